Source: an optimization exercise on an open RTL-to-GDS flow (aim: small area). Production flows keep margins and buffers that such runs may drop. Function was checked by simulation only, so behaviour that the tests miss may differ from the original. Order is by start time. A run may have started before the one above it ended, and the first run may already hold edits. Some runs may be left out. An edit can pass the tests and still lose a function that they never use.

## config.mk

```make
export PLATFORM = sky130hd
export DESIGN_NAME = cf_cpu
export DESIGN_NICKNAME = cf_cpu
export VERILOG_FILES = /design/flow/design.v
export SDC_FILE = /design/flow/constraint.sdc
export NUM_CORES = 4
export LEC_CHECK = 0
export CAP_MARGIN = 20
export CORE_MARGIN = 2
export CORE_UTILIZATION = 40
export SLEW_MARGIN = 20
```

## constraint.sdc

```tcl
create_clock -name core_clock -period 10.0 [get_ports {clk}]
set_input_delay 2.0000 -clock core_clock [delete_from_list [all_inputs] [get_ports {clk}]]
set_output_delay 2.0000 -clock core_clock [all_outputs]
set_load 0.01 [all_outputs]
```

## design.v

```verilog
`timescale 1ns/1ps
`default_nettype none
module serial_divide
	#(parameter
		BIT_WIDTH=16
	)(
	input wire clk,
	input wire rst_n,
	input wire [BIT_WIDTH-1:0] num,
	input wire [BIT_WIDTH-1:0] denom,
	input wire valid,
	output reg ready,
	output reg [BIT_WIDTH-1:0] quotient,
	output reg [BIT_WIDTH-1:0] remainder);
	reg [BIT_WIDTH-1:0] num_l;
	reg [BIT_WIDTH-1:0] denom_l;
	reg [BIT_WIDTH-1:0] tmp;
	reg [1:0] fsm_state;
	localparam
		FSM_IDLE      = 0,				 
		FSM_DONE      = 1,				 
		FSM_NORMALIZE = 2,				 
		FSM_REDUCE    = 3;				 
	always @(posedge clk) begin
		if (!rst_n) begin
			ready     <= 0;
			fsm_state <= FSM_IDLE;
		end else begin
			case(fsm_state)
				FSM_IDLE:
					begin
						if (valid) begin
							quotient  <= 0;
							remainder <= 0;
							num_l     <= num;
							denom_l   <= denom;
							tmp	      <= 1;
							if (num < denom || denom == 0) begin
								remainder <= denom > 0 ? num : 0;
								ready     <= 1;
								fsm_state <= FSM_DONE;
							end else begin
								fsm_state <= FSM_NORMALIZE;
							end
						end	
					end
				FSM_NORMALIZE:
					begin
						if ({denom_l, 1'b0} <= {1'b0, num_l}) begin
							denom_l <= {denom_l[BIT_WIDTH-2:0], 1'b0};
							tmp     <= {tmp[BIT_WIDTH-2:0], 1'b0};
						end else begin
							fsm_state <= FSM_REDUCE;
						end
					end
				FSM_REDUCE:
					begin
						if (denom_l <= num_l) begin
							quotient <= quotient + tmp;
							num_l    <= num_l - denom_l;
						end else begin
							denom_l  <= {1'b0, denom_l[BIT_WIDTH-1:1]};
							tmp		 <= {1'b0, tmp[BIT_WIDTH-1:1]};
							if (tmp == 1) begin
								remainder <= num_l;
								ready     <= 1;
								fsm_state <= FSM_DONE;
							end
						end
					end
				FSM_DONE:
					begin
						if (!valid) begin
							ready     <= 0;
							fsm_state <= FSM_IDLE;
						end
					end
				default: fsm_state <= FSM_IDLE;
			endcase
		end
	end
endmodule
`default_nettype none
`timescale 1ns/1ps
module cf_cpu #(
	parameter TOP_VER     = 8'h00,
    parameter BOOT_VECTOR = 16'hF000,
    parameter USE_BARREL  = 1            
)(
	input wire clk,
	input wire rst_n,
	output reg [16:0] bus_address,		 
	output reg bus_wr_en,				 
	output reg bus_io_flag,				 
	output reg bus_burst,				 
	output reg [15:0] bus_data_in,		 
	output reg bus_enable,				 
	input wire bus_ready,				 
	input wire [15:0] bus_data_out		 
);
	reg [15:0] reg_ACC;
	reg [15:0] reg_INDEX;
    reg [15:0] reg_R[0:1];
	reg [15:0] reg_SP;
	reg [15:0] reg_PC;
	reg [7:0]  reg_flags;  				 
	reg [15:0] reg_alt;
	reg [7:0]  cur_opcode;				 
    reg [7:0]  cur_opcode2;
	reg [15:0] reg_operand;				 
	reg 	   reg_operand_16;			 
	reg [15:0] switch_table_addr;		 
	reg [15:0] switch_addr;				 
    reg [15:0] cycle_count;              
	localparam
		FLAG_SLT = 0,
		FLAG_SGT = 1,
		FLAG_ULT = 2,
		FLAG_UGT = 3,
		FLAG_EQ  = 4;
	reg [3:0]  fsm_state;
	localparam
		FSM_FETCH_OPCODE                  = 0,
		FSM_FETCH_ALU_OPERAND_00_97       = 1,		 
		FSM_FETCH_ALU_OPERAND2_00_97      = 2,
		FSM_EXECUTE_ALU_OPCODE_00_97      = 3,
		FSM_FETCH_ALU_OPERAND_98_B7       = 4,		 
		FSM_FETCH_ALU_OPERAND_98_B7_STORE = 5,  	 
		FSM_EXECUTE_OPCODE_C8_CF          = 6,		 
		FSM_EXECUTE_OPERAND_D0_D9         = 7,		 
		FSM_OPCODE_D8_1                   = 8,
		FSM_EXECUTE_OPERAND_DA_DF         = 9,		 
		FSM_EXECUTE_OPERAND_E0_FF         = 10,		 
		FSM_SWITCH_LOAD_ADDR              = 11,		 
		FSM_SWITCH_LOAD_VALUE		      = 12;
	reg cf_start_fetch;
	reg [15:0] sd_num;
	reg [15:0] sd_denom;
	reg sd_valid;
	wire sd_ready;
	wire [15:0] sd_quotient;
	wire [15:0] sd_remainder;
	serial_divide divider(
		.clk(clk),
		.rst_n(rst_n),
		.num(sd_num), .denom(sd_denom), .valid(sd_valid),
		.ready(sd_ready), .quotient(sd_quotient), .remainder(sd_remainder));
    reg [31:0] temp_mult;
	always @(posedge clk) begin
		if (!rst_n) begin
			bus_enable   <= 0;
			reg_PC       <= BOOT_VECTOR;
			fsm_state    <= FSM_FETCH_OPCODE;
			sd_valid	 <= 0;
			cf_start_fetch <= 0;
            cycle_count  <= 0;
		end else begin
			cf_start_fetch <= 1'b0;
            cycle_count <= cycle_count + 1'b1;
			case(fsm_state)
				FSM_FETCH_OPCODE:
					begin
						if (!bus_enable) begin
							cf_start_fetch <= 1'b1;
							bus_enable  <= 1'b1;
							bus_wr_en   <= 1'b0;
							bus_io_flag <= 1'b0;
							bus_burst   <= 1'b1;
							bus_address <= {1'b0, reg_PC};
						end else if (bus_enable && bus_ready) begin
							reg_PC      <= reg_PC + 1'b1;
							cur_opcode  <= bus_data_out[7:0];
                            cur_opcode2 <= bus_data_out[15:8];
							bus_enable  <= 1'b0;
                            bus_burst   <= 1'b0;
                            case (1'b1)
                                (bus_data_out[7:0] <= 8'h97): begin
                                    fsm_state      <= FSM_FETCH_ALU_OPERAND_00_97;
                                    reg_operand_16 <= ~bus_data_out[3];
                                end
                                (bus_data_out[7:0] >= 8'h98 && bus_data_out[7:0] <= 8'hB7): begin
                                    fsm_state 		<= FSM_FETCH_ALU_OPERAND_98_B7;
                                    reg_operand_16 	<= (bus_data_out[7:4] == 4'hB) ? 1'b1 : ~bus_data_out[3];  
                                end
                                (bus_data_out[7:0] >= 8'hB8 && bus_data_out[7:0] <= 8'hC7): begin
                                    fsm_state		<= FSM_FETCH_ALU_OPERAND_00_97;
                                    reg_operand_16  <= 0;
                                end
                                (bus_data_out[7:0] >= 8'hC8 && bus_data_out[7:0] <= 8'hCF): begin
                                    fsm_state <= FSM_EXECUTE_OPCODE_C8_CF;
                                end
                                (bus_data_out[7:0] >= 8'hD0 && bus_data_out[7:0] <= 8'hD9): begin
                                    fsm_state <= FSM_EXECUTE_OPERAND_D0_D9;
                                end
                                (bus_data_out[7:0] >= 8'hDA && bus_data_out[7:0] <= 8'hDF): begin
                                    fsm_state <= FSM_EXECUTE_OPERAND_DA_DF;
                                end
                                (bus_data_out[7:0] >= 8'hE0): begin
                                    fsm_state <= FSM_EXECUTE_OPERAND_E0_FF;
                                end 
							endcase
						end
					end
				FSM_FETCH_ALU_OPERAND_00_97:
					begin
						if (!bus_enable) begin
							bus_enable  <= 1'b1;
                            bus_burst   <= 1'b1;
							case(cur_opcode[2:0])
								0:  
									begin
                                        if (reg_operand_16) begin
                                            bus_address <= {1'b0, reg_PC};
                                            reg_PC 		<= reg_PC + 1'b1 + reg_operand_16;
                                            bus_burst   <= reg_operand_16;		 
                                        end else begin
                                            bus_enable  <= 1'b0;
                                            reg_operand <= {8'b0, cur_opcode2};
                                            reg_PC      <= reg_PC + 1'b1;
                                            fsm_state   <= FSM_EXECUTE_ALU_OPCODE_00_97;
                                        end
									end
								1:  
									begin
										bus_address <= {1'b0, reg_PC};		 
										reg_PC 		<= reg_PC + 16'd2;
									end
								2:  
									begin
										bus_address <= {1'b1, reg_INDEX};	 
										bus_burst   <= reg_operand_16;		 
									end
								3:  
									begin
										bus_address <= {1'b1, reg_INDEX + {8'b0, cur_opcode2}};
										bus_burst   <= reg_operand_16;
										fsm_state   <= FSM_FETCH_ALU_OPERAND2_00_97;
                                        reg_PC      <= reg_PC + 1'b1;
									end
								4:  
									begin
										bus_address <= {1'b1, reg_SP + {8'b0, cur_opcode2}};
										bus_burst   <= reg_operand_16;
										fsm_state   <= FSM_FETCH_ALU_OPERAND2_00_97;
                                        reg_PC      <= reg_PC + 1'b1;
									end
								5, 6:  
									begin
										bus_address <= {1'b1, reg_SP};		 
										reg_SP      <= reg_SP + 16'd2;		 
									end
								7:  
									begin
										bus_address <= {1'b1, reg_SP};		 
									end
							endcase
						end else if (bus_enable && bus_ready) begin					 
							bus_enable <= 1'b0;
							case(cur_opcode[2:0])
								0:  
									begin
										reg_operand <= bus_data_out;
										fsm_state   <= FSM_EXECUTE_ALU_OPCODE_00_97;
									end
								1:  
									begin
										bus_address <= {1'b1, bus_data_out};
										bus_burst   <= reg_operand_16;
										fsm_state   <= FSM_FETCH_ALU_OPERAND2_00_97;
									end
								2:  
									begin
										reg_operand <= bus_data_out;
										fsm_state   <= FSM_EXECUTE_ALU_OPCODE_00_97;
									end
								5:  
									begin
										reg_operand <= bus_data_out;
										fsm_state   <= FSM_EXECUTE_ALU_OPCODE_00_97;
									end
								6:  
									begin
										bus_address <= {1'b1, bus_data_out};
										bus_burst   <= reg_operand_16;
										fsm_state   <= FSM_FETCH_ALU_OPERAND2_00_97;
									end
								7:  
									begin
										bus_address <= {1'b1, bus_data_out};
										bus_burst   <= reg_operand_16;
										fsm_state   <= FSM_FETCH_ALU_OPERAND2_00_97;
									end
							endcase
						end
					end
				FSM_FETCH_ALU_OPERAND2_00_97:
					begin
						if (!bus_enable) begin
							bus_enable  <= 1'b1;
						end else if (bus_enable && bus_ready) begin
							bus_enable  <= 1'b0;
							reg_operand <= bus_data_out;					 
							fsm_state   <= FSM_EXECUTE_ALU_OPCODE_00_97;
						end
					end
				FSM_EXECUTE_ALU_OPCODE_00_97:
					begin
						fsm_state <= FSM_FETCH_OPCODE;
						bus_enable  <= 1'b1;
						bus_wr_en   <= 1'b0;
						bus_io_flag <= 1'b0;
						bus_burst   <= 1'b1;
						bus_address <= {1'b0, reg_PC};
						case(cur_opcode[7:4])
							4'h0:  
								begin
									reg_ACC <= reg_operand;
								end
							4'h1:  
								begin
									reg_ACC <= reg_ACC + reg_operand;
								end
							4'h2:  
								begin
									reg_ACC <= reg_ACC - reg_operand;
								end
							4'h3:  
								begin
                                    if (bus_enable == 1'b0) begin
                                        fsm_state <= fsm_state;
                                        temp_mult <= {reg_ACC, reg_operand};
                                    end else begin
                                        {reg_alt,reg_ACC} <= temp_mult[15:0] * temp_mult[31:16];
                                    end
								end
							4'h4:  
								begin
									fsm_state <= fsm_state;			 
                                    sd_valid  <= ~sd_ready;
                                    sd_num   <= reg_ACC;
                                    sd_denom <= reg_operand;
									if (sd_ready) begin
										fsm_state <= FSM_FETCH_OPCODE;
										reg_ACC   <= sd_quotient;						 
										reg_alt   <= sd_remainder;
									end
								end
							4'h5:  
								begin
									reg_ACC <= reg_ACC & reg_operand;
								end
							4'h6:  
								begin
									reg_ACC <= reg_ACC | reg_operand;
								end
							4'h7:  
								begin
									reg_ACC <= reg_ACC ^ reg_operand;
								end
							4'h8:  
								begin
									reg_flags[FLAG_EQ]  <= (reg_ACC == reg_operand) ? 1'b1 : 1'b0;
									reg_ACC             <= (reg_ACC == reg_operand) ? 16'd1 : 16'd0;
									if (reg_operand_16) begin
										reg_flags[FLAG_SLT] <= ($signed(reg_ACC) < $signed(reg_operand)) ? 1'b1 : 1'b0;
										reg_flags[FLAG_SGT] <= ($signed(reg_ACC) > $signed(reg_operand)) ? 1'b1 : 1'b0;
									end else begin
										reg_flags[FLAG_SLT] <= ($signed(reg_ACC[7:0]) < $signed(reg_operand[7:0])) ? 1'b1 : 1'b0;
										reg_flags[FLAG_SGT] <= ($signed(reg_ACC[7:0]) > $signed(reg_operand[7:0])) ? 1'b1 : 1'b0;
									end
									reg_flags[FLAG_ULT] <= (reg_ACC < reg_operand) ? 1'b1 : 1'b0;
									reg_flags[FLAG_UGT] <= (reg_ACC > reg_operand) ? 1'b1 : 1'b0;
								end
							4'h9:  
								begin
									reg_INDEX <= reg_operand;
								end
							default:
								begin
									case(cur_opcode[7:3])
										5'h17:  
											begin
                                                if (USE_BARREL == 1) begin
                                                    if (bus_enable == 1'b0) begin
                                                        fsm_state      <= fsm_state;
                                                        temp_mult[3:0] <= reg_operand[3:0];
                                                    end else begin
                                                        reg_ACC <= reg_ACC >> temp_mult[3:0];
                                                    end
                                                end else begin
                                                    if (reg_operand != 0) begin
                                                        reg_ACC 	<= {1'b0, reg_ACC[15:1]};
                                                        reg_operand <= reg_operand - 1'b1;
                                                        fsm_state 	<= fsm_state;
                                                    end
                                                end
                                            end
										5'h18:  
											begin
                                                if (USE_BARREL == 1) begin
                                                    if (bus_enable == 1'b0) begin
                                                        fsm_state      <= fsm_state;
                                                        temp_mult[3:0] <= reg_operand[3:0];
                                                    end else begin
                                                        reg_ACC <= reg_ACC << temp_mult[3:0];
                                                    end
                                                end else begin
                                                    if (reg_operand != 0) begin
                                                        reg_ACC		<= {reg_ACC[14:0], 1'b0};
                                                        reg_operand <= reg_operand - 1'b1;
                                                        fsm_state   <= fsm_state;
                                                    end
                                                end
											end
										default: begin end
									endcase
								end
						endcase
					end
				FSM_FETCH_ALU_OPERAND_98_B7:								 
					begin
						if (!bus_enable) begin				 
							bus_enable  <= 1'b1;
							bus_wr_en   <= 1'b0;
                            bus_burst   <= 1'b1;
							bus_data_in <= (cur_opcode[7:4] == 4'hA) ? reg_ACC : reg_INDEX;  
							case(cur_opcode[2:0])
								1:  
									begin
										bus_address <= {1'b0, reg_PC};		 
										reg_PC 		<= reg_PC + 16'd2;
									end
								2:  
									begin
										bus_enable  <= 1'b0;
										bus_address <= {1'b0, reg_INDEX};
										fsm_state   <= FSM_FETCH_ALU_OPERAND_98_B7_STORE;
										bus_burst   <= reg_operand_16;									 
									end
								3:  
									begin
										bus_enable  <= 1'b0;
                                        fsm_state   <= FSM_FETCH_ALU_OPERAND_98_B7_STORE;
										bus_address <= {1'b0, reg_INDEX + cur_opcode2};
										reg_PC 		<= reg_PC + 1'b1;
										bus_burst   <= reg_operand_16;									 
									end
								4:  
									begin
										bus_enable  <= 1'b0;
                                        fsm_state   <= FSM_FETCH_ALU_OPERAND_98_B7_STORE;
										bus_address <= {1'b0, reg_SP + cur_opcode2};
										reg_PC 		<= reg_PC + 1'b1;
										bus_burst   <= reg_operand_16;									 
									end
								6:  
									begin
										bus_address <= {1'b1, reg_SP};		 
										if (cur_opcode[7:4] != 4'h9) begin   
											reg_SP <= reg_SP + 16'd2;
										end
									end
								7:  
									begin
										bus_address <= {1'b1, reg_SP};		 
									end
								default:  
									begin end
							endcase
						end else if (bus_enable && bus_ready) begin					 
							bus_enable  <= 1'b0;
							fsm_state   <= FSM_FETCH_ALU_OPERAND_98_B7_STORE;
							bus_burst   <= reg_operand_16;									 
                            bus_address <= {1'b1, bus_data_out};
						end
					end
				FSM_FETCH_ALU_OPERAND_98_B7_STORE:
					begin
						if (!bus_enable) begin
							if (cur_opcode[7:4] == 4'h9) begin  
								reg_INDEX <= bus_address[15:0];
								fsm_state <= FSM_FETCH_OPCODE;
							end else begin						 
								bus_wr_en  <= 1'b1;
								bus_enable <= 1'b1;
							end
						end else if (bus_enable && bus_ready) begin
							bus_wr_en  <= 1'b0;
							bus_enable <= 1'b0;
							fsm_state  <= FSM_FETCH_OPCODE;
						end
					end
				FSM_EXECUTE_OPCODE_C8_CF:  
					begin
						fsm_state <= FSM_FETCH_OPCODE;
						bus_enable  <= 1'b1;
						bus_wr_en   <= 1'b0;
						bus_io_flag <= 1'b0;
						bus_burst   <= 1'b1;
						bus_address <= {1'b0, reg_PC };
						case(cur_opcode[3:0])
							4'h8:  
								reg_ACC <= { 15'b0, reg_flags[FLAG_SLT] };
							4'h9:  
								reg_ACC <= { 15'b0, reg_flags[FLAG_SLT] | reg_flags[FLAG_EQ] };
							4'hA:  
								reg_ACC <= { 15'b0, reg_flags[FLAG_SGT] };
							4'hB:  
								reg_ACC <= { 15'b0, reg_flags[FLAG_SGT] | reg_flags[FLAG_EQ] };
							4'hC:  
								reg_ACC <= { 15'b0, reg_flags[FLAG_ULT] };
							4'hD:  
								reg_ACC <= { 15'b0, reg_flags[FLAG_ULT] | reg_flags[FLAG_EQ] };
							4'hE:  
								reg_ACC <= { 15'b0, reg_flags[FLAG_UGT] };
							4'hF:  
								reg_ACC <= { 15'b0, reg_flags[FLAG_UGT] | reg_flags[FLAG_EQ] };
							default: begin end
						endcase
					end
				FSM_EXECUTE_OPERAND_D0_D9:  
					begin
						if (!bus_enable) begin
							bus_enable  <= 1'b1;
							bus_wr_en   <= 1'b0;
							bus_io_flag <= 1'b0;
                            bus_burst   <= 1'b1;
							case(cur_opcode[3:0])
								4'h0, 4'h1, 4'h2:  
									begin
										bus_address <= {1'b0, reg_PC};
										reg_PC      <= reg_PC + 16'd2;
									end
								4'h3:  
									begin
										reg_PC <= reg_PC + 1'b1 + { {8{cur_opcode2[7]}}, cur_opcode2[7:0] };
                                        bus_enable <= 1'b0;
                                        fsm_state <= FSM_FETCH_OPCODE;
									end
								4'h4:  
									begin
										if (reg_ACC == 0) begin
											reg_PC <= reg_PC + 1'b1 + { {8{cur_opcode2[7]}}, cur_opcode2[7:0] };
										end else begin
                                            reg_PC <= reg_PC + 1'b1;
                                        end
                                        bus_enable <= 1'b0;
                                        fsm_state <= FSM_FETCH_OPCODE;
									end
								4'h5:  
									begin
										if (reg_ACC != 0) begin
											reg_PC <= reg_PC + 1'b1 + { {8{cur_opcode2[7]}}, cur_opcode2[7:0] };
										end	else begin
                                            reg_PC <= reg_PC + 1'b1;
                                        end
                                        bus_enable <= 1'b0;
                                        fsm_state <= FSM_FETCH_OPCODE;
									end
								4'h6:  
									begin
										bus_enable  <= 1'b0;
										reg_PC	    <= reg_ACC;
										fsm_state   <= FSM_FETCH_OPCODE;
									end
								4'h7:  
									begin
										bus_enable        <= 1'b0;
										bus_address 	  <= {1'b0, reg_INDEX};
										switch_table_addr <= reg_INDEX;
										fsm_state   	  <= FSM_SWITCH_LOAD_ADDR;
									end
								4'h8:  
									begin
										bus_address <= {1'b0, reg_PC};
										reg_PC      <= reg_PC + 16'd2;
									end
								4'h9:  
									begin
										bus_address <= {1'b1, reg_SP};
										reg_SP      <= reg_SP + 16'd2;
									end
								default: begin end
							endcase
						end else if (bus_enable && bus_ready) begin							 
							bus_enable <= 1'b0;
							fsm_state  <= FSM_FETCH_OPCODE;
							case(cur_opcode[3:0])
								4'h0:  
									begin
										reg_PC <= bus_data_out;
									end
								4'h1:  
									begin
										if (reg_ACC == 0) begin
											reg_PC <= bus_data_out;
										end
									end
								4'h2:  
									begin
										if (reg_ACC != 0) begin
											reg_PC <= bus_data_out;
										end
									end
								4'h8:  
									begin
										fsm_state <= FSM_OPCODE_D8_1;			 
										bus_address <= {1'b1, reg_SP - 16'd2};
										bus_data_in <= reg_PC;
										bus_wr_en   <= 1'b1;
										reg_SP      <= reg_SP - 16'd2;
										reg_PC      <= bus_data_out;
									end
								4'h9:  
									begin
										reg_PC <= bus_data_out;
									end
								default: begin end  
							endcase
						end
					end
				FSM_OPCODE_D8_1:  
					begin
						if (!bus_enable) begin
							bus_enable <= 1'b1;
						end else if (bus_enable && bus_ready) begin
							bus_enable <= 1'b0;
							bus_wr_en  <= 1'b0;
							fsm_state  <= FSM_FETCH_OPCODE;
						end
					end
				FSM_EXECUTE_OPERAND_DA_DF:  
					begin
						if (!bus_enable) begin
							bus_enable  <= 1'b1;
							bus_wr_en   <= 1'b0;
							bus_io_flag <= 1'b0;
							bus_burst   <= 1'b1;
							case(cur_opcode[3:0])
								4'hA:  
									begin
                                        bus_address <= {1'b0, reg_PC + 1'b1 };
										reg_PC      <= reg_PC + 1'b1;
                                        reg_SP      <= reg_SP - cur_opcode2;
                                        fsm_state   <= FSM_FETCH_OPCODE;
									end
								4'hB:  
									begin
                                        bus_address <= {1'b0, reg_PC + 1'b1 };
										reg_PC      <= reg_PC + 1'b1;
                                        reg_SP      <= reg_SP + cur_opcode2;
                                        fsm_state   <= FSM_FETCH_OPCODE;
									end
								4'hC:  
									begin
										bus_wr_en    <= 1'b1;
										bus_address  <= {1'b1, reg_SP - 16'd2};
										bus_data_in  <= reg_ACC;
										reg_SP	     <= reg_SP - 16'd2;
									end
								4'hD:  
									begin
										bus_wr_en    <= 1'b1;
										bus_address  <= {1'b1, reg_SP - 16'd2};
										bus_data_in  <= reg_INDEX;
										reg_SP	     <= reg_SP - 16'd2;
									end
								4'hE:  
									begin
                                        bus_address  <= {1'b0, reg_PC};
										reg_SP    <= reg_ACC;
										fsm_state <= FSM_FETCH_OPCODE;
									end
								4'hF:  
									begin
                                        bus_address  <= {1'b0, reg_PC};
										reg_ACC   <= reg_SP;
										fsm_state <= FSM_FETCH_OPCODE;
									end
								default: begin end  
							endcase
						end else if (bus_enable && bus_ready) begin
							bus_enable <= 1'b0;
							fsm_state  <= FSM_FETCH_OPCODE;
						end
					end
				FSM_EXECUTE_OPERAND_E0_FF:  
					begin
						if (!bus_enable) begin
							fsm_state <= FSM_FETCH_OPCODE;
							bus_enable  <= 1'b1;
							bus_wr_en   <= 1'b0;
							bus_io_flag <= 1'b0;
							bus_burst   <= 1'b1;
							bus_address <= {1'b0, reg_PC};
							case(cur_opcode[4:0])
								5'h00:  
									reg_ACC <= 0;
								5'h01:  
									reg_ACC <= ~reg_ACC;
								5'h02:  
									reg_ACC <= -reg_ACC;
								5'h03:  
									reg_ACC <= reg_ACC == 0 ? 16'd1 : 16'd0;
								5'h04:  
									reg_ACC <= reg_ACC + 1'b1;
								5'h05:  
									reg_ACC <= reg_ACC - 1'b1;
								5'h06:  
									reg_INDEX <= reg_ACC;
								5'h07:  
									reg_ACC <= reg_INDEX;
								5'h08:  
									reg_INDEX <= reg_INDEX + reg_ACC;
								5'h09:  
									reg_ACC <= reg_alt;
								5'h0A, 5'h0B:  
									begin
                                        fsm_state   <= fsm_state;
                                        bus_io_flag <= 1'b1;
                                        bus_address <= {1'b0, 8'b0, cur_opcode2};
                                        bus_data_in <= reg_ACC;
                                        bus_wr_en   <= cur_opcode[3:0] == 4'hA ? 1'b1 : 1'b0;   
                                        reg_PC      <= reg_PC + 1'b1;
									end
                                5'h0D:  
                                    reg_ACC   <= {TOP_VER, 8'h06};
                                5'h0E:  
                                    begin
                                        reg_ACC     <= cycle_count;
                                        cycle_count <= 16'b0;
                                    end
                                5'h0F:  
                                    reg_R[0] <= reg_ACC;
                                5'h10:  
                                    reg_R[1] <= reg_ACC;
                                5'h11:  
                                    reg_ACC <= reg_R[0];
                                5'h12:  
                                    reg_ACC <= reg_R[1];
                                5'h13:  
                                    begin
                                        reg_ACC <= reg_R[0];
                                        reg_R[0] <= reg_ACC;
                                    end
                                5'h14:  
                                    begin
                                        reg_ACC <= reg_R[1];
                                        reg_R[1] <= reg_ACC;
                                    end
                                5'h15:  
                                    begin
                                        reg_ACC  <= reg_R[0] - 1'b1;
                                        reg_R[0] <= reg_R[0] - 1'b1;
                                    end
                                5'h16:  
                                    begin
                                        reg_ACC  <= reg_R[1] - 1'b1;
                                        reg_R[1] <= reg_R[1] - 1'b1;
                                    end
                                5'h17:  
                                    reg_R[0] <= reg_R[0] + reg_ACC;
                                5'h18:  
                                    reg_R[1] <= reg_R[1] + reg_ACC;
                                5'h19:  
                                    begin
                                        reg_INDEX <= reg_R[0] + 1'b1;
                                        reg_R[0]  <= reg_R[0] + 1'b1;
                                    end
                                5'h1A:  
                                    begin
                                        reg_INDEX <= reg_R[1] + 1'b1;
                                        reg_R[1]  <= reg_R[1] + 1'b1;
                                    end
                                default: begin end
							endcase
						end else if (bus_enable && bus_ready) begin
							if (cur_opcode == 8'hEB || (bus_address[7:2] == 6'b111100)) begin	 
								reg_ACC <= bus_data_out;
							end
							bus_enable  <= 1'b0;
							bus_io_flag <= 1'b0;
                            bus_wr_en   <= 1'b0;
							fsm_state   <= FSM_FETCH_OPCODE;
						end
                    end
				FSM_SWITCH_LOAD_ADDR:  
					begin
						if (!bus_enable) begin
							bus_enable 		  <= 1'b1;
							switch_table_addr <= switch_table_addr + 16'd2;
						end else if (bus_enable && bus_ready) begin
							switch_addr <= bus_data_out;
							bus_enable  <= 1'b0;
							bus_address <= {1'b0, switch_table_addr};
							fsm_state   <= FSM_SWITCH_LOAD_VALUE;
						end
					end
				FSM_SWITCH_LOAD_VALUE:  
					begin
						if (!bus_enable) begin
							bus_enable 		  <= 1'b1;
							switch_table_addr <= switch_table_addr + 16'd2;
						end else if (bus_enable && bus_ready) begin
							bus_enable <= 1'b0;
                            fsm_state  <= FSM_FETCH_OPCODE;
							if (switch_addr == 0) begin				 
								reg_PC    <= bus_data_out;
							end else if (bus_data_out == reg_ACC) begin					 
								reg_PC    <= switch_addr;
							end else begin										 
								bus_address <= {1'b0, switch_table_addr};
								fsm_state   <= FSM_SWITCH_LOAD_ADDR;
							end
						end
					end					
				default:
					fsm_state <= FSM_FETCH_OPCODE;
			endcase
		end
	end
endmodule
```

## run.sh

```bash
#!/bin/bash
# synth_recipe.tcl (not shown) runs the flow's synth.tcl, then flattens the netlist and writes it again
# the make line also repeats each setting of config.mk as NAME=value (left out here)
make -C /OpenROAD-flow-scripts/flow DESIGN_CONFIG=/design/flow/config.mk WORK_HOME=/design/flow/orfs CLKGATE_MAP_FILE= SYNTH_SCRIPT=/design/flow/synth_recipe.tcl finish
```

==> results.tsv, run 1 <==
metric	value	unit
status	timing/DRC/antenna clean	
cts_hold_buf	0	
avgViaCountPerCell	6.672	
ioPinCount	56	
post_drt_wl_per_cell	30.55	um
netlist-cell-type-count	101	
rr_worst_depth	19	
yosysSeqAreaShare	24.41	%
yosys.area.top_type	edfxtp_1	
drv_cap	0	
holdCritPathClass	register to register	
worstSkewPairLatency	670	ps
met1_length	82360	um
synth_common_cells	nand2_1 (540), inv_1 (421), nor2_1 (413)	
top_regs	reg_R x32, temp_mult x32, bus_address x17	
fin_crit	7235	ps
post-cts-setup-buffers	0	
htree_levels	2	
finClkSkew	50.52	ps
drt_iter0_markers	7176	
cp-start-kind	register	
die-area	117600	sq um
cts.sinks	387	
timing.rr.start	temp_mult[4]	
coreArea	114200	sq um
drt-total-wl	213600	um
max-slew-margin-rel	14.74	%
dp_hpwl	155200	um
yosysMostFrequentCell	nand2_1	
hold_viol	0	
antenna_found_initial	15	
grt_max_degree	68	
end_kind	register	
cts_made_buffers	51	
root_buffer	clkbuf_16	
crit_fanout	16	
nets	5975	
critPathArrivalTime	7690	ps
worst_r2r_endpoint	reg_alt[13]	
grt_pass1_wl	307900	um
cts_resized	0	
initial_core_util	40.22	%
critical_path_class	register to register	
ys_seq_elements	387	
synth_warnings	3	
tightest_slew	1274	ps
vias	46640	
synthesis.area	45930	sq um
syn_to_final_growth	9.001	%
top_layer	met5	
syn_inst	5543	
avgSynthCellArea	8.286	sq um
synth_edf_count	346	
dieWidth	342.9	um
grt_overflow_total	0	
cts_buffer_depth	3	
port_buffers	55	
cp-startpoint	temp_mult[4]	
fin_setup_tns	0	ps
synthFlopType	edfxtp_1	
num_rows	124	
die_y	342.9	um
cp.required	10450	ps
r2r_setup_slack	2770	ps
synth_top_area_share	22.62	%
layout-drive-gt1-share	6.530	%
wl_met3	27790	um
rsz0062_at_grt	no	
cts_tree	yes	
globalplace.congestion	1.036	
fmax	0.1382	GHz
drc	0	
syn-num-nets	6092	
clk_pin_slew	60	ps
met2_length	87630	um
endpoint	reg_alt[13]	
ys_async_sr_fraction	0	%
drtPass1Iterations	10	
antenna_left	0	
min_period_over_period	72.35	%
grt_pass1_vias	44000	
setup_viol	0	
track_usage	35.40	%
drv_slew	0	
yosys-top-cells-area	edfxtp_1 (23%), fa_1 (9.0%), ha_1 (8.8%)	
-- metrics by stage --
stage,hold slack (ps),setup slack (ps),instances,cell area [sq um],utilization (%)
floorplan,440.7,1880,5543,45930,-
global placement,463.3,3037,6885,48300,42.30
detailed placement,468.3,2932,6885,48300,42.30
CTS,482.1,2860,6979,50030,43.82
global route,532.7,2544,6979,50040,43.82
finish,477.8,2765,6990,50060,43.84
-- how the worst min path moves through the flow --
| stage | startpoint | to | slack, ps | depth (start not counted) |
|---|---|---|---|---|
| after floorplan | cycle_count[0] | cycle_count[0] | 440 | 1 |
| after detailed placement | cycle_count[0] | cycle_count[0] | 470 | 1 |
| after CTS | cycle_count[0] | cycle_count[0] | 480 | 1 |
| after global routing | cycle_count[0] | cycle_count[0] | 530 | 1 |
| final | cycle_count[0] | cycle_count[0] | 480 | 1 |
| after global placement | cycle_count[0] | cycle_count[0] | 460 | 1 |
-- layer usage --
metal	vias up	global-route usage [%]
met5	-	0.3205
met4	18	20.57
li1	20090	-
met2	3183	51.04
met3	819	11.21
met1	22530	46.41
-- layout by cell type (no fill, tap or decap), drive strengths merged, types with 49 or more instances in the layout --
| cell | instances |
|---|---|
| nand2 | 540 |
| inv | 430 |
| nor2 | 414 |
| o21ai | 351 |
| a21oi | 346 |
| edfxtp | 346 |
| ha | 324 |
| fa | 206 |
| xnor2 | 169 |
| buf | 163 |
| and2 | 148 |
| nor3 | 138 |
| xor2 | 122 |
| nand3 | 118 |
| mux2i | 81 |
| a221oi | 80 |
| a22oi | 76 |
| a211oi | 75 |
| clkbuf | 71 |
| o211ai | 68 |
| nor2b | 67 |
| o22ai | 64 |
| nor4 | 62 |
| a21o | 59 |
| a31oi | 59 |
| or3 | 55 |
| clkdlybuf4s50 | 54 |
| o221ai | 49 |
-- cell type report --
type	instances	area (sq um)
Sequential cell	387	11220
Inverter	426	1599
Clock buffer	71	1454
Clock inverter	23	276.5
Timing Repair Buffer	217	1762
Tap cell	1512	1892
Multi-Input combinational cell	4343	31840
Antenna cell	11	27.53
Fill cell	11520	64130
-- cell families (layout without fill, tap and decap cells) --
kind of cell	count (synthesis)	count (layout)	synth area share, %
AND/OR/NAND/NOR	1788	1788	19.06
AO/OA/AOI/OAI	1633	1633	24.09
buffers and inverters	813	737	6.731
adder cells (fa/ha/maj)	530	530	17.80
flip-flops	387	387	24.41
XOR/XNOR	291	291	5.549
multiplexers	101	101	2.354
other	0	11	0
-- worst max-delay path: stages, from the launching register on --
cell and delay [ps]:
edfxtp_1 720, and2_1 330, fa_1 500, inv_1 50, fa_1 490, inv_1 60, fa_1 520, fa_1 590
fa_1 560, inv_1 60, fa_1 530, inv_1 40, ha_1 380, nand3_1 200, a2111oi_0 990, a22o_1 340
o21a_1 180, o41ai_1 110, and3_1 190, o31ai_1 190
Power of run 1 is not shown: the default activity estimate is doubtful for this run.
==> run 2, diff against run 1 <==
==> design.v (replaced) <==
`timescale 1ns/1ps
`default_nettype none
module serial_divide;
endmodule
`default_nettype none
`timescale 1ns/1ps
module cf_cpu (
	input wire clk,
	input wire rst_n,
	output wire [16:0] bus_address,
	output wire bus_wr_en,
	output wire bus_io_flag,
	output wire bus_burst,
	output wire [15:0] bus_data_in,
	output wire bus_enable,
	input wire bus_ready,
	input wire [15:0] bus_data_out
);
	localparam [5:0]
		S_INIT  = 6'd0,  S_FETCH = 6'd1,  S_RDOP  = 6'd2,  S_OPA   = 6'd3,
		S_OPN   = 6'd4,  S_NORM  = 6'd5,  S_AN    = 6'd6,  S_AXS   = 6'd7,
		S_ASP   = 6'd8,  S_RDP   = 6'd9,  S_AM    = 6'd10, S_RDO   = 6'd11,
		S_EXA   = 6'd12, S_CMP1  = 6'd13, S_SETB  = 6'd14, S_CLRT  = 6'd15,
		S_MSTEP = 6'd16, S_DZ    = 6'd17, S_SHLT  = 6'd18, S_TRIAL = 6'd19,
		S_STEP  = 6'd20, S_SHIFTA= 6'd21, S_SHX   = 6'd22, S_DATA  = 6'd23,
		S_WR    = 6'd24, S_LEA   = 6'd25, S_AP    = 6'd26, S_RDT   = 6'd27,
		S_JM    = 6'd28, S_SJ    = 6'd29, S_SWA   = 6'd30, S_SWB   = 6'd31,
		S_SWV   = 6'd32, S_SWC   = 6'd33, S_SWE   = 6'd34, S_PSH1  = 6'd35,
		S_PD    = 6'd36, S_SN    = 6'd37, S_MISC  = 6'd38, S_IOA   = 6'd39,
		S_IOX   = 6'd40, S_SWP1  = 6'd41, S_SWP2  = 6'd42, S_SWP3  = 6'd43;
	localparam [3:0] A_0 = 0, A_A = 1, A_X = 2, A_R0 = 3, A_R1 = 4, A_S = 5,
	                 A_P = 6, A_T = 7, A_M = 8, A_AR = 9;
	localparam [3:0] B_0 = 0, B_M = 1, B_N = 2, B_A = 3, B_K2 = 4, B_K6 = 5,
	                 B_KF = 6, B_V = 7, B_MQ = 8;
	localparam [2:0] O_ADD = 0, O_AND = 1, O_OR = 2, O_XOR = 3, O_SHL = 4;
	reg [3:0]  bc;
	reg [5:0]  st;
	reg        sy;
	reg [15:0] rA, rX, rR0, rR1, rS, rP, rT;
	reg [15:0] M, AR;
	reg [7:0]  IR;
	reg [3:0]  cnt;
	reg        c, q, zf, zA;
	reg        f_slt, f_seq, f_ult, f_eq;
	wire ph0  = (bc == 4'd0);
	wire ph7  = (bc == 4'd7);
	wire ph15 = (bc == 4'd15);
	wire [2:0] md = IR[2:0];
	wire g_alu = (IR <= 8'h97) || (IR >= 8'hB8 && IR <= 8'hC7);
	wire g_st  = (IR >= 8'h98 && IR <= 8'hB7);
	wire leai  = (IR[7:3] == 5'b10011);
	wire w16   = (IR <= 8'h97) ? ~IR[3] : 1'b0;
	wire isbus = (st == S_RDOP) | (st == S_RDP) | (st == S_RDO) | (st == S_WR) |
	             (st == S_RDT) | (st == S_SWA) | (st == S_SWV) | (st == S_IOX);
	wire step_end = ph15 & (~isbus | sy);
	reg [3:0] asel, bsel;
	reg [2:0] op;
	reg inv, cin;
	reg [1:0] cisel;        
	reg wA, wX, wR0, wR1, wS, wP, wT, wAR, arA, msh;
	reg [1:0] msel;         
	reg rshA, rshT;
	reg [5:0] nxt;
	wire en_sh = (cnt < M[3:0]);
	wire zA_n, zf_n;
	wire [5:0] adone = g_alu ? S_RDO : (leai ? S_LEA : S_DATA);
	reg [5:0] exd;
	always @* begin
		case (IR[7:4])
			4'h3: exd = S_CLRT;
			4'h4: exd = S_DZ;
			4'h8: exd = S_CMP1;
			4'hB, 4'hC: exd = S_SHX;
			default: exd = S_EXA;
		endcase
	end
	reg [5:0] disp;
	always @* begin
		disp = S_FETCH;
		if (g_alu || g_st) begin
			case (md)
				3'd0: disp = w16 ? S_OPA : S_OPN;
				3'd1: disp = S_OPA;
				3'd2, 3'd7: disp = S_AXS;
				3'd3, 3'd4: disp = S_AN;
				default: disp = S_ASP;
			endcase
		end else if (IR[7:3] == 5'b11001) begin
			disp = S_SETB;                        
		end else begin
			case (IR)
				8'hD0: disp = S_AP;
				8'hD1: disp = zA_n ? S_AP : S_OPA;
				8'hD2: disp = zA_n ? S_OPA : S_AP;
				8'hD3: disp = S_SJ;
				8'hD4: disp = zA_n ? S_SJ : S_OPN;
				8'hD5: disp = zA_n ? S_OPN : S_SJ;
				8'hD7: disp = S_AXS;
				8'hD8: disp = S_PSH1;
				8'hD9: disp = S_ASP;
				8'hDA, 8'hDB: disp = S_SN;
				8'hDC, 8'hDD: disp = S_PSH1;
				8'hE3: disp = S_SETB;
				8'hEA, 8'hEB: disp = S_OPN;
				8'hF3, 8'hF4: disp = S_SWP1;
				default: disp = S_MISC;
			endcase
		end
	end
	always @* begin
		asel = A_0; bsel = B_0; op = O_ADD; inv = 1'b0; cin = 1'b0; cisel = 2'd0;
		wA = 0; wX = 0; wR0 = 0; wR1 = 0; wS = 0; wP = 0; wT = 0; wAR = 0; arA = 0;
		msh = 0; msel = 2'd0; rshA = 0; rshT = 0;
		nxt = S_FETCH;
		case (st)
			S_INIT:  begin bsel = B_KF; wP = 1; end
			S_FETCH: begin asel = A_P; cin = 1; wP = 1; wAR = 1; arA = 1; nxt = S_RDOP; end
			S_RDOP:  nxt = disp;
			S_OPA:   begin asel = A_P; bsel = B_K2; wP = 1; wAR = 1; arA = 1;
			               nxt = (IR[7:4] == 4'hD) ? S_FETCH : (md == 3'd1 ? S_RDP : S_RDO); end
			S_OPN:   begin asel = A_P; cin = 1; wP = 1;
			               if (IR == 8'hEA || IR == 8'hEB) nxt = S_IOA;
			               else if (IR[7:4] == 4'hD) nxt = S_FETCH;
			               else if (md == 3'd0) nxt = S_NORM;
			               else nxt = adone; end
			S_NORM:  begin bsel = B_N; msh = 1; msel = 2'd0; nxt = exd; end
			S_AN:    begin asel = md[0] ? A_X : A_S; bsel = B_N; msh = 1; wAR = 1; nxt = S_OPN; end
			S_AXS:   begin asel = (md == 3'd7 && IR != 8'hD7) ? A_S : A_X; wAR = 1;
			               nxt = (IR == 8'hD7) ? S_SWA : (md == 3'd7 ? S_RDP : adone); end
			S_ASP:   begin asel = A_S; bsel = B_K2; wS = ~leai; wAR = 1; arA = 1;
			               nxt = (IR == 8'hD9) ? S_RDT : (md == 3'd6 ? S_RDP : S_RDO); end
			S_RDP:   nxt = S_AM;
			S_AM:    begin asel = A_M; msh = 1; msel = 2'd1; wAR = 1; nxt = adone; end
			S_RDO:   nxt = exd;
			S_EXA:   begin
			             bsel = B_M; msh = 1; msel = 2'd1;
			             case (IR[7:4])
			                 4'h1: asel = A_A;
			                 4'h2: begin asel = A_A; inv = 1; cin = 1; end
			                 4'h5: begin asel = A_A; op = O_AND; end
			                 4'h6: begin asel = A_A; op = O_OR; end
			                 4'h7: begin asel = A_A; op = O_XOR; end
			                 default: ;
			             endcase
			             if (IR[7:4] == 4'h9) wX = 1; else wA = 1;
			         end
			S_CMP1:  begin asel = A_A; bsel = B_M; inv = 1; cin = 1; wA = 1; msh = 1; msel = 2'd1; nxt = S_SETB; end
			S_SETB:  begin bsel = B_V; wA = 1; end
			S_CLRT:  begin wT = 1; nxt = S_MSTEP; end
			S_MSTEP: begin asel = A_T; bsel = B_MQ; msh = 1; msel = 2'd1; rshA = 1; rshT = 1;
			               nxt = (cnt == 4'd15) ? S_FETCH : S_MSTEP; end
			S_DZ:    begin wT = 1; msh = 1; msel = 2'd1; nxt = zf_n ? S_MISC : S_SHLT; end
			S_SHLT:  begin asel = A_T; op = O_SHL; cisel = 2'd2; wT = 1; nxt = S_TRIAL; end
			S_TRIAL: begin asel = A_T; bsel = B_M; inv = 1; cin = 1; msh = 1; msel = 2'd1; nxt = S_STEP; end
			S_STEP:  begin asel = A_T; bsel = B_MQ; inv = q; cin = q; msh = 1; msel = 2'd1; wT = 1; nxt = S_SHIFTA; end
			S_SHIFTA:begin asel = A_A; op = O_SHL; cisel = 2'd1; wA = 1;
			               nxt = (cnt == 4'd15) ? S_FETCH : S_SHLT; end
			S_SHX:   begin asel = A_A; op = O_SHL;
			               if (IR[7:4] == 4'hC) wA = en_sh; else rshA = en_sh;
			               nxt = (cnt == 4'd15) ? S_FETCH : S_SHX; end
			S_DATA:  begin asel = ((IR[7:3] == 5'b10110) || IR == 8'hDD) ? A_X : A_A; msh = 1; msel = 2'd0;
			               nxt = (IR[7:4] == 4'hE) ? S_IOX : S_WR; end
			S_WR:    nxt = (IR == 8'hD8) ? S_AP : S_FETCH;
			S_LEA:   begin asel = A_AR; wAR = 1; wX = 1; end
			S_AP:    begin asel = A_P; wAR = 1; nxt = S_RDT; end
			S_RDT:   nxt = S_JM;
			S_JM:    begin bsel = B_M; msh = 1; msel = 2'd1; wP = 1; end
			S_SJ:    begin asel = A_P; bsel = B_N; cin = 1; msh = 1; msel = 2'd2; wP = 1; end
			S_SWA:   nxt = S_SWB;
			S_SWB:   begin asel = A_AR; bsel = B_K2; wAR = 1; msh = 1; msel = 2'd1; nxt = S_SWV; end
			S_SWV:   nxt = zf ? S_JM : S_SWC;
			S_SWC:   begin asel = A_A; bsel = B_M; inv = 1; cin = 1; msh = 1; msel = 2'd0; nxt = S_SWE; end
			S_SWE:   begin asel = A_AR; bsel = B_K2; inv = zf; cin = zf; wAR = 1; nxt = zf ? S_RDT : S_SWA; end
			S_PSH1:  begin asel = A_S; bsel = B_K2; inv = 1; cin = 1; wS = 1; wAR = 1;
			               nxt = (IR == 8'hD8) ? S_PD : S_DATA; end
			S_PD:    begin asel = A_P; bsel = B_K2; msh = 1; msel = 2'd0; nxt = S_WR; end
			S_SN:    begin asel = A_S; bsel = B_N; msh = 1; inv = ~IR[0]; cin = ~IR[0]; wS = 1; nxt = S_OPN; end
			S_IOA:   begin bsel = B_N; msh = 1; wAR = 1; nxt = S_DATA; end
			S_IOX:   nxt = (IR[0] || AR[7:2] == 6'b111100) ? S_EXA : S_FETCH;
			S_SWP1:  begin asel = A_A; msh = 1; msel = 2'd0; nxt = S_SWP2; end
			S_SWP2:  begin asel = IR[0] ? A_R0 : A_R1; wA = 1; nxt = S_SWP3; end
			S_SWP3:  begin asel = A_M; msh = 1; msel = 2'd1; if (IR[0]) wR0 = 1; else wR1 = 1; end
			S_MISC:  begin
			             case (IR)
			                 8'hD6: begin asel = A_A; wP = 1; end                  
			                 8'hDE: begin asel = A_A; wS = 1; end                  
			                 8'hDF: begin asel = A_S; wA = 1; end                  
			                 8'hE0: wA = 1;                                         
			                 8'hE1: begin asel = A_A; inv = 1; op = O_XOR; wA = 1; end  
			                 8'hE2: begin bsel = B_A; inv = 1; cin = 1; wA = 1; end     
			                 8'hE4: begin asel = A_A; cin = 1; wA = 1; end         
			                 8'hE5: begin asel = A_A; inv = 1; wA = 1; end         
			                 8'hE6: begin asel = A_A; wX = 1; end                  
			                 8'hE7: begin asel = A_X; wA = 1; end                  
			                 8'hE8: begin asel = A_X; bsel = B_A; wX = 1; end      
			                 8'hE9: begin asel = A_T; wA = 1; end                  
			                 8'hED: begin bsel = B_K6; wA = 1; end                 
			                 8'hEF: begin asel = A_A; wR0 = 1; end                 
			                 8'hF0: begin asel = A_A; wR1 = 1; end                 
			                 8'hF1: begin asel = A_R0; wA = 1; end                 
			                 8'hF2: begin asel = A_R1; wA = 1; end                 
			                 8'hF5: begin asel = A_R0; inv = 1; wR0 = 1; wA = 1; end   
			                 8'hF6: begin asel = A_R1; inv = 1; wR1 = 1; wA = 1; end   
			                 8'hF7: begin asel = A_R0; bsel = B_A; wR0 = 1; end    
			                 8'hF8: begin asel = A_R1; bsel = B_A; wR1 = 1; end    
			                 8'hF9: begin asel = A_R0; cin = 1; wR0 = 1; wX = 1; end   
			                 8'hFA: begin asel = A_R1; cin = 1; wR1 = 1; wX = 1; end   
			                 default: if (IR[7:4] == 4'h4) wA = 1;                 
			             endcase
			         end
			default: ;
		endcase
	end
	reg a, b;
	always @* begin
		case (asel)
			A_A:  a = rA[0];
			A_X:  a = rX[0];
			A_R0: a = rR0[0];
			A_R1: a = rR1[0];
			A_S:  a = rS[0];
			A_P:  a = rP[0];
			A_T:  a = rT[0];
			A_M:  a = M[0];
			A_AR: a = AR[0];
			default: a = 1'b0;
		endcase
	end
	wire f_sgt = ~f_slt & ~f_seq;
	wire f_ugt = ~f_ult & ~f_eq;
	wire fbase = IR[2] ? (IR[1] ? f_ugt : f_ult) : (IR[1] ? f_sgt : f_slt);
	wire fv    = fbase | (IR[0] & f_eq);
	wire v     = (IR[7:5] == 3'b110) ? fv : zA;
	always @* begin
		case (bsel)
			B_M:  b = M[0];
			B_N:  b = M[8] & (~bc[3] | (st == S_SJ));
			B_A:  b = rA[0];
			B_K2: b = (bc == 4'd1);
			B_K6: b = (bc == 4'd1) | (bc == 4'd2);
			B_KF: b = bc[3] & bc[2];
			B_V:  b = ph0 & v;
			B_MQ: b = M[0] & q;
			default: b = 1'b0;
		endcase
	end
	wire bi = b ^ inv;
	reg  ci;
	always @* begin
		if (ph0) begin
			case (cisel)
				2'd1: ci = q;
				2'd2: ci = rA[15];
				default: ci = (op == O_SHL) ? 1'b0 : cin;
			endcase
		end else ci = c;
	end
	wire sum  = a ^ bi ^ ci;
	wire cout = (a & bi) | (a & ci) | (bi & ci);
	reg z, cn;
	always @* begin
		cn = cout;
		case (op)
			O_AND: z = a & bi;
			O_OR:  z = a | bi;
			O_XOR: z = a ^ bi;
			O_SHL: begin z = ci; cn = a; end
			default: z = sum;
		endcase
	end
	wire act = ~isbus;
	wire [15:0] dA_in;
	wire a15_in = rshA ? (ph0 ? (rshT & z) : rA[15]) : (wA ? z : rA[0]);
	wire a14_in = (rshA & ~ph0) ? rA[0] : rA[15];
	wire t15_in = rshT ? cn : (wT ? z : rT[0]);
	wire t14_in = (rshT & ~ph0) ? z : rT[15];
	wire m15_in = (msel == 2'd0) ? z : ((msel == 2'd1) ? M[0] : M[15]);
	assign zA_n = (ph0 | zA) & ~a15_in;
	assign zf_n = (ph0 | zf) & ~m15_in;
	always @(posedge clk) begin
		rA  <= {a15_in, a14_in, rA[14:1]};
		rT  <= {t15_in, t14_in, rT[14:1]};
		rX  <= {(wX  ? z : rX[0]),  rX[15:1]};
		rR0 <= {(wR0 ? z : rR0[0]), rR0[15:1]};
		rR1 <= {(wR1 ? z : rR1[0]), rR1[15:1]};
		rS  <= {(wS  ? z : rS[0]),  rS[15:1]};
		rP  <= {(wP  ? z : rP[0]),  rP[15:1]};
		c   <= cn;
		zA  <= zA_n;
		if (wAR) AR <= {(arA ? a : z), AR[15:1]};
		if (isbus & ~sy & bus_ready) M <= bus_data_out;
		else if (msh) M <= {m15_in, M[15:1]};
		if (msh) zf <= zf_n;
		if (st == S_RDOP && ~sy && bus_ready) IR <= bus_data_out[7:0];
		if ((st == S_CLRT || st == S_MSTEP) && ph15) q <= rA[1];
		if (st == S_SHLT && ph15) q <= cn;
		if (st == S_TRIAL && ph15) q <= q | cn;
		if (st == S_CMP1) begin
			if (ph15) begin
				f_ult <= ~cn;
				f_eq  <= zA_n;
			end
			if (IR[3] ? ph7 : ph15) begin
				f_slt <= z ^ ci ^ cn;
				f_seq <= zA_n;
			end
		end
	end
	always @(posedge clk) begin
		if (!rst_n) begin
			bc  <= 4'd0;
			st  <= S_INIT;
			sy  <= 1'b0;
		end else begin
			bc <= bc + 1'b1;
			if (isbus & ~sy & bus_ready) sy <= 1'b1;
			if (step_end) begin
				st <= nxt;
				sy <= 1'b0;
			end
			if (st == S_FETCH) cnt <= 4'd0;
			else if (step_end && (st == S_MSTEP || st == S_SHIFTA || st == S_SHX)) cnt <= cnt + 1'b1;
		end
	end
	assign bus_enable  = isbus & ~sy;
	assign bus_wr_en   = (st == S_WR) | ((st == S_IOX) & ~IR[0]);
	assign bus_io_flag = (st == S_IOX);
	assign bus_burst   = ~(((st == S_RDO) & IR[3] & (md != 3'd5)) | ((st == S_WR) & (IR[7:3] == 5'b10101)));
	assign bus_address = {~(st == S_IOX) & ~((IR[7:6] == 2'b10) & ((md == 3'd2) | (md == 3'd3) | (md == 3'd4))), AR};
	assign bus_data_in = M;
endmodule
==> run 2 against run 1 <==
  * Sequential share of layout area increased by 17 points
  * Setup slack better by 1400 ps
  * Critical path type unchanged
  * Wire length fell by 86%
  * Clock skew decreased by 36 ps
  * Still clean
  * Area after synthesis is 81% lower
  * Design area is 80% lower
  * Worst hold slack worse by 150 ps
  * Register-to-register slack improved by 1400 ps
  * Global-route usage is 9.7 points lower
==> results.tsv, run 2 <==
metric	value	unit	change
worstSkewPairLatency	430	ps	-240 ps
cts_buffer_depth	2		-1
synthFlopType	dfxtp_1		
htree_levels	4		+2
hold_viol	0		unchanged
fmax	0.1726	GHz	+25%
synth_warnings	1		-2
end_kind	register		
fin_setup_tns	0	ps	unchanged
drt_iter0_markers	1007		-86%
syn_inst	968		-83%
cpMostUsedCell	a211o_1		
diodes	0		-11
yosys-top-cells-area	dfxtp_1 (28%), edfxtp_1 (17%), o21ai_0 (3.6%)		
placed_cells	1249		-82%
synth_top_area_share	28.11	%	+5.5 points
syn-num-nets	1001		-84%
cp-start-kind	register		
cts_tree	yes		
antenna_left	0		unchanged
cp.required	10360	ps	-90 ps
cp-startpoint	st[1]		
grt_overflow_total	0		unchanged
coreArea	21820	sq um	-81%
dieWidth	153.2	um	-55%
syn_to_final_growth	14.58	%	
ioPinCount	56		unchanged
path_cells	buf_4, nor2_1, and3_1, a211o_1, a41oi_1, and2_1, and3b_1, or3_1, a32oi_1, fa_1, nor3b_2, a211o_1, a31o_2, mux2i_1, or3b_1, a41oi_2		
min_period_over_period	57.94	%	-14 points
track_usage	25.71	%	-9.7 points
dp_hpwl	21900	um	-86%
netlist-cell-type-count	105		+4.0%
multi_input_area	4422	sq um	-86%
yosys.area.top_type	dfxtp_1		
die-area	23470	sq um	-80%
cts_resized	0		unchanged
grt_max_degree	50		-26%
path_delay_family	simple AND/OR/NAND/NOR gates		
worst-path-buf-inv	1		-3
critical_path_class	register to register		
final_core_util	46.74	%	+2.9 points
fin_cells	1281		-82%
root_buffer	clkbuf_16		
seq_area	4004	sq um	-64%
critPathArrivalTime	6160	ps	-1530 ps
die_y	153.2	um	-55%
synth_edf_count	50		-86%
place_area	9584	sq um	-80%
cts.sinks	175		-55%
nets	1021		-83%
layout-drive-gt1-share	9.690	%	+3.2 points
num_rows	54		-56%
post-cts-setup-buffers	0		unchanged
design_area	10200	sq um	-80%
ys_seq_elements	175		-55%
drtPass1Iterations	5		-5
vias	8109		-83%
rsz0062_at_grt	no		
finClkSkew	14.50	ps	-36.01 ps
fin_crit	5794	ps	-1441 ps
cp_slowest_cell	dfxtp_1		
globalplace.congestion	1.013		-2.2%
cts_made_buffers	17		-67%
holdCritPathClass	register to register		
setup_viol	0		unchanged
r2r_setup_slack	4210	ps	+1440 ps
clk_pin_slew	80	ps	+20 ps
mostFrequentLayoutCells	dfxtp_1 (125), nor2_1 (80), nand2_1 (76)		
timing.rr.start	st[1]		
tightest_slew	1292	ps	+17.96 ps
layout_commonest_cell	dfxtp_1		
cpPeakStageDelay	770	ps	-220 ps
grt_pass1_wl	46460	um	-85%
post_drt_wl_per_cell	23.72	um	-22%
port_buffers	55		unchanged
drt-total-wl	30380	um	-86%
avgViaCountPerCell	6.330		-5.1%
drv_cap	0		unchanged
grt_pass1_vias	7619		-83%
antenna_found_initial	0		-15
status	timing/DRC/antenna clean		
synthesis.area	8902	sq um	-81%
yosysMostFrequentCell	dfxtp_1		
hold_start	rR1[15]		
cts_hold_buf	0		unchanged
initial_core_util	40.79	%	+0.57 points
ys_async_sr_fraction	0	%	unchanged
drv_slew	0		unchanged
yosysSeqAreaShare	44.98	%	+21 points
avgSynthCellArea	9.197	sq um	+11%
nFillCells	2103		-82%
max-slew-margin-rel	11.62	%	-3.1 points
synth_common_cells	dfxtp_1 (125), nor2_1 (80), nand2_1 (76)		
drc	0		unchanged
crit_fanout	38		+22
-- run 2: cell types whose count changed in the layout (fill, tap and decap cells not counted), sizes merged, moves of 101 or more --
cell and change:
nand2 -464, fa -205, nor2 -333, a21oi -292, inv -393, nor3 -101
o21ai -281, ha -311, and2 -136, xnor2 -162, xor2 -116, buf -144
edfxtp -296
-- run 2: final cells by class --
class                           count  area share [%]
Multi-Input combinational cell    690           43.35
Tap cell                          280           3.435
Timing Repair Buffer               74           6.796
Inverter                           30           1.129
Sequential cell                   175           39.25
Clock inverter                     15           1.865
Clock buffer                       17           4.171
-- run 2: final timing paths --
| path | to | cells past startpoint |
|---|---|---|
| worst max-delay path | st[3] | 16 |
| worst min-delay path | rR1[14] | 0 |
| worst max register to register | st[3] | 16 |
| worst min register to register | rR1[14] | 0 |
-- run 2: metal layers --
| layer | global-route usage [%] | up-vias | part of all wire [%] | routed length, um |
|---|---|---|---|---|
| li1 | - | 3641 | - | - |
| met1 | 35.04 | 3863 | 42 | 12890 |
| met2 | 38.44 | 511 | 44 | 13350 |
| met3 | 5.727 | 94 | 9.0 | 2730 |
| met4 | 12.92 | 0 | 4.6 | 1411 |
| met5 | 0 | - | 0 | 0 |
-- run 2: worst reg2reg max path, delay by kind of cell, from the launching register on --
family / cells / cell delay (ps)
muxes: 1 / 150
and+or+nand+nor: 7 / 1970
DFF: 1 / 770
AOI/OAI and AO/OA: 6 / 1830
adders and majority gates: 1 / 520
buffers and inverters: 1 / 490
-- run 2: cell families after synthesis --
kind of cell / share of synthesized area [%]
buffers and inverters: 5.355
DFF: 44.98
muxes: 3.162
adders and majority gates: 2.164
AOI/OAI and AO/OA: 21.07
and+or+nand+nor: 22.00
xor gates and xnor gates: 1.279
-- run 2: stage by stage --
| step | worst slack [ps] | hold slack [ps] |
|---|---|---|
| after floorplan | 5607 | 309.6 |
| after global placement | 4279 | 310.8 |
| after detailed placement | 4397 | 312.1 |
| after CTS | 4384 | 323.7 |
| after global routing | 3968 | 328.0 |
| final | 4206 | 325.5 |
Power of run 2 is not shown: the default activity estimate is doubtful for this run.
==> run 3, diff against run 2 <==
--- a/config.mk
+++ b/config.mk
@@ -6,4 +6,5 @@
 export NUM_CORES = 4
 export LEC_CHECK = 0
+export ABC_AREA = 1
 export CAP_MARGIN = 20
 export CORE_MARGIN = 2
==> run 3 against run 2 <==
  * Critical endpoint is now bus_enable
  * Utilization is 1.8 points higher
  * Highest routed layer unchanged
  * Design area is 10% lower
  * Still clean
  * Via count is 15% lower
  * Critical path type is now register to primary output
==> results.tsv, run 3 <==
metric	value	unit	change
status	timing/DRC/antenna clean		
finClkSkew	19.19	ps	+4.690 ps
hold_viol	0		unchanged
grt_pass1_wl	37000	um	-20%
antenna_found_initial	0		unchanged
cpMostUsedCell	inv_1		
post_drt_wl_per_cell	19.16	um	-19%
drt_iter0_markers	612		-39%
synth_edf_count	50		unchanged
dieWidth	142.9	um	-6.7%
drv_slew	0		unchanged
critical_path_class	register to primary output		
synth_common_cells	nand2_1 (181), nor2_1 (140), dfxtp_1 (125)		
rsz0062_at_grt	no		
cp-start-kind	register		
num_rows	50		-7.4%
fin_crit	5257	ps	-536.4 ps
dp_hpwl	18560	um	-15%
critPathArrivalTime	3260	ps	-2900 ps
syn-num-nets	963		-3.8%
diodes	0		unchanged
post-cts-setup-buffers	0		unchanged
initial_core_util	40.97	%	+0.18 points
setup_viol	0		unchanged
min_period_over_period	52.57	%	-5.4 points
syn_to_final_growth	18.44	%	
htree_levels	4		unchanged
cp_slowest_cell	clkdlybuf4s50_1		
crit_fanout	11		-71%
path_cells	inv_2, nor2_1, inv_1, nor3_1, inv_1, nand2_1, inv_1, nand4_1, nand2_1, inv_1, clkdlybuf4s50_1		
avgViaCountPerCell	5.448		-14%
grt_overflow_total	0		unchanged
grt_pass1_vias	6546		-14%
clk_pin_slew	90	ps	about the same
fmax	0.1902	GHz	+10%
drtPass1Iterations	6		+1
nFillCells	1860		-12%
worstSkewPairLatency	450	ps	+20 ps
track_usage	24.52	%	-1.2 points
die_y	142.9	um	-6.7%
port_buffers	55		unchanged
cpPeakStageDelay	540	ps	-230 ps
mostFrequentLayoutCells	nand2_1 (181), nor2_1 (140), dfxtp_1 (125)		
yosys-top-cells-area	dfxtp_1 (32%), edfxtp_1 (19%), nand2_1 (8.8%)		
grt_max_degree	23		-54%
synth_top_area_share	32.44	%	+4.3 points
tightest_slew	1127	ps	-164.8 ps
synthFlopType	dfxtp_1		
cts_made_buffers	17		unchanged
coreArea	18830	sq um	-14%
cp.required	8000	ps	-2360 ps
yosysMostFrequentCell	nand2_1		
layout-drive-gt1-share	8.591	%	-1.1 points
syn_inst	930		-3.9%
cts.sinks	175		unchanged
root_buffer	clkbuf_16		
layout_commonest_cell	nand2_1		
globalplace.congestion	1.001		-1.2%
max-slew-margin-rel	22.90	%	+11 points
cts_resized	0		unchanged
synthesis.area	7715	sq um	-13%
yosysSeqAreaShare	51.90	%	+6.9 points
holdCritPathClass	register to register		
vias	6870		-15%
synth_warnings	1		unchanged
cts_hold_buf	0		unchanged
avgSynthCellArea	8.296	sq um	-9.8%
nets	1021		unchanged
end_kind	primary output		
ys_seq_elements	175		unchanged
yosys.area.top_type	dfxtp_1		
fin_setup_tns	0	ps	unchanged
die-area	20410	sq um	-13%
netlist-cell-type-count	50		-52%
ys_async_sr_fraction	0	%	unchanged
hold_slack	322.8	ps	-2.674 ps
cts_buffer_depth	2		unchanged
cts_tree	yes		
drv_cap	0		unchanged
ioPinCount	56		unchanged
drc	0		unchanged
drt-total-wl	24160	um	-20%
antenna_left	0		unchanged
## run 3: final cells by class
| class | instances | area [sq um] | share of cell area (%) |
|---|---|---|---|
| clock inverters | 15 | 217.7 | 2.383 |
| inverters | 118 | 444.2 | 4.861 |
| repair buffers | 55 | 550.5 | 6.025 |
| well taps | 260 | 325.3 | 3.560 |
| flip-flops and latches | 175 | 4004 | 43.82 |
| clock buffers | 17 | 425.4 | 4.656 |
| multi-input cells | 621 | 3171 | 34.70 |
## run 3: metal layers
metal  up-vias  track usage, %  wire length (um)
li1       3231               -                 -
met1      3161           32.17             10560
met2       399           36.94             10240
met3        79           7.478              2359
met4         0           11.67               999
met5         -               0                 0
## run 3: critical path: cells and delay by family, from the launching register on
family                 cells  cell delay [ps]
flip-flops                 1              420
AND/OR/NAND/NOR            5             1240
buffers and inverters      6             1140
## run 3: worst paths after layout
path,depth (start not counted),end,from,slack [ps]
hold reg to reg,0,rS[3],rS[4],320
setup / recovery,11,bus_enable,st[4],4740
setup reg to reg,29,st[3],st[4],4970
hold / removal,0,rS[3],rS[4],320
## run 3: logic make-up after synthesis
logic type	count (synthesis)	synth area share, %
AO/OA/AOI/OAI	130	10.07
XOR/XNOR	4	0.4542
adder cells (fa/ha/maj)	14	2.368
buffers and inverters	134	7.006
flip-flops	175	51.90
multiplexers	12	1.752
AND/OR/NAND/NOR	461	26.45
## run 3: stage by stage
stage	setup slack, ps	util [%]	instance area [sq um]	std cells
6_report	4743	48.52	9138	1261
5_1_grt	4362	48.52	9138	1261
4_1_cts	4802	48.52	9138	1261
3_5_place_dp	5057	45.11	8494	1229
3_3_place_gp	5128	45.11	8494	1229
2_1_floorplan	6375	-	7715	930
Power of run 3 is not shown: the default activity estimate is doubtful for this run.
==> run 4, diff against run 3 <==
==> flow/run.sh (new file) <==
#!/bin/bash
# Layout flow: the standard flow, with smaller port buffers and a clock tree
# built without dummy loads.  Each tool's output goes to a log of its own.
set -e
cp standard.sh standard_sh_copy.log
cat >> config.mk <<'EOF'
export BUFFER_PORTS_ARGS = -buffer_cell sky130_fd_sc_hd__buf_1
export CTS_ARGS = -sink_clustering_enable -repair_clock_nets -dont_use_dummy_load
EOF
bash standard.sh > standard.log 2>&1
==> standard.sh (new file) <==
#!/bin/bash
# synth_recipe.tcl (not shown) runs the flow's synth.tcl, then flattens the netlist and writes it again
# the make line also repeats each setting of config.mk as NAME=value (left out here)
make -C /OpenROAD-flow-scripts/flow DESIGN_CONFIG=/design/flow/config.mk WORK_HOME=/design/flow/orfs CLKGATE_MAP_FILE= SYNTH_SCRIPT=/design/flow/synth_recipe.tcl "${@:-finish}"
--- a/config.mk
+++ b/config.mk
@@ -11,2 +11,4 @@
 export CORE_UTILIZATION = 40
 export SLEW_MARGIN = 20
+export BUFFER_PORTS_ARGS = -buffer_cell sky130_fd_sc_hd__buf_1
+export CTS_ARGS = -sink_clustering_enable -repair_clock_nets -dont_use_dummy_load
removed: run.sh
==> run 4 against run 3 <==
  * Wire length is 3.0% higher
  * Worst hold slack got worse by 16 ps
  * Die area did not move
  * Flip-flop and latch count stayed put
  * Critical path depth increased by 18
  * Largest cell class unchanged
  * Highest routed layer unchanged
==> results.tsv, run 4 <==
metric	value	unit	change
synth_warnings	1		unchanged
yosysSeqAreaShare	51.90	%	unchanged
critical_path_class	register to register		
finClkSkew	55.72	ps	+36.53 ps
cts_buffer_depth	2		unchanged
root_buffer	clkbuf_16		
globalplace.congestion	1.008		+0.70%
status	timing/DRC/antenna clean		
fin_setup_tns	0	ps	unchanged
dp_hpwl	19530	um	+5.2%
cp-start-kind	register		
hold_slack	307.3	ps	-15.57 ps
ys_async_sr_fraction	0	%	unchanged
synth_common_cells	nand2_1 (181), nor2_1 (140), dfxtp_1 (125)		
hold_viol	0		unchanged
grt_pass1_vias	6433		-1.7%
cts_resized	0		unchanged
drt-total-wl	24870	um	+3.0%
post-cts-setup-buffers	0		unchanged
end_kind	register		
drv_slew	0		unchanged
syn_to_final_growth	11.35	%	
avgViaCountPerCell	5.497		+0.89%
die_y	142.9	um	unchanged
grt_pass1_wl	37470	um	+1.3%
cpMostUsedCell	nand2_1		
final_core_util	45.62	%	-2.9 points
seq_area	4004	sq um	unchanged
post_drt_wl_per_cell	19.93	um	+4.0%
max-slew-margin-rel	42.71	%	+20 points
fin_crit	5078	ps	-179.7 ps
post-place-ws	5045	ps	-11.81 ps
grt_max_degree	23		unchanged
ys_seq_elements	175		unchanged
critPathArrivalTime	5370	ps	+2110 ps
cts_made_buffers	17		unchanged
yosysMostFrequentCell	nand2_1		
synth_top_area_share	32.44	%	unchanged
synthFlopType	dfxtp_1		
cts_hold_buf	0		unchanged
fmax	0.1969	GHz	+3.5%
die-area	20410	sq um	unchanged
mostFrequentLayoutCells	nand2_1 (181), nor2_1 (140), dfxtp_1 (125)		
drv_cap	0		unchanged
worstSkewPairLatency	440	ps	about the same
netlist-cell-type-count	50		unchanged
track_usage	24.93	%	+0.41 points
holdCritPathClass	register to register		
rsz0062_at_grt	no		
worst_slack	4922	ps	+179.7 ps
nFillCells	1872		+0.65%
crit_fanout	11		unchanged
synth_edf_count	50		unchanged
port_buffers	55		unchanged
synthesis.area	7715	sq um	unchanged
setup_viol	0		unchanged
syn-num-nets	963		unchanged
yosys-top-cells-area	dfxtp_1 (32%), edfxtp_1 (19%), nand2_1 (8.8%)		
layout-drive-gt1-share	7.389	%	-1.2 points
htree_levels	4		unchanged
tightest_slew	857.3	ps	-270.0 ps
ioPinCount	56		unchanged
drtPass1Iterations	6		unchanged
syn_inst	930		unchanged
cp_slowest_cell	nor2_1		
nets	1023		+0.20%
layout_commonest_cell	nand2_1		
cp.required	10290	ps	+2290 ps
multi_input_area	3171	sq um	unchanged
antenna_left	0		unchanged
yosys.area.top_type	dfxtp_1		
drt_iter0_markers	769		+26%
dieWidth	142.9	um	unchanged
cts.sinks	175		unchanged
min_period_over_period	50.78	%	-1.8 points
cpPeakStageDelay	570	ps	+30 ps
antenna_found_initial	0		unchanged
drc	0		unchanged
avgSynthCellArea	8.296	sq um	unchanged
initial_core_util	40.97	%	unchanged
num_rows	50		unchanged
coreArea	18830	sq um	unchanged
diodes	0		unchanged
cts_tree	yes		
vias	6860		-0.15%
grt_overflow_total	0		unchanged
clk_pin_slew	60	ps	-30 ps
==> run 4: cell counts after synthesis <==
No cell type changed its count.
==> run 4: cell families after synthesis <==
logic type | synth area share [%]
and+or+nand+nor | 26.45
xor gates and xnor gates | 0.4542
muxes | 1.752
buffers and inverters | 7.006
adders and majority gates | 2.368
DFF | 51.90
AOI/OAI and AO/OA | 10.07
==> run 4: critical path: cells and delay by family (launching register included) <==
family | cells | cell delay, ps
buf+inv | 5 | 750
compound gates | 3 | 380
simple gates | 20 | 2890
flops | 1 | 410
fa+ha+maj | 1 | 530
==> run 4: path summary, 6_finish.rpt <==
| check | from | end | slack (ps) | cells after the start |
|---|---|---|---|---|
| worst max-delay path | st[4] | st[3] | 4920 | 29 |
| worst min-delay path | rR0[7] | rR0[6] | 310 | 0 |
| worst max register to register | st[4] | st[3] | 4920 | 29 |
| worst min register to register | rR0[7] | rR0[6] | 310 | 0 |
==> run 4: layout make-up <==
cell class / instances / share of cell area [%]
clock buffer: 17 / 4.952
timing repair buffer: 57 / 2.578
tap: 260 / 3.787
inverter: 118 / 5.170
multi-input combinational: 621 / 36.91
sequential: 175 / 46.61
==> run 4: metrics by stage <==
step	instances	instance area (sq um)
finish	1248	8591
global route	1248	8591
CTS	1248	8591
detailed placement	1231	8165
global placement	1231	8165
floorplan	930	7715
==> run 4: metal layers <==
| metal | up-vias | global-route usage [%] | share of wire [%] |
|---|---|---|---|
| li1 | 3213 | - | - |
| met1 | 3219 | 34.10 | 44 |
| met2 | 375 | 37.50 | 43 |
| met3 | 53 | 5.701 | 9.1 |
| met4 | 0 | 11.57 | 3.8 |
| met5 | - | 0 | 0 |
Power of run 4 is not shown: the default activity estimate is doubtful for this run.
==> run 5, diff against run 4 <==
--- a/flow/run.sh
+++ b/flow/run.sh
@@ -6,5 +6,5 @@
 cat >> config.mk <<'EOF'
 export BUFFER_PORTS_ARGS = -buffer_cell sky130_fd_sc_hd__buf_1
-export CTS_ARGS = -sink_clustering_enable -repair_clock_nets -dont_use_dummy_load
+export CTS_ARGS = -sink_clustering_enable -repair_clock_nets -dont_use_dummy_load -buf_list sky130_fd_sc_hd__clkbuf_8
 EOF
 bash standard.sh > standard.log 2>&1
--- a/config.mk
+++ b/config.mk
@@ -12,3 +12,3 @@
 export SLEW_MARGIN = 20
 export BUFFER_PORTS_ARGS = -buffer_cell sky130_fd_sc_hd__buf_1
-export CTS_ARGS = -sink_clustering_enable -repair_clock_nets -dont_use_dummy_load
+export CTS_ARGS = -sink_clustering_enable -repair_clock_nets -dont_use_dummy_load -buf_list sky130_fd_sc_hd__clkbuf_8
==> run 5 against run 4 <==
  * Flip-flop and latch count unchanged
  * Die area unchanged
  * Design area shrank 2.2%
  * Utilization decreased by 1.0 points
  * Final cell count about the same
  * Clock skew is 1.1 ps higher
  * Wire length fell by 0.68%
  * Worst hold slack worse by 0.85 ps
  * Clock-buffer cell count unchanged
  * Synthesized cell count unchanged
  * Register-to-register slack got worse by 40 ps
  * Highest routed layer unchanged
==> results.tsv, run 5 <==
metric	value	unit	change
setup_viol	0		unchanged
htree_levels	4		unchanged
grt_overflow_total	0		unchanged
syn_inst	930		unchanged
ys_seq_elements	175		unchanged
fin_setup_tns	0	ps	unchanged
cpMostUsedCell	nand2_1		
yosys-top-cells-area	dfxtp_1 (32%), edfxtp_1 (19%), nand2_1 (8.8%)		
hold_viol	0		unchanged
dieWidth	142.9	um	unchanged
post-cts-setup-buffers	0		unchanged
netlist-cell-type-count	50		unchanged
initial_core_util	40.97	%	unchanged
critical_path_class	register to register		
status	timing/DRC/antenna clean		
drv_slew	0		unchanged
drt-total-wl	24700	um	-0.68%
min_period_over_period	51.17	%	+0.40 points
root_buffer	clkbuf_8		
layout_commonest_cell	nand2_1		
cpPeakStageDelay	580	ps	about the same
dp_hpwl	19530	um	unchanged
holdCritPathClass	register to register		
post_drt_wl_per_cell	19.78	um	-0.76%
cts_buffer_depth	2		unchanged
antenna_found_initial	1		+1
avgSynthCellArea	8.296	sq um	unchanged
num_rows	50		unchanged
cp.required	10310	ps	+20 ps
layout-drive-gt1-share	7.389	%	unchanged
end_kind	register		
multi_input_area	3171	sq um	unchanged
yosysMostFrequentCell	nand2_1		
drtPass1Iterations	5		-1
syn-num-nets	963		unchanged
drc	0		unchanged
finClkSkew	56.79	ps	+1.066 ps
cp_slowest_cell	nor2_1		
cts_tree	yes		
synthesis.area	7715	sq um	unchanged
critPathArrivalTime	5430	ps	+60 ps
coreArea	18830	sq um	unchanged
fmax	0.1954	GHz	-0.77%
port_buffers	55		unchanged
mostFrequentLayoutCells	nand2_1 (181), nor2_1 (140), dfxtp_1 (125)		
synthFlopType	dfxtp_1		
ys_async_sr_fraction	0	%	unchanged
die-area	20410	sq um	unchanged
drt_iter0_markers	805		+4.7%
cts_resized	0		unchanged
yosys.area.top_type	dfxtp_1		
antenna_left	0		unchanged
nFillCells	1889		+0.91%
synth_edf_count	50		unchanged
vias	6876		+0.23%
ioPinCount	56		unchanged
worstSkewPairLatency	450	ps	about the same
synth_top_area_share	32.44	%	unchanged
die_y	142.9	um	unchanged
yosysSeqAreaShare	51.90	%	unchanged
synth_warnings	1		unchanged
grt_pass1_vias	6434		+0.016%
synth_common_cells	nand2_1 (181), nor2_1 (140), dfxtp_1 (125)		
clk_pin_slew	80	ps	+20 ps
cp-start-kind	register		
seq_area	4004	sq um	unchanged
nets	1023		unchanged
grt_pass1_wl	37480	um	about the same
rsz0062_at_grt	no		
globalplace.congestion	1.008		unchanged
cts_hold_buf	0		unchanged
fin_crit	5117	ps	+39.51 ps
cts_made_buffers	17		unchanged
track_usage	24.76	%	-0.17 points
tightest_slew	855.4	ps	-1.958 ps
crit_fanout	11		unchanged
cts.sinks	175		unchanged
drv_cap	0		unchanged
grt_max_degree	23		unchanged
avgViaCountPerCell	5.505		+0.15%
max-slew-margin-rel	42.81	%	+0.11 points
syn_to_final_growth	8.904	%	
run 5: cell counts after synthesis:
No cell type changed its count.
run 5: layout make-up:
cell class / instances / area share [%]
Sequential cell: 175 / 47.65
Multi-Input combinational cell: 621 / 37.74
Inverter: 118 / 5.287
Tap cell: 260 / 3.872
Clock buffer: 17 / 2.785
Timing Repair Buffer: 57 / 2.636
Antenna cell: 1 / 0.02978
run 5: worst paths after layout:
path / from / endpoint / slack (ps) / depth (start not counted)
setup / recovery: st[4] / st[3] / 4880 / 29
hold / removal: rR0[7] / rR0[6] / 310 / 0
setup reg to reg: st[4] / st[3] / 4880 / 29
hold reg to reg: rR0[7] / rR0[6] / 310 / 0
run 5: cell families (layout without fill, tap and decap cells):
group           after synthesis  count (layout)  synth area share [%]
other cells                   0               1                     0
simple gates                461             461                 26.45
fa+ha+maj                    14              14                 2.368
buf+inv                     134             192                 7.006
flops                       175             175                 51.90
compound gates              130             130                 10.07
xor+xnor                      4               4                0.4542
mux                          12              12                 1.752
run 5: per-layer routing:
layer  GRT usage (%)  up-vias  part of all wire [%]
li1                -     3213                     -
met1           34.17     3240                    45
met2           37.27      356                    42
met3           4.930       67                   8.3
met4           11.83        0                   4.2
met5               0        -                     0
run 5: worst max-delay path, delay by kind of cell, from the launching register on:
kind / cells / cell delay (ps)
AND/OR/NAND/NOR: 20 / 2900
buffers and inverters: 5 / 790
adder cells (fa/ha/maj): 1 / 530
flip-flops: 1 / 410
AO/OA/AOI/OAI: 3 / 380
run 5: through the flow:
step	area [sq um]	setup WS (ps)	utilization, %	hold slack (ps)	cells
global placement	8165	4973	43.36	310.0	1231
detailed placement	8165	5045	43.36	312.1	1231
floorplan	7715	6375	-	309.6	930
global route	8399	4482	44.60	304.1	1248
CTS	8399	5002	44.60	308.4	1248
finish	8402	4883	44.62	306.4	1249
Power of run 5 is not shown: the default activity estimate is doubtful for this run.
==> run 6, diff against run 5 <==
==> design.v (replaced) <==
`timescale 1ns/1ps
`default_nettype none
module serial_divide;
endmodule
`default_nettype none
`timescale 1ns/1ps
module cf_cpu (
	input wire clk,
	input wire rst_n,
	output wire [16:0] bus_address,
	output wire bus_wr_en,
	output wire bus_io_flag,
	output wire bus_burst,
	output wire [15:0] bus_data_in,
	output wire bus_enable,
	input wire bus_ready,
	input wire [15:0] bus_data_out
);
	reg [3:0]  bc;
	reg [6:0]  st;
	reg        sy;
	reg [15:0] rA, rX, rR0, rR1, rS, rP, rT;
	reg [15:0] M, AR;
	reg [7:0]  IR;
	reg [3:0]  cnt;
	reg        c, q, zf, zAr;
	reg        f_slt, f_seq, f_ult, f_eq;
	wire ph0  = (bc == 4'd0);
	wire ph7  = (bc == 4'd7);
	wire ph15 = (bc == 4'd15);
	wire [2:0] md = IR[2:0];
	wire zA   = zAr & ~rA[0];           
	wire zfn  = zf & ~M[0];            
	wire last = (cnt == 4'd15);
	wire port = (AR[7:2] == 6'b111100);
	wire s_O_C8 = (st == 7'd72);
	wire s_O_C9 = (st == 7'd73);
	wire s_O_CA = (st == 7'd74);
	wire s_O_CB = (st == 7'd75);
	wire s_O_CC = (st == 7'd76);
	wire s_O_CD = (st == 7'd77);
	wire s_O_CE = (st == 7'd78);
	wire s_O_CF = (st == 7'd79);
	wire s_O_D0 = (st == 7'd80);
	wire s_O_D1 = (st == 7'd81);
	wire s_O_D2 = (st == 7'd82);
	wire s_O_D3 = (st == 7'd83);
	wire s_O_D4 = (st == 7'd84);
	wire s_O_D5 = (st == 7'd85);
	wire s_O_D6 = (st == 7'd86);
	wire s_O_D7 = (st == 7'd87);
	wire s_O_D8 = (st == 7'd88);
	wire s_O_D9 = (st == 7'd89);
	wire s_O_DA = (st == 7'd90);
	wire s_O_DB = (st == 7'd91);
	wire s_O_DC = (st == 7'd92);
	wire s_O_DD = (st == 7'd93);
	wire s_O_DE = (st == 7'd94);
	wire s_O_DF = (st == 7'd95);
	wire s_O_E0 = (st == 7'd96);
	wire s_O_E1 = (st == 7'd97);
	wire s_O_E2 = (st == 7'd98);
	wire s_O_E3 = (st == 7'd99);
	wire s_O_E4 = (st == 7'd100);
	wire s_O_E5 = (st == 7'd101);
	wire s_O_E6 = (st == 7'd102);
	wire s_O_E7 = (st == 7'd103);
	wire s_O_E8 = (st == 7'd104);
	wire s_O_E9 = (st == 7'd105);
	wire s_O_EA = (st == 7'd106);
	wire s_O_EB = (st == 7'd107);
	wire s_O_ED = (st == 7'd109);
	wire s_O_EF = (st == 7'd111);
	wire s_O_F0 = (st == 7'd112);
	wire s_O_F1 = (st == 7'd113);
	wire s_O_F2 = (st == 7'd114);
	wire s_O_F3 = (st == 7'd115);
	wire s_O_F4 = (st == 7'd116);
	wire s_O_F5 = (st == 7'd117);
	wire s_O_F6 = (st == 7'd118);
	wire s_O_F7 = (st == 7'd119);
	wire s_O_F8 = (st == 7'd120);
	wire s_O_F9 = (st == 7'd121);
	wire s_O_FA = (st == 7'd122);
	wire s_X_0 = (st == 7'd32);
	wire s_X_1 = (st == 7'd33);
	wire s_X_2 = (st == 7'd34);
	wire s_X_3 = (st == 7'd35);
	wire s_X_4 = (st == 7'd36);
	wire s_X_5 = (st == 7'd37);
	wire s_X_6 = (st == 7'd38);
	wire s_X_7 = (st == 7'd39);
	wire s_X_8 = (st == 7'd40);
	wire s_X_9 = (st == 7'd41);
	wire s_X_B = (st == 7'd43);
	wire s_X_C = (st == 7'd44);
	wire s_MD0 = (st == 7'd48);
	wire s_MD1 = (st == 7'd49);
	wire s_MD2 = (st == 7'd50);
	wire s_MD3 = (st == 7'd51);
	wire s_MD4 = (st == 7'd52);
	wire s_MD5 = (st == 7'd53);
	wire s_MD6 = (st == 7'd54);
	wire s_MD7 = (st == 7'd55);
	wire s_FETCH = (st == 7'd0);
	wire s_INIT = (st == 7'd1);
	wire s_AM = (st == 7'd2);
	wire s_OPN = (st == 7'd3);
	wire s_DATA = (st == 7'd4);
	wire s_LEA = (st == 7'd5);
	wire s_JM = (st == 7'd6);
	wire s_SJB = (st == 7'd7);
	wire s_MSTEP = (st == 7'd8);
	wire s_SHLT = (st == 7'd9);
	wire s_TRIAL = (st == 7'd10);
	wire s_STEP = (st == 7'd11);
	wire s_SHIFTA = (st == 7'd12);
	wire s_SWB = (st == 7'd13);
	wire s_SWC = (st == 7'd14);
	wire s_SWE = (st == 7'd15);
	wire s_PD = (st == 7'd16);
	wire s_IOA = (st == 7'd17);
	wire s_SWP2 = (st == 7'd18);
	wire s_SWP3 = (st == 7'd19);
	wire s_RDOP = (st == 7'd24);
	wire s_RDP = (st == 7'd25);
	wire s_RDO = (st == 7'd26);
	wire s_WR = (st == 7'd27);
	wire s_RDT = (st == 7'd28);
	wire s_SWA = (st == 7'd29);
	wire s_SWV = (st == 7'd30);
	wire s_IOX = (st == 7'd31);
	wire c_aA = (~st[6] & ~st[4] & st[3] & st[2] & ~st[0]) | (st[5] & ~st[4] & ~st[3] & ~st[1] & st[0]) | (~st[6] & st[5] & ~st[4] & st[1] & ~st[0]) | (~st[6] & st[5] & ~st[4] & st[2] & st[0]) | (~st[6] & st[5] & st[3] & ~st[0]) | (~st[5] & st[4] & ~st[3] & st[2] & st[1] & ~st[0]) | (st[6] & st[4] & st[3] & st[2] & st[1] & ~st[0]) | (st[6] & ~st[4] & ~st[3] & st[2] & ~st[0]) | (st[5] & st[3] & st[2] & st[1]) | (st[6] & st[5] & st[4] & ~st[3] & ~st[1] & ~st[0]) | (st[6] & st[5] & st[4] & ~st[2] & st[1] & st[0]) | (s_DATA & ((~IR[4]) | (IR[3] & ~IR[0])));
	wire c_aX = (~st[6] & st[5] & st[4] & ~st[2] & st[1]) | (~st[5] & st[4] & ~st[3] & st[2] & st[1] & st[0]) | (st[6] & ~st[4] & ~st[3] & st[2] & st[1] & st[0]) | (st[6] & st[5] & ~st[4] & st[3] & ~st[1] & ~st[0]) | (s_DATA & ((IR[4] & IR[0]) | (IR[4] & ~IR[3])));
	wire c_aR = (~st[6] & ~st[5] & st[4] & ~st[3] & st[1] & ~st[0]) | (st[6] & st[5] & st[4] & ~st[1] & st[0]) | (st[6] & st[5] & st[4] & st[1] & ~st[0]) | (st[6] & st[5] & st[4] & st[2] & st[0]) | (st[5] & st[4] & st[3]);
	wire c_aS = (~st[6] & st[4] & ~st[3] & st[2]) | (st[6] & ~st[5] & st[4] & st[3] & ~st[1]) | (st[6] & ~st[5] & st[4] & st[3] & ~st[2]) | (st[6] & st[4] & st[3] & st[1] & st[0]);
	wire c_aP = (~st[5] & ~st[3] & ~st[2] & ~st[1] & ~st[0]) | (~st[5] & ~st[4] & ~st[3] & st[1] & st[0]) | (~st[6] & st[5] & st[4] & ~st[2] & ~st[1]) | (st[6] & ~st[5] & ~st[3] & ~st[1]) | (st[6] & ~st[5] & ~st[3] & ~st[2]) | (st[5] & ~st[4] & st[3] & st[1] & ~st[0]) | (st[6] & st[5] & st[3] & ~st[2] & st[1] & st[0]);
	wire c_aT = (~st[6] & ~st[5] & ~st[4] & st[3] & ~st[2]) | (st[6] & st[5] & ~st[4] & st[3] & ~st[2] & ~st[1] & st[0]);
	wire c_aM = (~st[5] & ~st[4] & ~st[3] & ~st[2] & st[1] & ~st[0]) | (~st[6] & ~st[5] & st[4] & ~st[3] & st[1] & st[0]);
	wire c_aAR = (~st[5] & ~st[4] & ~st[3] & st[2] & ~st[1] & st[0]) | (~st[6] & ~st[4] & st[3] & st[2] & st[0]);
	wire c_bM = (~st[6] & ~st[4] & st[2] & st[1] & ~st[0]) | (~st[6] & ~st[4] & st[3] & st[1] & ~st[0]) | (~st[6] & st[5] & ~st[4] & ~st[2] & ~st[0]) | (~st[6] & st[5] & ~st[4] & ~st[1] & st[0]) | (~st[6] & st[5] & ~st[4] & st[2] & st[0]);
	wire c_bN = (~st[5] & ~st[4] & ~st[3] & st[2] & st[1] & st[0]) | (~st[6] & ~st[5] & st[4] & ~st[3] & ~st[1] & st[0]) | (~st[6] & st[5] & st[4] & ~st[2] & st[1] & st[0]) | (~st[6] & st[4] & ~st[3] & st[2] & ~st[1] & ~st[0]) | (st[6] & ~st[5] & ~st[3] & ~st[2] & st[1] & st[0]) | (st[6] & ~st[5] & st[4] & st[3] & ~st[2] & st[1]);
	wire c_bA = (st[6] & ~st[4] & ~st[3] & ~st[2] & st[1] & ~st[0]) | (st[6] & st[5] & st[3] & ~st[1] & ~st[0]) | (st[6] & st[5] & st[4] & st[2] & st[1] & st[0]);
	wire c_bK2 = (~st[6] & ~st[4] & st[3] & st[2] & st[0]) | (~st[6] & ~st[5] & st[4] & ~st[3] & ~st[1] & ~st[0]) | (~st[6] & st[5] & st[4] & ~st[1] & st[0]) | (~st[6] & st[4] & ~st[3] & st[2] & st[1] & ~st[0]) | (st[6] & ~st[5] & ~st[3] & ~st[2] & ~st[1] & st[0]) | (st[6] & ~st[5] & ~st[3] & ~st[2] & st[1] & ~st[0]) | (st[6] & ~st[5] & st[4] & st[3] & ~st[1]) | (s_MD0 & ((~IR[6] & ~IR[3]) | (~IR[7] & ~IR[3])));
	wire c_bK6 = (st[5] & st[3] & st[2] & ~st[1] & st[0]);
	wire c_bKF = (~st[5] & ~st[4] & ~st[3] & ~st[2] & ~st[1] & st[0]);
	wire c_bV = (st[6] & ~st[5] & ~st[4]) | (st[6] & ~st[4] & ~st[3] & ~st[2] & st[1] & st[0]);
	wire c_bMQ = (~st[6] & ~st[5] & ~st[4] & st[3] & ~st[2] & ~st[1] & ~st[0]) | (~st[6] & ~st[5] & ~st[4] & st[3] & ~st[2] & st[1] & st[0]);
	wire c_inv = (~st[6] & ~st[4] & st[3] & st[1] & ~st[0]) | (st[5] & ~st[4] & ~st[3] & ~st[2] & st[1] & ~st[0]) | (~st[6] & st[5] & st[3] & ~st[2] & ~st[0]) | (st[6] & ~st[5] & st[4] & st[3] & ~st[2] & ~st[0]) | (st[6] & st[4] & st[3] & st[2] & ~st[1]) | (st[6] & ~st[4] & ~st[3] & ~st[1] & st[0]) | (st[6] & st[5] & ~st[3] & st[2] & ~st[1] & st[0]) | (st[6] & st[5] & st[4] & st[2] & st[1] & ~st[0]);
	wire c_cin = (~st[5] & ~st[4] & ~st[3] & ~st[2] & ~st[1] & ~st[0]) | (~st[5] & ~st[4] & ~st[3] & ~st[2] & st[1] & st[0]) | (~st[6] & ~st[4] & st[3] & st[1] & ~st[0]) | (st[5] & ~st[4] & ~st[2] & st[1] & ~st[0]) | (~st[6] & st[5] & st[3] & ~st[2] & ~st[0]) | (st[6] & ~st[5] & ~st[3] & ~st[2] & st[1] & st[0]) | (~st[5] & st[4] & ~st[3] & st[2] & ~st[1]) | (st[6] & ~st[5] & st[4] & st[3] & ~st[1] & ~st[0]) | (st[6] & st[4] & st[3] & ~st[2] & st[1] & ~st[0]) | (st[6] & st[4] & st[3] & st[2] & ~st[1]) | (st[6] & ~st[4] & ~st[3] & st[2] & ~st[1] & ~st[0]) | (st[6] & st[5] & st[3] & ~st[2] & st[1]) | (st[5] & st[4] & st[3] & st[0]) | (s_MD0 & ((IR[3]) | (IR[7] & IR[6])));
	wire c_invq = (~st[6] & ~st[5] & ~st[4] & st[3] & ~st[2] & st[1] & st[0]);
	wire c_invz = (~st[6] & ~st[4] & st[3] & st[2] & st[1] & st[0]);
	wire c_oAND = (~st[6] & st[5] & ~st[4] & st[2] & ~st[1] & st[0]);
	wire c_oOR = (~st[6] & st[5] & ~st[4] & st[2] & st[1] & ~st[0]);
	wire c_oXOR = (~st[6] & st[5] & ~st[4] & st[2] & st[1] & st[0]) | (st[6] & ~st[4] & ~st[3] & ~st[2] & ~st[1] & st[0]);
	wire c_oSHL = (~st[6] & ~st[5] & ~st[4] & st[3] & ~st[2] & ~st[1] & st[0]) | (~st[6] & ~st[4] & st[3] & st[2] & ~st[1] & ~st[0]);
	wire c_ciQ = (~st[6] & ~st[5] & ~st[4] & st[3] & st[2] & ~st[1] & ~st[0]);
	wire c_ciA = (~st[6] & ~st[5] & ~st[4] & st[3] & ~st[2] & ~st[1] & st[0]);
	wire c_wA = (~st[5] & ~st[4] & st[3] & st[2] & ~st[1] & ~st[0]) | (~st[6] & ~st[5] & st[4] & ~st[3] & st[1] & ~st[0]) | (st[5] & ~st[4] & ~st[3] & ~st[2] & ~st[0]) | (st[5] & ~st[4] & ~st[3] & ~st[1] & st[0]) | (~st[6] & st[5] & ~st[4] & st[1] & ~st[0]) | (st[5] & ~st[4] & ~st[3] & st[2] & st[0]) | (~st[6] & st[5] & st[3] & ~st[2] & ~st[0]) | (st[6] & ~st[5] & ~st[4]) | (st[6] & st[4] & st[3] & st[2] & st[1] & st[0]) | (st[6] & ~st[4] & ~st[3] & st[0]) | (st[6] & ~st[4] & st[2] & ~st[1]) | (st[6] & ~st[4] & ~st[1] & st[0]) | (st[6] & st[5] & ~st[3] & ~st[1] & st[0]) | (st[6] & st[5] & ~st[3] & ~st[2] & st[1] & ~st[0]) | (st[6] & st[5] & st[4] & st[2] & st[1] & ~st[0]);
	wire c_wX = (~st[5] & ~st[4] & ~st[3] & st[2] & ~st[1] & st[0]) | (~st[6] & st[5] & st[3] & ~st[1] & st[0]) | (st[6] & ~st[4] & ~st[3] & st[2] & st[1] & ~st[0]) | (st[6] & st[5] & ~st[4] & st[3] & ~st[1] & ~st[0]) | (st[5] & st[4] & st[3] & st[0]) | (st[5] & st[4] & st[3] & st[1]);
	wire c_wR = (~st[6] & ~st[5] & st[4] & ~st[3] & st[1] & st[0]) | (st[5] & st[3] & st[2] & st[1]) | (st[6] & st[5] & st[4] & ~st[2] & ~st[1] & ~st[0]) | (st[6] & st[5] & st[4] & st[2] & st[0]) | (st[6] & st[5] & st[4] & st[2] & st[1]) | (st[5] & st[4] & st[3]);
	wire c_wS = (~st[6] & st[4] & ~st[3] & st[2] & ~st[1] & st[0]) | (st[6] & ~st[5] & st[4] & st[3] & ~st[0]) | (st[6] & ~st[5] & st[4] & st[3] & ~st[1]) | (st[6] & ~st[5] & st[4] & st[3] & ~st[2]) | (s_MD6 & ((~IR[3]) | (~IR[4]) | (~IR[7]) | (IR[5])));
	wire c_wP = (~st[5] & ~st[4] & ~st[3] & ~st[2] & ~st[1]) | (~st[5] & ~st[4] & ~st[3] & st[1] & st[0]) | (~st[5] & ~st[3] & st[2] & st[1] & ~st[0]) | (~st[6] & st[5] & st[4] & ~st[2] & ~st[1]) | (st[6] & ~st[5] & ~st[3] & ~st[1] & st[0]) | (st[6] & ~st[5] & ~st[3] & st[1] & ~st[0]) | (st[6] & ~st[5] & ~st[3] & ~st[2] & st[0]) | (~st[5] & st[4] & ~st[3] & st[2] & ~st[0]) | (st[5] & ~st[4] & st[3] & st[1] & ~st[0]) | (st[6] & st[5] & st[3] & ~st[2] & st[1] & st[0]);
	wire c_wT = (~st[6] & ~st[5] & ~st[4] & st[3] & ~st[2] & st[0]) | (~st[6] & st[5] & ~st[4] & ~st[3] & ~st[2] & st[1] & st[0]) | (~st[6] & st[5] & ~st[4] & ~st[3] & st[2] & ~st[1] & ~st[0]);
	wire c_wAR = (~st[5] & ~st[4] & ~st[3] & ~st[2] & ~st[0]) | (~st[5] & ~st[4] & ~st[3] & st[2] & ~st[1] & st[0]) | (~st[6] & ~st[4] & st[3] & st[2] & st[0]) | (~st[6] & st[4] & ~st[3] & ~st[1] & st[0]) | (~st[6] & st[5] & st[4]) | (st[6] & ~st[5] & ~st[3] & ~st[2] & ~st[0]) | (st[6] & ~st[5] & st[4] & ~st[2] & ~st[1]) | (~st[5] & st[4] & ~st[3] & st[2] & st[1] & st[0]) | (st[6] & st[4] & st[3] & st[2] & ~st[1]);
	wire c_arA = (~st[5] & ~st[4] & ~st[3] & ~st[2] & ~st[1] & ~st[0]) | (~st[6] & st[5] & st[4] & ~st[2] & ~st[1]) | (~st[6] & st[5] & st[4] & ~st[1] & st[0]) | (~st[6] & st[4] & ~st[3] & st[2] & st[1] & ~st[0]) | (st[6] & ~st[5] & ~st[3] & ~st[2] & st[1] & ~st[0]) | (st[6] & ~st[5] & st[4] & ~st[2] & ~st[1] & st[0]);
	wire c_msh = (~st[6] & ~st[4] & st[1] & ~st[0]) | (~st[6] & ~st[4] & st[3] & ~st[2] & ~st[0]) | (~st[6] & ~st[5] & ~st[4] & st[3] & ~st[2] & st[1]) | (~st[6] & ~st[4] & st[3] & st[2] & ~st[1] & st[0]) | (~st[6] & ~st[5] & st[4] & ~st[3] & ~st[1]) | (st[4] & ~st[3] & ~st[2] & st[1] & st[0]) | (~st[6] & st[5] & ~st[4] & ~st[2] & ~st[0]) | (~st[6] & st[5] & ~st[4] & ~st[1] & st[0]) | (~st[6] & ~st[3] & st[2] & ~st[1] & ~st[0]) | (~st[6] & ~st[4] & ~st[3] & st[2] & st[1]) | (st[6] & ~st[5] & st[4] & st[3] & ~st[2] & st[1]) | (st[5] & st[4] & st[2] & ~st[1] & ~st[0]);
	wire c_mZ = (~st[5] & ~st[4] & ~st[3] & st[2] & ~st[1] & ~st[0]) | (~st[6] & ~st[4] & st[3] & st[2] & st[1] & ~st[0]) | (~st[6] & ~st[5] & st[4] & ~st[3] & ~st[1] & ~st[0]) | (st[6] & st[5] & st[4] & ~st[2] & st[1] & st[0]) | (st[6] & st[5] & st[4] & st[2] & ~st[1] & ~st[0]);
	wire c_mR = (~st[5] & ~st[4] & ~st[3] & st[1] & ~st[0]) | (~st[6] & ~st[4] & st[3] & ~st[2] & ~st[0]) | (~st[6] & ~st[5] & ~st[4] & st[3] & ~st[2] & st[1]) | (~st[6] & ~st[4] & st[3] & st[2] & ~st[1] & st[0]) | (~st[6] & ~st[5] & st[4] & ~st[3] & st[1] & st[0]) | (~st[6] & st[5] & ~st[4] & ~st[1] & st[0]) | (~st[6] & st[5] & ~st[4] & ~st[3] & ~st[0]) | (~st[6] & st[5] & ~st[4] & st[2] & st[0]);
	wire c_mS = (~st[5] & ~st[4] & ~st[3] & st[2] & st[1] & st[0]) | (st[6] & ~st[5] & ~st[3] & ~st[2] & st[1] & st[0]);
	wire c_rsh = (~st[6] & ~st[5] & ~st[4] & st[3] & ~st[2] & ~st[1] & ~st[0]);
	wire c_shxL = (st[5] & st[3] & st[2] & ~st[0]);
	wire c_shxR = (~st[6] & st[5] & st[3] & st[1]);
	wire c_sx = (~st[5] & ~st[4] & ~st[3] & st[2] & st[1] & st[0]) | (st[6] & ~st[5] & ~st[3] & ~st[2] & st[1] & st[0]);
	wire c_qA1 = (~st[6] & ~st[5] & ~st[4] & st[3] & ~st[2] & ~st[1] & ~st[0]) | (~st[6] & st[5] & ~st[4] & ~st[3] & ~st[2] & st[1] & st[0]);
	wire c_qC = (~st[6] & ~st[5] & ~st[4] & st[3] & ~st[2] & ~st[1] & st[0]);
	wire c_qOr = (~st[6] & ~st[4] & st[3] & ~st[2] & st[1] & ~st[0]);
	wire c_cmpf = (~st[6] & st[5] & st[3] & ~st[2] & ~st[0]);
	wire c_cinc = (~st[6] & ~st[5] & ~st[4] & st[3] & ~st[1] & ~st[0]) | (~st[6] & st[5] & st[3] & st[1]) | (st[5] & st[3] & st[2] & ~st[0]);
	wire c_cclr = (~st[5] & ~st[4] & ~st[3] & ~st[2] & ~st[1] & ~st[0]);
	wire c_vF = (st[6] & ~st[5] & ~st[4]);
	wire c_vZ = (st[6] & ~st[4] & ~st[3] & ~st[2] & st[1] & st[0]);
	wire c_bus = (~st[6] & st[4] & st[3]);
	wire c_busW = (~st[6] & st[4] & st[3] & ~st[2] & st[1] & st[0]) | (s_IOX & ((~IR[0])));
	wire c_io = (~st[6] & st[4] & st[3] & st[2] & st[1] & st[0]);
	wire c_rdop = (~st[6] & st[4] & st[3] & ~st[2] & ~st[1] & ~st[0]);
	wire c_b8 = (s_RDO & ((IR[3] & ~IR[0]) | (IR[3] & ~IR[2]) | (IR[3] & IR[1]))) | (s_WR & ((~IR[6] & IR[3])));
	wire c_nx0 = (~st[5] & ~st[4] & ~st[3] & st[2] & ~st[1] & ~st[0]) | (~st[6] & ~st[4] & st[3] & st[1] & ~st[0]) | (~st[6] & ~st[5] & st[4] & ~st[3] & ~st[0]) | (~st[6] & st[4] & st[3] & st[2] & ~st[1] & st[0]) | (~st[6] & st[5] & st[3] & ~st[2] & ~st[0]) | (~st[6] & st[5] & st[4] & ~st[2] & st[0]) | (~st[6] & st[4] & ~st[3] & st[2] & ~st[0]) | (~st[6] & st[4] & ~st[3] & st[2] & st[1]) | (~st[5] & st[4] & ~st[3] & st[2] & st[1] & st[0]) | (st[6] & ~st[5] & st[4] & st[3] & ~st[2] & st[1]) | (st[5] & ~st[4] & st[3] & st[1] & ~st[0]) | (st[6] & st[5] & st[3] & ~st[2] & st[1] & st[0]) | (s_O_D4 & ((zA))) | (s_O_D5 & ((~zA))) | (s_X_4 & ((~zfn))) | (s_X_B & ((~last))) | (s_MD2 & ((IR[7] & ~IR[5] & IR[4] & IR[3]))) | (s_AM & ((IR[7] & ~IR[5] & IR[4] & IR[3]))) | (s_OPN & ((IR[7] & ~IR[6] & ~IR[5] & IR[4] & IR[3]))) | (s_SHIFTA & ((~last))) | (s_SWE & ((~zf))) | (s_RDOP & ((IR[0]))) | (s_RDO & ((IR[4])));
	wire c_nx1 = (~st[5] & ~st[4] & ~st[3] & st[2] & ~st[1] & ~st[0]) | (~st[6] & ~st[5] & st[3] & ~st[2] & ~st[1] & st[0]) | (~st[6] & ~st[4] & st[3] & st[1] & ~st[0]) | (~st[6] & ~st[4] & st[3] & st[2] & ~st[1] & st[0]) | (~st[6] & st[4] & ~st[3] & ~st[1] & ~st[0]) | (~st[6] & ~st[5] & st[4] & ~st[3] & ~st[0]) | (~st[6] & st[4] & st[2] & ~st[1] & ~st[0]) | (~st[6] & st[3] & st[2] & st[1] & ~st[0]) | (~st[6] & st[5] & st[3] & ~st[2] & ~st[0]) | (st[5] & st[4] & ~st[2] & st[1] & st[0]) | (~st[6] & st[4] & ~st[3] & st[2] & ~st[1]) | (st[6] & ~st[5] & st[4] & st[3] & ~st[2] & st[1]) | (st[5] & st[4] & st[2] & ~st[1] & ~st[0]) | (s_O_D4 & ((zA))) | (s_O_D5 & ((~zA))) | (s_X_B & ((~last))) | (s_MD2 & ((~IR[7]) | (~IR[5] & ~IR[3]) | (~IR[5] & ~IR[4]) | (IR[5] & IR[4] & IR[3]))) | (s_AM & ((~IR[7]) | (~IR[5] & ~IR[3]) | (~IR[5] & ~IR[4]) | (IR[5] & IR[4] & IR[3]))) | (s_OPN & ((~IR[7]) | (~IR[5] & ~IR[3]) | (~IR[5] & ~IR[4]) | (IR[5] & IR[4] & IR[3]))) | (s_RDOP & ((IR[1]))) | (s_RDO & ((IR[5])));
	wire c_nx2 = (~st[6] & ~st[5] & ~st[4] & st[3] & st[1] & st[0]) | (~st[6] & st[3] & st[2] & ~st[1] & st[0]) | (~st[6] & st[3] & st[2] & st[1] & ~st[0]) | (~st[6] & ~st[5] & st[4] & ~st[3] & ~st[1] & st[0]) | (st[4] & st[3] & st[2] & ~st[1]) | (st[6] & ~st[5] & ~st[3] & ~st[2] & ~st[1] & ~st[0]) | (~st[5] & st[4] & ~st[3] & st[2] & st[1] & st[0]) | (st[6] & ~st[5] & st[4] & st[3] & ~st[1] & st[0]) | (s_O_D1 & ((zA))) | (s_O_D2 & ((~zA))) | (s_O_D4 & ((zA))) | (s_O_D5 & ((~zA))) | (s_X_C & ((~last))) | (s_MD2 & ((IR[7] & ~IR[5] & IR[4] & IR[3]) | (IR[7] & IR[5] & ~IR[3]) | (IR[7] & IR[5] & ~IR[4]))) | (s_AM & ((IR[7] & ~IR[5] & IR[4] & IR[3]) | (IR[7] & IR[5] & ~IR[3]) | (IR[7] & IR[5] & ~IR[4]))) | (s_OPN & ((IR[7] & ~IR[6] & ~IR[5] & IR[4] & IR[3]) | (IR[7] & IR[5] & ~IR[3]) | (IR[7] & IR[5] & ~IR[4]))) | (s_DATA & ((IR[6] & IR[1]))) | (s_RDOP & ((IR[2]))) | (s_RDO & ((IR[6])));
	wire c_nx3 = (~st[5] & ~st[3] & ~st[2] & ~st[1] & ~st[0]) | (~st[5] & ~st[4] & ~st[3] & ~st[1] & ~st[0]) | (~st[6] & ~st[5] & ~st[4] & st[3] & st[0]) | (~st[6] & ~st[4] & st[3] & st[1] & ~st[0]) | (~st[6] & st[5] & ~st[4] & ~st[3] & ~st[2] & st[1] & st[0]) | (~st[6] & st[5] & st[4] & ~st[2] & ~st[1]) | (~st[6] & st[4] & st[2] & ~st[1] & st[0]) | (~st[6] & st[4] & ~st[3] & st[2] & st[1]) | (~st[5] & st[4] & ~st[3] & st[2] & st[1] & st[0]) | (st[6] & ~st[5] & st[4] & st[3] & ~st[2] & ~st[1] & st[0]) | (s_O_D1 & ((zA))) | (s_O_D2 & ((~zA))) | (s_X_4 & ((~zfn))) | (s_X_B & ((~last))) | (s_X_C & ((~last))) | (s_MD2 & ((~IR[7]) | (~IR[5] & ~IR[3]) | (~IR[5] & ~IR[4]) | (IR[5] & IR[4] & IR[3]))) | (s_AM & ((~IR[7]) | (~IR[5] & ~IR[3]) | (~IR[5] & ~IR[4]) | (IR[5] & IR[4] & IR[3]))) | (s_OPN & ((~IR[7]) | (~IR[5] & ~IR[3]) | (~IR[5] & ~IR[4]) | (IR[5] & IR[4] & IR[3]))) | (s_MSTEP & ((~last))) | (s_SHIFTA & ((~last))) | (s_RDOP & ((IR[7] & IR[6] & IR[3]))) | (s_RDO & ((IR[7]))) | (s_SWV & ((~zf)));
	wire c_nx4 = (~st[5] & ~st[4] & ~st[3] & ~st[1] & ~st[0]) | (~st[6] & ~st[4] & st[3] & st[2] & st[0]) | (~st[6] & ~st[5] & st[4] & ~st[3] & ~st[0]) | (~st[6] & st[5] & st[4] & ~st[2] & ~st[1]) | (~st[6] & st[4] & ~st[3] & st[2] & st[0]) | (~st[6] & st[4] & ~st[3] & st[2] & st[1]) | (~st[5] & st[4] & ~st[3] & st[2] & st[1] & st[0]) | (st[6] & ~st[5] & st[4] & ~st[2] & ~st[1] & ~st[0]) | (st[6] & ~st[5] & st[4] & st[3] & ~st[2] & ~st[1]) | (st[5] & ~st[4] & st[3] & st[1] & ~st[0]) | (st[6] & st[5] & st[3] & ~st[2] & st[1] & st[0]) | (st[6] & st[5] & st[4] & ~st[2] & st[1] & st[0]) | (st[6] & st[5] & st[4] & st[2] & ~st[1] & ~st[0]) | (s_O_D1 & ((zA))) | (s_O_D2 & ((~zA))) | (s_MD2 & ((~IR[7]) | (~IR[5] & ~IR[3]) | (~IR[5] & ~IR[4]) | (IR[5] & IR[4] & IR[3]))) | (s_AM & ((~IR[7]) | (~IR[5] & ~IR[3]) | (~IR[5] & ~IR[4]) | (IR[5] & IR[4] & IR[3]))) | (s_OPN & ((~IR[7]) | (~IR[5] & ~IR[3]) | (~IR[5] & ~IR[4]) | (IR[5] & IR[4] & IR[3]))) | (s_RDOP & ((~IR[7]) | (~IR[6]) | (~IR[5] & ~IR[3]) | (IR[4]))) | (s_WR & ((IR[6] & ~IR[2])));
	wire c_nx5 = (~st[6] & st[4] & st[3] & ~st[2] & st[1] & ~st[0]) | (~st[6] & st[5] & st[3] & ~st[2] & ~st[0]) | (s_X_4 & ((zfn))) | (s_X_B & ((~last))) | (s_X_C & ((~last))) | (s_RDOP & ((~IR[7]) | (~IR[6]) | (~IR[4] & ~IR[3]) | (IR[5]))) | (s_IOX & ((port) | (IR[0])));
	wire c_nx6 = (~st[6] & st[5] & st[3] & ~st[2] & ~st[0]) | (s_X_4 & ((zfn))) | (s_RDOP & ((IR[7] & IR[6] & IR[3]) | (IR[7] & IR[6] & IR[4]) | (IR[7] & IR[6] & IR[5]))) | (s_WR & ((IR[6] & ~IR[2])));
	wire [6:0] nxt = {c_nx6, c_nx5, c_nx4, c_nx3, c_nx2, c_nx1, c_nx0};
	wire step_end = ph15 & (~c_bus | sy);
	wire en_sh = (cnt < M[3:0]);
	wire rR = IR[0] ? rR0[0] : rR1[0];
	wire a = (c_aA & rA[0]) | (c_aX & rX[0]) | (c_aR & rR) | (c_aS & rS[0]) |
	         (c_aP & rP[0]) | (c_aT & rT[0]) | (c_aM & M[0]) | (c_aAR & AR[0]);
	wire f_sgt = ~f_slt & ~f_seq;
	wire f_ugt = ~f_ult & ~f_eq;
	wire fbase = IR[2] ? (IR[1] ? f_ugt : f_ult) : (IR[1] ? f_sgt : f_slt);
	wire fv    = fbase | (IR[0] & f_eq);
	wire v     = (c_vF & fv) | (c_vZ & zAr);
	wire b = (c_bM & M[0]) | (c_bN & M[8] & (~bc[3] | c_sx)) | (c_bA & rA[0]) |
	         (c_bK2 & (bc == 4'd1)) | (c_bK6 & ((bc == 4'd1) | (bc == 4'd2))) |
	         (c_bKF & bc[3] & bc[2]) | (c_bV & ph0 & v) | (c_bMQ & M[0] & q);
	wire inv_e = c_inv | (c_invq & q) | (c_invz & zf);
	wire cin_e = c_cin | (c_invq & q) | (c_invz & zf);
	wire bi = b ^ inv_e;
	wire ci = ph0 ? ((c_ciQ & q) | (c_ciA & rA[15]) | cin_e) : c;
	wire sum  = a ^ bi ^ ci;
	wire cout = (a & bi) | (a & ci) | (bi & ci);
	wire z  = c_oSHL ? ci : c_oAND ? (a & bi) : c_oOR ? (a | bi) : c_oXOR ? (a ^ bi) : sum;
	wire cn = c_oSHL ? a : cout;
	wire wA_e = c_wA | (c_shxL & en_sh);
	wire rshA = c_rsh | (c_shxR & en_sh);
	wire a15_in = rshA ? (ph0 ? (c_rsh & z) : rA[15]) : (wA_e ? z : rA[0]);
	wire a14_in = (rshA & ~ph0) ? rA[0] : rA[15];
	wire t15_in = c_rsh ? cn : (c_wT ? z : rT[0]);
	wire t14_in = (c_rsh & ~ph0) ? z : rT[15];
	wire m15_in = (c_mZ & z) | (c_mR & M[0]) | (c_mS & M[15]);
	wire ld = c_bus & ~sy & bus_ready;
	always @(posedge clk) begin
		rA  <= {a15_in, a14_in, rA[14:1]};
		rT  <= {t15_in, t14_in, rT[14:1]};
		rX  <= {(c_wX ? z : rX[0]),  rX[15:1]};
		rR0 <= {((c_wR & IR[0]) ? z : rR0[0]), rR0[15:1]};
		rR1 <= {((c_wR & ~IR[0]) ? z : rR1[0]), rR1[15:1]};
		rS  <= {(c_wS ? z : rS[0]),  rS[15:1]};
		rP  <= {(c_wP ? z : rP[0]),  rP[15:1]};
		c   <= cn;
		zAr <= (ph0 | zAr) & ~a15_in;
		if (c_wAR) AR <= {(c_arA ? a : z), AR[15:1]};
		if (ld) M <= bus_data_out;
		else if (c_msh) M <= {m15_in, M[15:1]};
		if (c_msh) zf <= (ph0 | zf) & ~m15_in;
		if (c_rdop & ~sy & bus_ready) IR <= bus_data_out[7:0];
		if (ph15) begin
			if (c_qA1) q <= rA[1];
			if (c_qC)  q <= cn;
			if (c_qOr) q <= q | cn;
		end
		if (c_cmpf) begin
			if (ph15) begin
				f_ult <= ~cn;
				f_eq  <= (ph0 | zAr) & ~a15_in;
			end
			if (IR[3] ? ph7 : ph15) begin
				f_slt <= z ^ ci ^ cn;
				f_seq <= (ph0 | zAr) & ~a15_in;
			end
		end
		if (c_cclr) cnt <= 4'd0;
		else if (c_cinc & step_end) cnt <= cnt + 1'b1;
	end
	always @(posedge clk) begin
		if (!rst_n) begin
			bc  <= 4'd0;
			st  <= 7'd1;
			sy  <= 1'b0;
		end else begin
			bc <= bc + 1'b1;
			if (ld) sy <= 1'b1;
			if (step_end) begin
				st <= nxt;
				sy <= 1'b0;
			end
		end
	end
	assign bus_enable  = c_bus & ~sy;
	assign bus_wr_en   = c_busW;
	assign bus_io_flag = c_io;
	assign bus_burst   = ~c_b8;
	assign bus_address = {~c_io & ~((IR[7:6] == 2'b10) & ((md == 3'd2) | (md == 3'd3) | (md == 3'd4))), AR};
	assign bus_data_in = M;
endmodule
--- a/config.mk
+++ b/config.mk
@@ -10,4 +10,5 @@
 export CORE_MARGIN = 2
 export CORE_UTILIZATION = 40
+export PLACE_DENSITY = 0.8
 export SLEW_MARGIN = 20
 export BUFFER_PORTS_ARGS = -buffer_cell sky130_fd_sc_hd__buf_1
==> run 6 against run 5 <==
  * Area after synthesis is 3.3% lower
  * Via count is 2.3% lower
  * Worst hold slack worse by 6.5 ps
  * Largest cell class unchanged
  * Die area is 3.2% lower
  * Critical path type is now register to primary output
  * Wire length is 3.9% higher
==> results.tsv, run 6 <==
metric	value	unit	change
status	timing/DRC/antenna clean		
hold_end	rX[13]		
ioPinCount	56		unchanged
fin_setup_tns	0	ps	unchanged
port_buffers	55		unchanged
initial_core_util	41.09	%	+0.12 points
drv_slew	0		unchanged
synthFlopType	dfxtp_1		
coreArea	18150	sq um	-3.6%
worst_r2r_endpoint	zf		
setup_viol	0		unchanged
crit_fanout	22		+11
dp_hpwl	19980	um	+2.3%
grt_overflow_total	0		unchanged
syn_to_final_growth	8.171	%	
cpPeakStageDelay	520	ps	-60 ps
die-area	19750	sq um	-3.2%
synth_edf_count	46		-8.0%
ys_async_sr_fraction	0	%	unchanged
antenna_found_initial	0		-1
synth_warnings	1		unchanged
synthesis.area	7457	sq um	-3.3%
grt_pass1_vias	6348		-1.3%
cp-start-kind	register		
diodes	0		-1
grt_max_degree	23		unchanged
cp_slowest_cell	dfxtp_1		
vias	6720		-2.3%
post_drt_wl_per_cell	21.74	um	+9.9%
yosys.area.top_type	dfxtp_1		
yosys-top-cells-area	dfxtp_1 (35%), edfxtp_1 (19%), nand2_1 (11%)		
rsz0062_at_grt	no		
avgSynthCellArea	8.304	sq um	+0.10%
path_cells	buf_4, inv_2, nand2_1, nor2_1, nand2_1, a31oi_1, o21ai_0, buf_1		
min_period_over_period	50.87	%	-0.30 points
mostFrequentLayoutCells	nand2_1 (223), dfxtp_1 (130), nor2_1 (105)		
cts_resized	0		unchanged
htree_levels	4		unchanged
yosysMostFrequentCell	nand2_1		
rr_worst_depth	18		-38%
root_buffer	clkbuf_8		
drc	0		unchanged
post-cts-setup-buffers	0		unchanged
track_usage	26.51	%	+1.7 points
cts_hold_buf	0		unchanged
max-slew-margin-rel	30.31	%	-13 points
layout_commonest_cell	nand2_1		
synth_top_area_share	34.90	%	+2.5 points
tightest_slew	1037	ps	+182.0 ps
drv_cap	0		unchanged
cts_made_buffers	17		unchanged
avgViaCountPerCell	5.690		+3.4%
globalplace.congestion	1.055		+4.7%
fin_crit	5087	ps	-29.99 ps
path_depth	8		-72%
clk_pin_slew	100	ps	+20 ps
num_rows	49		-2.0%
finClkSkew	32.24	ps	-24.55 ps
grt_pass1_wl	38570	um	+2.9%
synth_common_cells	nand2_1 (223), dfxtp_1 (130), nor2_1 (106)		
yosysSeqAreaShare	53.42	%	+1.5 points
nFillCells	1892		+0.16%
end_kind	primary output		
drt-total-wl	25680	um	+3.9%
path_delay_family	simple AND/OR/NAND/NOR gates		
critical_path_class	register to primary output		
cpMostUsedCell	nand2_1		
holdCritPathClass	register to register		
timing.rr.start	st[2]		
drt_iter0_markers	810		+0.62%
critPathArrivalTime	3090	ps	-2340 ps
ys_seq_elements	176		+0.57%
worstSkewPairLatency	460	ps	about the same
die_y	140.5	um	-1.6%
drtPass1Iterations	6		+1
cts_tree	yes		
cts.sinks	176		+0.57%
fmax	0.1966	GHz	+0.59%
dieWidth	140.5	um	-1.6%
syn_inst	898		-3.4%
syn-num-nets	928		-3.6%
hold_start	rX[14]		
cp.required	8000	ps	-2310 ps
r2r_setup_slack	5250	ps	+370 ps
nets	984		-3.8%
hold_viol	0		unchanged
antenna_left	0		unchanged
worst-path-buf-inv	3		-2
netlist-cell-type-count	47		-6.0%
layout-drive-gt1-share	6.513	%	-0.88 points
cts_buffer_depth	2		unchanged
hold_path_depth	0		unchanged
-- run 6: worst max-delay path by stage --
| stage | start | slack [ps] | end |
|---|---|---|---|
| after global placement | st[2] | 5370 | f_eq |
| final | st[0] | 4910 | bus_burst |
| after detailed placement | bus_ready | 5340 | M[4] |
| after CTS | st[0] | 5010 | bus_burst |
| after floorplan | bus_ready | 6530 | M[0] |
| after global routing | st[0] | 4740 | bus_burst |
-- run 6: area by class of cell --
| cell class | instances | area (sq um) | share of cell area, % |
|---|---|---|---|
| Clock buffer | 17 | 234.0 | 2.901 |
| Inverter | 95 | 356.6 | 4.421 |
| Multi-Input combinational cell | 608 | 2992 | 37.09 |
| Sequential cell | 176 | 3984 | 49.39 |
| Tap cell | 229 | 286.5 | 3.552 |
| Timing Repair Buffer | 56 | 214.0 | 2.652 |
-- run 6: metrics by stage --
stage               util (%)  hold slack [ps]  worst slack (ps)  std cells  area [sq um]
floorplan                  -            309.6              6533        898          7457
global placement       43.15            310.1              5372       1164          7830
detailed placement     43.15            312.1              5336       1164          7830
CTS                    44.44            300.6              5007       1181          8064
global route           44.45            297.9              4741       1181          8066
finish                 44.45            299.9              4913       1181          8066
-- run 6: kinds of logic after synthesis --
logic type | count (synthesis) | share of synthesized area (%)
flops | 176 | 53.42
mux | 1 | 0.1510
simple gates | 464 | 27.67
compound gates | 131 | 10.20
xor+xnor | 1 | 0.1175
fa+ha+maj | 11 | 1.946
buf+inv | 114 | 6.493
-- run 6: metal layers --
layer | vias up | global-route usage, % | share of wire [%]
met5 | - | 0 | 0
met4 | 0 | 11.37 | 4.1
met3 | 78 | 6.530 | 9.4
met2 | 410 | 41.07 | 44
met1 | 3140 | 35.45 | 43
li1 | 3092 | - | -
-- run 6: worst register-to-register path, cell delays in order, from the launching register on --
cell	delay [ps]
dfxtp_1	980
clkinv_1	640
nand2_1	420
nor2_1	110
nand2_1	80
a21oi_1	80
nor4_1	560
inv_1	130
nand2_1	100
nand2_1	80
fa_1	440
o21ai_0	180
nand2_1	70
nand2_1	120
nand3_4	140
nand2_4	140
nand2_1	80
nand2_1	60
a21oi_1	40
Power of run 6 is not shown: the default activity estimate is doubtful for this run.
==> run 7, diff against run 6 <==
--- a/config.mk
+++ b/config.mk
@@ -10,5 +10,4 @@
 export CORE_MARGIN = 2
 export CORE_UTILIZATION = 40
-export PLACE_DENSITY = 0.8
 export SLEW_MARGIN = 20
 export BUFFER_PORTS_ARGS = -buffer_cell sky130_fd_sc_hd__buf_1
==> run 7 against run 6 <==
  * Worst hold slack better by 10 ps
  * Via count fell by 1.7%
  * Non-clock buffer count up 2
  * Critical path depth down 1
  * Die area unchanged
  * Register-to-register slack improved by 70 ps
  * Synthesized cell count stayed put
  * Area after synthesis did not move
  * Clock skew fell by 3.5 ps
  * Setup slack got worse by 51 ps
  * Global-route usage down 0.97 points
  * Highest routed layer unchanged
==> results.tsv, run 7 <==
metric	value	unit	change
status	timing/DRC/antenna clean		
max-slew-margin-rel	36.16	%	+5.9 points
syn_inst	898		unchanged
netlist-cell-type-count	47		unchanged
synth_warnings	1		unchanged
drv_cap	0		unchanged
cp_slowest_cell	dfxtp_1		
ys_seq_elements	176		unchanged
syn_to_final_growth	8.406	%	
finClkSkew	28.76	ps	-3.487 ps
post-cts-setup-buffers	0		unchanged
cts_buffer_depth	2		unchanged
critPathArrivalTime	3140	ps	+50 ps
port_buffers	55		unchanged
dieWidth	140.5	um	unchanged
end_kind	primary output		
rr_worst_depth	20		+2
seq_area	3984	sq um	unchanged
path_cells	inv_2, nand2_1, nor2_1, nand2_1, a31oi_1, o21ai_0, buf_1		
hold_start	rS[11]		
grt_overflow_total	0		unchanged
num_rows	49		unchanged
synth_common_cells	nand2_1 (223), dfxtp_1 (130), nor2_1 (106)		
rsz0062_at_grt	no		
multi_input_area	2994	sq um	about the same
clk_pin_slew	90	ps	about the same
drt_iter0_markers	836		+3.2%
cp-start-kind	register		
cts_hold_buf	0		unchanged
grt_max_degree	23		unchanged
root_buffer	clkbuf_8		
die-area	19750	sq um	unchanged
worst_r2r_endpoint	zf		
drtPass1Iterations	5		-1
worstSkewPairLatency	450	ps	about the same
avgViaCountPerCell	5.583		-1.9%
drv_slew	0		unchanged
antenna_found_initial	0		unchanged
min_period_over_period	51.38	%	+0.51 points
globalplace.congestion	1.050		-0.49%
hold_end	rS[10]		
dp_hpwl	18930	um	-5.3%
drc	0		unchanged
fin_crit	5138	ps	+50.87 ps
cpPeakStageDelay	950	ps	+430 ps
die_y	140.5	um	unchanged
yosysSeqAreaShare	53.42	%	unchanged
synth_top_area_share	34.90	%	unchanged
antenna_left	0		unchanged
initial_core_util	41.09	%	unchanged
holdCritPathClass	register to register		
fin_setup_tns	0	ps	unchanged
worst-path-buf-inv	2		-1
grt_pass1_wl	37880	um	-1.8%
drt-total-wl	24680	um	-3.9%
mostFrequentLayoutCells	nand2_1 (223), dfxtp_1 (130), nor2_1 (106)		
hold_viol	0		unchanged
cts_made_buffers	17		unchanged
yosys-top-cells-area	dfxtp_1 (35%), edfxtp_1 (19%), nand2_1 (11%)		
synth_edf_count	46		unchanged
tightest_slew	954.7	ps	-82.70 ps
crit_fanout	22		unchanged
cts_resized	0		unchanged
vias	6605		-1.7%
path_delay_family	flip-flops		
ys_async_sr_fraction	0	%	unchanged
cts.sinks	176		unchanged
grt_pass1_vias	6317		-0.49%
track_usage	25.54	%	-0.97 points
synthFlopType	dfxtp_1		
critical_path_class	register to primary output		
yosysMostFrequentCell	nand2_1		
setup_viol	0		unchanged
post_drt_wl_per_cell	20.86	um	-4.0%
syn-num-nets	928		unchanged
avgSynthCellArea	8.304	sq um	unchanged
coreArea	18150	sq um	unchanged
timing.rr.start	st[0]		
r2r_setup_slack	5320	ps	+70 ps
hold_path_depth	0		unchanged
layout_commonest_cell	nand2_1		
yosys.area.top_type	dfxtp_1		
cp.required	8000	ps	about the same
diodes	0		unchanged
cpMostUsedCell	nand2_1		
ioPinCount	56		unchanged
nFillCells	1833		-3.1%
fmax	0.1946	GHz	-0.99%
nets	986		+0.20%
synthesis.area	7457	sq um	unchanged
cts_tree	yes		
layout-drive-gt1-share	6.709	%	+0.20 points
htree_levels	4		unchanged
-- run 7: routing by layer --
layer / vias to the layer above / global-route usage, % / share of wire [%]
met1: 3047 / 34.70 / 44
li1: 3093 / - / -
met4: 0 / 11.89 / 4.3
met5: - / 0 / 0
met2: 391 / 38.18 / 43
met3: 74 / 6.632 / 8.9
-- run 7: kinds of logic (layout without fill, tap and decap cells) --
group	after synthesis	count (layout)	share of synthesized area, %
adder cells (fa/ha/maj)	11	11	1.946
buffers and inverters	114	170	6.493
AND/OR/NAND/NOR	464	464	27.67
XOR/XNOR	1	1	0.1175
multiplexers	1	1	0.1510
flip-flops	176	176	53.42
AO/OA/AOI/OAI	131	131	10.20
-- run 7: how the worst max path moves through the flow --
| stage | endpoint | startpoint | cells after the start | slack, ps |
|---|---|---|---|---|
| 2_1_floorplan | M[0] | bus_ready | 5 | 6530 |
| 3_3_place_gp | bus_burst | st[0] | 7 | 5450 |
| 3_5_place_dp | bus_burst | st[0] | 7 | 5450 |
| 4_1_cts | bus_burst | st[0] | 7 | 4970 |
| 5_1_grt | bus_burst | st[0] | 7 | 4740 |
| 6_report | bus_burst | st[0] | 7 | 4860 |
-- run 7: cell type report --
| type | instances | share of cell area, % |
|---|---|---|
| Clock buffer | 17 | 2.894 |
| Timing Repair Buffer | 58 | 2.832 |
| Multi-Input combinational cell | 608 | 37.04 |
| Inverter | 95 | 4.411 |
| Sequential cell | 176 | 49.28 |
| Tap cell | 229 | 3.544 |
-- run 7: worst register-to-register path, delay by kind of cell, from the launching register on --
| kind | cells | cell delay (ps) |
|---|---|---|
| AND/OR/NAND/NOR | 13 | 1840 |
| flip-flops | 1 | 950 |
| buffers and inverters | 2 | 630 |
| AO/OA/AOI/OAI | 4 | 550 |
| adder cells (fa/ha/maj) | 1 | 450 |
-- run 7: per-stage QoR --
stage               instance area, sq um  setup slack [ps]  utilization, %  hold slack, ps  std cells
floorplan                           7457              6533               -           309.6        898
global placement                    7845              5452           43.23           309.5       1166
detailed placement                  7850              5449           43.26           312.1       1166
CTS                                 8084              4974           44.55           311.3       1183
global route                        8084              4745           44.55           311.4       1183
finish                              8084              4862           44.55           309.9       1183
Power of run 7 is not shown: the default activity estimate is doubtful for this run.
==> run 8, diff against run 7 <==
==> flow/run.sh (replaced) <==
#!/bin/bash
# Layout flow: the standard synthesis; then yosys/abc re-maps the
# combinational logic for area, keeping every flip-flop instance (name and
# cell type) as the standard synthesis made it; then the standard ORFS steps
# with buf_1 port buffers and a clock tree of clkbuf_8 without dummy loads.
# Each tool's output goes to a log of its own in this folder.
set -euo pipefail
cat >> config.mk <<'EOF'
export BUFFER_PORTS_ARGS = -buffer_cell sky130_fd_sc_hd__buf_1
export CTS_ARGS = -sink_clustering_enable -repair_clock_nets -dont_use_dummy_load -buf_list sky130_fd_sc_hd__clkbuf_8
EOF
bash standard.sh synth > synth.log 2>&1
R=orfs/results/${FLOW_PLATFORM}/cf_cpu/base
YOSYS=yosys
if [[ -x ${FLOW_HOME}/../tools/install/yosys/bin/yosys ]]; then YOSYS=${FLOW_HOME}/../tools/install/yosys/bin/yosys; fi
cp ${R}/1_2_yosys.v ${R}/1_2_yosys_std.v
REMAP_LIB=${FLOW_HOME}/platforms/sky130hd/lib/sky130_fd_sc_hd__tt_025C_1v80.lib \
REMAP_IN=${R}/1_2_yosys_std.v REMAP_OUT=${R}/1_2_yosys.v REMAP_ABC=flow/area.abc \
  ${YOSYS} -c flow/remap.tcl > remap.log 2>&1
rm -f ${R}/1_synth.odb ${R}/1_synth.sdc
bash standard.sh synth > synth_odb.log 2>&1
bash standard.sh > finish.log 2>&1
==> flow/area.abc (new file) <==
strash
dch -f
map -a
strash
dch -f
map -a
topo
==> flow/remap.tcl (new file) <==
# Re-map the combinational logic of a synthesized sky130hd netlist for area,
# keeping every flip-flop instance (name and cell type) as it is.
yosys -import
set lib $::env(REMAP_LIB)
set in  $::env(REMAP_IN)
set out $::env(REMAP_OUT)
read_liberty -ignore_miss_func -ignore_miss_data_latch $lib
read_verilog $in
hierarchy -top cf_cpu
set ffs [list sky130_fd_sc_hd__dfxtp_1 sky130_fd_sc_hd__edfxtp_1 sky130_fd_sc_hd__dfxtp_2 sky130_fd_sc_hd__dfxtp_4 sky130_fd_sc_hd__edfxtp_1 sky130_fd_sc_hd__dfrtp_1 sky130_fd_sc_hd__dfstp_2 sky130_fd_sc_hd__dfrtp_2 sky130_fd_sc_hd__dfrtp_4 sky130_fd_sc_hd__dfstp_1 sky130_fd_sc_hd__dfstp_4 sky130_fd_sc_hd__sdfxtp_1 sky130_fd_sc_hd__conb_1]
foreach f $ffs { catch { setattr -mod -set keep_hierarchy 1 $f } }
flatten
yosys rename -hide w:*.*
opt_clean -purge
stat
abc -script $::env(REMAP_ABC) -liberty $lib -dont_use sky130_fd_sc_hd__lpflow_* -dont_use sky130_fd_sc_hd__probe*
splitnets
opt_clean -purge
hilomap -singleton -hicell sky130_fd_sc_hd__conb_1 HI -locell sky130_fd_sc_hd__conb_1 LO
foreach f $ffs { catch { blackbox $f } }
stat -liberty $lib
write_verilog -noattr -noexpr -nohex -nodec $out
==> run 8 against run 7 <==
  * Non-clock buffer count grew 3
  * Highest routed layer unchanged
  * Die area shrank 8.2%
  * Critical path type is now register to register
  * Synthesized cell count shrank 12%
==> results.tsv, run 8 <==
metric	value	unit	change
cp_slowest_cell	dfxtp_1		
syn_to_final_growth	11.25	%	
antenna_found_initial	1		+1
cts_tree	yes		
port_buffers	55		unchanged
status	timing/DRC/antenna clean		
post-cts-setup-buffers	0		unchanged
setup_viol	0		unchanged
htree_levels	4		unchanged
synthesis.area	6827	sq um	-8.5%
avgSynthCellArea	8.641	sq um	+4.1%
die-area	18130	sq um	-8.2%
grt_pass1_wl	37990	um	+0.29%
cts_made_buffers	17		unchanged
layout_commonest_cell	nor2_1		
cpPeakStageDelay	810	ps	-140 ps
track_usage	28.90	%	+3.4 points
worstSkewPairLatency	480	ps	+30 ps
post_drt_wl_per_cell	23.58	um	+13%
cp.required	10180	ps	+2180 ps
min_period_over_period	62.68	%	+11 points
ioPinCount	56		unchanged
crit_fanout	16		-27%
vias	6363		-3.7%
clk_pin_slew	110	ps	+20 ps
path_delay_family	simple AND/OR/NAND/NOR gates		
hold_viol	0		unchanged
multi_input_area	2427	sq um	-19%
die_y	134.6	um	-4.2%
holdCritPathClass	register to register		
cts_hold_buf	0		unchanged
seq_area	3984	sq um	unchanged
tightest_slew	985.2	ps	+30.48 ps
cts_resized	0		unchanged
critPathArrivalTime	6450	ps	+3310 ps
drv_slew	0		unchanged
root_buffer	clkbuf_8		
critical_path_class	register to register		
grt_max_degree	23		unchanged
globalplace.congestion	1.055		+0.44%
antenna_left	0		unchanged
cts.sinks	176		unchanged
nFillCells	1655		-9.7%
drc	0		unchanged
avgViaCountPerCell	5.843		+4.7%
end_kind	register		
drt-total-wl	25680	um	+4.0%
syn-num-nets	809		-13%
cts_buffer_depth	2		unchanged
drt_iter0_markers	804		-3.8%
cp-start-kind	register		
path_depth	22		+15
dp_hpwl	19470	um	+2.9%
dieWidth	134.6	um	-4.2%
mostFrequentLayoutCells	nor2_1 (150), dfxtp_1 (130), nand2_1 (116)		
fin_crit	6268	ps	+1130 ps
drv_cap	0		unchanged
coreArea	16640	sq um	-8.3%
num_rows	47		-4.1%
hold_path_depth	0		unchanged
synth_warnings	1		unchanged
fin_setup_tns	0	ps	unchanged
drtPass1Iterations	9		+4
max-slew-margin-rel	34.08	%	-2.1 points
fmax	0.1595	GHz	-18%
finClkSkew	38.76	ps	+10.00 ps
nets	889		-9.8%
layout-drive-gt1-share	3.341	%	-3.4 points
worst-path-buf-inv	4		+2
initial_core_util	41.02	%	-0.073 points
grt_overflow_total	0		unchanged
rsz0062_at_grt	no		
path_cells	clkinv_1, nor2_1, clkinv_1, nor2_1, nor2_1, a21oi_1, a22oi_1, a221oi_1, nand3_1, nor2_1, clkinv_1, or2_2, nand2_1, clkinv_1, or2_2, a221oi_1, a21oi_1, or2_2, nand2_1, a21oi_1, a221oi_1, nand2_1		
rr_worst_depth	22		+10%
grt_pass1_vias	5938		-6.0%
syn_inst	790		-12%
run 8: area by class of cell:
type | instances | area share, %
multi-input cells | 502 | 31.96
clock buffers | 17 | 3.081
repair buffers | 61 | 3.311
well taps | 220 | 3.624
inverters | 112 | 5.535
diodes | 1 | 0.03295
flip-flops and latches | 176 | 52.45
run 8: path summary, 6_finish.rpt:
check	slack, ps	from	end
hold / removal	300	rS[14]	rS[13]
setup / recovery	3730	st[1]	M[15]
hold reg to reg	300	rS[14]	rS[13]
setup reg to reg	3730	st[1]	M[15]
run 8: worst reg2reg max path: cells and delay by family, from the launching register on:
kind                   cells  cell delay [ps]
and+or+nand+nor           11             2950
AOI/OAI and AO/OA          7             1300
buffers and inverters      4              950
DFF                        1              810
run 8: per-layer routing:
metal | vias to the layer above | wire, um | track usage, %
met4 | 0 | 1392 | 13.80
met3 | 91 | 2675 | 8.146
met5 | - | 0 | 0
li1 | 2855 | - | -
met1 | 2964 | 10610 | 38.47
met2 | 453 | 10990 | 43.43
run 8: through the flow:
| step | worst slack, ps | util [%] | hold slack, ps | cell area [sq um] | std cells |
|---|---|---|---|---|---|
| after detailed placement | 3964 | 44.21 | 312.1 | 7358 | 1071 |
| after floorplan | 5702 | - | 309.6 | 6827 | 790 |
| after global routing | 3450 | 45.62 | 302.2 | 7592 | 1088 |
| final | 3732 | 45.64 | 300.0 | 7595 | 1089 |
| after global placement | 3863 | 44.18 | 309.8 | 7353 | 1071 |
| after CTS | 3921 | 45.62 | 298.5 | 7592 | 1088 |
Power of run 8 is not shown: the default activity estimate is doubtful for this run.
==> run 9, diff against run 8 <==
==> design.v (replaced) <==
`timescale 1ns/1ps
`default_nettype none
module serial_divide;
endmodule
`default_nettype none
`timescale 1ns/1ps
module cf_cpu (
	input wire clk,
	input wire rst_n,
	output wire [16:0] bus_address,
	output wire bus_wr_en,
	output wire bus_io_flag,
	output wire bus_burst,
	output wire [15:0] bus_data_in,
	output wire bus_enable,
	input wire bus_ready,
	input wire [15:0] bus_data_out
);
	reg [3:0]  bc;
	reg [6:0]  st;
	reg        sy;
	reg [15:0] rA, rX, rR0, rR1, rS, rP, rT;
	reg [15:0] M, AR;
	reg [7:0]  IR;
	reg [3:0]  cnt;
	reg        c, q, zf, zAr;
	reg        f_slt, f_seq, f_ult, f_eq;
	wire ph0  = (bc == 4'd0);
	wire ph7  = (bc == 4'd7);
	wire ph15 = (bc == 4'd15);
	wire [2:0] md = IR[2:0];
	wire zA   = zAr & ~rA[0];           
	wire zfn  = zf & ~M[0];            
	wire last = (cnt == 4'd15);
	wire port = (AR[7:2] == 6'b111100);
	wire s_O_C8 = (st == 7'd72);
	wire s_O_C9 = (st == 7'd73);
	wire s_O_CA = (st == 7'd74);
	wire s_O_CB = (st == 7'd75);
	wire s_O_CC = (st == 7'd76);
	wire s_O_CD = (st == 7'd77);
	wire s_O_CE = (st == 7'd78);
	wire s_O_CF = (st == 7'd79);
	wire s_O_D0 = (st == 7'd80);
	wire s_O_D1 = (st == 7'd81);
	wire s_O_D2 = (st == 7'd82);
	wire s_O_D3 = (st == 7'd83);
	wire s_O_D4 = (st == 7'd84);
	wire s_O_D5 = (st == 7'd85);
	wire s_O_D6 = (st == 7'd86);
	wire s_O_D7 = (st == 7'd87);
	wire s_O_D8 = (st == 7'd88);
	wire s_O_D9 = (st == 7'd89);
	wire s_O_DA = (st == 7'd90);
	wire s_O_DB = (st == 7'd91);
	wire s_O_DC = (st == 7'd92);
	wire s_O_DD = (st == 7'd93);
	wire s_O_DE = (st == 7'd94);
	wire s_O_DF = (st == 7'd95);
	wire s_O_E0 = (st == 7'd96);
	wire s_O_E1 = (st == 7'd97);
	wire s_O_E2 = (st == 7'd98);
	wire s_O_E3 = (st == 7'd99);
	wire s_O_E4 = (st == 7'd100);
	wire s_O_E5 = (st == 7'd101);
	wire s_O_E6 = (st == 7'd102);
	wire s_O_E7 = (st == 7'd103);
	wire s_O_E8 = (st == 7'd104);
	wire s_O_E9 = (st == 7'd105);
	wire s_O_EA = (st == 7'd106);
	wire s_O_EB = (st == 7'd107);
	wire s_O_ED = (st == 7'd109);
	wire s_O_EF = (st == 7'd111);
	wire s_O_F0 = (st == 7'd112);
	wire s_O_F1 = (st == 7'd113);
	wire s_O_F2 = (st == 7'd114);
	wire s_O_F3 = (st == 7'd115);
	wire s_O_F4 = (st == 7'd116);
	wire s_O_F5 = (st == 7'd117);
	wire s_O_F6 = (st == 7'd118);
	wire s_O_F7 = (st == 7'd119);
	wire s_O_F8 = (st == 7'd120);
	wire s_O_F9 = (st == 7'd121);
	wire s_O_FA = (st == 7'd122);
	wire s_X_0 = (st == 7'd32);
	wire s_X_1 = (st == 7'd33);
	wire s_X_2 = (st == 7'd34);
	wire s_X_3 = (st == 7'd35);
	wire s_X_4 = (st == 7'd36);
	wire s_X_5 = (st == 7'd37);
	wire s_X_6 = (st == 7'd38);
	wire s_X_7 = (st == 7'd39);
	wire s_X_8 = (st == 7'd40);
	wire s_X_9 = (st == 7'd41);
	wire s_X_B = (st == 7'd43);
	wire s_X_C = (st == 7'd44);
	wire s_MD0 = (st == 7'd48);
	wire s_MD1 = (st == 7'd49);
	wire s_MD2 = (st == 7'd50);
	wire s_MD3 = (st == 7'd51);
	wire s_MD4 = (st == 7'd52);
	wire s_MD5 = (st == 7'd53);
	wire s_MD6 = (st == 7'd54);
	wire s_MD7 = (st == 7'd55);
	wire s_FETCH = (st == 7'd0);
	wire s_INIT = (st == 7'd69);
	wire s_AM = (st == 7'd3);
	wire s_OPN = (st == 7'd4);
	wire s_DATA = (st == 7'd21);
	wire s_LEA = (st == 7'd13);
	wire s_JM = (st == 7'd18);
	wire s_SJB = (st == 7'd19);
	wire s_MSTEP = (st == 7'd11);
	wire s_SHLT = (st == 7'd12);
	wire s_TRIAL = (st == 7'd26);
	wire s_STEP = (st == 7'd14);
	wire s_SHIFTA = (st == 7'd46);
	wire s_SWB = (st == 7'd59);
	wire s_SWC = (st == 7'd42);
	wire s_SWE = (st == 7'd66);
	wire s_PD = (st == 7'd17);
	wire s_IOA = (st == 7'd2);
	wire s_SWP2 = (st == 7'd8);
	wire s_SWP3 = (st == 7'd123);
	wire s_RDOP = (st == 7'd29);
	wire s_RDP = (st == 7'd20);
	wire s_RDO = (st == 7'd5);
	wire s_WR = (st == 7'd6);
	wire s_RDT = (st == 7'd16);
	wire s_SWA = (st == 7'd24);
	wire s_SWV = (st == 7'd25);
	wire s_IOX = (st == 7'd7);
	wire c_aA = (~st[6] & st[5] & ~st[4] & st[1] & ~st[0]) | (st[5] & ~st[4] & ~st[3] & ~st[1] & st[0]) | (~st[6] & st[5] & ~st[4] & st[2] & st[0]) | (~st[6] & st[5] & st[3] & ~st[0]) | (~st[5] & st[4] & st[2] & st[1] & ~st[0]) | (st[6] & ~st[4] & ~st[3] & st[2] & ~st[0]) | (st[5] & st[3] & st[2] & st[1]) | (st[6] & st[5] & st[4] & ~st[3] & ~st[1] & ~st[0]) | (st[6] & st[5] & st[4] & ~st[3] & ~st[2] & st[1] & st[0]) | (s_DATA & ((~IR[4]) | (IR[3] & ~IR[0])));
	wire c_aX = (~st[6] & st[5] & st[4] & ~st[3] & ~st[2] & st[1]) | (~st[5] & st[4] & ~st[3] & st[2] & st[1] & st[0]) | (st[6] & ~st[4] & ~st[3] & st[2] & st[1] & st[0]) | (st[6] & st[5] & ~st[4] & st[3] & ~st[1] & ~st[0]) | (s_DATA & ((IR[4] & IR[0]) | (IR[4] & ~IR[3])));
	wire c_aR = (~st[6] & ~st[5] & ~st[4] & st[3] & ~st[2] & ~st[0]) | (st[6] & st[5] & st[4] & ~st[1] & st[0]) | (st[6] & st[5] & st[4] & st[1] & ~st[0]) | (st[6] & st[5] & st[4] & st[2] & st[0]) | (st[5] & st[4] & st[3] & ~st[0]);
	wire c_aS = (~st[6] & st[5] & st[4] & st[2]) | (st[6] & ~st[5] & st[4] & st[3] & ~st[1]) | (st[6] & ~st[5] & st[4] & st[3] & ~st[2]) | (st[4] & st[3] & st[2] & st[1] & st[0]);
	wire c_aP = (~st[5] & ~st[4] & ~st[3] & ~st[1] & ~st[0]) | (~st[5] & st[4] & ~st[3] & ~st[2] & st[0]) | (~st[6] & st[5] & st[4] & ~st[2] & ~st[1]) | (st[6] & ~st[5] & st[4] & ~st[3] & ~st[2]) | (st[6] & ~st[5] & st[4] & ~st[3] & ~st[1]) | (st[6] & st[5] & ~st[4] & st[3] & ~st[2] & st[1]);
	wire c_aT = (~st[6] & ~st[5] & st[3] & st[1]) | (~st[6] & ~st[5] & st[3] & st[2] & ~st[0]) | (st[6] & st[5] & ~st[4] & st[3] & ~st[2] & ~st[1] & st[0]);
	wire c_aM = (~st[5] & ~st[4] & ~st[3] & ~st[2] & st[0]) | (st[6] & st[5] & st[4] & st[3] & st[1] & st[0]);
	wire c_aAR = (~st[6] & ~st[4] & st[3] & st[2] & st[0]) | (~st[6] & st[5] & st[4] & st[3]) | (st[6] & ~st[5] & ~st[4] & ~st[3] & ~st[0]);
	wire c_bM = (~st[6] & ~st[5] & st[4] & st[1] & ~st[0]) | (~st[6] & st[5] & ~st[4] & ~st[2] & ~st[0]) | (~st[6] & st[5] & ~st[4] & ~st[1] & st[0]) | (~st[6] & st[5] & ~st[4] & ~st[3] & st[1] & ~st[0]) | (~st[6] & st[5] & ~st[4] & st[2] & st[0]);
	wire c_bN = (~st[6] & ~st[5] & ~st[4] & ~st[2] & st[1] & ~st[0]) | (~st[5] & st[4] & ~st[2] & st[1] & st[0]) | (~st[6] & st[4] & ~st[3] & ~st[2] & st[1] & st[0]) | (~st[6] & st[5] & st[4] & st[2] & ~st[1] & ~st[0]) | (st[6] & ~st[5] & st[4] & st[3] & ~st[2] & st[1]);
	wire c_bA = (st[5] & st[3] & st[2] & ~st[0]) | (st[6] & st[5] & ~st[4] & ~st[3] & ~st[2] & st[1] & ~st[0]) | (st[6] & st[5] & st[3] & ~st[1] & ~st[0]) | (st[6] & st[5] & st[4] & st[2] & st[1] & st[0]);
	wire c_bT = (~st[6] & ~st[5] & st[3] & st[2] & ~st[1] & ~st[0]);
	wire c_bK2 = (~st[5] & ~st[3] & ~st[2] & ~st[1] & st[0]) | (~st[6] & st[5] & st[4] & ~st[1] & st[0]) | (~st[6] & st[4] & st[2] & st[1] & ~st[0]) | (~st[6] & st[5] & st[4] & st[3]) | (st[6] & ~st[5] & ~st[3] & ~st[2] & st[1] & ~st[0]) | (st[6] & ~st[5] & st[4] & st[3] & ~st[1]) | (s_MD0 & ((~IR[6] & ~IR[3]) | (~IR[7] & ~IR[3])));
	wire c_bK6 = (st[5] & st[3] & st[2] & ~st[1] & st[0]);
	wire c_bKF = (st[6] & ~st[5] & ~st[4] & ~st[3] & st[0]);
	wire c_bV = (st[6] & ~st[5] & ~st[4] & st[3]) | (st[6] & ~st[4] & ~st[3] & ~st[2] & st[1] & st[0]);
	wire c_bMQ = (~st[6] & ~st[5] & st[3] & st[1] & st[0]) | (~st[6] & ~st[5] & st[3] & st[2] & st[1]);
	wire c_inv = (st[5] & ~st[4] & ~st[3] & ~st[2] & st[1] & ~st[0]) | (~st[6] & st[5] & st[3] & ~st[2] & ~st[0]) | (st[6] & ~st[5] & st[4] & st[3] & ~st[1] & ~st[0]) | (~st[5] & st[4] & st[3] & ~st[2] & st[1] & ~st[0]) | (st[6] & st[4] & st[3] & st[2] & ~st[1]) | (st[6] & ~st[4] & ~st[3] & ~st[2] & ~st[1] & st[0]) | (st[6] & st[5] & ~st[3] & st[2] & ~st[1] & st[0]) | (st[6] & st[5] & st[4] & st[2] & st[1] & ~st[0]);
	wire c_cin = (~st[5] & ~st[4] & ~st[3] & ~st[1] & ~st[0]) | (st[4] & st[3] & ~st[2] & st[1] & ~st[0]) | (st[5] & ~st[4] & ~st[2] & st[1] & ~st[0]) | (~st[6] & st[5] & st[3] & ~st[2] & ~st[0]) | (st[6] & ~st[5] & ~st[3] & ~st[2] & st[1] & st[0]) | (st[6] & ~st[5] & st[4] & st[2] & ~st[1]) | (st[6] & ~st[5] & st[4] & st[3] & ~st[1] & ~st[0]) | (st[6] & ~st[4] & ~st[3] & st[2] & ~st[1] & ~st[0]) | (st[6] & st[5] & ~st[4] & st[3] & ~st[2] & st[1]) | (st[5] & st[4] & st[3] & ~st[1] & st[0]) | (s_MD0 & ((IR[3]) | (IR[7] & IR[6])));
	wire c_invq = (~st[6] & ~st[5] & st[3] & st[2] & st[1]);
	wire c_invz = (st[6] & ~st[5] & ~st[4] & ~st[3] & ~st[0]);
	wire c_lg = (~st[6] & st[5] & ~st[4] & st[2] & st[0]) | (~st[6] & st[5] & ~st[4] & ~st[3] & st[2] & st[1]) | (st[6] & ~st[4] & ~st[3] & ~st[2] & ~st[1] & st[0]);
	wire c_lgv = (~st[6] & st[5] & ~st[4] & ~st[3] & st[2] & st[1] & ~st[0]);
	wire c_oC = (~st[6] & st[5] & ~st[4] & st[2] & ~st[1] & st[0]) | (~st[6] & st[5] & ~st[4] & ~st[3] & st[2] & st[1] & ~st[0]);
	wire c_ciQ = (st[5] & st[3] & st[2] & st[1] & ~st[0]);
	wire c_ciA = (~st[6] & ~st[5] & st[3] & st[2] & ~st[1] & ~st[0]);
	wire c_wA = (st[5] & ~st[4] & ~st[3] & ~st[2] & ~st[0]) | (~st[4] & ~st[3] & ~st[2] & ~st[1] & st[0]) | (st[5] & ~st[4] & st[2] & ~st[1] & st[0]) | (~st[6] & st[5] & ~st[4] & st[2] & st[1]) | (~st[6] & ~st[4] & st[3] & ~st[2] & ~st[1] & ~st[0]) | (st[6] & ~st[5] & ~st[4] & st[3]) | (st[4] & st[3] & st[2] & st[1] & st[0]) | (st[6] & ~st[4] & ~st[3] & st[1] & st[0]) | (st[6] & ~st[4] & st[2] & ~st[1] & ~st[0]) | (st[6] & ~st[4] & ~st[2] & ~st[1] & st[0]) | (st[6] & st[5] & ~st[3] & ~st[1] & st[0]) | (st[6] & st[5] & ~st[3] & ~st[2] & st[1] & ~st[0]) | (st[6] & st[5] & st[4] & st[2] & st[1] & ~st[0]);
	wire c_wX = (~st[6] & ~st[4] & st[3] & ~st[1] & st[0]) | (st[6] & ~st[4] & ~st[3] & st[2] & st[1] & ~st[0]) | (st[6] & st[5] & ~st[4] & st[3] & ~st[1] & ~st[0]) | (st[5] & st[4] & st[3] & ~st[1] & st[0]) | (st[5] & st[4] & st[3] & st[1] & ~st[0]);
	wire c_wR = (st[5] & st[3] & st[2] & st[1] & st[0]) | (st[6] & st[5] & st[4] & ~st[2] & ~st[1] & ~st[0]) | (st[6] & st[5] & st[4] & st[2] & st[0]) | (st[6] & st[5] & st[4] & st[2] & st[1]) | (st[6] & st[5] & st[4] & st[3]);
	wire c_wS = (~st[6] & st[5] & st[4] & st[2] & ~st[1] & st[0]) | (st[6] & ~st[5] & st[4] & st[3] & ~st[0]) | (st[6] & ~st[5] & st[4] & st[3] & ~st[1]) | (st[6] & ~st[5] & st[4] & st[3] & ~st[2]) | (s_MD6 & ((~IR[3]) | (~IR[4]) | (~IR[7]) | (IR[5])));
	wire c_wP = (~st[5] & ~st[4] & ~st[3] & ~st[1] & ~st[0]) | (~st[5] & st[4] & ~st[3] & ~st[2] & st[1]) | (~st[6] & st[5] & st[4] & ~st[2] & ~st[1]) | (st[6] & ~st[5] & ~st[3] & ~st[1] & st[0]) | (st[6] & ~st[5] & ~st[3] & st[2] & ~st[0]) | (st[6] & st[5] & ~st[4] & st[3] & ~st[2] & st[1]);
	wire c_wT = (~st[6] & ~st[5] & st[3] & st[2] & ~st[0]) | (~st[6] & st[5] & ~st[4] & ~st[3] & ~st[2] & st[1] & st[0]) | (~st[6] & st[5] & ~st[4] & ~st[3] & st[2] & ~st[1] & ~st[0]);
	wire c_wAR = (~st[5] & ~st[4] & ~st[3] & ~st[2]) | (~st[6] & ~st[4] & st[3] & st[2] & st[0]) | (~st[6] & st[5] & st[4]) | (st[6] & ~st[5] & ~st[3] & ~st[2] & ~st[0]) | (~st[5] & st[4] & ~st[3] & st[2] & st[1] & st[0]) | (st[6] & ~st[5] & st[4] & ~st[2] & ~st[1]) | (st[6] & st[4] & st[3] & st[2] & ~st[1]);
	wire c_arA = (~st[5] & ~st[4] & ~st[3] & ~st[2] & ~st[1]) | (~st[6] & st[5] & st[4] & ~st[2] & ~st[1]) | (~st[6] & st[5] & st[4] & ~st[1] & st[0]) | (~st[6] & st[4] & st[2] & st[1] & ~st[0]) | (st[6] & ~st[5] & st[4] & ~st[3] & ~st[2] & st[1] & ~st[0]) | (st[6] & ~st[5] & st[4] & ~st[2] & ~st[1] & st[0]);
	wire c_msh = (~st[6] & ~st[5] & ~st[2] & st[1]) | (~st[6] & ~st[5] & st[3] & st[1]) | (~st[6] & ~st[5] & st[4] & ~st[3] & st[0]) | (~st[6] & st[5] & ~st[4] & ~st[2] & ~st[0]) | (~st[6] & ~st[4] & ~st[2] & ~st[1] & st[0]) | (~st[6] & st[5] & ~st[4] & ~st[3] & st[2]) | (st[4] & ~st[2] & st[1] & st[0]) | (st[5] & st[4] & st[2] & ~st[1] & ~st[0]) | (~st[5] & st[4] & st[3] & ~st[2] & st[1]);
	wire c_mZ = (~st[6] & ~st[5] & st[4] & ~st[3] & ~st[1] & st[0]) | (~st[6] & ~st[4] & st[3] & ~st[2] & st[1] & ~st[0]) | (st[6] & st[5] & st[4] & ~st[3] & ~st[2] & st[1] & st[0]) | (st[6] & st[5] & st[4] & st[2] & ~st[1] & ~st[0]);
	wire c_mR = (~st[5] & ~st[4] & ~st[3] & ~st[2] & st[0]) | (~st[6] & ~st[5] & st[3] & st[1]) | (~st[6] & ~st[5] & st[4] & st[1] & ~st[0]) | (~st[6] & st[5] & ~st[4] & ~st[2] & ~st[1]) | (~st[6] & st[5] & ~st[4] & ~st[3] & ~st[0]) | (~st[6] & st[5] & ~st[4] & st[2] & st[0]) | (st[5] & st[4] & st[3] & st[1] & st[0]);
	wire c_mS = (~st[5] & st[4] & ~st[3] & ~st[2] & st[1] & st[0]);
	wire c_rsh = (~st[6] & ~st[5] & st[3] & st[1] & st[0]);
	wire c_shxL = (st[5] & st[3] & st[2] & ~st[1] & ~st[0]);
	wire c_shxR = (~st[6] & st[5] & ~st[4] & st[3] & st[1] & st[0]);
	wire c_sx = (~st[5] & st[4] & ~st[3] & ~st[2] & st[1] & st[0]);
	wire c_qA1 = (~st[6] & ~st[5] & st[3] & st[1] & st[0]) | (~st[6] & st[5] & ~st[4] & ~st[3] & ~st[2] & st[1] & st[0]);
	wire c_qC = (~st[6] & ~st[5] & st[3] & st[2] & ~st[1] & ~st[0]);
	wire c_qOr = (~st[6] & st[4] & st[3] & st[1] & ~st[0]);
	wire c_cmpf = (~st[6] & st[5] & st[3] & ~st[2] & ~st[1] & ~st[0]);
	wire c_cinc = (~st[6] & ~st[4] & st[3] & st[1] & st[0]) | (st[5] & st[3] & st[2] & ~st[0]);
	wire c_cclr = (~st[5] & ~st[4] & ~st[3] & ~st[2] & ~st[1]);
	wire c_vF = (st[6] & ~st[5] & ~st[4] & st[3]);
	wire c_vZ = (st[6] & ~st[4] & ~st[3] & ~st[2] & st[1] & st[0]);
	wire c_bus = (~st[6] & ~st[5] & ~st[4] & ~st[3] & ~st[1] & st[0]) | (~st[5] & ~st[4] & ~st[3] & st[2] & st[1]) | (~st[6] & ~st[5] & st[4] & ~st[1] & ~st[0]) | (~st[6] & st[4] & st[3] & ~st[1]);
	wire c_busW = (~st[5] & ~st[4] & ~st[3] & st[2] & st[1] & ~st[0]) | (s_IOX & ((~IR[0])));
	wire c_io = (~st[6] & ~st[5] & st[2] & st[1] & st[0]);
	wire c_rdop = (~st[6] & st[4] & st[3] & st[2]);
	wire c_b8 = (s_RDO & ((IR[3] & ~IR[0]) | (IR[3] & ~IR[2]) | (IR[3] & IR[1]))) | (s_WR & ((~IR[6] & IR[3])));
	wire c_nx0 = (~st[6] & ~st[5] & ~st[4] & ~st[2] & ~st[0]) | (~st[6] & ~st[5] & st[4] & st[2] & ~st[0]) | (~st[5] & st[4] & st[3] & ~st[1] & ~st[0]) | (~st[6] & ~st[4] & ~st[3] & ~st[2] & st[1] & st[0]) | (~st[6] & st[3] & ~st[2] & ~st[1] & ~st[0]) | (~st[6] & st[5] & st[4] & ~st[2] & ~st[0]) | (~st[6] & st[5] & st[4] & st[2] & ~st[1] & st[0]) | (~st[6] & st[5] & st[4] & st[3]) | (st[6] & st[4] & st[3] & st[2] & ~st[1]) | (s_O_D4 & ((zA))) | (s_O_D5 & ((~zA))) | (s_X_B & ((~last))) | (s_OPN & ((~IR[4]) | (~IR[6]) | (~IR[7]))) | (s_DATA & ((IR[6] & IR[1]))) | (s_MSTEP & ((~last))) | (s_RDOP & ((IR[0]))) | (s_RDO & ((IR[4])));
	wire c_nx1 = (~st[6] & st[3] & ~st[2] & ~st[0]) | (~st[6] & ~st[5] & st[3] & ~st[0]) | (~st[6] & ~st[5] & ~st[2] & ~st[1] & st[0]) | (~st[6] & ~st[5] & st[4] & ~st[3] & ~st[1]) | (~st[6] & st[5] & ~st[4] & ~st[3] & ~st[2] & st[1] & st[0]) | (st[6] & st[5] & ~st[4] & st[3] & ~st[2] & st[1]) | (s_O_D4 & ((zA))) | (s_O_D5 & ((~zA))) | (s_X_B & ((~last))) | (s_MSTEP & ((~last))) | (s_RDOP & ((IR[1]))) | (s_RDO & ((IR[5])));
	wire c_nx2 = (~st[6] & ~st[5] & ~st[4] & ~st[3] & ~st[2]) | (~st[6] & ~st[5] & st[3] & st[1] & ~st[0]) | (~st[6] & st[4] & ~st[3] & ~st[1] & st[0]) | (~st[6] & st[5] & st[4] & ~st[3]) | (~st[5] & st[4] & st[3] & ~st[2] & st[1]) | (st[6] & st[4] & st[3] & st[2] & ~st[1]) | (s_X_4 & ((~zfn))) | (s_X_C & ((~last))) | (s_OPN & ((~IR[4]) | (~IR[6]) | (~IR[7]))) | (s_SHIFTA & ((~last))) | (s_RDOP & ((IR[2]))) | (s_RDO & ((IR[6])));
	wire c_nx3 = (~st[5] & ~st[4] & ~st[3] & ~st[2] & ~st[1]) | (~st[6] & ~st[5] & st[3] & ~st[0]) | (~st[6] & st[5] & ~st[4] & ~st[3] & ~st[2] & st[1] & st[0]) | (~st[6] & st[4] & st[3] & st[1]) | (~st[5] & st[4] & ~st[3] & st[2] & st[1] & st[0]) | (st[6] & st[5] & st[4] & ~st[3] & ~st[2] & st[1] & st[0]) | (st[6] & st[5] & st[4] & st[2] & ~st[1] & ~st[0]) | (s_X_4 & ((~zfn))) | (s_X_B & ((~last))) | (s_X_C & ((~last))) | (s_MD2 & ((IR[7] & ~IR[5] & IR[4] & IR[3]))) | (s_AM & ((IR[7] & ~IR[5] & IR[4] & IR[3]))) | (s_OPN & ((IR[7] & ~IR[6] & ~IR[5] & IR[4] & IR[3]))) | (s_MSTEP & ((~last))) | (s_SHIFTA & ((~last))) | (s_SWE & ((~zf))) | (s_RDOP & ((IR[7] & IR[6] & IR[3]))) | (s_RDO & ((IR[7]))) | (s_SWV & ((~zf)));
	wire c_nx4 = (~st[5] & ~st[4] & ~st[3] & ~st[2] & ~st[0]) | (~st[6] & ~st[5] & st[3] & ~st[1] & ~st[0]) | (~st[6] & st[5] & st[4] & ~st[2] & ~st[1] & st[0]) | (~st[6] & st[4] & st[2] & st[1]) | (~st[6] & st[5] & st[4] & st[3]) | (~st[5] & st[4] & ~st[3] & st[2] & st[1] & st[0]) | (~st[5] & st[4] & ~st[2] & ~st[1] & ~st[0]) | (st[6] & ~st[5] & st[4] & st[3] & ~st[1]) | (s_O_D1 & ((zA))) | (s_O_D2 & ((~zA))) | (s_O_D4 & ((zA))) | (s_O_D5 & ((~zA))) | (s_MD2 & ((IR[7] & IR[5] & ~IR[3]) | (IR[7] & IR[5] & ~IR[4]))) | (s_AM & ((IR[7] & IR[5] & ~IR[3]) | (IR[7] & IR[5] & ~IR[4]))) | (s_OPN & ((IR[7] & IR[5] & ~IR[3]) | (IR[7] & IR[5] & ~IR[4]))) | (s_RDOP & ((~IR[7]) | (~IR[6]) | (~IR[5] & ~IR[3]) | (IR[4]))) | (s_WR & ((IR[6] & ~IR[2]))) | (s_SWV & ((zf)));
	wire c_nx5 = (~st[6] & ~st[5] & ~st[4] & ~st[3] & ~st[1] & st[0]) | (~st[6] & st[3] & ~st[2] & ~st[1] & ~st[0]) | (~st[6] & ~st[5] & st[3] & st[2] & st[1]) | (s_X_4 & ((zfn))) | (s_X_B & ((~last))) | (s_X_C & ((~last))) | (s_RDOP & ((~IR[7]) | (~IR[6]) | (~IR[4] & ~IR[3]) | (IR[5]))) | (s_SWV & ((~zf))) | (s_IOX & ((port) | (IR[0])));
	wire c_nx6 = (~st[6] & ~st[4] & st[3] & ~st[2] & ~st[0]) | (s_X_4 & ((zfn))) | (s_RDOP & ((IR[7] & IR[6] & IR[3]) | (IR[7] & IR[6] & IR[4]) | (IR[7] & IR[6] & IR[5]))) | (s_WR & ((IR[6] & ~IR[2])));
	wire [6:0] nxt = {c_nx6, c_nx5, c_nx4, c_nx3, c_nx2, c_nx1, c_nx0};
	wire step_end = ph15 & (~c_bus | sy);
	wire en_sh = (cnt < M[3:0]);
	wire rR = IR[0] ? rR0[0] : rR1[0];
	wire a = (c_aA & rA[0]) | (c_aX & rX[0]) | (c_aR & rR) | (c_aS & rS[0]) |
	         (c_aP & rP[0]) | (c_aT & rT[0]) | (c_aM & M[0]) | (c_aAR & AR[0]);
	wire f_sgt = ~f_slt & ~f_seq;
	wire f_ugt = ~f_ult & ~f_eq;
	wire fbase = IR[2] ? (IR[1] ? f_ugt : f_ult) : (IR[1] ? f_sgt : f_slt);
	wire fv    = fbase | (IR[0] & f_eq);
	wire v     = (c_vF & fv) | (c_vZ & zAr);
	wire b = (c_bM & M[0]) | (c_bN & M[8] & (~bc[3] | c_sx)) | (c_bA & rA[0]) |
	         (c_bK2 & (bc == 4'd1)) | (c_bK6 & ((bc == 4'd1) | (bc == 4'd2))) |
	         (c_bKF & bc[3] & bc[2]) | (c_bV & ph0 & v) | (c_bMQ & M[0] & q) | (c_bT & rT[0]);
	wire inv_e = c_inv | (c_invq & q) | (c_invz & zf);
	wire cin_e = c_cin | (c_invq & q) | (c_invz & zf);
	wire bi = b ^ inv_e;
	wire ci = c_lg ? c_lgv : ph0 ? ((c_ciQ & q) | (c_ciA & rA[15]) | cin_e) : c;
	wire sum  = a ^ bi ^ ci;
	wire cout = (a & bi) | (a & ci) | (bi & ci);
	wire z  = c_oC ? cout : sum;
	wire cn = cout;
	wire wA_e = c_wA | (c_shxL & en_sh);
	wire rshA = c_rsh | (c_shxR & en_sh);
	wire a15_in = rshA ? (ph0 ? (c_rsh & z) : rA[15]) : (wA_e ? z : rA[0]);
	wire a14_in = (rshA & ~ph0) ? rA[0] : rA[15];
	wire t15_in = c_rsh ? cn : (c_wT ? z : rT[0]);
	wire t14_in = (c_rsh & ~ph0) ? z : rT[15];
	wire m15_in = (c_mZ & z) | (c_mR & M[0]) | (c_mS & M[15]);
	wire ld = c_bus & ~sy & bus_ready;
	always @(posedge clk) begin
		rA  <= {a15_in, a14_in, rA[14:1]};
		rT  <= {t15_in, t14_in, rT[14:1]};
		rX  <= {(c_wX ? z : rX[0]),  rX[15:1]};
		rR0 <= {((c_wR & IR[0]) ? z : rR0[0]), rR0[15:1]};
		rR1 <= {((c_wR & ~IR[0]) ? z : rR1[0]), rR1[15:1]};
		rS  <= {(c_wS ? z : rS[0]),  rS[15:1]};
		rP  <= {(c_wP ? z : rP[0]),  rP[15:1]};
		c   <= cn;
		zAr <= (ph0 | zAr) & ~a15_in;
		if (c_wAR) AR <= {(c_arA ? a : z), AR[15:1]};
		if (ld) M <= bus_data_out;
		else if (c_msh) M <= {m15_in, M[15:1]};
		if (c_msh) zf <= (ph0 | zf) & ~m15_in;
		if (c_rdop & ~sy & bus_ready) IR <= bus_data_out[7:0];
		if (ph15) begin
			if (c_qA1) q <= rA[1];
			if (c_qC)  q <= cn;
			if (c_qOr) q <= q | cn;
		end
		if (c_cmpf) begin
			if (ph15) begin
				f_ult <= ~cn;
				f_eq  <= (ph0 | zAr) & ~a15_in;
			end
			if (IR[3] ? ph7 : ph15) begin
				f_slt <= z ^ ci ^ cn;
				f_seq <= (ph0 | zAr) & ~a15_in;
			end
		end
		if (c_cclr) cnt <= 4'd0;
		else if (c_cinc & step_end) cnt <= cnt + 1'b1;
	end
	always @(posedge clk) begin
		if (!rst_n) begin
			bc  <= 4'd0;
			st  <= 7'd69;
			sy  <= 1'b0;
		end else begin
			bc <= bc + 1'b1;
			if (ld) sy <= 1'b1;
			if (step_end) begin
				st <= nxt;
				sy <= 1'b0;
			end
		end
	end
	assign bus_enable  = c_bus & ~sy;
	assign bus_wr_en   = c_busW;
	assign bus_io_flag = c_io;
	assign bus_burst   = ~c_b8;
	assign bus_address = {~c_io & ~((IR[7:6] == 2'b10) & ((md == 3'd2) | (md == 3'd3) | (md == 3'd4))), AR};
	assign bus_data_in = M;
endmodule
==> run 9 against run 8 <==
  * Global-route usage is 0.82 points higher
  * Register-to-register slack better by 1000 ps
  * Synthesized cell count is 1.9% lower
  * Clock-buffer cell count stayed put
  * Setup slack better by 560 ps
  * Sequential share of layout area is 0.41 points higher
  * Flip-flop and latch count stayed put
  * First-iteration DRC count is 3.1% lower
  * Final cell count is 1.4% lower
  * Utilization is 0.19 points lower
  * Design area is 0.77% lower
  * Worst hold slack better by 5.6 ps
==> results.tsv, run 9 <==
metric	value	unit	change
cts.sinks	176		unchanged
num_rows	47		unchanged
cts_tree	yes		
drtPass1Iterations	6		-3
fin_setup_tns	0	ps	unchanged
min_period_over_period	57.05	%	-5.6 points
max-slew-margin-rel	35.26	%	+1.2 points
cpMostUsedCell	clkinv_1		
tightest_slew	968.2	ps	-17.03 ps
drc	0		unchanged
nets	875		-1.6%
drt-total-wl	26220	um	+2.1%
avgViaCountPerCell	5.802		-0.71%
mostFrequentLayoutCells	nor2_1 (137), dfxtp_1 (130), clkinv_1 (120)		
synthesis.area	6768	sq um	-0.86%
drt_iter0_markers	779		-3.1%
cts_resized	0		unchanged
cts_hold_buf	0		unchanged
grt_pass1_vias	5840		-1.7%
cts_buffer_depth	2		unchanged
grt_pass1_wl	38160	um	+0.45%
ioPinCount	56		unchanged
grt_max_degree	22		-4.3%
status	timing/DRC/antenna clean		
post-cts-setup-buffers	0		unchanged
cp.required	8000	ps	-2180 ps
setup_viol	0		unchanged
die_y	134.1	um	-0.42%
cpPeakStageDelay	840	ps	+30 ps
globalplace.congestion	1.091		+3.5%
diodes	0		-1
dp_hpwl	20240	um	+4.0%
holdCritPathClass	register to register		
grt_overflow_total	0		unchanged
drv_cap	0		unchanged
layout_commonest_cell	nor2_1		
drv_slew	0		unchanged
cp-start-kind	register		
cts_made_buffers	17		unchanged
syn_to_final_growth	11.35	%	about the same
coreArea	16580	sq um	-0.35%
critical_path_class	register to primary output		
port_buffers	55		unchanged
end_kind	primary output		
antenna_found_initial	0		-1
path_delay_family	simple AND/OR/NAND/NOR gates		
final_core_util	45.44	%	-0.19 points
avgSynthCellArea	8.733	sq um	+1.1%
path_cells	clkinv_1, nor2_1, clkinv_1, nor3_1, nand2_1, o21ai_0, buf_1		
die-area	17980	sq um	-0.84%
fmax	0.1753	GHz	+9.9%
critPathArrivalTime	3700	ps	-2750 ps
track_usage	29.72	%	+0.82 points
clk_pin_slew	110	ps	about the same
syn-num-nets	794		-1.9%
root_buffer	clkbuf_8		
rsz0062_at_grt	no		
post_drt_wl_per_cell	24.41	um	+3.5%
worstSkewPairLatency	460	ps	-20 ps
initial_core_util	40.81	%	-0.21 points
layout-drive-gt1-share	3.162	%	-0.18 points
worst-path-buf-inv	3		-1
syn_inst	775		-1.9%
fin_crit	5705	ps	-563.7 ps
vias	6231		-2.1%
crit_fanout	15		-1
hold_viol	0		unchanged
dieWidth	134.1	um	-0.42%
finClkSkew	37.04	ps	-1.720 ps
cp_slowest_cell	nor2_1		
synth_warnings	1		unchanged
htree_levels	4		unchanged
antenna_left	0		unchanged
## run 9: cell type report
cell class | count | area (sq um)
clock buffer | 17 | 234.0
fill | 1727 | 9047
inverter | 120 | 450.4
multi-input combinational | 479 | 2333
sequential | 176 | 3984
tap | 220 | 275.3
timing repair buffer | 62 | 259.0
## run 9: path summary, 6_finish.rpt
kind,startpoint,to,slack [ps],depth (start not counted)
setup reg to reg,st[4],f_eq,4770,25
setup / recovery,st[1],bus_wr_en,4300,7
hold / removal,rX[6],rX[5],310,0
hold reg to reg,rX[6],rX[5],310,0
## run 9: metrics by stage
step                hold slack, ps  cell area [sq um]  std cells  worst slack (ps)
floorplan                    309.6               6768        775              5893
global placement             309.6               7302       1057              4807
detailed placement           312.1               7302       1057              5010
CTS                          311.1               7536       1074              4521
global route                 310.5               7536       1074              4173
finish                       305.6               7536       1074              4295
## run 9: metal layers
layer	wire length, um	up-vias	global-route usage [%]
met1	11040	2928	40.38
met3	2567	89	6.992
met5	0	-	0
met2	11120	402	44.33
li1	-	2812	-
met4	1486	0	15.32
Power of run 9 is not shown: the default activity estimate is doubtful for this run.
==> run 10, diff against run 9 <==
--- a/flow/run.sh
+++ b/flow/run.sh
@@ -8,5 +8,5 @@
 cat >> config.mk <<'EOF'
 export BUFFER_PORTS_ARGS = -buffer_cell sky130_fd_sc_hd__buf_1
-export CTS_ARGS = -sink_clustering_enable -repair_clock_nets -dont_use_dummy_load -buf_list sky130_fd_sc_hd__clkbuf_8
+export CTS_ARGS = -sink_clustering_enable -repair_clock_nets -dont_use_dummy_load -buf_list {sky130_fd_sc_hd__clkbuf_4 sky130_fd_sc_hd__clkbuf_8}
 EOF
 bash standard.sh synth > synth.log 2>&1
--- a/config.mk
+++ b/config.mk
@@ -12,3 +12,3 @@
 export SLEW_MARGIN = 20
 export BUFFER_PORTS_ARGS = -buffer_cell sky130_fd_sc_hd__buf_1
-export CTS_ARGS = -sink_clustering_enable -repair_clock_nets -dont_use_dummy_load -buf_list sky130_fd_sc_hd__clkbuf_8
+export CTS_ARGS = -sink_clustering_enable -repair_clock_nets -dont_use_dummy_load -buf_list {sky130_fd_sc_hd__clkbuf_4 sky130_fd_sc_hd__clkbuf_8}
==> run 10 against run 9 <==
  * Register-to-register slack about the same
  * Sequential share of layout area unchanged
  * Final cell count unchanged
  * Design area unchanged
  * Via count unchanged
  * Wire length unchanged
  * Worst hold slack is the same
  * Critical endpoint unchanged
==> results.tsv, run 10 <==
metric	value	unit	change
status	timing/DRC/antenna clean		
die_y	134.1	um	unchanged
rr_worst_depth	25		unchanged
hold_path_depth	0		unchanged
post-place-ws	5010	ps	unchanged
drv_slew	0		unchanged
final_core_util	45.44	%	unchanged
crit_fanout	15		unchanged
fmax	0.1753	GHz	unchanged
drt_iter0_markers	779		unchanged
mostFrequentLayoutCells	nor2_1 (137), dfxtp_1 (130), clkinv_1 (120)		
cts_hold_buf	0		unchanged
critPathArrivalTime	3700	ps	about the same
antenna_found_initial	0		unchanged
die-area	17980	sq um	unchanged
dp_hpwl	20240	um	unchanged
min_period_over_period	57.05	%	unchanged
grt_max_degree	22		unchanged
finClkSkew	37.04	ps	unchanged
num_rows	47		unchanged
post-cts-setup-buffers	0		unchanged
nets	875		unchanged
nFillCells	1727		unchanged
syn_inst	775		unchanged
clk_pin_slew	110	ps	about the same
hold_end	rX[5]		
setup_viol	0		unchanged
worst_slack	4295	ps	unchanged
cts.sinks	176		unchanged
drc	0		unchanged
end_kind	primary output		
cp.required	8000	ps	about the same
avgSynthCellArea	8.733	sq um	unchanged
drtPass1Iterations	6		unchanged
max-slew-margin-rel	35.26	%	unchanged
r2r_setup_slack	4770	ps	about the same
synth_warnings	1		unchanged
coreArea	16580	sq um	unchanged
tightest_slew	968.2	ps	unchanged
initial_core_util	40.81	%	unchanged
port_buffers	55		unchanged
worstSkewPairLatency	460	ps	about the same
htree_levels	4		unchanged
ioPinCount	56		unchanged
avgViaCountPerCell	5.802		unchanged
dieWidth	134.1	um	unchanged
track_usage	29.72	%	unchanged
cts_made_buffers	17		unchanged
holdCritPathClass	register to register		
grt_pass1_wl	38160	um	unchanged
post_drt_wl_per_cell	24.41	um	unchanged
critical_path_class	register to primary output		
antenna_left	0		unchanged
rsz0062_at_grt	no		
drv_cap	0		unchanged
grt_pass1_vias	5840		unchanged
timing.rr.start	st[4]		
worst_r2r_endpoint	f_eq		
drt-total-wl	26220	um	unchanged
hold_start	rX[6]		
vias	6231		unchanged
cts_buffer_depth	2		unchanged
cts_resized	0		unchanged
cp-start-kind	register		
syn_to_final_growth	11.35	%	unchanged
globalplace.congestion	1.091		unchanged
root_buffer	clkbuf_8		
cts_tree	yes		
fin_crit	5705	ps	unchanged
syn-num-nets	794		unchanged
layout_commonest_cell	nor2_1		
placed_cells	1057		unchanged
layout-drive-gt1-share	3.162	%	unchanged
diodes	0		unchanged
hold_viol	0		unchanged
fin_setup_tns	0	ps	unchanged
grt_overflow_total	0		unchanged
synthesis.area	6768	sq um	unchanged
fin_cells	1074		unchanged
==> run 10: worst max-delay path, stage by stage (launching register included) <==
cell and delay (ps):
dfxtp_1 710, clkinv_1 610, nor2_1 840, clkinv_1 400, nor3_1 350, nand2_1 80
o21ai_0 90, buf_1 170
==> run 10: cell type report <==
type	instances	area (sq um)	area share, %
multi-input combinational	479	2333	30.96
tap	220	275.3	3.653
sequential	176	3984	52.86
clock buffer	17	234.0	3.105
timing repair buffer	62	259.0	3.437
inverter	120	450.4	5.977
==> run 10: routing by layer <==
layer | up-vias | GRT usage (%) | routed length (um)
li1 | 2812 | - | -
met4 | 0 | 15.32 | 1486
met2 | 402 | 44.33 | 11120
met5 | - | 0 | 0
met3 | 89 | 6.992 | 2567
met1 | 2928 | 40.38 | 11040
==> run 10: how the worst max path moves through the flow <==
stage | start | end | cells after the start
global placement | st[0] | bus_burst | 11
CTS | st[0] | bus_burst | 11
floorplan | bus_ready | M[0] | 4
finish | st[1] | bus_wr_en | 7
global route | st[0] | bus_burst | 11
detailed placement | st[0] | bus_burst | 11
==> run 10: per-stage QoR <==
step                hold slack [ps]  instance area, sq um
floorplan                     309.6                  6768
global placement              309.6                  7302
detailed placement            312.1                  7302
CTS                           311.1                  7536
global route                  310.5                  7536
finish                        305.6                  7536
Power of run 10 is not shown: the default activity estimate is doubtful for this run.
==> run 11, diff against run 10 <==
--- a/flow/run.sh
+++ b/flow/run.sh
@@ -8,5 +8,5 @@
 cat >> config.mk <<'EOF'
 export BUFFER_PORTS_ARGS = -buffer_cell sky130_fd_sc_hd__buf_1
-export CTS_ARGS = -sink_clustering_enable -repair_clock_nets -dont_use_dummy_load -buf_list {sky130_fd_sc_hd__clkbuf_4 sky130_fd_sc_hd__clkbuf_8}
+export CTS_ARGS = -sink_clustering_enable -repair_clock_nets -dont_use_dummy_load -buf_list sky130_fd_sc_hd__clkbuf_8
 EOF
 bash standard.sh synth > synth.log 2>&1
==> flow/area.abc (replaced) <==
strash
fraig
resub
dc2
drw
resub
dch -f
map -a
strash
dch -f
amap
topo
--- a/config.mk
+++ b/config.mk
@@ -12,3 +12,3 @@
 export SLEW_MARGIN = 20
 export BUFFER_PORTS_ARGS = -buffer_cell sky130_fd_sc_hd__buf_1
-export CTS_ARGS = -sink_clustering_enable -repair_clock_nets -dont_use_dummy_load -buf_list {sky130_fd_sc_hd__clkbuf_4 sky130_fd_sc_hd__clkbuf_8}
+export CTS_ARGS = -sink_clustering_enable -repair_clock_nets -dont_use_dummy_load -buf_list sky130_fd_sc_hd__clkbuf_8
==> run 11 against run 10 <==
  * Worst hold slack worse by 8.1 ps
  * Critical path depth is 12 higher
  * Die area is 3.1% lower
  * Design area is 2.9% lower
  * Critical path type is now register to register
  * Highest routed layer unchanged
==> results.tsv, run 11 <==
metric	value	unit	change
fin_setup_tns	0	ps	unchanged
worstSkewPairLatency	460	ps	about the same
place_area	7079	sq um	-3.0%
nets	775		-11%
die-area	17410	sq um	-3.1%
setup_viol	0		unchanged
max-slew-margin-rel	33.78	%	-1.5 points
port_buffers	55		unchanged
root_buffer	clkbuf_8		
r2r_setup_slack	4000	ps	-770 ps
num_rows	46		-2.1%
grt_pass1_wl	35800	um	-6.2%
design_area	7317	sq um	-2.9%
fin_cells	970		-9.7%
syn_inst	675		-13%
synthesis.area	6550	sq um	-3.2%
drv_slew	0		unchanged
crit_fanout	13		-2
post-cts-setup-buffers	0		unchanged
coreArea	15940	sq um	-3.9%
syn-num-nets	694		-13%
ioPinCount	56		unchanged
cts_buffer_depth	2		unchanged
fmax	0.1666	GHz	-4.9%
antenna_left	0		unchanged
cts.sinks	176		unchanged
holdCritPathClass	register to register		
avgSynthCellArea	9.704	sq um	+11%
status	timing/DRC/antenna clean		
drt-total-wl	23490	um	-10%
end_kind	register		
post_drt_wl_per_cell	24.22	um	-0.78%
drv_cap	0		unchanged
cts_tree	yes		
cts_resized	0		unchanged
avgViaCountPerCell	6.126		+5.6%
seq_area	3984	sq um	unchanged
rsz0062_at_grt	no		
finClkSkew	44.98	ps	+7.938 ps
dieWidth	132.0	um	-1.6%
tightest_slew	968.3	ps	+0.1420 ps
rr_worst_depth	19		-24%
min_period_over_period	60.01	%	+3.0 points
initial_core_util	41.08	%	+0.27 points
critical_path_class	register to register		
cp.required	10140	ps	+2140 ps
diodes	0		unchanged
clk_pin_slew	110	ps	about the same
cp-start-kind	register		
globalplace.congestion	1.100		+0.82%
dp_hpwl	17770	um	-12%
synth_warnings	1		unchanged
mostFrequentLayoutCells	nor2_1 (138), dfxtp_1 (130), clkinv_1 (62)		
grt_max_degree	24		+9.1%
nFillCells	1539		-11%
cts_made_buffers	17		unchanged
vias	5942		-4.6%
layout_commonest_cell	nor2_1		
antenna_found_initial	0		unchanged
grt_overflow_total	0		unchanged
cts_hold_buf	0		unchanged
multi_input_area	2337	sq um	+0.16%
critPathArrivalTime	6140	ps	+2440 ps
drc	0		unchanged
drt_iter0_markers	643		-17%
track_usage	27.45	%	-2.3 points
hold_viol	0		unchanged
htree_levels	4		unchanged
placed_cells	953		-9.8%
fin_crit	6001	ps	+297.0 ps
grt_pass1_vias	5774		-1.1%
layout-drive-gt1-share	3.316	%	+0.15 points
die_y	132.0	um	-1.6%
drtPass1Iterations	7		+1
hold_path_depth	0		unchanged
syn_to_final_growth	11.71	%	
-- run 11: worst paths after layout --
path / startpoint / endpoint
worst max-delay path: st[3] / M[15]
worst min-delay path: rX[11] / rX[10]
worst max register to register: st[3] / M[15]
worst min register to register: rX[11] / rX[10]
-- run 11: worst max-delay path, cell delays in order (launching register included) --
cell       delay [ps]
dfxtp_1           340
clkinv_1          450
nor2_1            690
nand2_1           340
nor2_1            400
clkinv_1          240
nor2_1            220
a22oi_1           130
o21ai_0           140
nor4b_1            90
a2111oi_0         670
nor2_1            190
o21ai_0           290
nor2_1             90
a21oi_1           150
nor2_1             90
a21oi_2           590
a31oi_1           110
a311oi_1          350
a21oi_1           130
-- run 11: metrics by stage --
step / hold slack, ps / utilization, % / setup slack, ps
floorplan: 309.6 / - / 5591
global placement: 309.6 / 44.40 / 3977
detailed placement: 312.1 / 44.40 / 4009
CTS: 298.0 / 45.87 / 3941
global route: 296.1 / 45.90 / 3696
finish: 297.5 / 45.90 / 3999
-- run 11: layout make-up --
cell class                      count  area share (%)
Sequential cell                   176           54.45
Multi-Input combinational cell    437           31.94
Tap cell                          216           3.694
Timing Repair Buffer               62           3.540
Clock buffer                       17           3.198
Inverter                           62           3.181
-- run 11: per-layer routing --
| layer | vias to the layer above | track usage, % | part of all wire [%] |
|---|---|---|---|
| li1 | 2621 | - | - |
| met1 | 2808 | 36.11 | 41 |
| met4 | 0 | 15.64 | 6.2 |
| met3 | 89 | 5.690 | 9.2 |
| met5 | - | 0 | 0 |
| met2 | 424 | 42.13 | 44 |
Power of run 11 is not shown: the default activity estimate is doubtful for this run.
==> run 12, diff against run 11 <==
--- a/config.mk
+++ b/config.mk
@@ -10,4 +10,5 @@
 export CORE_MARGIN = 2
 export CORE_UTILIZATION = 40
+export GPL_TIMING_DRIVEN = 0
 export SLEW_MARGIN = 20
 export BUFFER_PORTS_ARGS = -buffer_cell sky130_fd_sc_hd__buf_1
==> run 12 against run 11 <==
  * Final cell count shrank 0.62%
  * Global-route usage is 0.73 points lower
  * Area after synthesis is the same
  * Register-to-register slack got worse by 990 ps
  * Utilization decreased by 0.22 points
  * Wire length shrank 2.9%
  * Worst hold slack better by 7.2 ps
  * Sequential share of layout area increased by 0.26 points
  * Design area fell by 0.48%
  * Setup slack worse by 990 ps
  * Clock skew up 19 ps
  * Die area unchanged
  * Still clean
==> results.tsv, run 12 <==
metric	value	unit	change
status	timing/DRC/antenna clean		
port_buffers	55		unchanged
syn_to_final_growth	11.17	%	
placed_cells	947		-0.63%
syn_inst	675		unchanged
grt_max_degree	24		unchanged
coreArea	15940	sq um	unchanged
initial_core_util	41.08	%	unchanged
rr_worst_depth	17		-2
hold_end	rS[9]		
rsz0062_at_grt	no		
cts_made_buffers	17		unchanged
avgViaCountPerCell	6.001		-2.0%
die_y	132.0	um	unchanged
critical_path_class	register to register		
cp.required	10160	ps	+20 ps
finClkSkew	64.30	ps	+19.32 ps
drc	0		unchanged
min_period_over_period	69.88	%	+9.9 points
vias	5785		-2.6%
end_kind	register		
cts_tree	yes		
fin_setup_tns	0	ps	unchanged
root_buffer	clkbuf_8		
htree_levels	4		unchanged
fin_crit	6988	ps	+986.2 ps
cts_hold_buf	0		unchanged
globalplace.congestion	1.002		-8.9%
timing.rr.start	st[1]		
dieWidth	132.0	um	unchanged
synthesis.area	6550	sq um	unchanged
drv_slew	0		unchanged
drt_iter0_markers	733		+14%
diodes	0		unchanged
fmax	0.1431	GHz	-14%
holdCritPathClass	register to register		
crit_fanout	23		+10
antenna_left	0		unchanged
cts_resized	0		unchanged
nets	769		-0.77%
layout-drive-gt1-share	2.807	%	-0.51 points
fin_cells	964		-0.62%
drtPass1Iterations	5		-2
worst_r2r_endpoint	M[15]		
hold_viol	0		unchanged
mostFrequentLayoutCells	nor2_1 (138), dfxtp_1 (130), clkinv_1 (62)		
dp_hpwl	17010	um	-4.3%
critPathArrivalTime	7150	ps	+1010 ps
drv_cap	0		unchanged
post_drt_wl_per_cell	23.67	um	-2.3%
synth_warnings	1		unchanged
num_rows	46		unchanged
tightest_slew	1004	ps	+35.46 ps
syn-num-nets	694		unchanged
clk_pin_slew	120	ps	about the same
grt_overflow_total	0		unchanged
setup_viol	0		unchanged
nFillCells	1553		+0.91%
hold_start	rS[10]		
hold_path_depth	0		unchanged
drt-total-wl	22820	um	-2.9%
ioPinCount	56		unchanged
track_usage	26.72	%	-0.73 points
cts_buffer_depth	2		unchanged
cp-start-kind	register		
layout_commonest_cell	nor2_1		
antenna_found_initial	0		unchanged
cts.sinks	176		unchanged
design_area	7282	sq um	-0.48%
worstSkewPairLatency	470	ps	about the same
grt_pass1_wl	34730	um	-3.0%
max-slew-margin-rel	32.99	%	-0.79 points
grt_pass1_vias	5798		+0.42%
r2r_setup_slack	3010	ps	-990 ps
avgSynthCellArea	9.704	sq um	unchanged
place_area	7048	sq um	-0.44%
final_core_util	45.68	%	-0.22 points
die-area	17410	sq um	unchanged
post-cts-setup-buffers	0		unchanged
==> run 12: how the worst max path moves through the flow <==
stage          slack, ps  depth (start not counted)     to   from
6_report            3010                         17  M[15]  st[1]
4_1_cts             3220                         17  M[15]  st[1]
3_5_place_dp        3280                         17  M[15]  st[1]
5_1_grt             2670                         17  M[15]  st[1]
2_1_floorplan       5590                         17  M[15]  st[1]
3_3_place_gp        2680                         17  M[15]  st[1]
==> run 12: layout make-up <==
type | count | area [sq um] | share of cell area (%)
multi-input cells | 437 | 2350 | 32.27
repair buffers | 56 | 211.5 | 2.904
well taps | 216 | 270.3 | 3.711
clock buffers | 17 | 234.0 | 3.213
flip-flops and latches | 176 | 3984 | 54.71
inverters | 62 | 232.7 | 3.196
==> run 12: stage by stage <==
stage / hold slack [ps] / setup WS [ps]
final: 304.7 / 3012
after global routing: 305.7 / 2672
after CTS: 308.2 / 3215
after detailed placement: 312.1 / 3285
after global placement: 309.7 / 2683
after floorplan: 309.6 / 5591
==> run 12: worst max-delay path: stages, from the launching register on <==
cell and delay, ps:
dfxtp_1 960, clkinv_1 960, nor2_1 560, clkinv_1 420
nor2_1 420, a2111oi_0 240, o311ai_0 190, nor4b_1 90
a2111oi_0 660, nor2_1 180, nand2_1 100, o21ai_0 100
nor2_1 160, a21oi_1 130, a21oi_2 680, a31oi_1 220
a311oi_1 460, a21oi_1 140
==> run 12: per-layer routing <==
layer | share of wire (%) | up-vias | GRT usage, %
met5 | 0 | - | 0
met4 | 5.0 | 0 | 14.61
met3 | 9.1 | 84 | 5.767
met2 | 44 | 334 | 41.35
met1 | 41 | 2765 | 34.94
li1 | - | 2602 | -
Power of run 12 is not shown: the default activity estimate is doubtful for this run.
==> run 13, diff against run 12 <==
==> design.v (replaced) <==
`timescale 1ns/1ps
`default_nettype none
module serial_divide;
endmodule
`default_nettype none
`timescale 1ns/1ps
module cf_cpu (
	input wire clk,
	input wire rst_n,
	output wire [16:0] bus_address,
	output wire bus_wr_en,
	output wire bus_io_flag,
	output wire bus_burst,
	output wire [15:0] bus_data_in,
	output wire bus_enable,
	input wire bus_ready,
	input wire [15:0] bus_data_out
);
	reg [3:0]  bc;
	reg [6:0]  st;
	reg        sy;
	reg [15:0] rA, rX, rR0, rR1, rS, rP, rT;
	reg [15:0] M, AR;
	reg [7:0]  IR;
	reg [3:0]  cnt;
	reg        c, q, zf, zAr;
	reg        f_slt, f_seq, f_ult, f_eq;
	wire ph0  = (bc == 4'd0);
	wire ph7  = (bc == 4'd7);
	wire ph15 = (bc == 4'd15);
	wire [2:0] md = IR[2:0];
	wire zA   = zAr & ~rA[0];           
	wire zfn  = zf & ~M[0];            
	wire last = (cnt == 4'd15);
	wire port = (AR[7:2] == 6'b111100);
	wire s_O_C8 = (st == 7'd72);
	wire s_O_C9 = (st == 7'd73);
	wire s_O_CA = (st == 7'd74);
	wire s_O_CB = (st == 7'd75);
	wire s_O_CC = (st == 7'd76);
	wire s_O_CD = (st == 7'd77);
	wire s_O_CE = (st == 7'd78);
	wire s_O_CF = (st == 7'd79);
	wire s_O_D0 = (st == 7'd80);
	wire s_O_D1 = (st == 7'd81);
	wire s_O_D2 = (st == 7'd82);
	wire s_O_D3 = (st == 7'd83);
	wire s_O_D4 = (st == 7'd84);
	wire s_O_D5 = (st == 7'd85);
	wire s_O_D6 = (st == 7'd86);
	wire s_O_D7 = (st == 7'd87);
	wire s_O_D8 = (st == 7'd88);
	wire s_O_D9 = (st == 7'd89);
	wire s_O_DA = (st == 7'd90);
	wire s_O_DB = (st == 7'd91);
	wire s_O_DC = (st == 7'd92);
	wire s_O_DD = (st == 7'd93);
	wire s_O_DE = (st == 7'd94);
	wire s_O_DF = (st == 7'd95);
	wire s_O_E0 = (st == 7'd96);
	wire s_O_E1 = (st == 7'd97);
	wire s_O_E2 = (st == 7'd98);
	wire s_O_E3 = (st == 7'd99);
	wire s_O_E4 = (st == 7'd100);
	wire s_O_E5 = (st == 7'd101);
	wire s_O_E6 = (st == 7'd102);
	wire s_O_E7 = (st == 7'd103);
	wire s_O_E8 = (st == 7'd104);
	wire s_O_E9 = (st == 7'd105);
	wire s_O_EA = (st == 7'd106);
	wire s_O_EB = (st == 7'd107);
	wire s_O_ED = (st == 7'd109);
	wire s_O_EF = (st == 7'd111);
	wire s_O_F0 = (st == 7'd112);
	wire s_O_F1 = (st == 7'd113);
	wire s_O_F2 = (st == 7'd114);
	wire s_O_F3 = (st == 7'd115);
	wire s_O_F4 = (st == 7'd116);
	wire s_O_F5 = (st == 7'd117);
	wire s_O_F6 = (st == 7'd118);
	wire s_O_F7 = (st == 7'd119);
	wire s_O_F8 = (st == 7'd120);
	wire s_O_F9 = (st == 7'd121);
	wire s_O_FA = (st == 7'd122);
	wire s_X_0 = (st == 7'd32);
	wire s_X_1 = (st == 7'd33);
	wire s_X_2 = (st == 7'd34);
	wire s_X_3 = (st == 7'd35);
	wire s_X_4 = (st == 7'd36);
	wire s_X_5 = (st == 7'd37);
	wire s_X_6 = (st == 7'd38);
	wire s_X_7 = (st == 7'd39);
	wire s_X_8 = (st == 7'd40);
	wire s_X_9 = (st == 7'd41);
	wire s_X_B = (st == 7'd43);
	wire s_X_C = (st == 7'd44);
	wire s_MD0 = (st == 7'd48);
	wire s_MD1 = (st == 7'd49);
	wire s_MD2 = (st == 7'd50);
	wire s_MD3 = (st == 7'd51);
	wire s_MD4 = (st == 7'd52);
	wire s_MD5 = (st == 7'd53);
	wire s_MD6 = (st == 7'd54);
	wire s_MD7 = (st == 7'd55);
	wire s_FETCH = (st == 7'd0);
	wire s_INIT = (st == 7'd69);
	wire s_AM = (st == 7'd2);
	wire s_OPN = (st == 7'd4);
	wire s_DATA = (st == 7'd21);
	wire s_LEA = (st == 7'd13);
	wire s_JM = (st == 7'd18);
	wire s_SJB = (st == 7'd19);
	wire s_MSTEP = (st == 7'd11);
	wire s_SHLT = (st == 7'd25);
	wire s_TRIAL = (st == 7'd26);
	wire s_STEP = (st == 7'd10);
	wire s_SHIFTA = (st == 7'd110);
	wire s_SWB = (st == 7'd45);
	wire s_SWC = (st == 7'd42);
	wire s_SWE = (st == 7'd66);
	wire s_PD = (st == 7'd17);
	wire s_IOA = (st == 7'd3);
	wire s_SWP2 = (st == 7'd8);
	wire s_SWP3 = (st == 7'd123);
	wire s_RDOP = (st == 7'd9);
	wire s_RDP = (st == 7'd20);
	wire s_RDO = (st == 7'd5);
	wire s_WR = (st == 7'd6);
	wire s_RDT = (st == 7'd16);
	wire s_SWA = (st == 7'd1);
	wire s_SWV = (st == 7'd14);
	wire s_IOX = (st == 7'd7);
	wire c_aA = (st[5] & ~st[4] & ~st[3] & ~st[1] & st[0]) | (~st[6] & st[5] & ~st[4] & st[1] & ~st[0]) | (~st[6] & st[5] & ~st[4] & st[2] & st[1]) | (~st[6] & st[5] & st[3] & ~st[0]) | (~st[5] & st[4] & st[2] & st[1] & ~st[0]) | (st[6] & ~st[4] & ~st[3] & st[2] & ~st[0]) | (st[5] & st[3] & st[2] & st[1]) | (st[6] & st[5] & st[4] & ~st[3] & ~st[1] & ~st[0]) | (st[6] & st[5] & st[4] & ~st[3] & ~st[2] & st[1] & st[0]) | (s_DATA & ((~IR[4]) | (IR[3] & ~IR[0])));
	wire c_aX = (~st[6] & st[5] & st[4] & ~st[2] & st[1]) | (~st[5] & st[4] & ~st[3] & st[2] & st[1] & st[0]) | (st[6] & ~st[4] & ~st[3] & st[2] & st[1] & st[0]) | (st[6] & st[5] & ~st[4] & st[3] & ~st[1] & ~st[0]) | (s_DATA & ((IR[4] & IR[0]) | (IR[4] & ~IR[3])));
	wire c_aR = (~st[6] & ~st[5] & st[3] & ~st[1] & ~st[0]) | (st[6] & st[5] & st[4] & ~st[1] & st[0]) | (st[6] & st[5] & st[4] & st[1] & ~st[0]) | (st[6] & st[5] & st[4] & st[2] & st[0]) | (st[5] & st[4] & st[3] & ~st[0]);
	wire c_aS = (~st[6] & st[5] & st[4] & st[2]) | (~st[5] & st[4] & st[3] & ~st[1] & ~st[0]) | (st[6] & ~st[5] & st[4] & st[3] & st[0]) | (st[6] & ~st[5] & st[4] & st[3] & ~st[2]);
	wire c_aP = (~st[5] & ~st[4] & ~st[3] & ~st[1] & ~st[0]) | (~st[5] & st[4] & ~st[3] & ~st[2] & st[0]) | (~st[6] & st[5] & st[4] & ~st[2] & ~st[1]) | (st[6] & ~st[5] & st[4] & ~st[3] & ~st[2]) | (st[6] & ~st[5] & st[4] & ~st[3] & ~st[1]) | (st[6] & st[5] & ~st[4] & st[3] & ~st[2] & st[1]);
	wire c_aT = (~st[6] & ~st[5] & st[3] & ~st[2] & st[1]) | (~st[6] & st[4] & st[3]) | (st[6] & st[5] & ~st[4] & st[3] & ~st[2] & ~st[1] & st[0]);
	wire c_aM = (~st[6] & ~st[5] & ~st[4] & ~st[3] & ~st[2] & st[1] & ~st[0]) | (st[5] & st[4] & st[3] & st[1] & st[0]);
	wire c_aAR = (~st[6] & st[3] & st[2] & st[0]) | (st[6] & ~st[5] & ~st[4] & ~st[3] & ~st[0]);
	wire c_bM = (~st[6] & ~st[5] & st[4] & st[1] & ~st[0]) | (~st[6] & st[5] & ~st[4] & ~st[2] & ~st[1]) | (~st[6] & st[5] & ~st[4] & ~st[3] & ~st[1] & st[0]) | (~st[6] & st[5] & ~st[4] & st[1] & ~st[0]) | (~st[6] & st[5] & ~st[4] & st[2] & st[1]);
	wire c_bN = (~st[5] & ~st[3] & ~st[2] & st[1] & st[0]) | (~st[6] & st[4] & ~st[2] & st[1] & st[0]) | (~st[6] & st[5] & st[4] & st[2] & ~st[1] & ~st[0]) | (st[6] & ~st[5] & st[4] & st[3] & ~st[2] & st[1]);
	wire c_bA = (st[5] & st[3] & st[2] & ~st[0]) | (st[6] & st[5] & ~st[4] & ~st[3] & ~st[2] & st[1] & ~st[0]) | (st[6] & st[5] & st[3] & ~st[1] & ~st[0]) | (st[6] & st[5] & st[4] & st[2] & st[1] & st[0]);
	wire c_bT = (~st[6] & st[4] & st[3] & st[0]);
	wire c_bK2 = (~st[5] & st[4] & ~st[3] & ~st[2] & ~st[1] & st[0]) | (~st[6] & st[5] & st[3] & st[2] & st[0]) | (~st[6] & st[5] & st[4] & ~st[1] & st[0]) | (~st[6] & st[4] & st[2] & st[1] & ~st[0]) | (st[6] & ~st[5] & ~st[3] & ~st[2] & st[1] & ~st[0]) | (st[6] & ~st[5] & st[4] & st[3] & ~st[1]) | (s_MD0 & ((~IR[6] & ~IR[3]) | (~IR[7] & ~IR[3])));
	wire c_bK6 = (st[6] & st[5] & st[3] & st[2] & ~st[1]);
	wire c_bKF = (st[6] & ~st[5] & ~st[4] & ~st[3] & st[0]);
	wire c_bV = (st[6] & ~st[5] & ~st[4] & st[3]) | (st[6] & ~st[4] & ~st[3] & ~st[2] & st[1] & st[0]);
	wire c_bMQ = (~st[6] & ~st[5] & ~st[4] & st[3] & ~st[2] & st[1]);
	wire c_inv = (st[5] & ~st[4] & ~st[3] & ~st[2] & st[1] & ~st[0]) | (~st[6] & st[5] & st[3] & ~st[2] & ~st[0]) | (~st[5] & st[4] & st[3] & ~st[2] & ~st[0]) | (st[4] & st[3] & st[2] & ~st[1]) | (st[6] & ~st[4] & ~st[3] & ~st[2] & ~st[1] & st[0]) | (st[6] & st[5] & ~st[3] & st[2] & ~st[1] & st[0]) | (st[6] & st[5] & st[4] & st[2] & st[1] & ~st[0]);
	wire c_cin = (~st[5] & ~st[4] & ~st[3] & ~st[1] & ~st[0]) | (st[5] & ~st[4] & ~st[2] & st[1] & ~st[0]) | (~st[6] & st[5] & st[3] & ~st[2] & ~st[0]) | (st[6] & ~st[5] & ~st[3] & ~st[2] & st[1] & st[0]) | (st[6] & ~st[5] & st[4] & st[2] & ~st[1]) | (~st[5] & st[4] & st[3] & ~st[1] & ~st[0]) | (st[4] & st[3] & ~st[2] & st[1] & ~st[0]) | (st[6] & ~st[4] & ~st[3] & st[2] & ~st[1] & ~st[0]) | (st[6] & st[5] & ~st[4] & st[3] & ~st[2] & st[1]) | (st[5] & st[4] & st[3] & ~st[1] & st[0]) | (s_MD0 & ((IR[3]) | (IR[7] & IR[6])));
	wire c_invq = (~st[6] & ~st[5] & ~st[4] & st[3] & ~st[2] & st[1] & ~st[0]);
	wire c_invz = (st[6] & ~st[5] & ~st[4] & ~st[3] & ~st[0]);
	wire c_lg = (~st[6] & st[5] & ~st[4] & ~st[3] & st[2] & st[0]) | (~st[6] & st[5] & ~st[4] & st[2] & st[1]) | (st[6] & ~st[4] & ~st[3] & ~st[2] & ~st[1] & st[0]);
	wire c_lgv = (~st[6] & st[5] & ~st[4] & st[2] & st[1] & ~st[0]);
	wire c_oC = (~st[6] & st[5] & ~st[4] & ~st[3] & st[2] & ~st[1] & st[0]) | (~st[6] & st[5] & ~st[4] & st[2] & st[1] & ~st[0]);
	wire c_ciQ = (st[5] & st[3] & st[2] & st[1] & ~st[0]);
	wire c_ciA = (~st[6] & st[4] & st[3] & st[0]);
	wire c_wA = (st[5] & ~st[4] & ~st[3] & ~st[2] & ~st[0]) | (st[5] & ~st[4] & ~st[3] & ~st[1] & st[0]) | (~st[6] & st[5] & ~st[4] & st[2] & st[1]) | (~st[6] & st[3] & ~st[2] & ~st[1] & ~st[0]) | (st[6] & ~st[5] & ~st[4] & st[3]) | (st[4] & st[3] & st[2] & st[1] & st[0]) | (st[6] & ~st[4] & ~st[3] & st[1] & st[0]) | (st[6] & ~st[4] & st[2] & ~st[1] & ~st[0]) | (st[6] & ~st[4] & st[3] & ~st[1] & st[0]) | (st[5] & st[3] & st[2] & st[1] & ~st[0]) | (st[6] & st[5] & ~st[3] & ~st[1] & st[0]) | (st[6] & st[5] & ~st[3] & ~st[2] & st[1] & ~st[0]) | (st[6] & st[5] & st[4] & st[2] & st[1] & ~st[0]);
	wire c_wX = (~st[6] & ~st[5] & st[3] & st[2] & st[0]) | (~st[6] & st[5] & st[3] & ~st[2] & ~st[1] & st[0]) | (st[6] & ~st[4] & ~st[3] & st[2] & st[1] & ~st[0]) | (st[6] & st[5] & ~st[4] & st[3] & ~st[1] & ~st[0]) | (st[5] & st[4] & st[3] & ~st[1] & st[0]) | (st[5] & st[4] & st[3] & st[1] & ~st[0]);
	wire c_wR = (st[5] & st[3] & st[2] & st[1] & st[0]) | (st[6] & st[5] & st[4] & ~st[2] & ~st[1] & ~st[0]) | (st[6] & st[5] & st[4] & st[2] & st[0]) | (st[6] & st[5] & st[4] & st[2] & st[1]) | (st[5] & st[4] & st[3]);
	wire c_wS = (~st[6] & st[5] & st[4] & st[2] & ~st[1] & st[0]) | (st[6] & ~st[5] & st[4] & st[3] & ~st[1]) | (st[6] & ~st[5] & st[4] & st[3] & ~st[0]) | (st[6] & ~st[5] & st[4] & st[3] & ~st[2]) | (s_MD6 & ((~IR[3]) | (~IR[4]) | (~IR[7]) | (IR[5])));
	wire c_wP = (~st[5] & ~st[4] & ~st[3] & ~st[1] & ~st[0]) | (~st[5] & st[4] & ~st[3] & ~st[2] & st[1]) | (~st[6] & st[5] & st[4] & ~st[2] & ~st[1]) | (st[6] & ~st[5] & ~st[3] & ~st[1] & st[0]) | (st[6] & ~st[5] & ~st[3] & st[2] & ~st[0]) | (st[6] & st[5] & ~st[4] & st[3] & ~st[2] & st[1]);
	wire c_wT = (~st[6] & ~st[5] & ~st[4] & st[3] & ~st[2] & st[1] & ~st[0]) | (~st[6] & st[4] & st[3] & st[0]) | (~st[6] & st[5] & ~st[4] & ~st[3] & ~st[2] & st[1] & st[0]) | (~st[6] & st[5] & ~st[4] & ~st[3] & st[2] & ~st[1] & ~st[0]);
	wire c_wAR = (~st[5] & ~st[4] & ~st[3] & ~st[2] & ~st[0]) | (~st[5] & ~st[4] & ~st[3] & ~st[2] & st[1]) | (~st[6] & st[3] & st[2] & st[0]) | (~st[6] & st[5] & st[4]) | (st[6] & ~st[5] & ~st[3] & ~st[2] & ~st[0]) | (~st[5] & st[4] & ~st[3] & st[2] & st[1] & st[0]) | (st[6] & ~st[5] & st[4] & ~st[2] & ~st[1]) | (st[4] & st[3] & st[2] & ~st[1]);
	wire c_arA = (~st[5] & ~st[4] & ~st[3] & ~st[2] & ~st[1] & ~st[0]) | (~st[6] & st[5] & st[4] & ~st[2] & ~st[1]) | (~st[6] & st[5] & st[4] & ~st[1] & st[0]) | (~st[6] & st[4] & st[2] & st[1] & ~st[0]) | (st[6] & ~st[5] & st[4] & ~st[3] & ~st[2] & st[1] & ~st[0]) | (st[6] & ~st[5] & st[4] & ~st[2] & ~st[1] & st[0]);
	wire c_msh = (~st[6] & ~st[5] & ~st[2] & st[1]) | (~st[6] & ~st[5] & st[4] & ~st[3] & st[0]) | (~st[6] & st[5] & ~st[4] & ~st[2] & ~st[0]) | (~st[6] & st[5] & ~st[4] & ~st[1] & st[0]) | (~st[6] & st[5] & ~st[4] & ~st[3] & st[2]) | (st[4] & ~st[2] & st[1] & st[0]) | (st[5] & st[4] & st[2] & ~st[1] & ~st[0]) | (~st[5] & st[4] & st[3] & ~st[2] & st[1]);
	wire c_mZ = (~st[6] & ~st[5] & st[4] & ~st[3] & ~st[1] & st[0]) | (~st[6] & st[5] & st[3] & st[1] & ~st[0]) | (st[6] & st[5] & st[4] & ~st[3] & ~st[2] & st[1] & st[0]) | (st[6] & st[5] & st[4] & st[2] & ~st[1] & ~st[0]);
	wire c_mR = (~st[6] & ~st[5] & ~st[2] & st[1] & ~st[0]) | (~st[6] & ~st[5] & st[3] & st[1] & st[0]) | (~st[6] & st[5] & ~st[4] & ~st[2] & ~st[1]) | (~st[6] & st[5] & ~st[4] & ~st[3] & ~st[0]) | (~st[6] & st[5] & ~st[4] & st[2] & st[0]) | (st[5] & st[4] & st[3] & st[1] & st[0]);
	wire c_mS = (~st[5] & st[4] & ~st[3] & ~st[2] & st[1] & st[0]);
	wire c_rsh = (~st[6] & ~st[5] & st[3] & st[1] & st[0]);
	wire c_shxL = (st[5] & st[3] & st[2] & ~st[1] & ~st[0]);
	wire c_shxR = (~st[6] & st[5] & st[3] & st[1] & st[0]);
	wire c_sx = (~st[5] & st[4] & ~st[3] & ~st[2] & st[1] & st[0]);
	wire c_qA1 = (~st[6] & ~st[5] & st[3] & st[1] & st[0]) | (~st[6] & st[5] & ~st[4] & ~st[3] & ~st[2] & st[1] & st[0]);
	wire c_qC = (~st[6] & st[4] & st[3] & st[0]);
	wire c_qOr = (~st[6] & st[4] & st[3] & ~st[0]);
	wire c_cmpf = (~st[6] & st[5] & st[3] & ~st[2] & ~st[1] & ~st[0]);
	wire c_cinc = (~st[6] & st[3] & st[1] & st[0]) | (st[5] & st[3] & st[2] & ~st[0]);
	wire c_cclr = (~st[5] & ~st[4] & ~st[3] & ~st[2] & ~st[1] & ~st[0]);
	wire c_vF = (st[6] & ~st[5] & ~st[4] & st[3]);
	wire c_vZ = (st[6] & ~st[4] & ~st[3] & ~st[2] & st[1] & st[0]);
	wire c_bus = (~st[6] & ~st[5] & ~st[4] & ~st[3] & ~st[1] & st[0]) | (~st[6] & ~st[5] & st[2] & st[1]) | (~st[6] & ~st[5] & ~st[4] & ~st[2] & ~st[1] & st[0]) | (~st[6] & ~st[5] & st[4] & ~st[1] & ~st[0]);
	wire c_busW = (~st[5] & ~st[4] & ~st[3] & st[2] & st[1] & ~st[0]) | (s_IOX & ((~IR[0])));
	wire c_io = (~st[6] & ~st[5] & st[2] & st[1] & st[0]);
	wire c_rdop = (~st[6] & ~st[5] & ~st[4] & st[3] & ~st[2] & ~st[1] & st[0]);
	wire c_b8 = (s_RDO & ((IR[3] & ~IR[0]) | (IR[3] & ~IR[2]) | (IR[3] & IR[1]))) | (s_WR & ((~IR[6] & IR[3])));
	wire c_nx0 = (~st[6] & ~st[5] & ~st[4] & ~st[3] & ~st[2]) | (~st[6] & st[3] & ~st[2] & ~st[1] & ~st[0]) | (~st[6] & ~st[4] & ~st[3] & ~st[2] & st[1] & st[0]) | (~st[6] & st[5] & st[4] & ~st[2] & ~st[0]) | (~st[6] & st[5] & st[4] & st[2] & ~st[1] & st[0]) | (~st[5] & st[4] & ~st[3] & st[2] & st[1] & st[0]) | (~st[5] & st[4] & st[3] & ~st[1] & ~st[0]) | (st[4] & st[3] & st[2] & ~st[1]) | (st[6] & st[5] & ~st[4] & st[3] & ~st[2] & st[1]) | (s_O_D4 & ((zA))) | (s_O_D5 & ((~zA))) | (s_X_4 & ((~zfn))) | (s_X_B & ((~last))) | (s_OPN & ((~IR[4]) | (~IR[6]) | (~IR[7]))) | (s_DATA & ((IR[6] & IR[1]))) | (s_MSTEP & ((~last))) | (s_SHIFTA & ((~last))) | (s_SWE & ((~zf))) | (s_RDOP & ((IR[0]))) | (s_RDO & ((IR[4])));
	wire c_nx1 = (~st[6] & st[3] & ~st[2] & ~st[0]) | (~st[6] & st[3] & st[1] & ~st[0]) | (~st[6] & ~st[5] & st[4] & ~st[1]) | (~st[6] & st[5] & ~st[4] & ~st[3] & ~st[2] & st[1] & st[0]) | (~st[6] & st[5] & st[3] & st[2] & st[0]) | (st[6] & st[5] & ~st[4] & st[3] & ~st[2] & st[1]) | (s_O_D4 & ((zA))) | (s_O_D5 & ((~zA))) | (s_X_B & ((~last))) | (s_MSTEP & ((~last))) | (s_RDOP & ((IR[1]))) | (s_RDO & ((IR[5])));
	wire c_nx2 = (~st[5] & ~st[4] & ~st[3] & ~st[2] & st[0]) | (~st[6] & ~st[5] & ~st[4] & ~st[2] & st[1] & ~st[0]) | (~st[6] & st[4] & ~st[3] & ~st[1] & st[0]) | (~st[6] & st[5] & st[3] & st[2] & st[0]) | (~st[6] & st[5] & st[4]) | (st[6] & ~st[5] & st[4] & st[3] & ~st[2] & st[1]) | (st[4] & st[3] & st[2] & ~st[1]) | (s_X_C & ((~last))) | (s_OPN & ((~IR[4]) | (~IR[6]) | (~IR[7]))) | (s_RDOP & ((IR[2]))) | (s_RDO & ((IR[6])));
	wire c_nx3 = (~st[5] & ~st[4] & ~st[3] & ~st[2] & ~st[1]) | (~st[6] & ~st[5] & st[3] & ~st[2] & ~st[0]) | (~st[6] & st[4] & st[3]) | (~st[6] & st[5] & ~st[4] & ~st[3] & ~st[2] & st[1] & st[0]) | (~st[6] & st[5] & st[3] & st[2] & st[0]) | (st[6] & st[5] & st[4] & ~st[3] & ~st[2] & st[1] & st[0]) | (st[6] & st[5] & st[4] & st[2] & ~st[1] & ~st[0]) | (s_X_4 & ((~zfn))) | (s_X_B & ((~last))) | (s_X_C & ((~last))) | (s_MD2 & ((IR[7] & ~IR[5] & IR[4] & IR[3]))) | (s_AM & ((IR[7] & ~IR[5] & IR[4] & IR[3]))) | (s_OPN & ((IR[7] & ~IR[6] & ~IR[5] & IR[4] & IR[3]))) | (s_MSTEP & ((~last))) | (s_SHIFTA & ((~last))) | (s_RDOP & ((IR[7] & IR[6] & IR[3]))) | (s_RDO & ((IR[7]))) | (s_SWV & ((~zf)));
	wire c_nx4 = (~st[5] & ~st[4] & ~st[3] & ~st[2] & st[1] & st[0]) | (~st[6] & ~st[5] & st[3] & ~st[1] & ~st[0]) | (~st[5] & st[4] & ~st[2] & ~st[1] & ~st[0]) | (~st[5] & st[4] & st[3] & ~st[1]) | (~st[6] & st[5] & st[4] & ~st[2] & ~st[1] & st[0]) | (~st[6] & st[4] & st[2] & st[1]) | (s_O_D1 & ((zA))) | (s_O_D2 & ((~zA))) | (s_O_D4 & ((zA))) | (s_O_D5 & ((~zA))) | (s_X_4 & ((~zfn))) | (s_MD2 & ((IR[7] & IR[5] & ~IR[3]) | (IR[7] & IR[5] & ~IR[4]))) | (s_AM & ((IR[7] & IR[5] & ~IR[3]) | (IR[7] & IR[5] & ~IR[4]))) | (s_OPN & ((IR[7] & IR[5] & ~IR[3]) | (IR[7] & IR[5] & ~IR[4]))) | (s_SHIFTA & ((~last))) | (s_SWE & ((zf))) | (s_RDOP & ((~IR[7]) | (~IR[6]) | (~IR[5] & ~IR[3]) | (IR[4]))) | (s_WR & ((IR[6] & ~IR[2]))) | (s_SWV & ((zf)));
	wire c_nx5 = (~st[6] & ~st[5] & ~st[4] & ~st[3] & ~st[1] & st[0]) | (~st[6] & st[3] & ~st[2] & ~st[1] & ~st[0]) | (~st[6] & ~st[5] & ~st[4] & st[3] & ~st[2] & ~st[0]) | (s_X_4 & ((zfn))) | (s_X_B & ((~last))) | (s_X_C & ((~last))) | (s_RDOP & ((~IR[7]) | (~IR[6]) | (~IR[4] & ~IR[3]) | (IR[5]))) | (s_SWV & ((~zf))) | (s_IOX & ((port) | (IR[0])));
	wire c_nx6 = (~st[6] & ~st[4] & st[3] & ~st[2] & ~st[0]) | (s_X_4 & ((zfn))) | (s_RDOP & ((IR[7] & IR[6] & IR[3]) | (IR[7] & IR[6] & IR[4]) | (IR[7] & IR[6] & IR[5]))) | (s_WR & ((IR[6] & ~IR[2])));
	wire [6:0] nxt = {c_nx6, c_nx5, c_nx4, c_nx3, c_nx2, c_nx1, c_nx0};
	wire step_end = ph15 & (~c_bus | sy);
	wire en_sh = (cnt < M[3:0]);
	wire rR = IR[0] ? rR0[0] : rR1[0];
	wire a = (c_aA & rA[0]) | (c_aX & rX[0]) | (c_aR & rR) | (c_aS & rS[0]) |
	         (c_aP & rP[0]) | (c_aT & rT[0]) | (c_aM & M[0]) | (c_aAR & AR[0]);
	wire f_sgt = ~f_slt & ~f_seq;
	wire f_ugt = ~f_ult & ~f_eq;
	wire fbase = IR[2] ? (IR[1] ? f_ugt : f_ult) : (IR[1] ? f_sgt : f_slt);
	wire fv    = fbase | (IR[0] & f_eq);
	wire v     = (c_vF & fv) | (c_vZ & zAr);
	wire b = (c_bM & M[0]) | (c_bN & M[8] & (~bc[3] | c_sx)) | (c_bA & rA[0]) |
	         (c_bK2 & (bc == 4'd1)) | (c_bK6 & ((bc == 4'd1) | (bc == 4'd2))) |
	         (c_bKF & bc[3] & bc[2]) | (c_bV & ph0 & v) | (c_bMQ & M[0] & q) | (c_bT & rT[0]);
	wire inv_e = c_inv | (c_invq & q) | (c_invz & zf);
	wire cin_e = c_cin | (c_invq & q) | (c_invz & zf);
	wire bi = b ^ inv_e;
	wire ci = c_lg ? c_lgv : ph0 ? ((c_ciQ & q) | (c_ciA & rA[15]) | cin_e) : c;
	wire sum  = a ^ bi ^ ci;
	wire cout = (a & bi) | (a & ci) | (bi & ci);
	wire z  = c_oC ? cout : sum;
	wire cn = cout;
	wire wA_e = c_wA | (c_shxL & en_sh);
	wire rshA = c_rsh | (c_shxR & en_sh);
	wire a15_in = rshA ? (ph0 ? (c_rsh & z) : rA[15]) : (wA_e ? z : rA[0]);
	wire a14_in = (rshA & ~ph0) ? rA[0] : rA[15];
	wire t15_in = c_rsh ? cn : (c_wT ? z : rT[0]);
	wire t14_in = (c_rsh & ~ph0) ? z : rT[15];
	wire m15_in = (c_mZ & z) | (c_mR & M[0]) | (c_mS & M[15]);
	wire ld = c_bus & ~sy & bus_ready;
	always @(posedge clk) begin
		rA  <= {a15_in, a14_in, rA[14:1]};
		rT  <= {t15_in, t14_in, rT[14:1]};
		rX  <= {(c_wX ? z : rX[0]),  rX[15:1]};
		rR0 <= {((c_wR & IR[0]) ? z : rR0[0]), rR0[15:1]};
		rR1 <= {((c_wR & ~IR[0]) ? z : rR1[0]), rR1[15:1]};
		rS  <= {(c_wS ? z : rS[0]),  rS[15:1]};
		rP  <= {(c_wP ? z : rP[0]),  rP[15:1]};
		c   <= cn;
		zAr <= (ph0 | zAr) & ~a15_in;
		if (c_wAR) AR <= {(c_arA ? a : z), AR[15:1]};
		if (ld) M <= bus_data_out;
		else if (c_msh) M <= {m15_in, M[15:1]};
		if (c_msh) zf <= (ph0 | zf) & ~m15_in;
		if (c_rdop & ~sy & bus_ready) IR <= bus_data_out[7:0];
		if (ph15) begin
			if (c_qA1) q <= rA[1];
			if (c_qC)  q <= cn;
			if (c_qOr) q <= q | cn;
		end
		if (c_cmpf) begin
			if (ph15) begin
				f_ult <= ~cn;
				f_eq  <= (ph0 | zAr) & ~a15_in;
			end
			if (IR[3] ? ph7 : ph15) begin
				f_slt <= z ^ ci ^ cn;
				f_seq <= (ph0 | zAr) & ~a15_in;
			end
		end
		if (c_cclr) cnt <= 4'd0;
		else if (c_cinc & step_end) cnt <= cnt + 1'b1;
	end
	always @(posedge clk) begin
		if (!rst_n) begin
			bc  <= 4'd0;
			st  <= 7'd69;
			sy  <= 1'b0;
		end else begin
			bc <= bc + 1'b1;
			if (ld) sy <= 1'b1;
			if (step_end) begin
				st <= nxt;
				sy <= 1'b0;
			end
		end
	end
	assign bus_enable  = c_bus & ~sy;
	assign bus_wr_en   = c_busW;
	assign bus_io_flag = c_io;
	assign bus_burst   = ~c_b8;
	assign bus_address = {~c_io & ~((IR[7:6] == 2'b10) & ((md == 3'd2) | (md == 3'd3) | (md == 3'd4))), AR};
	assign bus_data_in = M;
endmodule
==> run 13 against run 12 <==
  * Fmax rose by 3.9%
  * Critical path depth increased by 5
  * Utilization decreased by 0.071 points
  * Wire length increased by 1.1%
  * Non-clock buffer count is 1 higher
  * First-iteration DRC count is 4.4% lower
  * Global-route usage is 0.18 points higher
  * Flip-flop and latch count is the same
  * Die area is 0.46% lower
  * Design area down 0.52%
  * Final cell count grew 1.5%
  * Still clean
  * Register-to-register slack improved by 260 ps
==> results.tsv, run 13 <==
metric	value	unit	change
status	timing/DRC/antenna clean		
mostFrequentLayoutCells	nor2_1 (136), dfxtp_1 (130), clkinv_1 (70)		
layout-drive-gt1-share	2.493	%	-0.31 points
grt_pass1_wl	34670	um	-0.18%
tightest_slew	1060	ps	+55.79 ps
dp_hpwl	17300	um	+1.7%
drc	0		unchanged
die-area	17330	sq um	-0.46%
diodes	0		unchanged
nFillCells	1590		+2.4%
worstSkewPairLatency	460	ps	about the same
post_drt_wl_per_cell	23.60	um	-0.33%
fin_setup_tns	0	ps	unchanged
drtPass1Iterations	5		unchanged
ioPinCount	56		unchanged
syn-num-nets	707		+1.9%
synth_warnings	1		unchanged
post-place-ws	3646	ps	+361.8 ps
synthesis.area	6519	sq um	-0.48%
hold_path_depth	0		unchanged
crit_fanout	15		-35%
dieWidth	131.7	um	-0.23%
cp_slowest_cell	nor2_1		
design_area	7244	sq um	-0.52%
drv_slew	0		unchanged
cp.required	10240	ps	+80 ps
post-cts-setup-buffers	0		unchanged
cpPeakStageDelay	720	ps	-240 ps
path_delay_family	buffers and inverters		
rsz0062_at_grt	no		
track_usage	26.90	%	+0.18 points
hold_start	rS[14]		
cp-start-kind	register		
vias	5838		+0.92%
grt_pass1_vias	5639		-2.7%
place_area	7010	sq um	-0.53%
cpMostUsedCell	clkinv_1		
worst_slack	3272	ps	+259.9 ps
timing.rr.start	st[1]		
fmax	0.1486	GHz	+3.9%
num_rows	46		unchanged
hold_viol	0		unchanged
cts_tree	yes		
syn_to_final_growth	11.13	%	about the same
fin_crit	6728	ps	-259.9 ps
globalplace.congestion	0.9764		-2.6%
port_buffers	55		unchanged
critical_path_class	register to register		
cts_hold_buf	0		unchanged
end_kind	register		
cts_made_buffers	17		unchanged
critPathArrivalTime	6970	ps	-180 ps
cts_buffer_depth	2		unchanged
setup_viol	0		unchanged
clk_pin_slew	110	ps	about the same
die_y	131.7	um	-0.23%
r2r_setup_slack	3270	ps	+260 ps
coreArea	15890	sq um	-0.36%
path_cells	clkinv_1, nor2_1, clkinv_1, nor2_1, clkinv_1, nor4_1, nor4_1, o21ai_0, a21oi_1, a21oi_1, a2111oi_0, o31ai_1, clkinv_1, nand2_1, o21ai_0, clkinv_1, o21ai_0, o21ai_1, clkinv_1, o211ai_1, o311ai_0, nor2_1		
drt-total-wl	23080	um	+1.1%
cts.sinks	176		unchanged
worst_r2r_endpoint	f_eq		
nets	783		+1.8%
cts_resized	0		unchanged
layout_commonest_cell	nor2_1		
drt_iter0_markers	701		-4.4%
root_buffer	clkbuf_8		
max-slew-margin-rel	29.27	%	-3.7 points
initial_core_util	41.04	%	-0.048 points
holdCritPathClass	register to register		
hold_end	rS[13]		
avgViaCountPerCell	5.969		-0.53%
avgSynthCellArea	9.475	sq um	-2.4%
grt_max_degree	24		unchanged
htree_levels	4		unchanged
antenna_left	0		unchanged
syn_inst	688		+1.9%
drv_cap	0		unchanged
worst-path-buf-inv	6		+4
min_period_over_period	67.28	%	-2.6 points
rr_worst_depth	22		+5
antenna_found_initial	1		+1
finClkSkew	44.87	ps	-19.43 ps
hold_slack	299.3	ps	-5.439 ps
grt_overflow_total	0		unchanged
==> run 13: cell count changes in the layout (fill, tap and decap cells not counted), sizes merged, moves of 4 or more <==
cell / delta
o22a: -6
nor4: +4
nand3: +5
a2111oi: -8
o21ai: +14
nor3: +4
clkinv: +8
==> run 13: layout make-up <==
class | count | area [sq um] | area share [%]
Clock buffer | 17 | 234.0 | 3.230
Inverter | 70 | 262.8 | 3.627
Multi-Input combinational cell | 442 | 2272 | 31.36
Sequential cell | 176 | 3984 | 54.99
Tap cell | 216 | 270.3 | 3.731
Timing Repair Buffer | 57 | 221.5 | 3.057
==> run 13: how the worst max path moves through the flow <==
stage	startpoint	endpoint	depth (start not counted)
floorplan	st[1]	f_eq	19
global placement	st[1]	f_eq	19
detailed placement	st[1]	f_seq	22
CTS	st[1]	f_eq	22
global route	st[1]	f_eq	22
finish	st[1]	f_eq	22
==> run 13: per-stage QoR <==
step           utilization (%)  cells
2_1_floorplan                -    688
3_3_place_gp             44.04    959
3_5_place_dp             44.13    961
4_1_cts                  45.60    978
5_1_grt                  45.60    978
6_report                 45.60    978
==> run 13: metal layers <==
metal  vias up  track usage (%)  routed length, um
met5         -                0                 20
met4         2            11.53                890
met3        59            6.404               2049
met2       340            41.16              10290
met1      2805            36.45               9829
li1       2632                -                  -
Power of run 13 is not shown: the default activity estimate is doubtful for this run.
==> run 14, diff against run 13 <==
--- a/config.mk
+++ b/config.mk
@@ -11,4 +11,5 @@
 export CORE_UTILIZATION = 40
 export GPL_TIMING_DRIVEN = 0
+export PLACE_DENSITY = 0.75
 export SLEW_MARGIN = 20
 export BUFFER_PORTS_ARGS = -buffer_cell sky130_fd_sc_hd__buf_1
==> run 14 against run 13 <==
  * Clock-buffer cell count stayed put
  * Wire length is 9.3% lower
  * Flip-flop and latch count stayed put
==> results.tsv, run 14 <==
metric	value	unit	change
finClkSkew	31.66	ps	-13.21 ps
globalplace.congestion	1.027		+5.1%
cp.required	10220	ps	-20 ps
avgSynthCellArea	9.475	sq um	unchanged
antenna_left	0		unchanged
worst_r2r_endpoint	f_eq		
cts_made_buffers	17		unchanged
drtPass1Iterations	5		unchanged
diodes	0		unchanged
grt_max_degree	24		unchanged
drv_cap	0		unchanged
hold_end	rR0[13]		
port_buffers	55		unchanged
ioPinCount	56		unchanged
worstSkewPairLatency	440	ps	-20 ps
fin_setup_tns	0	ps	unchanged
grt_pass1_wl	32010	um	-7.7%
rsz0062_at_grt	no		
initial_core_util	41.04	%	unchanged
syn_inst	688		unchanged
hold_viol	0		unchanged
min_period_over_period	66.74	%	-0.54 points
layout-drive-gt1-share	2.365	%	-0.13 points
cts_buffer_depth	2		unchanged
fmax	0.1498	GHz	+0.81%
setup_viol	0		unchanged
critPathArrivalTime	6890	ps	-80 ps
drc	0		unchanged
cp-start-kind	register		
r2r_setup_slack	3330	ps	+50 ps
post_drt_wl_per_cell	21.41	um	-9.3%
hold_start	rR0[14]		
critical_path_class	register to register		
nFillCells	1601		+0.69%
vias	5771		-1.1%
synth_warnings	1		unchanged
die_y	131.7	um	unchanged
drt_iter0_markers	551		-21%
status	timing/DRC/antenna clean		
mostFrequentLayoutCells	nor2_1 (136), dfxtp_1 (130), clkinv_1 (70)		
timing.rr.start	st[1]		
holdCritPathClass	register to register		
tightest_slew	976.0	ps	-83.57 ps
track_usage	24.35	%	-2.5 points
rr_worst_depth	22		unchanged
synthesis.area	6519	sq um	unchanged
grt_pass1_vias	5405		-4.1%
cts_tree	yes		
drt-total-wl	20920	um	-9.3%
cts_resized	0		unchanged
post-cts-setup-buffers	0		unchanged
cts.sinks	176		unchanged
die-area	17330	sq um	unchanged
num_rows	46		unchanged
dp_hpwl	15410	um	-11%
drv_slew	0		unchanged
layout_commonest_cell	nor2_1		
root_buffer	clkbuf_8		
avgViaCountPerCell	5.907		-1.0%
dieWidth	131.7	um	unchanged
hold_path_depth	0		unchanged
cts_hold_buf	0		unchanged
fin_crit	6674	ps	-54.11 ps
syn-num-nets	707		unchanged
antenna_found_initial	0		-1
clk_pin_slew	90	ps	-20 ps
nets	782		-0.13%
crit_fanout	15		unchanged
coreArea	15890	sq um	unchanged
syn_to_final_growth	11.07	%	about the same
max-slew-margin-rel	34.84	%	+5.6 points
htree_levels	4		unchanged
end_kind	register		
grt_overflow_total	0		unchanged
-- run 14: area by class of cell --
type / instances / area, sq um / share of cell area [%]
Sequential cell: 176 / 3984 / 55.02
Multi-Input combinational cell: 442 / 2272 / 31.38
Tap cell: 216 / 270.3 / 3.733
Inverter: 70 / 262.8 / 3.629
Clock buffer: 17 / 234.0 / 3.231
Timing Repair Buffer: 56 / 217.7 / 3.007
-- run 14: per-stage QoR --
| stage | setup slack (ps) | hold WS [ps] | util (%) | cells | area [sq um] |
|---|---|---|---|---|---|
| 2_1_floorplan | 5808 | 309.6 | - | 688 | 6519 |
| 3_3_place_gp | 3092 | 310.7 | 44.04 | 959 | 6995 |
| 3_5_place_dp | 3643 | 312.1 | 44.11 | 960 | 7007 |
| 4_1_cts | 3579 | 308.6 | 45.58 | 977 | 7241 |
| 5_1_grt | 3026 | 304.8 | 45.58 | 977 | 7241 |
| 6_report | 3326 | 306.2 | 45.58 | 977 | 7241 |
-- run 14: worst max-delay path by stage --
stage               endpoint   from  cells after the start
detailed placement     f_seq  st[1]                     22
CTS                     f_eq  st[1]                     22
finish                  f_eq  st[1]                     22
global route            f_eq  st[1]                     22
floorplan               f_eq  st[1]                     19
global placement       f_seq  st[1]                     19
-- run 14: worst max-delay path, stage by stage (launching register included) --
cell       delay (ps)
dfxtp_1           650
clkinv_1          650
nor2_1            670
clkinv_1          420
nor2_1            320
clkinv_1          310
nor4_1            420
nor4_1            150
o21ai_0           120
a21oi_1            80
a21oi_1           280
a2111oi_0         110
o31ai_1           240
clkinv_1          200
nand2_1            90
o21ai_0           180
clkinv_1          150
o21ai_0            80
o21ai_1           520
clkinv_1          160
o211ai_1          200
o311ai_0          180
nor2_1            270
-- run 14: metal layers --
| metal | vias to the layer above | part of all wire [%] | track usage [%] |
|---|---|---|---|
| li1 | 2620 | - | - |
| met1 | 2730 | 43 | 32.95 |
| met2 | 353 | 43 | 35.22 |
| met3 | 68 | 9.7 | 6.867 |
| met4 | 0 | 4.4 | 13.04 |
| met5 | - | 0 | 0 |
Power of run 14 is not shown: the default activity estimate is doubtful for this run.
==> run 15, diff against run 14 <==
==> design.v (replaced) <==
`timescale 1ns/1ps
`default_nettype none
module serial_divide;
endmodule
`default_nettype none
`timescale 1ns/1ps
module cf_cpu (
	input wire clk,
	input wire rst_n,
	output wire [16:0] bus_address,
	output wire bus_wr_en,
	output wire bus_io_flag,
	output wire bus_burst,
	output wire [15:0] bus_data_in,
	output wire bus_enable,
	input wire bus_ready,
	input wire [15:0] bus_data_out
);
	reg [3:0]  bc;
	reg [6:0]  st;
	reg        sy;
	reg [15:0] rA, rX, rR0, rR1, rS, rP, rT;
	reg [15:0] M, AR;
	reg [7:0]  IR;
	reg [3:0]  cnt;
	reg        c, q, zf, zAr;
	reg        f_slt, f_seq, f_ult, f_eq;
	wire ph0  = (bc == 4'd0);
	wire ph7  = (bc == 4'd7);
	wire ph15 = (bc == 4'd15);
	wire [2:0] md = IR[2:0];
	wire zA   = zAr & ~rA[0];           
	wire zfn  = zf & ~M[0];            
	wire last = (cnt == 4'd15);
	wire port = (AR[7:2] == 6'b111100);
	wire s_O_C8 = (st == 7'd72);
	wire s_O_C9 = (st == 7'd73);
	wire s_O_CA = (st == 7'd74);
	wire s_O_CB = (st == 7'd75);
	wire s_O_CC = (st == 7'd76);
	wire s_O_CD = (st == 7'd77);
	wire s_O_CE = (st == 7'd78);
	wire s_O_CF = (st == 7'd79);
	wire s_O_D0 = (st == 7'd80);
	wire s_O_D1 = (st == 7'd81);
	wire s_O_D2 = (st == 7'd82);
	wire s_O_D3 = (st == 7'd83);
	wire s_O_D4 = (st == 7'd84);
	wire s_O_D5 = (st == 7'd85);
	wire s_O_D6 = (st == 7'd86);
	wire s_O_D7 = (st == 7'd87);
	wire s_O_D8 = (st == 7'd88);
	wire s_O_D9 = (st == 7'd89);
	wire s_O_DA = (st == 7'd90);
	wire s_O_DB = (st == 7'd91);
	wire s_O_DC = (st == 7'd92);
	wire s_O_DD = (st == 7'd93);
	wire s_O_DE = (st == 7'd94);
	wire s_O_DF = (st == 7'd95);
	wire s_O_E0 = (st == 7'd96);
	wire s_O_E1 = (st == 7'd97);
	wire s_O_E2 = (st == 7'd98);
	wire s_O_E3 = (st == 7'd99);
	wire s_O_E4 = (st == 7'd100);
	wire s_O_E5 = (st == 7'd101);
	wire s_O_E6 = (st == 7'd102);
	wire s_O_E7 = (st == 7'd103);
	wire s_O_E8 = (st == 7'd104);
	wire s_O_E9 = (st == 7'd105);
	wire s_O_EA = (st == 7'd106);
	wire s_O_EB = (st == 7'd107);
	wire s_O_ED = (st == 7'd109);
	wire s_O_EF = (st == 7'd111);
	wire s_O_F0 = (st == 7'd112);
	wire s_O_F1 = (st == 7'd113);
	wire s_O_F2 = (st == 7'd114);
	wire s_O_F3 = (st == 7'd115);
	wire s_O_F4 = (st == 7'd116);
	wire s_O_F5 = (st == 7'd117);
	wire s_O_F6 = (st == 7'd118);
	wire s_O_F7 = (st == 7'd119);
	wire s_O_F8 = (st == 7'd120);
	wire s_O_F9 = (st == 7'd121);
	wire s_O_FA = (st == 7'd122);
	wire s_X_0 = (st == 7'd32);
	wire s_X_1 = (st == 7'd33);
	wire s_X_2 = (st == 7'd34);
	wire s_X_3 = (st == 7'd35);
	wire s_X_4 = (st == 7'd36);
	wire s_X_5 = (st == 7'd37);
	wire s_X_6 = (st == 7'd38);
	wire s_X_7 = (st == 7'd39);
	wire s_X_8 = (st == 7'd40);
	wire s_X_9 = (st == 7'd41);
	wire s_X_B = (st == 7'd43);
	wire s_X_C = (st == 7'd44);
	wire s_MD0 = (st == 7'd48);
	wire s_MD1 = (st == 7'd49);
	wire s_MD2 = (st == 7'd50);
	wire s_MD3 = (st == 7'd51);
	wire s_MD4 = (st == 7'd52);
	wire s_MD5 = (st == 7'd53);
	wire s_MD6 = (st == 7'd54);
	wire s_MD7 = (st == 7'd55);
	wire s_FETCH = (st == 7'd0);
	wire s_INIT = (st == 7'd25);
	wire s_AM = (st == 7'd2);
	wire s_OPN = (st == 7'd4);
	wire s_DATA = (st == 7'd21);
	wire s_LEA = (st == 7'd69);
	wire s_JM = (st == 7'd18);
	wire s_SJB = (st == 7'd19);
	wire s_MSTEP = (st == 7'd11);
	wire s_SHLT = (st == 7'd14);
	wire s_TRIAL = (st == 7'd26);
	wire s_STEP = (st == 7'd10);
	wire s_SHIFTA = (st == 7'd110);
	wire s_SWB = (st == 7'd23);
	wire s_SWC = (st == 7'd42);
	wire s_SWE = (st == 7'd66);
	wire s_PD = (st == 7'd17);
	wire s_IOA = (st == 7'd3);
	wire s_SWP2 = (st == 7'd8);
	wire s_SWP3 = (st == 7'd123);
	wire s_RDOP = (st == 7'd13);
	wire s_RDP = (st == 7'd20);
	wire s_RDO = (st == 7'd5);
	wire s_WR = (st == 7'd6);
	wire s_RDT = (st == 7'd16);
	wire s_SWA = (st == 7'd1);
	wire s_SWV = (st == 7'd9);
	wire s_IOX = (st == 7'd7);
	wire c_aA = (st[5] & ~st[4] & ~st[3] & ~st[1] & st[0]) | (~st[6] & st[5] & ~st[4] & st[1] & ~st[0]) | (~st[6] & st[5] & ~st[4] & st[2] & st[0]) | (~st[6] & st[5] & st[3] & ~st[0]) | (~st[5] & st[4] & st[2] & st[1] & ~st[0]) | (st[6] & ~st[4] & ~st[3] & st[2] & ~st[0]) | (st[5] & st[3] & st[2] & st[1]) | (st[6] & st[5] & st[4] & ~st[3] & ~st[1] & ~st[0]) | (st[6] & st[5] & st[4] & ~st[3] & ~st[2] & st[1] & st[0]) | (s_DATA & ((~IR[4]) | (IR[3] & ~IR[0])));
	wire c_aX = (~st[6] & st[5] & st[4] & ~st[2] & st[1]) | (st[6] & ~st[5] & ~st[3] & st[2] & st[1] & st[0]) | (st[6] & ~st[4] & ~st[3] & st[2] & st[1] & st[0]) | (st[6] & st[5] & ~st[4] & st[3] & ~st[1] & ~st[0]) | (s_DATA & ((IR[4] & IR[0]) | (IR[4] & ~IR[3])));
	wire c_aR = (~st[6] & ~st[5] & st[3] & ~st[1] & ~st[0]) | (st[6] & st[5] & st[4] & ~st[1] & st[0]) | (st[6] & st[5] & st[4] & st[1] & ~st[0]) | (st[6] & st[5] & st[4] & st[2] & st[0]) | (st[5] & st[4] & st[3] & ~st[0]);
	wire c_aS = (~st[6] & st[5] & st[4] & st[2]) | (~st[5] & st[4] & st[3] & ~st[1] & ~st[0]) | (st[6] & ~st[5] & st[4] & st[3] & st[0]) | (st[6] & ~st[5] & st[4] & st[3] & ~st[2]);
	wire c_aP = (~st[5] & ~st[4] & ~st[3] & ~st[1] & ~st[0]) | (~st[5] & st[4] & ~st[3] & ~st[2] & st[0]) | (~st[6] & st[5] & st[4] & ~st[2] & ~st[1]) | (st[6] & ~st[5] & st[4] & ~st[3] & ~st[2]) | (st[6] & ~st[5] & st[4] & ~st[3] & ~st[1]) | (st[6] & st[5] & ~st[4] & st[3] & ~st[2] & st[1]);
	wire c_aT = (~st[6] & ~st[5] & st[3] & st[1]) | (st[6] & st[5] & ~st[4] & st[3] & ~st[2] & ~st[1] & st[0]);
	wire c_aM = (~st[6] & ~st[5] & ~st[4] & ~st[3] & ~st[2] & st[1] & ~st[0]) | (st[5] & st[4] & st[3] & st[1] & st[0]);
	wire c_aAR = (~st[6] & ~st[5] & st[4] & st[2] & st[1]) | (st[6] & ~st[5] & ~st[4] & ~st[3]);
	wire c_bM = (~st[6] & ~st[5] & st[4] & st[1] & ~st[0]) | (~st[6] & st[5] & ~st[4] & ~st[2] & ~st[0]) | (~st[6] & st[5] & ~st[4] & ~st[1] & st[0]) | (~st[6] & st[5] & ~st[4] & st[1] & ~st[0]) | (~st[6] & st[5] & ~st[4] & st[2] & st[0]);
	wire c_bN = (~st[5] & ~st[3] & ~st[2] & st[1] & st[0]) | (~st[6] & st[4] & ~st[2] & st[1] & st[0]) | (~st[6] & st[5] & st[4] & st[2] & ~st[1] & ~st[0]) | (st[6] & ~st[5] & st[4] & st[3] & ~st[2] & st[1]);
	wire c_bA = (st[5] & st[3] & st[2] & ~st[0]) | (st[6] & st[5] & ~st[4] & ~st[3] & ~st[2] & st[1] & ~st[0]) | (st[6] & st[5] & st[3] & ~st[1] & ~st[0]) | (st[6] & st[5] & st[4] & st[2] & st[1] & st[0]);
	wire c_bT = (~st[6] & st[3] & st[2] & st[1]);
	wire c_bK2 = (~st[5] & st[4] & ~st[3] & ~st[2] & ~st[1] & st[0]) | (~st[6] & ~st[5] & st[4] & st[2] & st[1]) | (~st[6] & st[5] & st[4] & ~st[1] & st[0]) | (~st[6] & st[4] & st[2] & st[1] & ~st[0]) | (st[6] & ~st[5] & ~st[3] & ~st[2] & st[1] & ~st[0]) | (st[6] & ~st[5] & st[4] & st[3] & ~st[1]) | (s_MD0 & ((~IR[6] & ~IR[3]) | (~IR[7] & ~IR[3])));
	wire c_bK6 = (st[5] & st[3] & st[2] & ~st[1] & st[0]);
	wire c_bKF = (~st[6] & st[4] & st[3] & st[0]);
	wire c_bV = (st[6] & ~st[5] & ~st[4] & st[3]) | (st[6] & ~st[4] & ~st[3] & ~st[2] & st[1] & st[0]);
	wire c_bMQ = (~st[6] & ~st[5] & ~st[4] & st[3] & ~st[2] & st[1]);
	wire c_inv = (st[5] & ~st[4] & ~st[3] & ~st[2] & st[1] & ~st[0]) | (~st[6] & st[5] & st[3] & ~st[2] & ~st[0]) | (~st[5] & st[4] & st[3] & ~st[2] & ~st[0]) | (st[4] & st[3] & st[2] & ~st[1]) | (st[6] & ~st[4] & ~st[3] & ~st[2] & ~st[1] & st[0]) | (st[6] & st[5] & ~st[3] & st[2] & ~st[1] & st[0]) | (st[6] & st[5] & st[4] & st[2] & st[1] & ~st[0]);
	wire c_cin = (~st[5] & ~st[4] & ~st[3] & ~st[1] & ~st[0]) | (st[5] & ~st[4] & ~st[2] & st[1] & ~st[0]) | (~st[6] & st[5] & st[3] & ~st[2] & ~st[0]) | (st[6] & ~st[5] & ~st[3] & ~st[2] & st[1] & st[0]) | (st[6] & ~st[5] & st[4] & st[2] & ~st[1]) | (~st[5] & st[4] & st[3] & ~st[1] & ~st[0]) | (st[4] & st[3] & ~st[2] & st[1] & ~st[0]) | (st[6] & ~st[4] & ~st[3] & st[2] & ~st[1] & ~st[0]) | (st[6] & st[5] & ~st[4] & st[3] & ~st[2] & st[1]) | (st[5] & st[4] & st[3] & ~st[1] & st[0]) | (s_MD0 & ((IR[3]) | (IR[7] & IR[6])));
	wire c_invq = (~st[6] & ~st[5] & ~st[4] & st[3] & ~st[2] & st[1] & ~st[0]);
	wire c_invz = (st[6] & ~st[5] & ~st[4] & ~st[3] & ~st[0]);
	wire c_lg = (~st[6] & st[5] & ~st[4] & st[2] & st[0]) | (~st[6] & st[5] & ~st[4] & st[2] & st[1]) | (st[6] & ~st[4] & ~st[3] & ~st[2] & ~st[1] & st[0]);
	wire c_lgv = (~st[6] & st[5] & ~st[4] & st[2] & st[1] & ~st[0]);
	wire c_oC = (~st[6] & st[5] & ~st[4] & st[2] & ~st[1] & st[0]) | (~st[6] & st[5] & ~st[4] & st[2] & st[1] & ~st[0]);
	wire c_ciQ = (st[5] & st[3] & st[2] & st[1] & ~st[0]);
	wire c_ciA = (~st[6] & st[3] & st[2] & st[1]);
	wire c_wA = (st[5] & ~st[4] & ~st[3] & ~st[2] & ~st[0]) | (st[5] & ~st[4] & ~st[3] & ~st[1] & st[0]) | (~st[6] & st[5] & ~st[4] & st[2] & st[1]) | (~st[6] & st[3] & ~st[2] & ~st[1] & ~st[0]) | (st[6] & ~st[5] & ~st[4] & st[3]) | (st[4] & st[3] & st[2] & st[1] & st[0]) | (st[6] & ~st[4] & ~st[3] & st[1] & st[0]) | (st[6] & ~st[4] & st[2] & ~st[1] & ~st[0]) | (st[6] & ~st[4] & ~st[2] & ~st[1] & st[0]) | (st[5] & st[3] & st[2] & ~st[1] & st[0]) | (st[5] & st[3] & st[2] & st[1] & ~st[0]) | (st[6] & st[5] & ~st[3] & ~st[1] & st[0]) | (st[6] & st[5] & ~st[3] & ~st[2] & st[1] & ~st[0]) | (st[6] & st[5] & st[4] & st[2] & st[1] & ~st[0]);
	wire c_wX = (~st[6] & st[5] & st[3] & ~st[1] & st[0]) | (st[6] & ~st[5] & ~st[4] & ~st[3] & st[0]) | (st[6] & ~st[4] & ~st[3] & st[2] & st[1] & ~st[0]) | (st[6] & st[5] & ~st[4] & st[3] & ~st[1] & ~st[0]) | (st[5] & st[4] & st[3] & ~st[1] & st[0]) | (st[5] & st[4] & st[3] & st[1] & ~st[0]);
	wire c_wR = (st[5] & st[3] & st[2] & st[1] & st[0]) | (st[6] & st[5] & st[4] & ~st[2] & ~st[1] & ~st[0]) | (st[6] & st[5] & st[4] & st[2] & st[0]) | (st[6] & st[5] & st[4] & st[2] & st[1]) | (st[5] & st[4] & st[3]);
	wire c_wS = (~st[6] & st[5] & st[4] & st[2] & ~st[1] & st[0]) | (st[6] & ~st[5] & st[4] & st[3] & ~st[1]) | (st[6] & ~st[5] & st[4] & st[3] & ~st[0]) | (st[6] & ~st[5] & st[4] & st[3] & ~st[2]) | (s_MD6 & ((~IR[3]) | (~IR[4]) | (~IR[7]) | (IR[5])));
	wire c_wP = (~st[5] & ~st[4] & ~st[3] & ~st[1] & ~st[0]) | (~st[5] & st[4] & ~st[3] & ~st[2] & st[1]) | (~st[6] & st[4] & st[3] & st[0]) | (~st[6] & st[5] & st[4] & ~st[2] & ~st[1]) | (st[6] & ~st[5] & ~st[3] & st[2] & ~st[0]) | (st[6] & ~st[5] & st[4] & ~st[3] & ~st[1] & st[0]) | (st[6] & st[5] & ~st[4] & st[3] & ~st[2] & st[1]);
	wire c_wT = (~st[6] & ~st[5] & ~st[4] & st[3] & st[1] & ~st[0]) | (~st[6] & st[5] & ~st[4] & ~st[3] & ~st[2] & st[1] & st[0]) | (~st[6] & st[5] & ~st[4] & ~st[3] & st[2] & ~st[1] & ~st[0]);
	wire c_wAR = (~st[5] & ~st[4] & ~st[3] & ~st[2] & ~st[0]) | (~st[5] & ~st[4] & ~st[3] & ~st[2] & st[1]) | (~st[6] & st[5] & st[4]) | (st[6] & ~st[5] & ~st[4] & ~st[3]) | (st[6] & ~st[5] & ~st[3] & ~st[2] & ~st[0]) | (~st[5] & st[4] & ~st[3] & st[2] & st[1] & st[0]) | (st[6] & ~st[5] & st[4] & ~st[2] & ~st[1]) | (st[4] & st[3] & st[2] & ~st[1]);
	wire c_arA = (~st[5] & ~st[4] & ~st[3] & ~st[2] & ~st[1] & ~st[0]) | (~st[6] & st[5] & st[4] & ~st[2] & ~st[1]) | (~st[6] & st[5] & st[4] & ~st[1] & st[0]) | (~st[6] & st[4] & st[2] & st[1] & ~st[0]) | (st[6] & ~st[5] & st[4] & ~st[3] & ~st[2] & st[1] & ~st[0]) | (st[6] & ~st[5] & st[4] & ~st[2] & ~st[1] & st[0]);
	wire c_msh = (~st[6] & ~st[5] & ~st[2] & st[1]) | (~st[6] & ~st[5] & st[4] & ~st[3] & st[0]) | (~st[6] & st[5] & ~st[4] & ~st[2] & ~st[0]) | (~st[6] & st[5] & ~st[4] & ~st[1] & st[0]) | (~st[6] & st[5] & ~st[4] & ~st[3] & st[2]) | (st[4] & ~st[2] & st[1] & st[0]) | (st[5] & st[4] & st[2] & ~st[1] & ~st[0]) | (~st[5] & st[4] & st[3] & ~st[2] & st[1]);
	wire c_mZ = (~st[6] & ~st[5] & st[4] & ~st[3] & ~st[1] & st[0]) | (~st[6] & st[5] & st[3] & st[1] & ~st[0]) | (st[6] & st[5] & st[4] & ~st[3] & ~st[2] & st[1] & st[0]) | (st[6] & st[5] & st[4] & st[2] & ~st[1] & ~st[0]);
	wire c_mR = (~st[6] & ~st[5] & ~st[2] & st[1] & ~st[0]) | (~st[6] & ~st[5] & st[3] & st[1] & st[0]) | (~st[6] & ~st[5] & st[4] & st[2] & st[1]) | (~st[6] & st[5] & ~st[4] & ~st[2] & ~st[1]) | (~st[6] & st[5] & ~st[4] & ~st[3] & ~st[0]) | (~st[6] & st[5] & ~st[4] & st[2] & st[0]) | (st[5] & st[4] & st[3] & st[1] & st[0]);
	wire c_mS = (~st[5] & st[4] & ~st[3] & ~st[2] & st[1] & st[0]);
	wire c_rsh = (~st[6] & ~st[5] & st[3] & st[1] & st[0]);
	wire c_shxL = (~st[6] & st[5] & st[3] & st[2]);
	wire c_shxR = (~st[6] & st[5] & st[3] & st[1] & st[0]);
	wire c_sx = (~st[5] & st[4] & ~st[3] & ~st[2] & st[1] & st[0]);
	wire c_qA1 = (~st[6] & ~st[5] & st[3] & st[1] & st[0]) | (~st[6] & st[5] & ~st[4] & ~st[3] & ~st[2] & st[1] & st[0]);
	wire c_qC = (~st[6] & st[3] & st[2] & st[1]);
	wire c_qOr = (~st[6] & st[4] & st[3] & ~st[0]);
	wire c_cmpf = (~st[6] & st[5] & st[3] & ~st[2] & ~st[1] & ~st[0]);
	wire c_cinc = (~st[6] & st[3] & st[1] & st[0]) | (st[5] & st[3] & st[2] & ~st[0]);
	wire c_cclr = (~st[5] & ~st[4] & ~st[3] & ~st[2] & ~st[1] & ~st[0]);
	wire c_vF = (st[6] & ~st[5] & ~st[4] & st[3]);
	wire c_vZ = (st[6] & ~st[4] & ~st[3] & ~st[2] & st[1] & st[0]);
	wire c_bus = (~st[6] & ~st[5] & ~st[4] & ~st[1] & st[0]) | (~st[5] & ~st[4] & ~st[3] & st[2] & st[1]) | (~st[6] & ~st[5] & st[4] & ~st[1] & ~st[0]);
	wire c_busW = (~st[5] & ~st[4] & ~st[3] & st[2] & st[1] & ~st[0]) | (s_IOX & ((~IR[0])));
	wire c_io = (~st[5] & ~st[4] & ~st[3] & st[2] & st[1] & st[0]);
	wire c_rdop = (~st[6] & st[3] & st[2] & st[0]);
	wire c_b8 = (s_RDO & ((IR[3] & ~IR[0]) | (IR[3] & ~IR[2]) | (IR[3] & IR[1]))) | (s_WR & ((~IR[6] & IR[3])));
	wire c_nx0 = (~st[6] & ~st[5] & ~st[4] & ~st[3] & ~st[2]) | (~st[6] & st[3] & ~st[2] & ~st[1] & ~st[0]) | (~st[6] & ~st[4] & ~st[3] & ~st[2] & st[1] & st[0]) | (~st[6] & st[5] & st[4] & ~st[2] & ~st[0]) | (~st[6] & st[5] & st[4] & st[2] & ~st[1] & st[0]) | (~st[5] & st[4] & ~st[3] & st[2] & st[1] & st[0]) | (~st[5] & st[4] & st[3] & ~st[1] & ~st[0]) | (st[4] & st[3] & st[2] & ~st[1]) | (st[6] & st[5] & ~st[4] & st[3] & ~st[2] & st[1]) | (s_O_D4 & ((zA))) | (s_O_D5 & ((~zA))) | (s_X_B & ((~last))) | (s_OPN & ((~IR[4]) | (~IR[6]) | (~IR[7]))) | (s_DATA & ((IR[6] & IR[1]))) | (s_MSTEP & ((~last))) | (s_SWE & ((~zf))) | (s_RDOP & ((IR[0]))) | (s_RDO & ((IR[4])));
	wire c_nx1 = (~st[6] & st[3] & ~st[2] & ~st[0]) | (~st[6] & ~st[5] & ~st[4] & ~st[2] & ~st[1] & st[0]) | (~st[6] & st[3] & st[1] & ~st[0]) | (~st[6] & ~st[5] & st[4] & ~st[3] & ~st[1]) | (~st[6] & st[5] & ~st[4] & ~st[3] & ~st[2] & st[1] & st[0]) | (st[6] & st[5] & ~st[4] & st[3] & ~st[2] & st[1]) | (s_O_D4 & ((zA))) | (s_O_D5 & ((~zA))) | (s_X_4 & ((~zfn))) | (s_X_B & ((~last))) | (s_MSTEP & ((~last))) | (s_SHIFTA & ((~last))) | (s_RDOP & ((IR[1]))) | (s_RDO & ((IR[5])));
	wire c_nx2 = (~st[6] & ~st[5] & ~st[4] & ~st[3] & ~st[2]) | (~st[6] & ~st[5] & ~st[4] & ~st[2] & st[1] & ~st[0]) | (~st[6] & st[4] & ~st[3] & ~st[1] & st[0]) | (~st[6] & st[5] & st[4]) | (st[6] & ~st[5] & st[4] & st[3] & ~st[2] & st[1]) | (st[4] & st[3] & st[2] & ~st[1]) | (s_X_4 & ((~zfn))) | (s_X_C & ((~last))) | (s_OPN & ((~IR[4]) | (~IR[6]) | (~IR[7]))) | (s_SHIFTA & ((~last))) | (s_RDOP & ((IR[2]))) | (s_RDO & ((IR[6])));
	wire c_nx3 = (~st[5] & ~st[4] & ~st[3] & ~st[2] & ~st[1] & ~st[0]) | (~st[6] & ~st[5] & st[3] & ~st[0]) | (~st[6] & ~st[5] & st[4] & st[2] & st[1]) | (~st[6] & st[5] & ~st[4] & ~st[3] & ~st[2] & st[1] & st[0]) | (st[6] & st[5] & st[4] & ~st[3] & ~st[2] & st[1] & st[0]) | (st[6] & st[5] & st[4] & st[2] & ~st[1] & ~st[0]) | (s_X_4 & ((~zfn))) | (s_X_B & ((~last))) | (s_X_C & ((~last))) | (s_MSTEP & ((~last))) | (s_SHIFTA & ((~last))) | (s_RDOP & ((IR[7] & IR[6] & IR[3]))) | (s_RDO & ((IR[7]))) | (s_SWV & ((~zf)));
	wire c_nx4 = (~st[5] & ~st[4] & ~st[3] & ~st[2] & st[0]) | (~st[6] & ~st[5] & st[3] & ~st[1] & ~st[0]) | (~st[6] & st[3] & st[2] & st[1]) | (~st[5] & st[4] & ~st[2] & ~st[1] & ~st[0]) | (~st[6] & st[5] & st[4] & ~st[2] & ~st[1] & st[0]) | (~st[6] & st[5] & st[4] & st[2] & st[1]) | (st[6] & ~st[5] & st[4] & st[3] & ~st[1]) | (s_O_D1 & ((zA))) | (s_O_D2 & ((~zA))) | (s_O_D4 & ((zA))) | (s_O_D5 & ((~zA))) | (s_MD2 & ((IR[7] & IR[5] & ~IR[3]) | (IR[7] & IR[5] & ~IR[4]))) | (s_AM & ((IR[7] & IR[5] & ~IR[3]) | (IR[7] & IR[5] & ~IR[4]))) | (s_OPN & ((IR[7] & IR[5] & ~IR[3]) | (IR[7] & IR[5] & ~IR[4]))) | (s_SWE & ((zf))) | (s_RDOP & ((~IR[7]) | (~IR[6]) | (~IR[5] & ~IR[3]) | (IR[4]))) | (s_WR & ((IR[6] & ~IR[2]))) | (s_SWV & ((zf)));
	wire c_nx5 = (~st[6] & ~st[5] & ~st[4] & ~st[3] & st[2] & ~st[1] & st[0]) | (~st[6] & st[3] & ~st[2] & ~st[1] & ~st[0]) | (~st[6] & ~st[5] & ~st[4] & st[3] & ~st[2] & ~st[0]) | (s_X_4 & ((zfn))) | (s_X_B & ((~last))) | (s_X_C & ((~last))) | (s_RDOP & ((~IR[7]) | (~IR[6]) | (~IR[4] & ~IR[3]) | (IR[5]))) | (s_SWV & ((~zf))) | (s_IOX & ((port) | (IR[0])));
	wire c_nx6 = (~st[6] & ~st[4] & st[3] & ~st[2] & ~st[0]) | (s_X_4 & ((zfn))) | (s_MD2 & ((IR[7] & ~IR[5] & IR[4] & IR[3]))) | (s_AM & ((IR[7] & ~IR[5] & IR[4] & IR[3]))) | (s_OPN & ((IR[7] & ~IR[6] & ~IR[5] & IR[4] & IR[3]))) | (s_RDOP & ((IR[7] & IR[6] & IR[3]) | (IR[7] & IR[6] & IR[4]) | (IR[7] & IR[6] & IR[5]))) | (s_WR & ((IR[6] & ~IR[2])));
	wire [6:0] nxt = {c_nx6, c_nx5, c_nx4, c_nx3, c_nx2, c_nx1, c_nx0};
	wire step_end = ph15 & (~c_bus | sy);
	wire en_sh = (cnt < M[3:0]);
	wire rR = IR[0] ? rR0[0] : rR1[0];
	wire a = (c_aA & rA[0]) | (c_aX & rX[0]) | (c_aR & rR) | (c_aS & rS[0]) |
	         (c_aP & rP[0]) | (c_aT & rT[0]) | (c_aM & M[0]) | (c_aAR & AR[0]);
	wire f_sgt = ~f_slt & ~f_seq;
	wire f_ugt = ~f_ult & ~f_eq;
	wire fbase = IR[2] ? (IR[1] ? f_ugt : f_ult) : (IR[1] ? f_sgt : f_slt);
	wire fv    = fbase | (IR[0] & f_eq);
	wire v     = (c_vF & fv) | (c_vZ & zAr);
	wire b = (c_bM & M[0]) | (c_bN & M[8] & (~bc[3] | c_sx)) | (c_bA & rA[0]) |
	         (c_bK2 & (bc == 4'd1)) | (c_bK6 & ((bc == 4'd1) | (bc == 4'd2))) |
	         (c_bKF & bc[3] & bc[2]) | (c_bV & ph0 & v) | (c_bMQ & M[0] & q) | (c_bT & rT[0]);
	wire inv_e = c_inv | (c_invq & q) | (c_invz & zf);
	wire cin_e = c_cin | (c_invq & q) | (c_invz & zf);
	wire bi = b ^ inv_e;
	wire ci = c_lg ? c_lgv : ph0 ? ((c_ciQ & q) | (c_ciA & rA[15]) | cin_e) : c;
	wire sum  = a ^ bi ^ ci;
	wire cout = (a & bi) | (a & ci) | (bi & ci);
	wire z  = c_oC ? cout : sum;
	wire cn = cout;
	wire wA_e = c_wA | (c_shxL & en_sh);
	wire rshA = c_rsh | (c_shxR & en_sh);
	wire a15_in = rshA ? (ph0 ? (c_rsh & z) : rA[15]) : (wA_e ? z : rA[0]);
	wire a14_in = (rshA & ~ph0) ? rA[0] : rA[15];
	wire t15_in = c_rsh ? cn : (c_wT ? z : rT[0]);
	wire t14_in = (c_rsh & ~ph0) ? z : rT[15];
	wire m15_in = (c_mZ & z) | (c_mR & M[0]) | (c_mS & M[15]);
	wire ld = c_bus & ~sy & bus_ready;
	always @(posedge clk) begin
		rA  <= {a15_in, a14_in, rA[14:1]};
		rT  <= {t15_in, t14_in, rT[14:1]};
		rX  <= {(c_wX ? z : rX[0]),  rX[15:1]};
		rR0 <= {((c_wR & IR[0]) ? z : rR0[0]), rR0[15:1]};
		rR1 <= {((c_wR & ~IR[0]) ? z : rR1[0]), rR1[15:1]};
		rS  <= {(c_wS ? z : rS[0]),  rS[15:1]};
		rP  <= {(c_wP ? z : rP[0]),  rP[15:1]};
		c   <= cn;
		zAr <= (ph0 | zAr) & ~a15_in;
		if (c_wAR) AR <= {(c_arA ? a : z), AR[15:1]};
		if (ld) M <= bus_data_out;
		else if (c_msh) M <= {m15_in, M[15:1]};
		if (c_msh) zf <= (ph0 | zf) & ~m15_in;
		if (c_rdop & ~sy & bus_ready) IR <= bus_data_out[7:0];
		if (ph15) begin
			if (c_qA1) q <= rA[1];
			if (c_qC)  q <= cn;
			if (c_qOr) q <= q | cn;
		end
		if (c_cmpf) begin
			if (ph15) begin
				f_ult <= ~cn;
				f_eq  <= (ph0 | zAr) & ~a15_in;
			end
			if (IR[3] ? ph7 : ph15) begin
				f_slt <= z ^ ci ^ cn;
				f_seq <= (ph0 | zAr) & ~a15_in;
			end
		end
		if (c_cclr) cnt <= 4'd0;
		else if (c_cinc & step_end) cnt <= cnt + 1'b1;
	end
	always @(posedge clk) begin
		if (!rst_n) begin
			bc  <= 4'd0;
			st  <= 7'd25;
			sy  <= 1'b0;
		end else begin
			bc <= bc + 1'b1;
			if (ld) sy <= 1'b1;
			if (step_end) begin
				st <= nxt;
				sy <= 1'b0;
			end
		end
	end
	assign bus_enable  = c_bus & ~sy;
	assign bus_wr_en   = c_busW;
	assign bus_io_flag = c_io;
	assign bus_burst   = ~c_b8;
	assign bus_address = {~c_io & ~((IR[7:6] == 2'b10) & ((md == 3'd2) | (md == 3'd3) | (md == 3'd4))), AR};
	assign bus_data_in = M;
endmodule
==> run 15 against run 14 <==
  * Global-route usage about the same
  * Die area shrank 0.33%
  * Fmax down 7.1%
  * Critical path depth fell by 1
  * Setup slack got worse by 510 ps
  * Wire length down 0.48%
  * Register-to-register slack worse by 510 ps
  * Critical endpoint is now rP[15]
  * Clock-buffer cell count unchanged
  * Critical path type unchanged
  * Sequential share of layout area about the same
  * Area after synthesis fell by 0.35%
  * Clock skew grew 9.3 ps
==> results.tsv, run 15 <==
metric	value	unit	change
setup_viol	0		unchanged
avgViaCountPerCell	5.943		+0.62%
rsz0062_at_grt	no		
placed_cells	934		-2.7%
root_buffer	clkbuf_8		
critical_path_class	register to register		
vias	5652		-2.1%
cts_resized	0		unchanged
globalplace.congestion	1.077		+4.9%
synth_warnings	1		unchanged
cts_buffer_depth	2		unchanged
worstSkewPairLatency	460	ps	+20 ps
timing.rr.start	st[4]		
antenna_left	0		unchanged
ioPinCount	56		unchanged
htree_levels	4		unchanged
holdCritPathClass	register to register		
syn_inst	661		-3.9%
syn-num-nets	680		-3.8%
min_period_over_period	71.84	%	+5.1 points
fmax	0.1392	GHz	-7.1%
nets	756		-3.3%
drv_cap	0		unchanged
die-area	17280	sq um	-0.33%
cts_hold_buf	0		unchanged
max-slew-margin-rel	32.34	%	-2.5 points
end_kind	register		
crit_fanout	14		-1
port_buffers	55		unchanged
grt_overflow_total	0		unchanged
drtPass1Iterations	5		unchanged
drt-total-wl	20820	um	-0.48%
grt_pass1_vias	5357		-0.89%
tightest_slew	989.3	ps	+13.34 ps
grt_max_degree	24		unchanged
drt_iter0_markers	870		+58%
hold_viol	0		unchanged
cp-start-kind	register		
busiest_layer	met2		
num_rows	46		unchanged
mostFrequentLayoutCells	dfxtp_1 (130), nor2_1 (128), clkinv_1 (65)		
dieWidth	131.4	um	-0.17%
fin_setup_tns	0	ps	unchanged
initial_core_util	40.89	%	-0.14 points
layout_commonest_cell	dfxtp_1		
coreArea	15890	sq um	unchanged
critPathArrivalTime	7490	ps	+600 ps
fin_crit	7184	ps	+510.3 ps
post_drt_wl_per_cell	21.89	um	+2.2%
cp.required	10300	ps	+80 ps
hold_slack	303.0	ps	-3.184 ps
post-cts-setup-buffers	0		unchanged
avgSynthCellArea	9.828	sq um	+3.7%
diodes	0		unchanged
clk_pin_slew	80	ps	about the same
antenna_found_initial	0		unchanged
drc	0		unchanged
met2_usage	34.70	%	-0.52 points
synthesis.area	6496	sq um	-0.35%
finClkSkew	40.98	ps	+9.321 ps
use_met3	7.137	%	+0.27 points
syn_to_final_growth	11.38	%	
drv_slew	0		unchanged
cp-startpoint	st[4]		
track_usage	24.39	%	+0.038 points
dp_hpwl	15300	um	-0.76%
cts.sinks	176		unchanged
cts_tree	yes		
cts_made_buffers	17		unchanged
layout-drive-gt1-share	2.857	%	+0.49 points
r2r_setup_slack	2820	ps	-510 ps
hold_start	rP[11]		
use_met1	33.20	%	+0.25 points
grt_pass1_wl	31820	um	-0.61%
fin_cells	951		-2.7%
status	timing/DRC/antenna clean		
die_y	131.4	um	-0.17%
==> run 15: worst paths after layout <==
path / endpoint / cells past startpoint
hold / removal: rP[10] / 0
setup / recovery: rP[15] / 21
hold reg to reg: rP[10] / 0
setup reg to reg: rP[15] / 21
==> run 15: critical path, cell delays in order (launching register included) <==
cell	delay, ps
dfxtp_1	720
clkinv_1	700
nor2_1	860
clkinv_1	370
nor2_1	210
clkinv_1	340
nor2_1	480
a222oi_1	140
o2111ai_1	150
nor3_1	80
nand3_1	90
o22ai_1	90
o21a_1	140
nor3_1	530
a21oi_1	170
and2_0	230
nor2_1	190
clkinv_1	230
o21ai_0	150
nor2b_1	450
clkinv_1	360
a21oi_1	370
==> run 15: area by class of cell <==
type	instances	area [sq um]
inverter	65	244.0
multi-input combinational	420	2281
clock buffer	17	234.0
tap	216	270.3
timing repair buffer	57	222.7
sequential	176	3984
fill	1544	8650
==> run 15: stage by stage <==
stage	area, sq um	setup WS, ps	util, %
6_report	7236	2816	45.55
5_1_grt	7236	2586	45.55
4_1_cts	7236	3245	45.55
3_5_place_dp	7002	3228	44.08
3_3_place_gp	6973	2962	43.90
2_1_floorplan	6496	5629	-
==> run 15: metal layers <==
layer / part of all wire (%) / up-vias
li1: - / 2569
met1: 42 / 2553
met2: 41 / 430
met3: 11 / 100
met4: 6.3 / 0
met5: 0 / -
Power of run 15 is not shown: the default activity estimate is doubtful for this run.

## separate check: timing with driven ports
How much do the figures lean on ideal ports? The routed layouts below were timed once more, with nothing changed but the port constraints.
Step 1 (the two cells are an assumption about what drives the block):
set clk [get_ports {clk}]
set_driving_cell -lib_cell sky130_fd_sc_hd__clkbuf_16 $clk
set_driving_cell -lib_cell sky130_fd_sc_hd__buf_2 [delete_from_list [all_inputs] $clk]
Step 2 moves the port delays by t, midway between the first and last clock arrival at a register: inputs arrive t later, outputs are due t later. That takes back most of the time a late clock gives input paths.
Three values: ideal, step 1, step 2; two values: the first two.
run	shift t [ns]	slack for setup (ns)	worst setup path at the end	latest minus earliest clock arrival (ns)	worst slew at a driven data input, ns
run 1	0.727	2.765 / 2.765 / 2.765	register to register	0.052 / 0.052	0.08
run 2	0.476	4.206 / 4.206 / 4.206	register to register	0.015 / 0.016	0.04
run 3	0.479	4.743 / 4.698 / 4.971	register to register	0.021 / 0.021	0.04
run 4	0.461	4.922 / 4.922 / 4.922	register to register	0.055 / 0.056	0.04
run 5	0.464	4.883 / 4.883 / 4.883	register to register	0.057 / 0.057	0.04
run 6	0.479	4.913 / 4.872 / 5.253	register to register	0.038 / 0.038	0.04
run 7	0.472	4.862 / 4.822 / 5.294	register to output	0.030 / 0.030	0.04
run 8	0.490	3.732 / 3.732 / 3.732	register to register	0.054 / 0.053	0.03
run 9	0.478	4.295 / 4.258 / 4.736	register to output	0.039 / 0.039	0.05
run 10	0.478	4.295 / 4.258 / 4.736	register to output	0.039 / 0.039	0.05
run 11	0.480	3.999 / 3.999 / 3.999	register to register	0.046 / 0.046	0.04
run 12	0.477	3.012 / 3.012 / 3.012	register to register	0.065 / 0.064	0.03
run 13	0.474	3.272 / 3.272 / 3.272	register to register	0.053 / 0.053	0.03
run 14	0.457	3.326 / 3.326 / 3.326	register to register	0.031 / 0.032	0.04
run 15	0.469	2.816 / 2.816 / 2.816	register to register	0.054 / 0.054	0.04
After both steps every run listed still meets setup and hold.
